This is an optimization exercise on Yosys and OpenROAD, whose aim is small area, not a production implementation.
Where RTL was checked, it was by simulation tests only, not by an equivalence proof against the original.
Runs are listed by start time; runs that overlapped did not see each other's results, and the first one shown may already differ from the original design.
Some runs may be left out. An edit can pass the tests and still lose a function that they never use.
No functional check of the RTL was part of runs 8, 14 and 15.
In runs 6 to 18 the design's own scripts or RTL, not TritonCTS, make the clock network.
The clock input has no modelled driver; a real chip could not lean on it and would need a root buffer or a full tree.
Power and IR drop assume default switching activity.

`design.v`:
```
module clock (
	input clk,     
	input rst_n,  
	output clk100ms,
	output tick100ms  
);
reg [23:0] cnt100ms;
reg rclk100ms;
always @(posedge clk or negedge rst_n) begin : proc_cnt100ms
	if(~rst_n) begin
		cnt100ms <= 0;
		rclk100ms <=0;
	end else begin
		if(cnt100ms == 24'd4_999) begin
			cnt100ms <= 24'd0;
			rclk100ms <= ~rclk100ms;
		end
		else
			cnt100ms <= cnt100ms + 1'd1;
	end
end
assign clk100ms = rclk100ms;
assign tick100ms = (cnt100ms == 24'd4_999) & ~rclk100ms;
endmodule
module light_control (
	input clk,     
	input ce,      
	input rst_n,   
	output Gx,Rx,Gy,Ry
);
reg rGx;
reg rGy;
reg rRx;
reg rRy;
reg [1:0] state;
reg [23:0] cnt;
parameter Tx =30;
parameter Ty = 15;
always @(posedge clk or negedge rst_n) begin : proc_cnt
	if(~rst_n) begin
		cnt <= 0;
	end else if (ce) begin
		if (cnt == (Tx+Ty)*10-1)
			cnt <= 0;
		else
			cnt <= 1'd1+cnt;
	end
end
always @(posedge clk or negedge rst_n) begin : proc_light_control
	if(~rst_n) begin
		state <= 2'd0;
		rGx <= 1'd0;
		rGy <= 1'd0;
		rRx <=1'd0;
		rRy <= 1'd0;
	end else if (ce) begin
		case (state)
			2'd0:begin 
				if(cnt == Tx * 10 - 51) begin
					state <= 2'd1;
					rGx <= 1'b0;
				end
				else
					rGx <= 1'b1;
					rRy <= 1'b1;
					rRx <= 1'b0;
					rGy <= 1'b0;
			end
			2'd1:begin 
				if(cnt == Tx*10 -1) begin
					state <= 2'd2;
					rGx <= 1'b0;
				end
				else if(cnt == Tx*10 - 6) begin 
					rGx <= 1'b1;
				end
				else if(cnt == Tx*10 - 11) begin 
					rGx <= 1'b0;
					end
				else if(cnt == Tx*10 - 16) begin 
					rGx <= 1'b1;
					end
				else if(cnt == Tx*10 - 21) begin 
					rGx <= 1'b0;
					end
				else if(cnt == Tx*10 - 26) begin 
					rGx <= 1'b1;
					end
				else if(cnt == Tx*10 - 31) begin 
					rGx <= 1'b0;
					end
				else if(cnt == Tx*10 - 36) begin 
					rGx <= 1'b1;
					end
				else if(cnt == Tx*10 - 41) begin 
					rGx <= 1'b0;
					end
				else if(cnt == Tx*10- 46) begin 
					rGx <= 1'b1;
					end
			end
			2'd2:begin 
				if(cnt == (Tx+Ty)*10-51) begin 
					state <= 2'd3;
					rGy <= 1'b0;
				end
				else begin
					rRy <=1'b0;
					rGy <= 1'b1;
					rRx <= 1'b1;
				end
			end
			2'd3:begin 
				if(cnt == (Tx+Ty)*10-1) begin
					rGy <= 1'b0;
					state <= 2'd0;
				end
				else if(cnt == (Tx+Ty)*10-6) begin 
					rGy <= 1'b1;
				end
				else if(cnt == (Tx+Ty)*10-11) begin 
					rGy<= 1'b0;
					end
				else if(cnt == (Tx+Ty)*10-16) begin 
					rGy <= 1'b1;
					end
				else if(cnt == (Tx+Ty)*10-21) begin 
					rGy <= 1'b0;
					end		
				if(cnt == (Tx+Ty)*10-26) begin
					rGy <= 1'b1;
				end
				else if(cnt == (Tx+Ty)*10-31) begin 
					rGy <= 1'b0;
				end
				else if(cnt == (Tx+Ty)*10-36) begin 
					rGy<= 1'b1;
					end
				else if(cnt == (Tx+Ty)*10-41) begin 
					rGy <= 1'b0;
					end
				else if(cnt == (Tx+Ty)*10-46) begin 
					rGy <= 1'b1;
					end
			end
			default : state <= 2'd0;
		endcase
	end
end
assign Gx = rGx;
assign Gy = rGy;
assign Rx = rRx;
assign Ry = rRy;
endmodule
module num_generate (
	input clk,     
	input ce,      
	input rst_n,  
	output [7:0]Numout,
	output test
	);
parameter Tx =30;
parameter Ty = 15;
reg [7:0] rNumout;
reg [8:0]cnt1;
reg clk1;
reg flag;
always @(posedge clk or negedge rst_n) begin : proc_Numour
	if(~rst_n) begin
		rNumout <= Tx-1;
		cnt1 <=0;
		flag <=0;
	end else if (ce) begin
		if(flag ==0) begin
			if(cnt1 == 9) begin
				cnt1 <=0;
				rNumout <=rNumout -1'b1;
			end
			else cnt1 <= cnt1 +1'b1;
			if(rNumout == 8'b11111111) begin
				rNumout <= Ty-1;
				flag <=1;
			end
		end
		else if (flag==1) begin 
			if(cnt1 == 9) begin
				cnt1 <=0;
				rNumout <=rNumout -1'b1;
			end
			else cnt1 <= cnt1 +1'b1;
			if(rNumout == 8'b11111111) begin
				rNumout <= Tx-1;
				flag <=0;
			end
		end
		end
	end
	assign Numout = rNumout;
endmodule
module number_mod_module
(
	CLK,RSTn,Number_Data,Ten_Data,One_Data
);
	input CLK;
	input RSTn;
	input [7:0]Number_Data;
	output[3:0]Ten_Data;
	output[3:0]One_Data;
	 reg [31:0]rTen;
	 reg[31:0]rOne;
	 always@(posedge CLK or negedge RSTn)
	 	if(!RSTn)
	 		begin
	 			rOne<=32'd0;
	 		end
	 	else
	 		begin
	 			rTen<=Number_Data/10;
	 			rOne<=Number_Data%10;
	 		end
	 		assign Ten_Data=rTen[3:0];
	 		assign One_Data=rOne[3:0];
	 endmodule
module smg_encoder_module
(
	CLK,RSTn,Ten_Data,One_Data,Ten_SMG_Data,One_SMG_Data
); 
	input CLK;
	input RSTn;
	input [3:0]Ten_Data;
	input [3:0]One_Data;
	output[7:0]Ten_SMG_Data;
	output[7:0]One_SMG_Data;
	parameter 
	_0=8'b1100_0000,
	_1=8'b1111_1001,
	_2=8'b1010_0100,
	_3=8'b1011_0000,
	_4=8'b1001_1001,
	_5=8'b1001_0010,
	_6=8'b1000_0010,
	_7=8'b1111_1000,
	_8=8'b1000_0000,
	_9=8'b1001_0000;
	reg[7:0] rTen_SMG_Data;
	always@(posedge CLK or negedge RSTn)
		if(!RSTn)
			begin
				rTen_SMG_Data<=8'b1111_1111;
			end
		else
			case(Ten_Data)
				4'd0:rTen_SMG_Data<=_0;
				4'd1:rTen_SMG_Data<=_1;
				4'd2:rTen_SMG_Data<=_2;
				4'd3:rTen_SMG_Data<=_3;
				4'd4:rTen_SMG_Data<=_4;
				4'd5:rTen_SMG_Data<=_5;
				4'd6:rTen_SMG_Data<=_6;
				4'd7:rTen_SMG_Data<=_7;
				4'd8:rTen_SMG_Data<=_8;
				4'd9:rTen_SMG_Data<=_9;
			endcase
		reg[7:0]rOne_SMG_Data;
		always@(posedge CLK or negedge RSTn)
			if(!RSTn)
				begin
					rOne_SMG_Data<=8'b1111_1111;
				end
			else
				case(One_Data)
				4'd0:rOne_SMG_Data<=_0;
				4'd1:rOne_SMG_Data<=_1;
				4'd2:rOne_SMG_Data<=_2;
				4'd3:rOne_SMG_Data<=_3;
				4'd4:rOne_SMG_Data<=_4;
				4'd5:rOne_SMG_Data<=_5;
				4'd6:rOne_SMG_Data<=_6;
				4'd7:rOne_SMG_Data<=_7;
				4'd8:rOne_SMG_Data<=_8;
				4'd9:rOne_SMG_Data<=_9;
			endcase
	assign Ten_SMG_Data=rTen_SMG_Data;
	assign One_SMG_Data=rOne_SMG_Data;
endmodule
module row_scan_module
(
	CLK,RSTn,Ten_SMG_Data,One_SMG_Data,Row_Scan_Sig
); 
	input CLK;
	input RSTn;
	input [7:0]Ten_SMG_Data;
	input [7:0]One_SMG_Data;
	output[7:0]Row_Scan_Sig;
	parameter T10MS=19'd999;
	reg[18:0] Count1;
	always@(posedge CLK or negedge RSTn)
		if(!RSTn)
			Count1<=19'd0;
		else if(Count1==T10MS)
			Count1<=19'd0;
		else
			Count1<=Count1+19'b1;
	reg[1:0]t;
	always @(posedge CLK or negedge RSTn)
		if(!RSTn)
			t<=2'd0;
		else if (t==2'd2)
			t<=2'd0;
		else if (Count1==T10MS)
			t<=t+1'b1;
	reg[7:0]rData;
	always@(posedge CLK or negedge RSTn)
		if(!RSTn)
			rData<=8'd0;
		else if (Count1==T10MS)
			case(t)
				2'd0:rData<=Ten_SMG_Data;
				2'd1:rData<=One_SMG_Data;
			endcase
	assign Row_Scan_Sig=rData;
endmodule
module column_scan_module
(
	CLK,RSTn,Column_Scan_Sig
); 
	input CLK;
	input RSTn;
	output [1:0] Column_Scan_Sig;
	parameter T10MS=19'd999;
	reg[18:0] Count1;
	always @ (posedge CLK or negedge RSTn)
		if(!RSTn)
			Count1<=19'd0;
		else if(Count1==T10MS)
			Count1<=19'd0;
		else
			Count1<=Count1+19'b1;
	reg[1:0]t;
	always@(posedge CLK or negedge RSTn)
		if(!RSTn)
			t<=2'd0;
		else if (t==2'd2)
			t<=2'd0;
		else if(Count1==T10MS)
			t<=t+1'b1;
	reg[1:0]rColumn_Scan;
	always@(posedge CLK or negedge RSTn)
		if(!RSTn)
			rColumn_Scan<=2'b10;
		else if(Count1==T10MS)
			case(t)
				2'd0:rColumn_Scan<=2'b10;
				2'd1:rColumn_Scan<=2'b01;
			endcase
	assign Column_Scan_Sig=rColumn_Scan;
endmodule
 module smg_scan_module
 (
 	CLK,RSTn,Ten_SMG_Data,One_SMG_Data,
 	Row_Scan_Sig,Column_Scan_Sig
 );
 	input CLK;
 	input RSTn;
 	input[7:0]Ten_SMG_Data;
 	input[7:0]One_SMG_Data;
 	output[7:0]Row_Scan_Sig;
 	output[1:0]Column_Scan_Sig;
 	row_scan_module U1
 	(
 		.CLK(CLK),
 		.RSTn(RSTn),
 		.Ten_SMG_Data(Ten_SMG_Data),
 		.One_SMG_Data(One_SMG_Data),
 		.Row_Scan_Sig(Row_Scan_Sig)
 	);
 	column_scan_module U2
 	(
 		.CLK(CLK),
 		.RSTn(RSTn),
 		.Column_Scan_Sig(Column_Scan_Sig)
 	);
 endmodule
module num_display
(
    CLK, RSTn, 
	 Number_Data,
	 Row_Scan_Sig, Column_Scan_Sig
);
    input CLK;
	 input RSTn;
	 input [7:0]Number_Data;
	 output [7:0]Row_Scan_Sig;
	 output [1:0]Column_Scan_Sig;
	 wire [3:0]Ten_Data;
	 wire [3:0]One_Data;
	 number_mod_module U1
	 (
	     .CLK( CLK ),
		  .RSTn( RSTn ),
		  .Number_Data( Number_Data ),
		  .Ten_Data( Ten_Data ), 
		  .One_Data( One_Data ) 
	 );
	 wire [7:0]Ten_SMG_Data;
	 wire [7:0]One_SMG_Data;
	 smg_encoder_module U2
	 (
	     .CLK( CLK ),
		  .RSTn( RSTn ),
		  .Ten_Data( Ten_Data ), 
		  .One_Data( One_Data ), 
		  .Ten_SMG_Data( Ten_SMG_Data ),
		  .One_SMG_Data( One_SMG_Data ) 
	 );
	 smg_scan_module U3
	 (
	     .CLK( CLK ),
		  .RSTn( RSTn ),
		  .Ten_SMG_Data( Ten_SMG_Data ), 
		  .One_SMG_Data( One_SMG_Data ), 
		  .Row_Scan_Sig( Row_Scan_Sig ), 
		  .Column_Scan_Sig( Column_Scan_Sig )
	 );
endmodule
module traffic_light (
	input clk,     
	input rst_n,   
	output [7:0]Row_Scan_Sig,
	output[1:0]Column_Scan_Sig,
	output[1:0]Column_Scan_Sig2,
	output [3:0]ledout
);
parameter Tx=30;
parameter Ty=15;
wire clk100ms;
wire tick100ms;
wire [7:0] Numout;
clock U1
(
	.clk(clk),
	.rst_n(rst_n),
	.clk100ms(clk100ms),
	.tick100ms(tick100ms)
	);
light_control #(Tx,Ty) U2
(
	.clk(clk),
	.ce(tick100ms),
	.rst_n(rst_n),
	.Gx(ledout[0]),
	.Rx(ledout[1]),
	.Gy(ledout[2]),
	.Ry(ledout[3])
	);
num_generate #(Tx,Ty) U3
(
	.clk(clk),
	.ce(tick100ms),
	.rst_n(rst_n),
	.Numout(Numout)
	);
num_display U4
(
	.CLK(clk),
	.RSTn(rst_n),
	.Number_Data(Numout),
	.Row_Scan_Sig(Row_Scan_Sig),
	.Column_Scan_Sig(Column_Scan_Sig)
	);
num_display U5
(
	.CLK(clk),
	.RSTn(rst_n),
	.Column_Scan_Sig(Column_Scan_Sig2)
	);
endmodule
```
`run.sh`:
```
#!/bin/bash
# synth_recipe.tcl (not shown) runs the flow's synth.tcl, then flattens the netlist and writes it again
# the make line also repeats each setting of config.mk as NAME=value (left out here)
make -C /OpenROAD-flow-scripts/flow DESIGN_CONFIG=/design/flow/config.mk WORK_HOME=/design/flow/orfs CLKGATE_MAP_FILE= SYNTH_SCRIPT=/design/flow/synth_recipe.tcl finish
```
`config.mk`:
```
export PLATFORM = sky130hd
export DESIGN_NAME = traffic_light
export DESIGN_NICKNAME = traffic_light
export VERILOG_FILES = /design/flow/design.v
export SDC_FILE = /design/flow/constraint.sdc
export NUM_CORES = 4
export LEC_CHECK = 0
export CAP_MARGIN = 20
export CORE_MARGIN = 2
export CORE_UTILIZATION = 40
export SLEW_MARGIN = 20
```
`constraint.sdc`:
```
create_clock -name core_clock -period 5.0 [get_ports {clk}]
set_input_delay 1.0000 -clock core_clock [delete_from_list [all_inputs] [get_ports {clk}]]
set_output_delay 1.0000 -clock core_clock [all_outputs]
set_load 0.01 [all_outputs]
```
==> results.cfg, run 1 <==
[run_status]
status = no timing/DRC/antenna violations

[placement]
dp.cells = 1180
place_hpwl_mm = 10.9
pre_cts_slack_ns = 1.78
portBuffers = 17
place_area_sq_mm = 0.00937
routabilityCongestion = 0.855

[synthesis]
synth_top_family_by_area = simple AND/OR/NAND/NOR gates
synth_compound_gate_area_share_pct = 9.94
synth_top_area_share_pct = 40.6
synthAdderAreaFrac_pct = 2.88
avgSynthCellArea_sq_um = 9.77
yosysTopAreaCell = dfrtp_1
yosys.area_share.simple_pct = 23.3
yosysWarnings = 7
synthMuxAreaShare_pct = 2.30
ys_seq_elements = 170
seq_area_frac_synth_pct = 47.8
synth_edf_count = 4
ys_types = 80
synth_area_leaders = dfrtp_1 41%, xnor2_1 7.3%, dfstp_2 5.8%
synth_xor_area_share_pct = 11.0
yosys_most_used_dff = dfrtp_1
synth_nets = 941
syn_inst = 920
postSynth.asyncResetShare_pct = 97.6
syn-cell-area_sq_mm = 0.00899

[floorplanning]
die_h_um = 154
start_util_pct = 40.9
fp.coreArea_sq_mm = 0.0220
placementRows = 54
die_x_um = 154
dieArea_sq_mm = 0.0237
ios = 18

[clock_network]
postCtsSetupRepairBufs = 0
numCtsBuffers = 17
post_cts_resized = 0
cts_tree = built
root_buffer = clkbuf_16
hold_buffers = 0
clockBufferDepth = 2
insertion_delay_ns = 0.43
clkSinkCount = 170
clk_pin_slew_ns = 0.06
h-tree-depth = 4

[sta]
fin_crit_sh_pct = 64.7
finalCriticalPeriod_ns = 3.24
worst_slew_pin_slew_ns = 0.987
finalHoldViolCount = 0
rsz0062_at_grt = no
fin_skew_ns = 0.0173
tns_ns = 0
fmax_ghz = 0.309
post-route-worst-setup-slack_ns = 1.76
setup_viol = 0
final_max_slew_viol_count = 0
max_slew_margin_pct = 33.7
hold_ws_ns = 0.432

[detailed_routing]
wl_per_cell_um = 13.4
num_vias = 6354
dr.pass1.iters = 4
final_antenna_net_count = 0
drt-total-wl_mm = 16.2
drtIter0Drc = 326
post-route-drc-count = 0
viasPerCell = 5.24

[finish]
post-route-util_pct = 45.4
finish.net_count = 940
drive_gt1_share_pct = 9.55
area_growth_pct = 11.0
postLayoutCellArea_sq_mm = 0.00998
diodes = 0
instances_no_fill = 1212

[pwr]
p_per_area_mw_per_mm2 = 277
leakage_nw = 4.14
ir_drop_mv = 0.199
power_mw = 2.77

[setup_path]
cp.required_ns = 5.31
end_kind = register
crit_arrival_ns = 3.55
startpoint_type = register
crit_type = reg2reg
worst-path-max-fanout = 16

[worst_hold_path]
hold_path.class = reg2reg

[global_route]
grt.total_usage_pct = 14.5
antenna_found_initial = 0
grt_max_degree = 99
grt_pass1_wl_mm = 28.7
overflow = 0
grt_pass1_vias = 5988

[run]
max_cap_violations = 0
==> power by group <==
group / leakage (nW) / switching (mW) / internal (mW) / total (mW)
combinational: 1.63 / 0.0290 / 0.00603 / 0.0351
clock: 0.287 / 0.557 / 0.785 / 1.34
sequential: 2.23 / 0.00505 / 1.39 / 1.39
==> layer usage <==
| metal | part of all wire, % | global-route usage (%) |
|---|---|---|
| met1 | 51 | 20.4 |
| met2 | 45 | 22.7 |
| met3 | 2.7 | 2.99 |
| met4 | 1.2 | 4.36 |
| met5 | 0 | 0 |
==> cell families (layout without fill, tap and decap cells) <==
logic type | after synthesis | in the layout
XOR/XNOR | 113 | 113
flip-flops | 170 | 170
adder cells (fa/ha/maj) | 21 | 21
buffers and inverters | 59 | 71
AO/OA/AOI/OAI | 134 | 134
AND/OR/NAND/NOR | 403 | 403
multiplexers | 20 | 20
==> worst paths after layout <==
path / to / slack [ns] / cells after the start / start
worst min-delay path: U4.U1.rOne[0] / 0.43 / 0 / U3.rNumout[0]
worst max-delay path: U4.U1.rOne[3] / 1.76 / 12 / U3.rNumout[5]
min in group asynchronous: U4.U3.U2.rColumn_Scan[0] / 0.63 / 1 / rst_n
worst min register to register: U4.U1.rOne[0] / 0.43 / 0 / U3.rNumout[0]
worst max register to register: U4.U1.rOne[3] / 1.76 / 12 / U3.rNumout[5]
max in group asynchronous: asynchronous set/reset pin / 3.29 / 2 / rst_n
==> synth_stat cells (all sizes together), types with 7 or more instances <==
library cell and n:
clkbuf 24, dfrtp 146, nand2b 11, o21ai 35
xnor2 75, o31ai 7, a31oi 7, a21oi 34
buf 16, nor3 28, mux2i 15, nand4 23
ha 19, nor2b 12, and2 8, a22o 8
nand3 68, inv 19, nor4 20, dfstp 20
and3 23, nand2 96, xor2 38, nor2 84
==> cell type report <==
| cell class | count | area, sq um |
|---|---|---|
| fillers | 2043 | 12000 |
| multi-input cells | 691 | 4460 |
| flip-flops and latches | 170 | 4300 |
| clock buffers | 17 | 425 |
| well taps | 280 | 350 |
| repair buffers | 20 | 194 |
| clock inverters | 15 | 175 |
| inverters | 19 | 71.3 |
==> critical path, stage by stage, from the launching register on <==
cell and delay (ns):
dfrtp_1 0.54, nor2_2 0.31, inv_1 0.07, ha_1 0.31
nand2b_1 0.23, o21ai_1 0.36, nand2_2 0.17, a221oi_1 0.30
nand2_1 0.13, o21ai_2 0.25, maj3_1 0.23, o211ai_1 0.09
o211a_1 0.14
==> registers in the layout, indices dropped and copies added (netlist names), 6 cells and up, named ones only <==
name,count
U4.U2.rTen_SMG_Data,7
U4.U3.U1.rData,8
U5.U3.U2.Count1,19
U4.U2.rOne_SMG_Data,7
U3.rNumout,6
U4.U3.U2.Count1,19
U1.cnt100ms,24
U3.cnt1,9
U2.cnt,24
U4.U3.U1.Count1,19
==> placed cells by master (no fill, tap or decap), types with 4 or more instances in the layout <==
| cell type | netlist | final |
|---|---|---|
| a21boi_0 | 5 | 5 |
| and4_1 | 5 | 5 |
| xnor2_1 | 75 | 75 |
| o31ai_1 | 7 | 7 |
| clkinv_4 | 0 | 4 |
| a31oi_1 | 6 | 6 |
| edfxtp_1 | 4 | 4 |
| nor4_1 | 16 | 15 |
| a21oi_1 | 32 | 32 |
| nand2_1 | 95 | 95 |
| clkbuf_16 | 0 | 17 |
| a22oi_1 | 5 | 5 |
| nand2b_1 | 11 | 11 |
| o21a_1 | 5 | 5 |
| inv_1 | 18 | 18 |
| dfrtp_1 | 146 | 146 |
| clkdlybuf4s50_1 | 0 | 16 |
| dfstp_2 | 20 | 20 |
| mux2i_1 | 15 | 15 |
| nor2_1 | 82 | 82 |
| xor2_1 | 38 | 38 |
| and3_1 | 23 | 23 |
| ha_1 | 19 | 19 |
| nor2b_1 | 11 | 11 |
| and2_1 | 8 | 8 |
| a22o_1 | 8 | 8 |
| nor3_1 | 26 | 25 |
| mux2_2 | 4 | 4 |
| or3_1 | 5 | 5 |
| o22ai_1 | 4 | 4 |
| o21ai_0 | 31 | 31 |
| nand3_1 | 67 | 67 |
| nand4_1 | 22 | 22 |
==> run 2, diff against run 1 <==
==> design.v (replaced) <==
module traffic_light (
	input clk,     
	input rst_n,   
	output [7:0]Row_Scan_Sig,
	output[1:0]Column_Scan_Sig,
	output[1:0]Column_Scan_Sig2,
	output [3:0]ledout
);
reg [9:0] f;
reg [3:0] s;
reg [3:0] r;
reg ph;           
reg [1:0] t;      
reg [3:0] o;      
wire st = (f == 10'b1000111000);
wire fb = f[9] ^ f[6] ^ st;
wire s9 = (s == 4'd9);
wire adv = st & s9;
wire r9 = (r == 4'd9);
wire rl = (r == 4'd0) & (t == 2'd3);
wire [3:0] nr = r9 ? 4'd0 : r + 4'd1;
wire nph = rl ? ~ph : ph;
wire [1:0] nt = r9 ? ((o == 4'd0) ? t - 2'd1 : t) : rl ? (ph ? 2'd2 : 2'd1) : t;
wire [3:0] no = r9 ? ((o == 4'd0) ? 4'd9 : o - 4'd1) : rl ? (ph ? 4'd9 : 4'd4) : o;
always @(posedge clk or negedge rst_n) begin
	if (~rst_n) begin
		f <= 10'b0001110000;
		s <= 4'd4;
		r <= 4'd0;
		ph <= 1'b0;
		t <= 2'd2;
		o <= 4'd9;
	end else begin
		f <= {f[8:0], fb};
		if (st)
			s <= s9 ? 4'd0 : s + 4'd1;
		if (adv) begin
			r <= nr;
			ph <= nph;
			t <= nt;
			o <= no;
		end
	end
end
wire first = (r == 4'd0) & (t == 2'd2) & (o == 4'd9);
wire k0 = first & (s == 4'd4);
wire odd = s[0];
wire lph = s9 ? nph : ph;
wire [1:0] lt = s9 ? nt : t;
wire [3:0] lo = s9 ? no : o;
wire [3:0] lr = s9 ? nr : r;
wire lfirst = first & ~s9;
wire ge5 = (lt != 2'd3) & ((lt != 2'd0) | (lo >= 4'd5) | (lr >= 4'd5));
assign ledout[0] = ~lph & ge5 & ~lfirst;   
assign ledout[1] = lph;                    
assign ledout[2] = lph & ge5;              
assign ledout[3] = ~lph & ~lfirst;         
wire [3:0] d = odd ? ((t == 2'd3) ? 4'd9 : {2'b00, t}) : ((t == 2'd3) ? 4'd5 : o);
reg [7:0] seg;
always @(*) begin
	case (d)
		4'd0: seg = 8'b1100_0000;
		4'd1: seg = 8'b1111_1001;
		4'd2: seg = 8'b1010_0100;
		4'd3: seg = 8'b1011_0000;
		4'd4: seg = 8'b1001_1001;
		4'd5: seg = 8'b1001_0010;
		4'd6: seg = 8'b1000_0010;
		4'd7: seg = 8'b1111_1000;
		4'd8: seg = 8'b1000_0000;
		default: seg = 8'b1001_0000;
	endcase
end
assign Row_Scan_Sig = k0 ? 8'h00 : seg;
assign Column_Scan_Sig = (odd | k0) ? 2'b10 : 2'b01;
assign Column_Scan_Sig2 = Column_Scan_Sig;
endmodule
==> results.cfg, run 2 <==
[run_status]
status = no timing/DRC/antenna violations

[synthesis]
ys_types = 50
synthAdderAreaFrac_pct = 5.28
ys_seq_elements = 25
yosysMostFrequentCell = dfrtp_1
yosys_most_used_dff = dfrtp_1
synth_area_leaders = dfrtp_1 27%, dfstp_2 11%, ha_1 5.3%
synth_commonest_cells = 18 x dfrtp_1, 16 x nand2_1, 13 x a21oi_1, 13 x nor2_1, 10 x inv_1
syn_inst = 184
yosysTopAreaCell = dfrtp_1
synth_edf_count = 0
avgSynthCellArea_sq_um = 9.02
yosysWarnings = 1
yosys.area_share.simple_pct = 26.5
synth_top_area_share_pct = 27.1
synth_compound_gate_area_share_pct = 16.8
postSynth.asyncResetShare_pct = 100
seq_area_frac_synth_pct = 38.2
synth_top_family_by_area = simple AND/OR/NAND/NOR gates
synth_xor_area_share_pct = 3.17
syn-cell-area_sq_mm = 0.00166
synth_nets = 193
synthMuxAreaShare_pct = 2.56

[setup_path]
r2r_cells = 5
crit_top_cell = ha_1
crit_type = reg2out
startpoint_type = register
path_cells = ha_1, a211oi_1, inv_1, ha_1, nor3_1, clkdlybuf4s50_1
end_kind = output pin
crit_arrival_ns = 3.05
cp.depth = 6
cp.required_ns = 4.00
critPathLaunch = t[0]
slowest_delay_ns = 0.61
timing.rr.start = f[7]
worst-path-buf-inv = 2
crit_family = adder cells
slowest_stage = a211oi_1
worst-path-max-fanout = 13

[detailed_routing]
final_antenna_net_count = 0
drt-total-wl_mm = 3.42
viasPerCell = 5.63
num_vias = 1358
dr.pass1.iters = 4
drtIter0Drc = 90
post-route-drc-count = 0
wl_per_cell_um = 14.2

[worst_hold_path]
whs_path_depth = 0
hp-start = f[5]
hold_path.class = reg2reg

[finish]
area_growth_pct = 12.4
mostFrequentLayoutCell = dfrtp_1
finish.net_count = 201
layout_common_cells = 18 x dfrtp_1, 16 x nand2_1, 16 x clkdlybuf4s50_1
largest_reg_flops = 10
fillers = 390
largest-register = f
drive_gt1_share_pct = 11.5
diodes = 0

[clock_network]
post_cts_resized = 0
clkSinkCount = 25
h-tree-depth = 1
hold_buffers = 0
clockBufferDepth = 2
cts_tree = built
clk_pin_slew_ns = 0.09
insertion_delay_ns = 0.27
root_buffer = clkbuf_8
numCtsBuffers = 3
postCtsSetupRepairBufs = 0

[sta]
finalHoldViolCount = 0
finalCriticalPeriod_ns = 4.05
worst_slew_pin_slew_ns = 0.688
max_slew_margin_pct = 53.9
rsz0062_at_grt = no
setup_viol = 0
final_max_slew_viol_count = 0
fin_crit_sh_pct = 81.0
fmax_ghz = 0.247
fin_skew_ns = 0.00666
tns_ns = 0

[floorplanning]
fp.coreArea_sq_mm = 0.00400
start_util_pct = 41.5
die_x_um = 68.4
ios = 18
die_h_um = 68.4
dieArea_sq_mm = 0.00468
placementRows = 23

[placement]
place_hpwl_mm = 2.55
portBuffers = 17
routabilityCongestion = 0.802

[run]
max_cap_violations = 0

[global_route]
grt_pass1_wl_mm = 5.94
grt_pass1_vias = 1280
grt_max_degree = 26
overflow = 0
grt.total_usage_pct = 16.7
antenna_found_initial = 0
==> run 2: kinds of logic after synthesis <==
logic type               after synthesis
multiplexers                           4
AO/OA/AOI/OAI                         44
AND/OR/NAND/NOR                       72
flip-flops                            25
buffers and inverters                 26
adder cells (fa/ha/maj)                7
XOR/XNOR                               6
==> run 2: final cells by class <==
| class | count | area, sq um | share of cell area (%) |
|---|---|---|---|
| multi-input combinational | 133 | 902 | 48.4 |
| tap | 50 | 62.6 | 3.35 |
| clock buffer | 3 | 41.3 | 2.21 |
| clock inverter | 1 | 7.51 | 0.402 |
| inverter | 10 | 37.5 | 2.01 |
| sequential | 25 | 634 | 34.0 |
| timing repair buffer | 19 | 180 | 9.66 |
==> run 2: path summary, 6_finish.rpt <==
path / endpoint / slack [ns]
setup reg to reg: o[3] / 2.90
min in group asynchronous: r[3] / 0.71
hold / removal: f[6] / 0.37
max in group asynchronous: o[0] / 3.91
setup / recovery: Row_Scan_Sig[1] / 0.95
hold reg to reg: f[6] / 0.37
==> run 2: per-stage QoR <==
step / hold WS [ns] / area [sq um] / std cells / utilization, % / setup WS, ns
2_1_floorplan: 0.347 / 1660 / 184 / - / 2.04
3_3_place_gp: 0.357 / 1820 / 237 / 45.5 / 1.41
3_5_place_dp: 0.358 / 1820 / 237 / 45.5 / 1.27
4_1_cts: 0.371 / 1870 / 241 / 46.8 / 0.953
5_1_grt: 0.377 / 1870 / 241 / 46.6 / 0.737
6_report: 0.369 / 1870 / 241 / 46.6 / 0.949
==> run 2: metal layers <==
| metal | vias to the layer above | GRT usage [%] | part of all wire, % |
|---|---|---|---|
| met5 | - | 0 | 0 |
| met1 | 662 | 21.5 | 47 |
| met4 | 0 | 4.00 | 1.0 |
| met3 | 6 | 3.78 | 3.0 |
| met2 | 27 | 28.2 | 49 |
| li1 | 663 | - | - |
Power of run 2 is not shown: the default activity estimate is doubtful for this run.
==> run 3, diff against run 2 <==
==> design.v (replaced) <==
module traffic_light (
	input clk,     
	input rst_n,   
	output [7:0]Row_Scan_Sig,
	output[1:0]Column_Scan_Sig,
	output[1:0]Column_Scan_Sig2,
	output [3:0]ledout
);
localparam [9:0] F0 = 10'b0001110000;
localparam [2:0] M0 = 3'b010;
localparam [1:0] T0 = 2'd2;
localparam [3:0] O0 = 4'd9;
reg [9:0] fx;
reg sp;
reg [2:0] smx;
reg rh;
reg [2:0] rmx;
reg ph;           
reg [1:0] tx;
reg [3:0] ox;
wire [9:0] f = fx ^ F0;
wire [2:0] sm = smx ^ M0;
wire [2:0] rm = rmx ^ M0;
wire [1:0] t = tx ^ T0;      
wire [3:0] o = ox ^ O0;      
wire st = (f == 10'b1000111000);
wire fb = f[9] ^ f[6] ^ st;
wire s9 = sp & ~sm[1] & sm[0];
wire k0 = ~sm[2] & sm[1] & ~sm[0];
wire adv = st & s9;
wire first = ~rm[2] & rm[1] & ~rm[0];
wire r4 = rm[1] & rm[0];
wire r9 = rh & r4;
wire r0 = ~rh & rm[2] & rm[1];
wire rl = r0 & (t == 2'd3);
wire nph = ph ^ rl;
reg [3:0] odec;    
always @(*) begin
	case (o)
		4'd1: odec = 4'd0;
		4'd2: odec = 4'd1;
		4'd3: odec = 4'd2;
		4'd4: odec = 4'd3;
		4'd5: odec = 4'd4;
		4'd6: odec = 4'd5;
		4'd7: odec = 4'd6;
		4'd8: odec = 4'd7;
		4'd9: odec = 4'd8;
		default: odec = (t == 2'd0) ? 4'd5 : 4'd9;
	endcase
end
wire o0 = (o == 4'd0);
wire [1:0] tdec = {t[1] ^ ~t[0], ~t[0]};
wire [1:0] nt = r9 ? (o0 ? tdec : t) : rl ? (ph ? 2'd2 : 2'd1) : t;
wire [3:0] no = r9 ? odec : rl ? (ph ? 4'd9 : 4'd4) : o;
always @(posedge clk or negedge rst_n) begin
	if (~rst_n) begin
		fx <= 10'd0;
		sp <= 1'b0;
		smx <= 3'd0;
		rh <= 1'b0;
		rmx <= 3'd0;
		ph <= 1'b0;
		tx <= 2'd0;
		ox <= 4'd0;
	end else begin
		fx <= {f[8:0], fb} ^ F0;
		if (st) begin
			sp <= ~sp;
			if (~sp)
				smx <= {sm[1:0], ~(sm[2] | sm[1])} ^ M0;
		end
		if (adv) begin
			if (r4)
				rh <= ~rh;
			rmx <= {rm[1:0], ~(rm[2] | rm[1])} ^ M0;
			ph <= nph;
			tx <= nt ^ T0;
			ox <= no ^ O0;
		end
	end
end
wire t12 = t[1] ^ t[0];
wire o5 = o[3] | (o[2] & (o[1] | o[0]));
wire o6 = o[3] | (o[2] & o[1]);
wire ge5c = (t != 2'd3) & (t12 | o5 | rh);
wire ge5a = r9 ? (t12 | o6) : (rl | ((t != 2'd3) & (t12 | o5 | rh | r4)));
wire ge5 = s9 ? ge5a : ge5c;
wire lph = ph ^ (s9 & rl);
wire lfirst = first & ~s9;
assign ledout[0] = ~lph & ge5 & ~lfirst;   
assign ledout[1] = lph;                    
assign ledout[2] = lph & ge5;              
assign ledout[3] = ~lph & ~lfirst;         
wire [3:0] d = k0 ? 4'd8 : sp ? {t[1] & t[0], 1'b0, t[1] & ~t[0], t[0]} : o;
wire [6:0] seg;
assign seg[0] = (~d[3] & ~d[2] & ~d[1] & d[0]) | (d[2] & ~d[1] & ~d[0]);
assign seg[1] = d[2] & (d[1] ^ d[0]);
assign seg[2] = ~d[2] & d[1] & ~d[0];
assign seg[3] = (~d[3] & ~d[2] & ~d[1] & d[0]) | (d[2] & ~d[1] & ~d[0]) | (d[2] & d[1] & d[0]);
assign seg[4] = (d[2] & ~d[1]) | d[0];
assign seg[5] = (~d[3] & ~d[2] & d[0]) | (~d[2] & d[1]) | (d[1] & d[0]);
assign seg[6] = (~d[3] & ~d[2] & ~d[1]) | (d[2] & d[1] & d[0]);
assign Row_Scan_Sig = {~k0, seg};
assign Column_Scan_Sig = (sp | k0) ? 2'b10 : 2'b01;
assign Column_Scan_Sig2 = Column_Scan_Sig;
endmodule
==> flow/run.sh (new file) <==
#!/bin/bash
# Own layout flow: the standard flow, with two changes for area.
#  1. After the standard synthesis, its combinational logic is re-mapped with an
#     area-oriented ABC script (flip-flops untouched: same names, same cells).
#  2. Ports are buffered with buf_1, and CTS inserts no dummy load.
# Each tool's output goes to a log file of its own in the work folder.
set -euo pipefail
W=$(pwd)
LIB=$FLOW_HOME/platforms/sky130hd/lib/sky130_fd_sc_hd__tt_025C_1v80.lib
R=$W/orfs/results/${FLOW_PLATFORM}/traffic_light/base
YOSYS=$(command -v yosys || echo "$FLOW_HOME/../tools/install/yosys/bin/yosys")

bash standard.sh synth > "$W/log_1_std_synth.txt" 2>&1
cp "$R/1_2_yosys.v" "$W/std_1_2_yosys.v"

sed -e "s#@LIB@#$LIB#g" -e "s#@IN@#$W/std_1_2_yosys.v#" -e "s#@OUT@#$W/remap_1_2_yosys.v#" \
    -e "s#@TOP@#$FLOW_TOP#" -e "s#@ABC@#$W/flow/remap.abc#" flow/remap.ys > "$W/remap_run.ys"
ok=0
if "$YOSYS" -s "$W/remap_run.ys" > "$W/log_2_remap.txt" 2>&1; then
  grep -E '^\s*sky130_fd_sc_hd__df' "$W/std_1_2_yosys.v" | awk '{print $1, $2}' | sort > "$W/ff_std.txt"
  grep -E '^\s*sky130_fd_sc_hd__df' "$W/remap_1_2_yosys.v" | awk '{print $1, $2}' | sort > "$W/ff_remap.txt"
  if [[ -s "$W/ff_std.txt" ]] && cmp -s "$W/ff_std.txt" "$W/ff_remap.txt"; then ok=1; fi
fi
if [[ $ok == 1 ]]; then
  echo "using the re-mapped netlist" > "$W/log_3_choice.txt"
  cp "$W/remap_1_2_yosys.v" "$R/1_2_yosys.v"
  touch "$R/1_2_yosys.v"
  bash standard.sh synth > "$W/log_4_synth_odb.txt" 2>&1
else
  echo "re-map failed or changed the flip-flops: using the standard netlist" > "$W/log_3_choice.txt"
fi

CTS="-sink_clustering_enable -repair_clock_nets -dont_use_dummy_load -buf_list sky130_fd_sc_hd__clkbuf_8"
bash standard.sh finish \
  "BUFFER_PORTS_ARGS=-buffer_cell sky130_fd_sc_hd__buf_1" \
  "CTS_ARGS=$CTS" \
  > "$W/log_5_layout.txt" 2>&1
==> flow/remap.abc (new file) <==
strash
&get -n
&deepsyn -T 20
&put
dch -f
amap
topo
==> flow/remap.ys (new file) <==
# Re-map the combinational logic of the standard synthesis netlist for area.
# The flip-flop instances are kept as they are (same names and cell types).
read_liberty -ignore_miss_func @LIB@
blackbox sky130_fd_sc_hd__df* sky130_fd_sc_hd__conb_1
read_verilog @IN@
hierarchy -top @TOP@
flatten
opt -purge
abc -liberty @LIB@ -dont_use sky130_fd_sc_hd__probe_p_8 -dont_use sky130_fd_sc_hd__probec_p_8 -dont_use sky130_fd_sc_hd__lpflow_bleeder_1 -dont_use sky130_fd_sc_hd__lpflow_clkbufkapwr_1 -dont_use sky130_fd_sc_hd__lpflow_clkbufkapwr_16 -dont_use sky130_fd_sc_hd__lpflow_clkbufkapwr_2 -dont_use sky130_fd_sc_hd__lpflow_clkbufkapwr_4 -dont_use sky130_fd_sc_hd__lpflow_clkbufkapwr_8 -dont_use sky130_fd_sc_hd__lpflow_clkinvkapwr_1 -dont_use sky130_fd_sc_hd__lpflow_clkinvkapwr_16 -dont_use sky130_fd_sc_hd__lpflow_clkinvkapwr_2 -dont_use sky130_fd_sc_hd__lpflow_clkinvkapwr_4 -dont_use sky130_fd_sc_hd__lpflow_clkinvkapwr_8 -dont_use sky130_fd_sc_hd__lpflow_decapkapwr_12 -dont_use sky130_fd_sc_hd__lpflow_decapkapwr_3 -dont_use sky130_fd_sc_hd__lpflow_decapkapwr_4 -dont_use sky130_fd_sc_hd__lpflow_decapkapwr_6 -dont_use sky130_fd_sc_hd__lpflow_decapkapwr_8 -dont_use sky130_fd_sc_hd__lpflow_inputiso0n_1 -dont_use sky130_fd_sc_hd__lpflow_inputiso0p_1 -dont_use sky130_fd_sc_hd__lpflow_inputiso1n_1 -dont_use sky130_fd_sc_hd__lpflow_inputiso1p_1 -dont_use sky130_fd_sc_hd__lpflow_inputisolatch_1 -dont_use sky130_fd_sc_hd__lpflow_isobufsrc_1 -dont_use sky130_fd_sc_hd__lpflow_isobufsrc_16 -dont_use sky130_fd_sc_hd__lpflow_isobufsrc_2 -dont_use sky130_fd_sc_hd__lpflow_isobufsrc_4 -dont_use sky130_fd_sc_hd__lpflow_isobufsrc_8 -dont_use sky130_fd_sc_hd__lpflow_isobufsrckapwr_16 -dont_use sky130_fd_sc_hd__lpflow_lsbuf_lh_hl_isowell_tap_1 -dont_use sky130_fd_sc_hd__lpflow_lsbuf_lh_hl_isowell_tap_2 -dont_use sky130_fd_sc_hd__lpflow_lsbuf_lh_hl_isowell_tap_4 -dont_use sky130_fd_sc_hd__lpflow_lsbuf_lh_isowell_4 -dont_use sky130_fd_sc_hd__lpflow_lsbuf_lh_isowell_tap_1 -dont_use sky130_fd_sc_hd__lpflow_lsbuf_lh_isowell_tap_2 -dont_use sky130_fd_sc_hd__lpflow_lsbuf_lh_isowell_tap_4 -dont_use sky130_fd_sc_hd__fill_1 -dont_use sky130_fd_sc_hd__fill_2 -dont_use sky130_fd_sc_hd__fill_4 -dont_use sky130_fd_sc_hd__fill_8  -script @ABC@
opt_clean -purge
read_liberty -lib -ignore_redef @LIB@
hilomap -singleton -hicell sky130_fd_sc_hd__conb_1 HI -locell sky130_fd_sc_hd__conb_1 LO
splitnets
opt_clean -purge
read_liberty -lib -ignore_redef @LIB@
check -assert
stat -liberty @LIB@
write_verilog -noattr -nohex -nodec @OUT@
==> standard.sh (new file) <==
#!/bin/bash
# synth_recipe.tcl (not shown) runs the flow's synth.tcl, then flattens the netlist and writes it again
# the make line also repeats each setting of config.mk as NAME=value (left out here)
make -C /OpenROAD-flow-scripts/flow DESIGN_CONFIG=/design/flow/config.mk WORK_HOME=/design/flow/orfs CLKGATE_MAP_FILE= SYNTH_SCRIPT=/design/flow/synth_recipe.tcl "${@:-finish}"
--- a/config.mk
+++ b/config.mk
@@ -7,5 +7,5 @@
 export LEC_CHECK = 0
 export CAP_MARGIN = 20
 export CORE_MARGIN = 2
-export CORE_UTILIZATION = 40
+export CORE_UTILIZATION = 85
 export SLEW_MARGIN = 20
removed: run.sh
==> results.cfg, run 3 <==
[run_status]
status = did not finish
flow.stopped_at = 3_3_place_gp
stop_error = [ERROR GPL-0301] Utilization 104.773 % exceeds 100%.

[floorplanning]
die_x_um = 40.7
die_h_um = 40.7
start_util_pct = 89.2
placementRows = 13
ios = 18

[synthesis]
yosysWarnings = 1
synth_nets = 130
syn-cell-area_sq_mm = 0.00115
syn_inst = 128
avgSynthCellArea_sq_um = 8.95

[placement]
portBuffers = 17
==> run 4, diff against run 3 <==
--- a/config.mk
+++ b/config.mk
@@ -7,5 +7,5 @@
 export LEC_CHECK = 0
 export CAP_MARGIN = 20
 export CORE_MARGIN = 2
-export CORE_UTILIZATION = 85
+export CORE_UTILIZATION = 60
 export SLEW_MARGIN = 20
==> results.cfg, run 4 <==
[setup_path]
crit_arrival_ns = 2.46
cp.required_ns = 4.00
worst-path-buf-inv = 2
path_cells = clkinv_1, nor3_1, nand3_1, nor2b_1, a21oi_1, o21a_1, nor3b_1, nor2_1, buf_1
regToRegSetupSlack_ns = 2.44
end_kind = output pin
timing.rr.start = sp
worst-path-max-fanout = 6
endpoint = ledout[0]
slowest_delay_ns = 0.46
critPathLaunch = sp
cp.depth = 9
slowest_stage = nor3_1
crit_family = simple AND/OR/NAND/NOR gates
startpoint_type = register
crit_type = reg2out
r2r_cells = 9

[sta]
rsz0062_at_grt = no
final_max_slew_viol_count = 0
finalHoldViolCount = 0
setup_viol = 0
max_slew_margin_pct = 59.1
finalCriticalPeriod_ns = 3.46
fmax_ghz = 0.289
fin_crit_sh_pct = 69.2
fin_skew_ns = 0.0263
worst_slew_pin_slew_ns = 0.608
post-route-worst-setup-slack_ns = 1.54
tns_ns = 0

[synthesis]
yosysWarnings = 1
syn-cell-area_sq_mm = 0.00115
synth_nets = 130
avgSynthCellArea_sq_um = 8.95
syn_inst = 128

[floorplanning]
placementRows = 15
start_util_pct = 65.0
dieArea_sq_mm = 0.00228
die_x_um = 47.7
ios = 18
fp.coreArea_sq_mm = 0.00176
die_h_um = 47.7

[clock_network]
clkSinkCount = 25
clk_pin_slew_ns = 0.09
clockBufferDepth = 2
hold_buffers = 0
root_buffer = clkbuf_8
post_cts_resized = 0
h-tree-depth = 1
cts_tree = built
postCtsSetupRepairBufs = 0
numCtsBuffers = 3
insertion_delay_ns = 0.28

[detailed_routing]
drtIter0Drc = 30
num_vias = 989
wl_per_cell_um = 13.2
drt-total-wl_mm = 2.30
dr.pass1.iters = 4
viasPerCell = 5.68
post-route-drc-count = 0
final_antenna_net_count = 0

[global_route]
antenna_found_initial = 0
grt_pass1_wl_mm = 3.59
grt_pass1_vias = 860
grt_max_degree = 26
grt.total_usage_pct = 22.8
overflow = 0

[placement]
pre_cts_slack_ns = 1.86
portBuffers = 17
routabilityCongestion = 0.872
place_hpwl_mm = 1.75

[finish]
register_area_sq_um = 626
drive_gt1_share_pct = 2.68
mostFrequentLayoutCell = dfrtp_1
finish.net_count = 153
multi_input_area_sq_um = 434
layout_common_cells = 25 x dfrtp_1, 23 x clkinv_1, 22 x nor2_1
fillers = 143
area_growth_pct = 12.6
diodes = 0

[run_status]
status = no timing/DRC/antenna violations

[run]
max_cap_violations = 0

[worst_hold_path]
hold_path.class = reg2reg
## run 4: worst min-delay path by stage
stage / startpoint / end / slack, ns / depth (start not counted)
after floorplan: fx[2] / fx[3] / 0.35 / 0
after global placement: fx[2] / fx[3] / 0.36 / 0
after detailed placement: fx[7] / fx[8] / 0.36 / 0
after CTS: fx[2] / fx[3] / 0.39 / 0
after global routing: fx[7] / fx[8] / 0.41 / 0
final: fx[2] / fx[3] / 0.39 / 0
## run 4: area by class of cell
| type | instances | area share (%) |
|---|---|---|
| Clock buffer | 3 | 3.20 |
| Inverter | 23 | 6.69 |
| Multi-Input combinational cell | 80 | 33.7 |
| Sequential cell | 25 | 48.5 |
| Tap cell | 25 | 2.42 |
| Timing Repair Buffer | 18 | 5.53 |
## run 4: per-layer routing
metal | track usage (%) | routed length, um | share of wire (%)
met1 | 31.9 | 1070 | 46
met2 | 36.3 | 1080 | 47
met3 | 3.77 | 116 | 5.0
met4 | 8.11 | 40 | 1.7
met5 | 0 | 0 | 0
## run 4: stage by stage
step                      hold slack (ns)  std cells  cell area (sq um)  utilization (%)
after floorplan                     0.354        128               1150                -
after global placement              0.356        171               1250             70.8
after detailed placement            0.364        171               1250             70.8
after CTS                           0.389        174               1290             73.1
after global routing                0.407        174               1290             73.1
final                               0.394        174               1290             73.1
Power of run 4 is not shown: the default activity estimate is doubtful for this run.
==> run 5, diff against run 4 <==
--- a/flow/run.sh
+++ b/flow/run.sh
@@ -2,7 +2,9 @@
 # Own layout flow: the standard flow, with two changes for area.
 #  1. After the standard synthesis, its combinational logic is re-mapped with an
 #     area-oriented ABC script (flip-flops untouched: same names, same cells).
-#  2. Ports are buffered with buf_1, and CTS inserts no dummy load.
+#  2. Ports are buffered with buf_1.
+#  3. The clock tree is one clkbuf_16 driving every register (cts_one_buffer.tcl,
+#     run as ORFS's PRE_CTS_TCL hook in place of TritonCTS).
 # Each tool's output goes to a log file of its own in the work folder.
 set -euo pipefail
 W=$(pwd)
@@ -30,8 +32,7 @@
   echo "re-map failed or changed the flip-flops: using the standard netlist" > "$W/log_3_choice.txt"
 fi
 
-CTS="-sink_clustering_enable -repair_clock_nets -dont_use_dummy_load -buf_list sky130_fd_sc_hd__clkbuf_8"
 bash standard.sh finish \
   "BUFFER_PORTS_ARGS=-buffer_cell sky130_fd_sc_hd__buf_1" \
-  "CTS_ARGS=$CTS" \
+  "PRE_CTS_TCL=$W/flow/cts_one_buffer.tcl" \
   > "$W/log_5_layout.txt" 2>&1
==> flow/cts_one_buffer.tcl (new file) <==
# PRE_CTS_TCL hook: a clock tree of one buffer. The clock port drives a single
# clkbuf_16 placed at the centre of the registers, and that buffer drives every
# register's clock pin, so all registers get the same clock arrival.
rename clock_tree_synthesis orfs_clock_tree_synthesis
proc clock_tree_synthesis { args } {
  set block [ord::get_db_block]
  set port [lindex [get_ports clk] 0]
  set clknet [$block findNet [get_full_name [get_nets -of_objects $port]]]
  set master [[ord::get_db] findMaster sky130_fd_sc_hd__clkbuf_16]
  set buf [odb::dbInst_create $block $master clkbuf_root]
  set net [odb::dbNet_create $block clk_root]
  $net setSigType CLOCK
  set xs 0
  set ys 0
  set n 0
  foreach it [$clknet getITerms] {
    set inst [$it getInst]
    if { [$inst getName] == "clkbuf_root" } { continue }
    set loc [$inst getLocation]
    set xs [expr { $xs + [lindex $loc 0] }]
    set ys [expr { $ys + [lindex $loc 1] }]
    incr n
    $it disconnect
    $it connect $net
  }
  $buf setLocation [expr { $xs / $n }] [expr { $ys / $n }]
  $buf setPlacementStatus PLACED
  [$buf findITerm A] connect $clknet
  [$buf findITerm X] connect $net
  puts "clock_tree_synthesis (one buffer): clkbuf_16 drives $n clock pins"
  set_propagated_clock [all_clocks]
}
--- a/config.mk
+++ b/config.mk
@@ -7,5 +7,5 @@
 export LEC_CHECK = 0
 export CAP_MARGIN = 20
 export CORE_MARGIN = 2
-export CORE_UTILIZATION = 60
+export CORE_UTILIZATION = 70
 export SLEW_MARGIN = 20
==> results.cfg, run 5 <==
[run_status]
flow.stopped_at = 4_1_cts
status = did not finish
stop_error = [ERROR STA-0100] unsupported object type Port.

[synthesis]
avgSynthCellArea_sq_um = 8.95
yosysWarnings = 1
syn-cell-area_sq_mm = 0.00115
synth_nets = 130
syn_inst = 128

[placement]
routabilityCongestion = 0.896
pre_cts_slack_ns = 1.89
place_hpwl_mm = 1.67
portBuffers = 17
dp.cells = 162

[floorplanning]
start_util_pct = 75.2
die_h_um = 44.5
ios = 18
die_x_um = 44.5
placementRows = 14
## run 5: worst max-delay path by stage
stage                      endpoint  cells past startpoint
after detailed placement  ledout[0]                      9
after global placement    ledout[0]                      9
after floorplan           ledout[3]                      7
## run 5: power by group through the flow
stage / clock network [mW] / logic (mW) / registers (mW)
3_3_place_gp: 0 / 0.00452 / 0.206
2_1_floorplan: 0 / 0.000000155 / 0.206
3_5_place_dp: 0 / 0.00463 / 0.206
## run 5: through the flow
stage | total power [mW] | hold WS (ns) | cell area [sq um] | utilization, %
after floorplan | 0.206 | 0.354 | 1150 | -
after global placement | 0.211 | 0.355 | 1240 | 81.2
after detailed placement | 0.211 | 0.362 | 1240 | 81.2
==> run 6, diff against run 5 <==
--- a/flow/cts_one_buffer.tcl
+++ b/flow/cts_one_buffer.tcl
@@ -4,8 +4,7 @@
 rename clock_tree_synthesis orfs_clock_tree_synthesis
 proc clock_tree_synthesis { args } {
   set block [ord::get_db_block]
-  set port [lindex [get_ports clk] 0]
-  set clknet [$block findNet [get_full_name [get_nets -of_objects $port]]]
+  set clknet [[$block findBTerm clk] getNet]
   set master [[ord::get_db] findMaster sky130_fd_sc_hd__clkbuf_16]
   set buf [odb::dbInst_create $block $master clkbuf_root]
   set net [odb::dbNet_create $block clk_root]
==> results.cfg, run 6 <==
[finish]
mostFrequentLayoutCell = dfrtp_1
area_growth_pct = 10.2
drive_gt1_share_pct = 1.36
layout_common_cells = 25 x dfrtp_1, 23 x clkinv_1, 22 x nor2_1
diodes = 0
finish.net_count = 151

[setup_path]
slowest_delay_ns = 0.47
end_kind = output pin
path_cells = clkinv_1, nor3_1, nand3_1, nor2b_1, a21oi_1, o21a_1, nor3b_1, nor2_1, buf_1
cp.depth = 9
cp.required_ns = 4.00
startpoint_type = register
worst-path-buf-inv = 2
crit_type = reg2out
slowest_stage = nor3_1
crit_family = simple AND/OR/NAND/NOR gates
worst-path-max-fanout = 6
crit_arrival_ns = 2.35
r2r_cells = 9

[detailed_routing]
drtIter0Drc = 29
num_vias = 954
viasPerCell = 5.85
post-route-drc-count = 0
final_antenna_net_count = 0
drt-total-wl_mm = 2.13
wl_per_cell_um = 13.0
dr.pass1.iters = 4

[floorplanning]
dieArea_sq_mm = 0.00198
die_x_um = 44.5
start_util_pct = 75.2
placementRows = 14
die_h_um = 44.5
fp.coreArea_sq_mm = 0.00152
ios = 18

[clock_network]
postCtsSetupRepairBufs = 0
insertion_delay_ns = 0.15
hold_buffers = 0
post_cts_resized = 0
clk_pin_slew_ns = 0.09

[synthesis]
yosysWarnings = 1
avgSynthCellArea_sq_um = 8.95
synth_nets = 130
syn-cell-area_sq_mm = 0.00115
syn_inst = 128

[placement]
portBuffers = 17
routabilityCongestion = 0.896
place_hpwl_mm = 1.67

[sta]
fin_skew_ns = 0.00158
fin_crit_sh_pct = 67.0
setup_viol = 0
fmax_ghz = 0.298
finalHoldViolCount = 0
max_slew_margin_pct = 58.3
rsz0062_at_grt = no
tns_ns = 0
final_max_slew_viol_count = 0
finalCriticalPeriod_ns = 3.35
worst_slew_pin_slew_ns = 0.621

[worst_hold_path]
whs_path_depth = 0
hold_path.class = reg2reg

[run_status]
status = no timing/DRC/antenna violations

[global_route]
grt_max_degree = 26
grt.total_usage_pct = 23.7
grt_pass1_wl_mm = 3.54
antenna_found_initial = 0
grt_pass1_vias = 857
overflow = 0

[run]
max_cap_violations = 0
## run 6: layout make-up
class / instances / area (sq um)
flip-flops and latches: 25 / 626
multi-input cells: 80 / 434
fillers: 94 / 262
inverters: 23 / 86.3
repair buffers: 18 / 71.3
plain buffers: 1 / 25.0
well taps: 16 / 20.0
## run 6: through the flow
| step | instance area, sq um | util (%) | cells | worst slack, ns | hold slack, ns |
|---|---|---|---|---|---|
| after floorplan | 1150 | - | 128 | 2.20 | 0.354 |
| after global placement | 1240 | 81.2 | 162 | 2.04 | 0.355 |
| after detailed placement | 1240 | 81.2 | 162 | 1.89 | 0.362 |
| after CTS | 1260 | 82.8 | 163 | 1.70 | 0.382 |
| after global routing | 1260 | 82.8 | 163 | 1.43 | 0.397 |
| final | 1260 | 82.8 | 163 | 1.65 | 0.380 |
## run 6: final timing paths
path | end | startpoint | slack, ns
worst max-delay path | ledout[0] | sp | 1.65
worst min-delay path | fx[3] | fx[2] | 0.38
worst max register to register | register | sp | 2.42
worst min register to register | fx[3] | fx[2] | 0.38
max in group asynchronous | fx[0] | rst_n | 3.95
min in group asynchronous | smx[0] | rst_n | 0.81
## run 6: metal layers
layer	vias to the layer above	share of wire [%]	track usage [%]
met3	2	4.9	0.816
li1	485	-	-
met5	-	0	0
met1	432	48	34.7
met2	35	46	39.4
met4	0	0.80	5.45
Power of run 6 is not shown: the default activity estimate is doubtful for this run.
==> run 7, diff against run 6 <==
--- a/config.mk
+++ b/config.mk
@@ -6,6 +6,6 @@
 export NUM_CORES = 4
 export LEC_CHECK = 0
 export CAP_MARGIN = 20
-export CORE_MARGIN = 2
-export CORE_UTILIZATION = 70
+export CORE_AREA = 2.3 2.72 57.6 59.9
+export DIE_AREA = 0 0 59.7 62.0
 export SLEW_MARGIN = 20
==> results.cfg, run 7 <==
[run_status]
status = no timing/DRC/antenna violations

[synthesis]
synth_nets = 130
syn_inst = 128
syn-cell-area_sq_mm = 0.00115
avgSynthCellArea_sq_um = 8.95
yosysWarnings = 1

[detailed_routing]
num_vias = 944
post-route-drc-count = 0
viasPerCell = 5.22
wl_per_cell_um = 12.0
drtIter0Drc = 33
drt-total-wl_mm = 2.16
final_antenna_net_count = 0
dr.pass1.iters = 4

[worst_hold_path]
hold_path.class = reg2reg

[floorplanning]
die_h_um = 62
placementRows = 21
ios = 18
fp.coreArea_sq_mm = 0.00315
start_util_pct = 36.3
die_x_um = 59.7
dieArea_sq_mm = 0.00370

[sta]
worst_slew_pin_slew_ns = 0.656
rsz0062_at_grt = no
fmax_ghz = 0.295
setup_viol = 0
finalCriticalPeriod_ns = 3.39
final_max_slew_viol_count = 0
max_slew_margin_pct = 55.9
tns_ns = 0
finalHoldViolCount = 0
fin_skew_ns = 0.00147
fin_crit_sh_pct = 67.8

[setup_path]
crit_arrival_ns = 2.39
slowest_delay_ns = 0.46
cp.required_ns = 4.00
worst-path-max-fanout = 6
end_kind = output pin
startpoint_type = register
path_cells = clkinv_1, nor3_1, nand3_1, nor2b_1, a21oi_1, o21a_1, nor3b_1, nor2_1, buf_1
crit_type = reg2out
slowest_stage = nor3_1

[finish]
finish.net_count = 151
postLayoutCellArea_sq_mm = 0.00128
diodes = 0
layout_common_cells = 25 x dfrtp_1, 23 x clkinv_1, 22 x nor2_1
drive_gt1_share_pct = 1.36
area_growth_pct = 12.1
mostFrequentLayoutCell = dfrtp_1
fillers = 326

[placement]
place_hpwl_mm = 1.74
routabilityCongestion = 0.789
portBuffers = 17
place_area_sq_mm = 0.00126

[global_route]
antenna_found_initial = 0
overflow = 0
grt_pass1_vias = 838
grt_pass1_wl_mm = 3.63
grt_max_degree = 26
grt.total_usage_pct = 12.2

[clock_network]
clk_pin_slew_ns = 0.09
post_cts_resized = 0
hold_buffers = 0
insertion_delay_ns = 0.15
postCtsSetupRepairBufs = 0

[run]
max_cap_violations = 0
==> run 7: path summary, 6_finish.rpt <==
check                            from        end  slack [ns]  cells after the start
worst max-delay path               sp  ledout[2]        1.61                      9
worst min-delay path            fx[2]      fx[3]        0.38                      0
worst max register to register     sp   register        2.47                      9
worst min register to register  fx[2]      fx[3]        0.38                      0
max in group asynchronous       rst_n     rmx[2]        3.96                      2
min in group asynchronous       rst_n      ox[2]        0.80                      2
==> run 7: area by class of cell <==
cell class,instances,area (sq um),area share (%)
timing repair buffer,18,71.3,5.55
inverter,23,86.3,6.72
multi-input combinational,80,434,33.8
buffer,1,25.0,1.95
sequential,25,626,48.7
tap,34,42.5,3.31
==> run 7: per-layer routing <==
layer | vias to the layer above | global-route usage, % | wire length (um) | part of all wire (%)
li1 | 482 | - | - | -
met1 | 438 | 18.8 | 1120 | 52
met2 | 22 | 19.9 | 954 | 44
met3 | 2 | 0.414 | 67 | 3.1
met4 | 0 | 1.27 | 25 | 1.2
met5 | - | 0 | 0 | 0
==> run 7: through the flow <==
step	worst slack, ns	utilization (%)	hold WS, ns	cells
4_1_cts	1.60	40.8	0.389	181
3_5_place_dp	1.81	40.0	0.361	180
2_1_floorplan	2.20	-	0.354	128
3_3_place_gp	1.99	40.0	0.357	180
5_1_grt	1.34	40.8	0.408	181
6_report	1.61	40.8	0.384	181
==> run 7: worst max-delay path: cells and delay by family, from the launching register on <==
kind / cells / cell delay [ns]
buffers and inverters: 2 / 0.29
AND/OR/NAND/NOR: 5 / 1.29
AO/OA/AOI/OAI: 2 / 0.23
flip-flops: 1 / 0.44
Power of run 7 is not shown: the default activity estimate is doubtful for this run.
==> run 8, diff against run 7 <==
--- a/design.v
+++ b/design.v
@@ -6,11 +6,10 @@
 	output[1:0]Column_Scan_Sig2,
 	output [3:0]ledout
 );
-localparam [9:0] F0 = 10'b0001110000;
 localparam [2:0] M0 = 3'b010;
 localparam [1:0] T0 = 2'd2;
 localparam [3:0] O0 = 4'd9;
-reg [9:0] fx;
+reg [9:0] f;
 reg sp;
 reg [2:0] smx;
 reg rh;
@@ -18,13 +17,12 @@
 reg ph;           
 reg [1:0] tx;
 reg [3:0] ox;
-wire [9:0] f = fx ^ F0;
 wire [2:0] sm = smx ^ M0;
 wire [2:0] rm = rmx ^ M0;
 wire [1:0] t = tx ^ T0;      
 wire [3:0] o = ox ^ O0;      
-wire st = (f == 10'b1000111000);
-wire fb = f[9] ^ f[6] ^ st;
+wire st = (f == 10'b0001000000);
+wire fb = ~(f[9] ^ f[2]) & ~st;
 wire s9 = sp & ~sm[1] & sm[0];
 wire k0 = ~sm[2] & sm[1] & ~sm[0];
 wire adv = st & s9;
@@ -34,7 +32,10 @@
 wire r0 = ~rh & rm[2] & rm[1];
 wire rl = r0 & (t == 2'd3);
 wire nph = ph ^ rl;
-reg [3:0] odec;    
+wire o0 = (o == 4'd0);
+wire ev_o = r9 | rl;
+wire ev_t = (r9 & o0) | rl;
+reg [3:0] odec;
 always @(*) begin
 	case (o)
 		4'd1: odec = 4'd0;
@@ -46,16 +47,15 @@
 		4'd7: odec = 4'd6;
 		4'd8: odec = 4'd7;
 		4'd9: odec = 4'd8;
-		default: odec = (t == 2'd0) ? 4'd5 : 4'd9;
+		default: odec = (t == 2'd0) ? (ph ? 4'd0 : 4'd5) : 4'd9;
 	endcase
 end
-wire o0 = (o == 4'd0);
-wire [1:0] tdec = {t[1] ^ ~t[0], ~t[0]};
-wire [1:0] nt = r9 ? (o0 ? tdec : t) : rl ? (ph ? 2'd2 : 2'd1) : t;
-wire [3:0] no = r9 ? odec : rl ? (ph ? 4'd9 : 4'd4) : o;
+wire [1:0] tdec = (rl & ~ph) ? 2'd1 : {t[1] ^ ~t[0], ~t[0]};
+wire [1:0] nt = ev_t ? tdec : t;
+wire [3:0] no = ev_o ? odec : o;
 always @(posedge clk or negedge rst_n) begin
 	if (~rst_n) begin
-		fx <= 10'd0;
+		f <= 10'd0;
 		sp <= 1'b0;
 		smx <= 3'd0;
 		rh <= 1'b0;
@@ -64,7 +64,7 @@
 		tx <= 2'd0;
 		ox <= 4'd0;
 	end else begin
-		fx <= {f[8:0], fb} ^ F0;
+		f <= {f[8:7], f[6] & ~st, f[5:0], fb};
 		if (st) begin
 			sp <= ~sp;
 			if (~sp)
@@ -92,7 +92,8 @@
 assign ledout[1] = lph;                    
 assign ledout[2] = lph & ge5;              
 assign ledout[3] = ~lph & ~lfirst;         
-wire [3:0] d = k0 ? 4'd8 : sp ? {t[1] & t[0], 1'b0, t[1] & ~t[0], t[0]} : o;
+wire t3 = t[1] & t[0];
+wire [3:0] d = k0 ? 4'd8 : sp ? {t3, 1'b0, t[1] & ~t[0], t[0]} : {o[3], o[2] | t3, o[1], o[0] | t3};
 wire [6:0] seg;
 assign seg[0] = (~d[3] & ~d[2] & ~d[1] & d[0]) | (d[2] & ~d[1] & ~d[0]);
 assign seg[1] = d[2] & (d[1] ^ d[0]);
==> flow/run.sh (replaced) <==
#!/bin/bash
# Own layout flow: the standard flow, with three changes for area.
#  1. After the standard synthesis, its combinational logic is re-mapped with an
#     area-oriented ABC script (flip-flops untouched: same names, same cells).
#     ABC's deepsyn is randomised, so it runs with four seeds and the smallest
#     netlist whose flip-flops match the standard synthesis's is kept.
#  2. Ports are buffered with buf_1.
#  3. The clock tree is one buf_12 driving every register (cts_one_buffer.tcl,
#     run as ORFS's PRE_CTS_TCL hook in place of TritonCTS).
# Each tool's output goes to a log file of its own in the work folder.
set -euo pipefail
W=$(pwd)
LIB=$FLOW_HOME/platforms/sky130hd/lib/sky130_fd_sc_hd__tt_025C_1v80.lib
R=$W/orfs/results/${FLOW_PLATFORM}/traffic_light/base
YOSYS=$(command -v yosys || echo "$FLOW_HOME/../tools/install/yosys/bin/yosys")

bash standard.sh synth > "$W/log_1_std_synth.txt" 2>&1
cp "$R/1_2_yosys.v" "$W/std_1_2_yosys.v"
grep -E '^\s*sky130_fd_sc_hd__df' "$W/std_1_2_yosys.v" | awk '{print $1, $2}' | sort > "$W/ff_std.txt"

for S in 1 2 3 4; do
  sed -e "s#@SEED@#$S#" flow/remap.abc > "$W/remap_$S.abc"
  sed -e "s#@LIB@#$LIB#g" -e "s#@IN@#$W/std_1_2_yosys.v#" -e "s#@OUT@#$W/remap_$S.v#" \
      -e "s#@TOP@#$FLOW_TOP#" -e "s#@ABC@#$W/remap_$S.abc#" flow/remap.ys > "$W/remap_$S.ys"
  ( "$YOSYS" -s "$W/remap_$S.ys" > "$W/log_2_remap_$S.txt" 2>&1 || true ) &
done
wait

best=""
best_area=""
for S in 1 2 3 4; do
  [[ -s "$W/remap_$S.v" ]] || continue
  grep -E '^\s*sky130_fd_sc_hd__df' "$W/remap_$S.v" | awk '{print $1, $2}' | sort > "$W/ff_remap_$S.txt"
  [[ -s "$W/ff_std.txt" ]] && cmp -s "$W/ff_std.txt" "$W/ff_remap_$S.txt" || continue
  a=$(grep 'Chip area' "$W/log_2_remap_$S.txt" | tail -1 | awk '{print $NF}')
  [[ -n "$a" ]] || continue
  if [[ -z "$best" ]] || awk -v a="$a" -v b="$best_area" 'BEGIN { exit !(a < b) }'; then
    best=$S
    best_area=$a
  fi
done

if [[ -n "$best" ]]; then
  echo "using the re-mapped netlist of seed $best (area $best_area)" > "$W/log_3_choice.txt"
  cp "$W/remap_$best.v" "$R/1_2_yosys.v"
  touch "$R/1_2_yosys.v"
  bash standard.sh synth > "$W/log_4_synth_odb.txt" 2>&1
else
  echo "re-map failed or changed the flip-flops: using the standard netlist" > "$W/log_3_choice.txt"
fi

bash standard.sh finish \
  "BUFFER_PORTS_ARGS=-buffer_cell sky130_fd_sc_hd__buf_1" \
  "PRE_CTS_TCL=$W/flow/cts_one_buffer.tcl" \
  > "$W/log_5_layout.txt" 2>&1
--- a/flow/cts_one_buffer.tcl
+++ b/flow/cts_one_buffer.tcl
@@ -1,11 +1,11 @@
 # PRE_CTS_TCL hook: a clock tree of one buffer. The clock port drives a single
-# clkbuf_16 placed at the centre of the registers, and that buffer drives every
+# buf_12 placed at the centre of the registers, and that buffer drives every
 # register's clock pin, so all registers get the same clock arrival.
 rename clock_tree_synthesis orfs_clock_tree_synthesis
 proc clock_tree_synthesis { args } {
   set block [ord::get_db_block]
   set clknet [[$block findBTerm clk] getNet]
-  set master [[ord::get_db] findMaster sky130_fd_sc_hd__clkbuf_16]
+  set master [[ord::get_db] findMaster sky130_fd_sc_hd__buf_12]
   set buf [odb::dbInst_create $block $master clkbuf_root]
   set net [odb::dbNet_create $block clk_root]
   $net setSigType CLOCK
@@ -26,6 +26,6 @@
   $buf setPlacementStatus PLACED
   [$buf findITerm A] connect $clknet
   [$buf findITerm X] connect $net
-  puts "clock_tree_synthesis (one buffer): clkbuf_16 drives $n clock pins"
+  puts "clock_tree_synthesis (one buffer): buf_12 drives $n clock pins"
   set_propagated_clock [all_clocks]
 }
==> flow/remap.abc (replaced) <==
strash
&get -n
&deepsyn -T 30 -S @SEED@
&put
dch -f
amap
topo
==> results.cfg, run 8 <==
[floorplanning]
die_h_um = 62
start_util_pct = 36.4
dieArea_sq_mm = 0.00370
placementRows = 21
ios = 18
fp.coreArea_sq_mm = 0.00315
die_x_um = 59.7

[finish]
area_growth_pct = 11.7
mostFrequentLayoutCell = dfrtp_1
finish.net_count = 153
fillers = 319
drive_gt1_share_pct = 1.34
layout_common_cells = 25 x dfrtp_1, 22 x clkinv_1, 21 x nor2_1
diodes = 0
post-route-util_pct = 40.6

[setup_path]
r2r_cells = 8
timing.rr.start = f[0]
startpoint_type = register
end_kind = output pin
cp.required_ns = 4.00
worstReg2RegEnd = ox[2]
crit_type = reg2out
worst-path-max-fanout = 6
regToRegSetupSlack_ns = 2.22
crit_arrival_ns = 1.99

[synthesis]
avgSynthCellArea_sq_um = 8.83
yosysWarnings = 1
syn_inst = 130
syn-cell-area_sq_mm = 0.00115
synth_nets = 132

[detailed_routing]
final_antenna_net_count = 0
viasPerCell = 5.31
drt-total-wl_mm = 2.25
dr.pass1.iters = 4
drtIter0Drc = 23
wl_per_cell_um = 12.3
post-route-drc-count = 0
num_vias = 972

[sta]
fmax_ghz = 0.334
rsz0062_at_grt = no
setup_viol = 0
finalCriticalPeriod_ns = 2.99
worst_slew_pin_slew_ns = 0.540
fin_skew_ns = 0.00262
finalHoldViolCount = 0
tns_ns = 0
max_slew_margin_pct = 63.7
final_max_slew_viol_count = 0
fin_crit_sh_pct = 59.9

[clock_network]
insertion_delay_ns = 0.13
clk_pin_slew_ns = 0.10
postCtsSetupRepairBufs = 0
post_cts_resized = 0
hold_buffers = 0

[global_route]
grt_pass1_wl_mm = 3.82
overflow = 0
antenna_found_initial = 0
grt_pass1_vias = 814
grt.total_usage_pct = 12.9
grt_max_degree = 26

[worst_hold_path]
whs_path_depth = 0
hold_path.class = reg2reg
hp-start = f[4]
hold_path_end = f[5]

[run_status]
status = no timing/DRC/antenna violations

[placement]
routabilityCongestion = 0.824
place_hpwl_mm = 1.73
portBuffers = 17

[run]
max_cap_violations = 0
[run 8: critical path: stages, from the launching register on]
cell	delay (ns)
dfrtp_1	0.38
clkinv_1	0.13
nor2_1	0.34
nor2_1	0.09
nor2_1	0.14
nor2_1	0.06
nor3_1	0.27
clkinv_1	0.13
o21ai_0	0.16
buf_1	0.17
[run 8: per-layer routing]
metal  wire, um  GRT usage, %
met1       1210          20.4
met2        941          20.5
met3         83         0.621
met4         18         0.952
met5          0             0
[run 8: per-stage QoR]
stage / instances / cell area [sq um] / setup WS, ns / hold slack [ns]
after floorplan: 130 / 1150 / 2.22 / 0.346
after global placement: 182 / 1260 / 2.24 / 0.350
after detailed placement: 182 / 1260 / 2.18 / 0.360
after CTS: 183 / 1280 / 2.03 / 0.383
after global routing: 183 / 1280 / 1.72 / 0.404
final: 183 / 1280 / 2.01 / 0.379
[run 8: cell type report]
cell class,count,area (sq um),area share (%)
Multi-Input combinational cell,83,439,34.3
Tap cell,34,42.5,3.32
Sequential cell,25,626,48.8
Buffer,1,20.0,1.56
Timing Repair Buffer,18,71.3,5.57
Inverter,22,82.6,6.45
[run 8: worst max path at each step]
stage,startpoint,end
after detailed placement,f[0],ox[2]
after floorplan,smx[1],Row_Scan_Sig[5]
after CTS,tx[0],Row_Scan_Sig[5]
after global routing,tx[0],Row_Scan_Sig[5]
final,tx[0],Row_Scan_Sig[5]
after global placement,f[0],ox[2]
Power of run 8 is not shown: the default activity estimate is doubtful for this run.
==> run 9, diff against run 8 <==
==> design.v (replaced) <==
module traffic_light (
	input clk,     
	input rst_n,   
	output [7:0]Row_Scan_Sig,
	output[1:0]Column_Scan_Sig,
	output[1:0]Column_Scan_Sig2,
	output [3:0]ledout
);
localparam [2:0] Q0 = 3'b101;
localparam [2:0] RM0 = 3'b010;
localparam [1:0] T0 = 2'd2;
localparam [3:0] O0 = 4'd9;
reg [9:0] f;
reg sp;
reg [2:0] qx;
reg rh;
reg [2:0] rmx;
reg ph;           
reg [1:0] tx;
reg [3:0] ox;
wire [2:0] q = qx ^ Q0;
wire [2:0] rm = rmx ^ RM0;
wire [1:0] t = tx ^ T0;      
wire [3:0] o = ox ^ O0;      
wire st = (f == 10'b0001000000);
wire fb = ~(f[9] ^ f[2]) & ~st;
wire k0 = ~sp & q[2] & ~q[1] & q[0];
wire s5 = sp & q[2];
wire adv = st & ~sp & ~q[2] & ~q[1] & q[0];
reg [2:0] nq;
always @(*) begin
	if (sp)
		nq = q[2] ? 3'b100 : q;
	else
		case (q)
			3'b000: nq = 3'b001;
			3'b001: nq = {1'b1, t};
			3'b010: nq = 3'b011;
			3'b100: nq = 3'b010;
			default: nq = 3'b000;
		endcase
end
wire first = ~rm[2] & rm[1] & ~rm[0];
wire r4 = rm[1] & rm[0];
wire r9 = rh & r4;
wire r0 = ~rh & rm[2] & rm[1];
wire t3 = t[1] & t[0];
wire rl = r0 & t3;
wire o0 = (o == 4'd0);
wire ev_o = r9 | rl;
wire ev_t = (r9 & o0) | rl;
reg [3:0] odec;
always @(*) begin
	case (o)
		4'd1: odec = 4'd0;
		4'd2: odec = 4'd1;
		4'd3: odec = 4'd2;
		4'd4: odec = 4'd3;
		4'd5: odec = 4'd4;
		4'd6: odec = 4'd5;
		4'd7: odec = 4'd6;
		4'd8: odec = 4'd7;
		4'd9: odec = 4'd8;
		default: odec = (t == 2'd0) ? (ph ? 4'd0 : 4'd5) : 4'd9;
	endcase
end
wire [1:0] tdec = (rl & ~ph) ? 2'd1 : {t[1] ^ ~t[0], ~t[0]};
always @(posedge clk or negedge rst_n) begin
	if (~rst_n) begin
		f <= 10'd0;
		sp <= 1'b0;
		qx <= 3'd0;
		rh <= 1'b0;
		rmx <= 3'd0;
		ph <= 1'b0;
		tx <= 2'd0;
		ox <= 4'd0;
	end else begin
		f <= {f[8:7], f[6] & ~st, f[5:0], fb};
		if (st) begin
			sp <= ~sp;
			qx <= nq ^ Q0;
		end
		if (adv) begin
			if (r4)
				rh <= ~rh;
			rmx <= {rm[1:0], ~(rm[2] | rm[1])} ^ RM0;
			ph <= ph ^ rl;
			if (ev_t)
				tx <= tdec ^ T0;
			if (ev_o)
				ox <= odec ^ O0;
		end
	end
end
wire o5 = o[3] | (o[2] & (o[1] | o[0]));
wire ge5 = ~t3 & (t[1] | t[0] | o5 | rh);
assign ledout[0] = ~ph & ge5 & ~first;   
assign ledout[1] = ph;                   
assign ledout[2] = ph & ge5;             
assign ledout[3] = ~ph & ~first;         
wire [1:0] ts = s5 ? q[1:0] : t;
wire ts3 = ts[1] & ts[0];
wire [3:0] d = k0 ? 4'd8 : sp ? {ts3, 1'b0, ts[1] & ~ts[0], ts[0]} : {o[3], o[2] | t3, o[1], o[0] | t3};
wire [6:0] seg;
assign seg[0] = (~d[3] & ~d[2] & ~d[1] & d[0]) | (d[2] & ~d[1] & ~d[0]);
assign seg[1] = d[2] & (d[1] ^ d[0]);
assign seg[2] = ~d[2] & d[1] & ~d[0];
assign seg[3] = (~d[3] & ~d[2] & ~d[1] & d[0]) | (d[2] & ~d[1] & ~d[0]) | (d[2] & d[1] & d[0]);
assign seg[4] = (d[2] & ~d[1]) | d[0];
assign seg[5] = (~d[3] & ~d[2] & d[0]) | (~d[2] & d[1]) | (d[1] & d[0]);
assign seg[6] = (~d[3] & ~d[2] & ~d[1]) | (d[2] & d[1] & d[0]);
assign Row_Scan_Sig = {~k0, seg};
assign Column_Scan_Sig = (sp | k0) ? 2'b10 : 2'b01;
assign Column_Scan_Sig2 = Column_Scan_Sig;
endmodule
--- a/flow/run.sh
+++ b/flow/run.sh
@@ -2,7 +2,7 @@
 # Own layout flow: the standard flow, with three changes for area.
 #  1. After the standard synthesis, its combinational logic is re-mapped with an
 #     area-oriented ABC script (flip-flops untouched: same names, same cells).
-#     ABC's deepsyn is randomised, so it runs with four seeds and the smallest
+#     ABC's deepsyn is randomised, so it runs (twice in a row) with four seeds and the smallest
 #     netlist whose flip-flops match the standard synthesis's is kept.
 #  2. Ports are buffered with buf_1.
 #  3. The clock tree is one buf_12 driving every register (cts_one_buffer.tcl,
==> flow/remap.abc (replaced) <==
strash
&get -n
&deepsyn -T 25 -S @SEED@
&put
dch -f
amap
strash
&get -n
&deepsyn -T 25 -S 1@SEED@
&put
dch -f
amap
topo
==> results.cfg, run 9 <==
[global_route]
grt.total_usage_pct = 11.5
grt_pass1_vias = 824
grt_max_degree = 26
antenna_found_initial = 0
grt_pass1_wl_mm = 3.40
overflow = 0

[setup_path]
worst-path-max-fanout = 6
endpoint = ox[2]
end_kind = register
path_cells = or4_1, nor3_1, o21ai_0, nor3_1, nand2_1, nor4_1, clkinv_1, nand2_1, o21ai_0, a21oi_1, o22ai_1
slowest_delay_ns = 0.51
timing.rr.start = f[0]
crit_family = simple AND/OR/NAND/NOR gates
worst-path-buf-inv = 1
startpoint_type = register
r2r_cells = 11
crit_type = reg2reg
worstReg2RegEnd = ox[2]
cp.depth = 11
slowest_stage = or4_1
regToRegSetupSlack_ns = 1.30
cp.required_ns = 5.01
critPathLaunch = f[0]
crit_arrival_ns = 3.71

[sta]
final_max_slew_viol_count = 0
worst_slew_pin_slew_ns = 0.609
setup_viol = 0
fin_crit_sh_pct = 74.0
finalHoldViolCount = 0
rsz0062_at_grt = no
max_slew_margin_pct = 59.0
fmax_ghz = 0.270
tns_ns = 0
finalCriticalPeriod_ns = 3.70
fin_skew_ns = 0.00120

[floorplanning]
dieArea_sq_mm = 0.00370
fp.coreArea_sq_mm = 0.00315
die_x_um = 59.7
placementRows = 21
ios = 18
start_util_pct = 35.4
die_h_um = 62

[synthesis]
yosysWarnings = 1
syn_inst = 125
syn-cell-area_sq_mm = 0.00112
synth_nets = 127
avgSynthCellArea_sq_um = 8.94

[clock_network]
hold_buffers = 0
insertion_delay_ns = 0.13
clk_pin_slew_ns = 0.09
post_cts_resized = 0
postCtsSetupRepairBufs = 0

[detailed_routing]
drtIter0Drc = 43
num_vias = 894
post-route-drc-count = 0
viasPerCell = 5.02
final_antenna_net_count = 0
drt-total-wl_mm = 2.06
dr.pass1.iters = 4
wl_per_cell_um = 11.6

[finish]
finish.net_count = 148
post-route-util_pct = 39.7
reg.largest.list = f: 10 flops, ox: 4 flops, rmx: 3 flops
mostFrequentLayoutCell = dfrtp_1
layout_common_cells = 25 x dfrtp_1, 23 x clkinv_1, 17 x buf_1
postLayoutCellArea_sq_mm = 0.00125
largest_reg_flops = 10
drive_gt1_share_pct = 1.39
largest-register = f
area_growth_pct = 12.0
diodes = 0

[placement]
place_hpwl_mm = 1.64
place_area_sq_mm = 0.00123
portBuffers = 17
routabilityCongestion = 0.697

[run]
max_cap_violations = 0

[run_status]
status = no timing/DRC/antenna violations

[worst_hold_path]
hold_path.class = reg2reg
==> run 9: final cells by class <==
type | instances | area [sq um]
Tap cell | 34 | 42.5
Fill cell | 322 | 1900
Multi-Input combinational cell | 77 | 405
Buffer | 1 | 20.0
Timing Repair Buffer | 18 | 71.3
Sequential cell | 25 | 626
Inverter | 23 | 86.3
==> run 9: through the flow <==
step,hold slack [ns],setup WS [ns],std cells
3_5_place_dp,0.357,1.34,177
6_report,0.373,1.30,178
2_1_floorplan,0.346,1.78,125
3_3_place_gp,0.347,1.51,177
5_1_grt,0.387,0.891,178
4_1_cts,0.379,1.29,178
==> run 9: worst min path at each step <==
stage | slack (ns) | from | to | cells past startpoint
5_1_grt | 0.39 | f[0] | f[1] | 0
4_1_cts | 0.38 | f[5] | f[6] | 0
3_5_place_dp | 0.36 | f[5] | f[6] | 0
3_3_place_gp | 0.35 | f[0] | f[1] | 0
2_1_floorplan | 0.35 | f[4] | f[5] | 0
6_report | 0.37 | f[5] | f[6] | 0
==> run 9: routing by layer <==
metal | global-route usage [%] | wire (um) | share of wire [%] | vias to the layer above
li1 | - | - | - | 468
met5 | 0 | 0 | 0 | -
met2 | 18.8 | 897 | 43 | 17
met4 | 2.54 | 50 | 2.4 | 0
met1 | 16.9 | 1060 | 51 | 405
met3 | 0.828 | 59 | 2.9 | 4
Power of run 9 is not shown: the default activity estimate is doubtful for this run.
==> run 10, diff against run 9 <==
--- a/design.v
+++ b/design.v
@@ -46,24 +46,16 @@
 wire r0 = ~rh & rm[2] & rm[1];
 wire t3 = t[1] & t[0];
 wire rl = r0 & t3;
-wire o0 = (o == 4'd0);
+wire tz = (t == 2'd0);
+wire o0 = o[3] & ~o[0];
+wire o5 = o[0];             
 wire ev_o = r9 | rl;
 wire ev_t = (r9 & o0) | rl;
-reg [3:0] odec;
-always @(*) begin
-	case (o)
-		4'd1: odec = 4'd0;
-		4'd2: odec = 4'd1;
-		4'd3: odec = 4'd2;
-		4'd4: odec = 4'd3;
-		4'd5: odec = 4'd4;
-		4'd6: odec = 4'd5;
-		4'd7: odec = 4'd6;
-		4'd8: odec = 4'd7;
-		4'd9: odec = 4'd8;
-		default: odec = (t == 2'd0) ? (ph ? 4'd0 : 4'd5) : 4'd9;
-	endcase
-end
+wire [3:0] odec;
+assign odec[3] = o[2] & o[1];
+assign odec[2] = (~o[3] & o[1]) | (o[2] & o[0]) | (tz & o[1]);
+assign odec[1] = ~o[2] | (~o[3] & o[1]) | (tz & ph & o[3] & ~o[0]);
+assign odec[0] = ~((~o[3] & ~o[0]) | (o[2] & ~o[1]) | (tz & ph & ~o[0]));
 wire [1:0] tdec = (rl & ~ph) ? 2'd1 : {t[1] ^ ~t[0], ~t[0]};
 always @(posedge clk or negedge rst_n) begin
 	if (~rst_n) begin
@@ -93,24 +85,29 @@
 		end
 	end
 end
-wire o5 = o[3] | (o[2] & (o[1] | o[0]));
 wire ge5 = ~t3 & (t[1] | t[0] | o5 | rh);
 assign ledout[0] = ~ph & ge5 & ~first;   
 assign ledout[1] = ph;                   
 assign ledout[2] = ph & ge5;             
 assign ledout[3] = ~ph & ~first;         
 wire [1:0] ts = s5 ? q[1:0] : t;
-wire ts3 = ts[1] & ts[0];
-wire [3:0] d = k0 ? 4'd8 : sp ? {ts3, 1'b0, ts[1] & ~ts[0], ts[0]} : {o[3], o[2] | t3, o[1], o[0] | t3};
-wire [6:0] seg;
-assign seg[0] = (~d[3] & ~d[2] & ~d[1] & d[0]) | (d[2] & ~d[1] & ~d[0]);
-assign seg[1] = d[2] & (d[1] ^ d[0]);
-assign seg[2] = ~d[2] & d[1] & ~d[0];
-assign seg[3] = (~d[3] & ~d[2] & ~d[1] & d[0]) | (d[2] & ~d[1] & ~d[0]) | (d[2] & d[1] & d[0]);
-assign seg[4] = (d[2] & ~d[1]) | d[0];
-assign seg[5] = (~d[3] & ~d[2] & d[0]) | (~d[2] & d[1]) | (d[1] & d[0]);
-assign seg[6] = (~d[3] & ~d[2] & ~d[1]) | (d[2] & d[1] & d[0]);
-assign Row_Scan_Sig = {~k0, seg};
+wire [6:0] segt;
+assign segt[0] = ~ts[1] & ts[0];
+assign segt[1] = 1'b0;
+assign segt[2] = ts[1] & ~ts[0];
+assign segt[3] = ~ts[1] & ts[0];
+assign segt[4] = ts[0];
+assign segt[5] = ts[1] ^ ts[0];
+assign segt[6] = ~ts[1];
+wire [6:0] sego;
+assign sego[0] = ~o[3] & o[2] & ~o[0];
+assign sego[1] = (o[3] & o[2] & o[0]) | t3;
+assign sego[2] = ~o[2] & o[1] & ~o[0];
+assign sego[3] = ~o[3] & o[2];
+assign sego[4] = ~o[1] | (~o[3] & o[2]) | t3;
+assign sego[5] = (~o[2] & ~o[0]) | (~o[3] & o[2] & o[1]);
+assign sego[6] = o[1] & o[2] & ~t3 & ~(o[3] & o[0]);
+assign Row_Scan_Sig = {~k0, sp ? segt : (sego & {7{~k0}})};
 assign Column_Scan_Sig = (sp | k0) ? 2'b10 : 2'b01;
 assign Column_Scan_Sig2 = Column_Scan_Sig;
 endmodule
==> results.cfg, run 10 <==
[synthesis]
synth_nets = 124
syn-cell-area_sq_mm = 0.00109
avgSynthCellArea_sq_um = 8.97
syn_inst = 122
yosysWarnings = 1

[sta]
rsz0062_at_grt = no
final_max_slew_viol_count = 0
setup_viol = 0
finalCriticalPeriod_ns = 4.05
fin_crit_sh_pct = 80.9
worst_slew_pin_slew_ns = 0.430
fin_skew_ns = 0.00198
fmax_ghz = 0.247
finalHoldViolCount = 0
max_slew_margin_pct = 71.1
tns_ns = 0

[finish]
diodes = 0
multi_input_area_sq_um = 372
fillers = 300
register_area_sq_um = 626
area_growth_pct = 12.2
largest_reg_flops = 10
mostFrequentLayoutCell = clkinv_1
layout_common_cells = 26 x clkinv_1, 25 x dfrtp_1, 21 x nor2_1
reg.largest.list = f: 10 flops, ox: 4 flops, rmx: 3 flops
largest-register = f
finish.net_count = 145
drive_gt1_share_pct = 1.42

[setup_path]
worst-path-max-fanout = 6
end_kind = register
cp.required_ns = 5.02
startpoint_type = register
crit_type = reg2reg
crit_arrival_ns = 4.06

[detailed_routing]
dr.pass1.iters = 4
post-route-drc-count = 0
num_vias = 882
drt-total-wl_mm = 2.10
wl_per_cell_um = 12.0
drtIter0Drc = 55
final_antenna_net_count = 0
viasPerCell = 5.04

[global_route]
antenna_found_initial = 0
grt_max_degree = 26
overflow = 0
grt.total_usage_pct = 12.2
grt_pass1_vias = 787
grt_pass1_wl_mm = 3.60

[clock_network]
postCtsSetupRepairBufs = 0
clk_pin_slew_ns = 0.10
post_cts_resized = 0
insertion_delay_ns = 0.13
hold_buffers = 0

[floorplanning]
fp.coreArea_sq_mm = 0.00315
ios = 18
dieArea_sq_mm = 0.00370
die_x_um = 59.7
die_h_um = 62
placementRows = 21
start_util_pct = 34.7

[placement]
place_hpwl_mm = 1.66
portBuffers = 17
routabilityCongestion = 0.872

[run_status]
status = no timing/DRC/antenna violations

[worst_hold_path]
hold_path.class = reg2reg

[run]
max_cap_violations = 0
-- run 10: final timing paths --
| path | from | to | slack, ns | depth (start not counted) |
|---|---|---|---|---|
| min in group asynchronous | rst_n | ox[1] | 0.83 | 2 |
| max reg2reg | f[4] | tx[1] | 0.95 | 15 |
| min reg2reg | f[3] | f[4] | 0.38 | 0 |
| max in group asynchronous | rst_n | f[7] | 3.93 | 2 |
| max | f[4] | tx[1] | 0.95 | 15 |
| min | f[3] | f[4] | 0.38 | 0 |
-- run 10: layer usage --
metal  track usage, %  wire length [um]
met4             1.27                18
met3            0.621                61
met2             19.9               897
met5                0                 0
met1             18.6              1130
-- run 10: area by class of cell --
cell class              count  area share [%]
plain buffers               1            1.63
inverters                  26            7.94
multi-input cells          71            30.2
flip-flops and latches     25            50.9
well taps                  34            3.46
repair buffers             18            5.80
-- run 10: critical path: stages, from the launching register on --
cell,delay [ns]
dfrtp_1,0.39
or4_1,0.52
nor3_1,0.39
o21ai_0,0.24
clkinv_1,0.11
nand2_1,0.07
nor2_1,0.33
clkinv_1,0.22
nor3_1,0.29
clkinv_1,0.12
o21ai_0,0.36
clkinv_1,0.21
o31ai_1,0.32
o21ai_0,0.18
nand2_1,0.09
o21ai_0,0.07
-- run 10: stage by stage --
stage | setup slack [ns] | cell area (sq um) | util, % | instances | hold WS, ns
2_1_floorplan | 1.60 | 1090 | - | 122 | 0.346
3_3_place_gp | 1.18 | 1210 | 38.3 | 174 | 0.352
3_5_place_dp | 1.04 | 1210 | 38.3 | 174 | 0.355
4_1_cts | 1.01 | 1230 | 39.0 | 175 | 0.378
5_1_grt | 0.515 | 1230 | 39.0 | 175 | 0.390
6_report | 0.954 | 1230 | 39.0 | 175 | 0.375
Power of run 10 is not shown: the default activity estimate is doubtful for this run.
==> run 11, diff against run 10 <==
--- a/design.v
+++ b/design.v
@@ -9,7 +9,7 @@
 localparam [2:0] Q0 = 3'b101;
 localparam [2:0] RM0 = 3'b010;
 localparam [1:0] T0 = 2'd2;
-localparam [3:0] O0 = 4'd9;
+localparam [3:0] O0 = 4'b1100;
 reg [9:0] f;
 reg sp;
 reg [2:0] qx;
@@ -47,15 +47,16 @@
 wire t3 = t[1] & t[0];
 wire rl = r0 & t3;
 wire tz = (t == 2'd0);
-wire o0 = o[3] & ~o[0];
-wire o5 = o[0];             
+wire w = t3 & ph;
+wire o0 = ~o[3] & ~o[2];
+wire o5 = o[3];             
 wire ev_o = r9 | rl;
 wire ev_t = (r9 & o0) | rl;
 wire [3:0] odec;
-assign odec[3] = o[2] & o[1];
-assign odec[2] = (~o[3] & o[1]) | (o[2] & o[0]) | (tz & o[1]);
-assign odec[1] = ~o[2] | (~o[3] & o[1]) | (tz & ph & o[3] & ~o[0]);
-assign odec[0] = ~((~o[3] & ~o[0]) | (o[2] & ~o[1]) | (tz & ph & ~o[0]));
+assign odec[3] = ~((~o[3] & o[2]) | (~w & ~o[2] & ~o[1]));
+assign odec[2] = ~o[1] | ~o[0] | (~tz & ~o[3] & ~o[2]);
+assign odec[1] = (o[2] & o[0]) | (~w & ~o[2] & ~o[1]);
+assign odec[0] = o[2] & ~(o[1] & ~o[0]);
 wire [1:0] tdec = (rl & ~ph) ? 2'd1 : {t[1] ^ ~t[0], ~t[0]};
 always @(posedge clk or negedge rst_n) begin
 	if (~rst_n) begin
@@ -91,23 +92,21 @@
 assign ledout[2] = ph & ge5;             
 assign ledout[3] = ~ph & ~first;         
 wire [1:0] ts = s5 ? q[1:0] : t;
-wire [6:0] segt;
-assign segt[0] = ~ts[1] & ts[0];
-assign segt[1] = 1'b0;
-assign segt[2] = ts[1] & ~ts[0];
-assign segt[3] = ~ts[1] & ts[0];
-assign segt[4] = ts[0];
-assign segt[5] = ts[1] ^ ts[0];
-assign segt[6] = ~ts[1];
-wire [6:0] sego;
-assign sego[0] = ~o[3] & o[2] & ~o[0];
-assign sego[1] = (o[3] & o[2] & o[0]) | t3;
-assign sego[2] = ~o[2] & o[1] & ~o[0];
-assign sego[3] = ~o[3] & o[2];
-assign sego[4] = ~o[1] | (~o[3] & o[2]) | t3;
-assign sego[5] = (~o[2] & ~o[0]) | (~o[3] & o[2] & o[1]);
-assign sego[6] = o[1] & o[2] & ~t3 & ~(o[3] & o[0]);
-assign Row_Scan_Sig = {~k0, sp ? segt : (sego & {7{~k0}})};
+wire [3:0] tc;              
+assign tc[3] = ts[1] & ts[0];
+assign tc[2] = ts[1] | ts[0];
+assign tc[1] = ~ts[1];
+assign tc[0] = ~(ts[1] & ts[0]);
+wire [3:0] d = k0 ? 4'b1101 : sp ? tc : o;
+wire [6:0] seg;
+assign seg[0] = ~d[3] & d[2] & d[1];
+assign seg[1] = d[3] & ~d[2];
+assign seg[2] = ~d[3] & ~d[1] & d[0];
+assign seg[3] = d[2] & d[1];
+assign seg[4] = ~d[0] | (d[2] & d[1]);
+assign seg[5] = (~d[3] & ~d[1]) | (d[2] & d[1] & d[0]);
+assign seg[6] = d[1] & d[0] & ~(d[3] & ~d[2]);
+assign Row_Scan_Sig = {~k0, seg};
 assign Column_Scan_Sig = (sp | k0) ? 2'b10 : 2'b01;
 assign Column_Scan_Sig2 = Column_Scan_Sig;
 endmodule
==> results.cfg, run 11 <==
[sta]
worst_slew_pin_slew_ns = 0.598
setup_viol = 0
tns_ns = 0
rsz0062_at_grt = no
fmax_ghz = 0.231
fin_skew_ns = 0.00476
max_slew_margin_pct = 59.9
fin_crit_sh_pct = 86.7
finalHoldViolCount = 0
finalCriticalPeriod_ns = 4.34
final_max_slew_viol_count = 0

[finish]
largest-register = f
area_growth_pct = 13.0
fillers = 301
largest_reg_flops = 10
drive_gt1_share_pct = 2.21
diodes = 0
layout_common_cells = 27 x clkinv_1, 25 x dfrtp_1, 17 x buf_1
finish.net_count = 140
mostFrequentLayoutCell = clkinv_1
reg.largest.list = f: 10 flops, ox: 4 flops, rmx: 3 flops

[global_route]
grt_max_degree = 26
antenna_found_initial = 0
grt.total_usage_pct = 10.8
overflow = 0
grt_pass1_vias = 751
grt_pass1_wl_mm = 3.25

[setup_path]
timing.rr.start = f[4]
regToRegSetupSlack_ns = 0.66
startpoint_type = register
worstReg2RegEnd = tx[1]
crit_arrival_ns = 4.39
end_kind = register
crit_type = reg2reg
critPathLaunch = f[4]
cp.required_ns = 5.05
worst-path-max-fanout = 6
r2r_cells = 14

[floorplanning]
die_x_um = 59.7
die_h_um = 62
placementRows = 21
start_util_pct = 34.2
fp.coreArea_sq_mm = 0.00315
dieArea_sq_mm = 0.00370
ios = 18

[detailed_routing]
post-route-drc-count = 0
dr.pass1.iters = 4
viasPerCell = 5.24
drt-total-wl_mm = 2.02
final_antenna_net_count = 0
drtIter0Drc = 30
wl_per_cell_um = 11.9
num_vias = 890

[synthesis]
synth_nets = 119
syn_inst = 117
avgSynthCellArea_sq_um = 9.22
yosysWarnings = 1
syn-cell-area_sq_mm = 0.00108

[run]
max_cap_violations = 0

[clock_network]
postCtsSetupRepairBufs = 0
insertion_delay_ns = 0.13
clk_pin_slew_ns = 0.09
hold_buffers = 0

[placement]
place_hpwl_mm = 1.69
routabilityCongestion = 0.793
portBuffers = 17

[worst_hold_path]
whs_path_depth = 0
hp-start = f[7]
hold_path.class = reg2reg
hold_path_end = f[8]

[run_status]
status = no timing/DRC/antenna violations
-- run 11: metal layers --
metal	vias up	routed length [um]	GRT usage, %
met5	-	0	0
met4	0	23	0.635
met3	2	58	0.414
met2	21	919	19.1
met1	417	1020	15.6
li1	450	-	-
-- run 11: worst max-delay path, cell delays in order, from the launching register on --
cell and delay (ns):
dfrtp_1 0.39, or4_1 0.51, nor3_1 0.52, clkinv_1 0.26, nor4_2 0.58, clkinv_1 0.23, nor3_1 0.31, clkinv_1 0.13
o21ai_0 0.44, nand2_1 0.14, nor2_1 0.18, clkinv_1 0.11, o22ai_1 0.21, clkinv_1 0.11, o22ai_1 0.16
-- run 11: final cells by class --
cell class,count,area [sq um],share of cell area [%]
timing repair buffer,18,71.3,5.85
sequential,25,626,51.3
buffer,1,20.0,1.64
inverter,27,101,8.32
tap,34,42.5,3.49
multi-input combinational,65,358,29.4
-- run 11: through the flow --
stage | hold WS (ns) | worst slack [ns] | instances | utilization (%) | instance area (sq um)
2_1_floorplan | 0.346 | 1.22 | 117 | - | 1080
3_3_place_gp | 0.355 | 0.852 | 169 | 37.8 | 1190
3_5_place_dp | 0.358 | 0.469 | 169 | 37.8 | 1190
4_1_cts | 0.380 | 0.446 | 170 | 38.5 | 1210
5_1_grt | 0.389 | 0.133 | 170 | 38.7 | 1220
6_report | 0.378 | 0.664 | 170 | 38.7 | 1220
-- run 11: repair_timing --
action | 4_1_cts | 5_1_grt
hold endpoints to repair | 0 | 0
setup endpoints to repair | 0 | 2
gates resized for setup | 0 | 1
-- run 11: worst max-delay path by stage --
stage / end / slack [ns] / cells past startpoint
after floorplan: tx[1] / 1.22 / 14
after global placement: tx[1] / 0.85 / 14
after detailed placement: tx[1] / 0.47 / 14
after CTS: tx[1] / 0.45 / 14
after global routing: tx[1] / 0.13 / 14
final: tx[1] / 0.66 / 14
Power of run 11 is not shown: the default activity estimate is doubtful for this run.
==> run 12, diff against run 11 <==
--- a/flow/run.sh
+++ b/flow/run.sh
@@ -2,8 +2,8 @@
 # Own layout flow: the standard flow, with three changes for area.
 #  1. After the standard synthesis, its combinational logic is re-mapped with an
 #     area-oriented ABC script (flip-flops untouched: same names, same cells).
-#     ABC's deepsyn is randomised, so it runs (twice in a row) with four seeds and the smallest
-#     netlist whose flip-flops match the standard synthesis's is kept.
+#     ABC's deepsyn is randomised, so it runs with two scripts and four seeds each,
+#     and the smallest netlist whose flip-flops match the standard synthesis's is kept.
 #  2. Ports are buffered with buf_1.
 #  3. The clock tree is one buf_12 driving every register (cts_one_buffer.tcl,
 #     run as ORFS's PRE_CTS_TCL hook in place of TritonCTS).
@@ -18,17 +18,21 @@
 cp "$R/1_2_yosys.v" "$W/std_1_2_yosys.v"
 grep -E '^\s*sky130_fd_sc_hd__df' "$W/std_1_2_yosys.v" | awk '{print $1, $2}' | sort > "$W/ff_std.txt"
 
-for S in 1 2 3 4; do
-  sed -e "s#@SEED@#$S#" flow/remap.abc > "$W/remap_$S.abc"
-  sed -e "s#@LIB@#$LIB#g" -e "s#@IN@#$W/std_1_2_yosys.v#" -e "s#@OUT@#$W/remap_$S.v#" \
-      -e "s#@TOP@#$FLOW_TOP#" -e "s#@ABC@#$W/remap_$S.abc#" flow/remap.ys > "$W/remap_$S.ys"
-  ( "$YOSYS" -s "$W/remap_$S.ys" > "$W/log_2_remap_$S.txt" 2>&1 || true ) &
+# eight ABC runs, four at a time: two scripts (remap_a.abc, remap_b.abc), four seeds each
+for K in a b; do
+  for S in 1 2 3 4; do
+    N=$K$S
+    sed -e "s#@SEED@#$S#" flow/remap_$K.abc > "$W/remap_$N.abc"
+    sed -e "s#@LIB@#$LIB#g" -e "s#@IN@#$W/std_1_2_yosys.v#" -e "s#@OUT@#$W/remap_$N.v#" \
+        -e "s#@TOP@#$FLOW_TOP#" -e "s#@ABC@#$W/remap_$N.abc#" flow/remap.ys > "$W/remap_$N.ys"
+    ( "$YOSYS" -s "$W/remap_$N.ys" > "$W/log_2_remap_$N.txt" 2>&1 || true ) &
+  done
+  wait
 done
-wait
 
 best=""
 best_area=""
-for S in 1 2 3 4; do
+for S in a1 a2 a3 a4 b1 b2 b3 b4; do
   [[ -s "$W/remap_$S.v" ]] || continue
   grep -E '^\s*sky130_fd_sc_hd__df' "$W/remap_$S.v" | awk '{print $1, $2}' | sort > "$W/ff_remap_$S.txt"
   [[ -s "$W/ff_std.txt" ]] && cmp -s "$W/ff_std.txt" "$W/ff_remap_$S.txt" || continue
==> flow/remap_a.abc (new file) <==
strash
&get -n
&deepsyn -T 25 -S @SEED@
&put
dch -f
amap
strash
&get -n
&deepsyn -T 25 -S 1@SEED@
&put
dch -f
amap
topo
==> flow/remap_b.abc (new file) <==
strash
&get -n
&deepsyn -T 30 -S @SEED@
&put
dch -f
amap
strash
dch -f
amap
topo
removed: flow/remap.abc
==> results.cfg, run 12 <==
[clock_network]
post_cts_resized = 0
clk_pin_slew_ns = 0.09
postCtsSetupRepairBufs = 0
insertion_delay_ns = 0.13
hold_buffers = 0

[sta]
fin_skew_ns = 0.00476
final_max_slew_viol_count = 0
max_slew_margin_pct = 59.9
rsz0062_at_grt = no
fin_crit_sh_pct = 86.7
worst_slew_pin_slew_ns = 0.598
finalHoldViolCount = 0
tns_ns = 0
fmax_ghz = 0.231
setup_viol = 0
finalCriticalPeriod_ns = 4.34

[detailed_routing]
num_vias = 890
drt-total-wl_mm = 2.02
viasPerCell = 5.24
final_antenna_net_count = 0
wl_per_cell_um = 11.9
post-route-drc-count = 0
dr.pass1.iters = 4
drtIter0Drc = 30

[placement]
place_hpwl_mm = 1.69
routabilityCongestion = 0.793
portBuffers = 17

[setup_path]
crit_top_cell = clkinv_1
crit_arrival_ns = 4.39
worst-path-buf-inv = 5
end_kind = register
crit_family = simple AND/OR/NAND/NOR gates
endpoint = tx[1]
timing.rr.start = f[4]
slowest_stage = nor4_2
worst-path-max-fanout = 6
worstReg2RegEnd = tx[1]
cp.required_ns = 5.05
slowest_delay_ns = 0.58
path_cells = or4_1, nor3_1, clkinv_1, nor4_2, clkinv_1, nor3_1, clkinv_1, o21ai_0, nand2_1, nor2_1, clkinv_1, o22ai_1, clkinv_1, o22ai_1
critPathLaunch = f[4]
crit_type = reg2reg
regToRegSetupSlack_ns = 0.66
cp.depth = 14
startpoint_type = register
r2r_cells = 14

[floorplanning]
die_x_um = 59.7
dieArea_sq_mm = 0.00370
ios = 18
start_util_pct = 34.2
fp.coreArea_sq_mm = 0.00315
placementRows = 21
die_h_um = 62

[synthesis]
syn_inst = 117
syn-cell-area_sq_mm = 0.00108
synth_nets = 119
yosysWarnings = 1
avgSynthCellArea_sq_um = 9.22

[finish]
largest-register = f
diodes = 0
largest_reg_flops = 10
mostFrequentLayoutCell = clkinv_1
area_growth_pct = 13.0
layout_common_cells = 27 x clkinv_1, 25 x dfrtp_1, 17 x buf_1
fillers = 301
finish.net_count = 140
reg.largest.list = f: 10 flops, ox: 4 flops, rmx: 3 flops
drive_gt1_share_pct = 2.21

[run_status]
status = no timing/DRC/antenna violations

[global_route]
overflow = 0
antenna_found_initial = 0
grt_pass1_wl_mm = 3.25
grt_pass1_vias = 751
grt.total_usage_pct = 10.8
grt_max_degree = 26

[worst_hold_path]
hold_path.class = reg2reg

[run]
max_cap_violations = 0
run 12: cell type report:
type	count	area [sq um]	area share (%)
buffer	1	20.0	1.64
inverter	27	101	8.32
multi-input combinational	65	358	29.4
sequential	25	626	51.3
tap	34	42.5	3.49
timing repair buffer	18	71.3	5.85
run 12: layer usage:
metal  up-vias  wire length [um]  global-route usage [%]
met5         -                 0                       0
met4         0                23                   0.635
met3         2                58                   0.414
met2        21               919                    19.1
met1       417              1020                    15.6
li1        450                 -                       -
run 12: per-stage QoR:
stage | hold WS [ns] | instance area [sq um] | std cells | worst slack, ns | utilization, %
after floorplan | 0.346 | 1080 | 117 | 1.22 | -
after global placement | 0.355 | 1190 | 169 | 0.852 | 37.8
after detailed placement | 0.358 | 1190 | 169 | 0.469 | 37.8
after CTS | 0.380 | 1210 | 170 | 0.446 | 38.5
after global routing | 0.389 | 1220 | 170 | 0.133 | 38.7
final | 0.378 | 1220 | 170 | 0.664 | 38.7
run 12: worst min-delay path by stage:
stage          startpoint   end  slack (ns)  depth (start not counted)
3_5_place_dp         f[3]  f[4]        0.36                          0
6_report             f[7]  f[8]        0.38                          0
4_1_cts              f[3]  f[4]        0.38                          0
5_1_grt              f[7]  f[8]        0.39                          0
2_1_floorplan        f[0]  f[1]        0.35                          0
3_3_place_gp         f[4]  f[5]        0.35                          0
Power of run 12 is not shown: the default activity estimate is doubtful for this run.
==> run 13, diff against run 12 <==
==> flow/run.sh (replaced) <==
#!/bin/bash
# Own layout flow: the standard flow, with three changes for area.
#  1. After the standard synthesis, its combinational logic is re-mapped with an
#     area-oriented ABC script (flip-flops untouched: same names, same cells).
#     ABC's deepsyn is randomised, so it runs in rounds of four seeds, each round
#     starting from the smallest netlist so far whose flip-flops match the
#     standard synthesis's; the smallest is kept.
#  2. Ports are buffered with buf_1.
#  3. The clock tree is one buf_12 driving every register (cts_one_buffer.tcl,
#     run as ORFS's PRE_CTS_TCL hook in place of TritonCTS).
# Each tool's output goes to a log file of its own in the work folder.
set -euo pipefail
W=$(pwd)
LIB=$FLOW_HOME/platforms/sky130hd/lib/sky130_fd_sc_hd__tt_025C_1v80.lib
R=$W/orfs/results/${FLOW_PLATFORM}/traffic_light/base
YOSYS=$(command -v yosys || echo "$FLOW_HOME/../tools/install/yosys/bin/yosys")

bash standard.sh synth > "$W/log_1_std_synth.txt" 2>&1
cp "$R/1_2_yosys.v" "$W/std_1_2_yosys.v"
grep -E '^\s*sky130_fd_sc_hd__df' "$W/std_1_2_yosys.v" | awk '{print $1, $2}' | sort > "$W/ff_std.txt"

cur="$W/std_1_2_yosys.v"
best=""
best_area=""
for round in 1 2 3; do
  for S in 1 2 3 4; do
    N=r${round}s$S
    sed -e "s#@SEED@#$round$S#" flow/remap.abc > "$W/remap_$N.abc"
    sed -e "s#@LIB@#$LIB#g" -e "s#@IN@#$cur#" -e "s#@OUT@#$W/remap_$N.v#" \
        -e "s#@TOP@#$FLOW_TOP#" -e "s#@ABC@#$W/remap_$N.abc#" flow/remap.ys > "$W/remap_$N.ys"
    ( "$YOSYS" -s "$W/remap_$N.ys" > "$W/log_2_remap_$N.txt" 2>&1 || true ) &
  done
  wait
  for S in 1 2 3 4; do
    N=r${round}s$S
    [[ -s "$W/remap_$N.v" ]] || continue
    grep -E '^\s*sky130_fd_sc_hd__df' "$W/remap_$N.v" | awk '{print $1, $2}' | sort > "$W/ff_remap_$N.txt"
    [[ -s "$W/ff_std.txt" ]] && cmp -s "$W/ff_std.txt" "$W/ff_remap_$N.txt" || continue
    a=$(grep 'Chip area' "$W/log_2_remap_$N.txt" | tail -1 | awk '{print $NF}')
    [[ -n "$a" ]] || continue
    if [[ -z "$best" ]] || awk -v a="$a" -v b="$best_area" 'BEGIN { exit !(a < b) }'; then
      best=$N
      best_area=$a
    fi
  done
  [[ -n "$best" ]] && cur="$W/remap_$best.v"
done

if [[ -n "$best" ]]; then
  echo "using the re-mapped netlist $best (area $best_area)" > "$W/log_3_choice.txt"
  cp "$W/remap_$best.v" "$R/1_2_yosys.v"
  touch "$R/1_2_yosys.v"
  bash standard.sh synth > "$W/log_4_synth_odb.txt" 2>&1
else
  echo "re-map failed or changed the flip-flops: using the standard netlist" > "$W/log_3_choice.txt"
fi

bash standard.sh finish \
  "BUFFER_PORTS_ARGS=-buffer_cell sky130_fd_sc_hd__buf_1" \
  "PRE_CTS_TCL=$W/flow/cts_one_buffer.tcl" \
  > "$W/log_5_layout.txt" 2>&1
==> flow/remap.abc (new file) <==
strash
&get -n
&deepsyn -T 30 -S @SEED@
&put
dch -f
amap
strash
dch -f
amap
topo
removed: flow/remap_a.abc
removed: flow/remap_b.abc
==> results.cfg, run 13 <==
[finish]
post-route-util_pct = 38.2
finish.net_count = 138
diodes = 0
layout_common_cells = 25 x dfrtp_1, 23 x clkinv_1, 17 x buf_1
area_growth_pct = 13.3
largest_reg_flops = 10
largest-register = f
drive_gt1_share_pct = 2.24
reg.largest.list = f: 10 flops, ox: 4 flops, rmx: 3 flops
mostFrequentLayoutCell = dfrtp_1
instances_no_fill = 168

[sta]
worst_slew_pin_slew_ns = 0.496
tns_ns = 0
finalHoldViolCount = 0
max_slew_margin_pct = 66.6
fin_crit_sh_pct = 76.3
final_max_slew_viol_count = 0
rsz0062_at_grt = no
fin_skew_ns = 0.00149
setup_viol = 0
finalCriticalPeriod_ns = 3.82
fmax_ghz = 0.262

[global_route]
antenna_found_initial = 0
overflow = 0
grt_pass1_vias = 755
grt_pass1_wl_mm = 3.24
grt.total_usage_pct = 11.0
grt_max_degree = 26

[detailed_routing]
wl_per_cell_um = 11.5
viasPerCell = 5.08
post-route-drc-count = 0
drtIter0Drc = 15
final_antenna_net_count = 0
dr.pass1.iters = 4
num_vias = 854
drt-total-wl_mm = 1.93

[worst_hold_path]
hp-start = f[7]
hold_path.class = reg2reg

[placement]
place_hpwl_mm = 1.57
dp.cells = 167
portBuffers = 17
routabilityCongestion = 0.819

[clock_network]
postCtsSetupRepairBufs = 0
hold_buffers = 0
insertion_delay_ns = 0.13
clk_pin_slew_ns = 0.09
post_cts_resized = 0

[setup_path]
end_kind = register
timing.rr.start = f[6]
crit_type = reg2reg
startpoint_type = register
critPathLaunch = f[6]
worst-path-max-fanout = 6
cp.required_ns = 5.01
crit_arrival_ns = 3.83

[run]
max_cap_violations = 0

[floorplanning]
die_h_um = 62
dieArea_sq_mm = 0.00370
ios = 18
start_util_pct = 33.7
placementRows = 21
die_x_um = 59.7
fp.coreArea_sq_mm = 0.00315

[synthesis]
avgSynthCellArea_sq_um = 9.33
syn-cell-area_sq_mm = 0.00106
syn_inst = 114
yosysWarnings = 1
synth_nets = 116

[run_status]
status = no timing/DRC/antenna violations
-- run 13: layout make-up --
class | count | area [sq um]
fillers | 321 | 1950
flip-flops and latches | 25 | 626
multi-input cells | 66 | 352
inverters | 23 | 86.3
repair buffers | 19 | 78.8
well taps | 34 | 42.5
plain buffers | 1 | 20.0
-- run 13: worst max-delay path, stage by stage, from the launching register on --
cell and delay, ns:
dfrtp_1 0.35, clkinv_1 0.08, or4_1 0.52, nor3_1 0.19, buf_4 0.17, o21ai_0 0.11
clkinv_1 0.08, nand2_1 0.06, nor2_1 0.30, clkinv_1 0.18, nor3_1 0.27, clkinv_1 0.13
o21ai_0 0.43, nor2b_1 0.32, nand2_1 0.14, o21ai_0 0.26, o21ai_0 0.11
-- run 13: stage by stage --
| step | hold slack (ns) | instance area [sq um] | setup WS (ns) |
|---|---|---|---|
| 2_1_floorplan | 0.346 | 1060 | 1.51 |
| 3_3_place_gp | 0.350 | 1180 | 1.30 |
| 3_5_place_dp | 0.353 | 1180 | 1.17 |
| 4_1_cts | 0.374 | 1200 | 1.15 |
| 5_1_grt | 0.379 | 1200 | 0.558 |
| 6_report | 0.371 | 1200 | 1.18 |
-- run 13: path summary, 6_finish.rpt --
| check | end | slack (ns) | depth (start not counted) |
|---|---|---|---|
| max in group asynchronous | qx[1] | 3.94 | 2 |
| worst max-delay path | tx[1] | 1.18 | 16 |
| worst max register to register | tx[1] | 1.18 | 16 |
| min in group asynchronous | f[9] | 0.83 | 2 |
| worst min-delay path | f[8] | 0.37 | 0 |
| worst min register to register | f[8] | 0.37 | 0 |
-- run 13: metal layers --
layer,part of all wire [%],track usage (%),up-vias
li1,-,-,435
met1,49,16.1,407
met3,2.9,0.621,2
met2,47,18.6,10
met5,0,0,-
met4,1.3,1.27,0
Power of run 13 is not shown: the default activity estimate is doubtful for this run.
==> run 14, diff against run 13 <==
--- a/design.v
+++ b/design.v
@@ -8,8 +8,8 @@
 );
 localparam [2:0] Q0 = 3'b101;
 localparam [2:0] RM0 = 3'b010;
-localparam [1:0] T0 = 2'd2;
-localparam [3:0] O0 = 4'b1100;
+localparam [1:0] T0 = 2'b01;
+localparam [3:0] O0 = 4'b0101;
 reg [9:0] f;
 reg sp;
 reg [2:0] qx;
@@ -44,20 +44,22 @@
 wire r4 = rm[1] & rm[0];
 wire r9 = rh & r4;
 wire r0 = ~rh & rm[2] & rm[1];
-wire t3 = t[1] & t[0];
+wire t3 = ~t[1] & ~t[0];
+wire tz = t[1] & ~t[0];
+wire t12 = t[0];
 wire rl = r0 & t3;
-wire tz = (t == 2'd0);
 wire w = t3 & ph;
-wire o0 = ~o[3] & ~o[2];
-wire o5 = o[3];             
+wire o0 = o[3] & o[2] & o[1];
+wire o5 = (~o[3] & o[2]) | (~o[2] & ~o[0]);      
 wire ev_o = r9 | rl;
 wire ev_t = (r9 & o0) | rl;
 wire [3:0] odec;
-assign odec[3] = ~((~o[3] & o[2]) | (~w & ~o[2] & ~o[1]));
-assign odec[2] = ~o[1] | ~o[0] | (~tz & ~o[3] & ~o[2]);
-assign odec[1] = (o[2] & o[0]) | (~w & ~o[2] & ~o[1]);
-assign odec[0] = o[2] & ~(o[1] & ~o[0]);
-wire [1:0] tdec = (rl & ~ph) ? 2'd1 : {t[1] ^ ~t[0], ~t[0]};
+assign odec[3] = (o[1] & o[0]) | (~w & ~o[1] & ~o[0]);
+assign odec[2] = ~o[0] | (o[3] & ~o[2]) | (~o[3] & o[2] & ~o[1]);
+assign odec[1] = ~o[2] | (~o[3] & o[0]);
+assign odec[0] = ~o[1] | (~o[3] & ~o[2]) | (~tz & o[3] & o[2]);
+wire jy = rl & ~ph;
+wire [1:0] tdec = {jy | t[0], jy | ~t[1]};
 always @(posedge clk or negedge rst_n) begin
 	if (~rst_n) begin
 		f <= 10'd0;
@@ -86,26 +88,26 @@
 		end
 	end
 end
-wire ge5 = ~t3 & (t[1] | t[0] | o5 | rh);
+wire ge5 = ~t3 & (t12 | o5 | rh);
 assign ledout[0] = ~ph & ge5 & ~first;   
 assign ledout[1] = ph;                   
 assign ledout[2] = ph & ge5;             
 assign ledout[3] = ~ph & ~first;         
 wire [1:0] ts = s5 ? q[1:0] : t;
 wire [3:0] tc;              
-assign tc[3] = ts[1] & ts[0];
-assign tc[2] = ts[1] | ts[0];
-assign tc[1] = ~ts[1];
-assign tc[0] = ~(ts[1] & ts[0]);
-wire [3:0] d = k0 ? 4'b1101 : sp ? tc : o;
+assign tc[3] = ts[1];
+assign tc[2] = ~ts[0];
+assign tc[1] = ts[1] | ts[0];
+assign tc[0] = ~ts[1] | ts[0];
+wire [3:0] d = k0 ? 4'b0111 : sp ? tc : o;
 wire [6:0] seg;
-assign seg[0] = ~d[3] & d[2] & d[1];
-assign seg[1] = d[3] & ~d[2];
-assign seg[2] = ~d[3] & ~d[1] & d[0];
-assign seg[3] = d[2] & d[1];
-assign seg[4] = ~d[0] | (d[2] & d[1]);
-assign seg[5] = (~d[3] & ~d[1]) | (d[2] & d[1] & d[0]);
-assign seg[6] = d[1] & d[0] & ~(d[3] & ~d[2]);
+assign seg[0] = d[3] & d[0];
+assign seg[1] = ~d[3] & ~d[0];
+assign seg[2] = ~d[3] & ~d[2] & d[1];
+assign seg[3] = d[3] & ~(d[2] & d[1]);
+assign seg[4] = ~d[1] | (d[3] & ~d[2]);
+assign seg[5] = ~d[2];
+assign seg[6] = d[3] & d[1];
 assign Row_Scan_Sig = {~k0, seg};
 assign Column_Scan_Sig = (sp | k0) ? 2'b10 : 2'b01;
 assign Column_Scan_Sig2 = Column_Scan_Sig;
==> results.cfg, run 14 <==
[floorplanning]
die_h_um = 62
ios = 18
dieArea_sq_mm = 0.00370
die_x_um = 59.7
fp.coreArea_sq_mm = 0.00315
placementRows = 21
start_util_pct = 34.4

[sta]
fin_crit_sh_pct = 78.3
fin_skew_ns = 0.00265
setup_viol = 0
worst_slew_pin_slew_ns = 0.766
max_slew_margin_pct = 48.5
tns_ns = 0
fmax_ghz = 0.255
finalCriticalPeriod_ns = 3.92
final_max_slew_viol_count = 0
finalHoldViolCount = 0
rsz0062_at_grt = no

[worst_hold_path]
hold_path_end = f[5]
hold_path.class = reg2reg
whs_path_depth = 0
hp-start = f[4]

[finish]
mostFrequentLayoutCell = dfrtp_1
finish.net_count = 139
register_area_sq_um = 626
drive_gt1_share_pct = 1.48
fillers = 324
largest_reg_flops = 10
diodes = 0
largest-register = f
reg.largest.list = f: 10 flops, ox: 4 flops, rmx: 3 flops
multi_input_area_sq_um = 379
area_growth_pct = 12.4
layout_common_cells = 25 x dfrtp_1, 21 x clkinv_1, 17 x buf_1

[global_route]
grt_max_degree = 26
grt_pass1_vias = 771
overflow = 0
grt.total_usage_pct = 11.5
grt_pass1_wl_mm = 3.39
antenna_found_initial = 0

[run_status]
status = no timing/DRC/antenna violations

[detailed_routing]
wl_per_cell_um = 12.1
drt-total-wl_mm = 2.04
dr.pass1.iters = 4
final_antenna_net_count = 0
viasPerCell = 5.14
num_vias = 868
drtIter0Drc = 28
post-route-drc-count = 0

[synthesis]
yosysWarnings = 1
syn_inst = 116
synth_nets = 118
syn-cell-area_sq_mm = 0.00108
avgSynthCellArea_sq_um = 9.34

[setup_path]
r2r_cells = 11
startpoint_type = register
cp.required_ns = 5.02
crit_type = reg2reg
worst-path-max-fanout = 6
timing.rr.start = f[0]
end_kind = register
regToRegSetupSlack_ns = 1.08
worstReg2RegEnd = ox[1]
crit_arrival_ns = 3.93

[placement]
place_hpwl_mm = 1.56
portBuffers = 17
routabilityCongestion = 0.829

[clock_network]
hold_buffers = 0
post_cts_resized = 0
clk_pin_slew_ns = 0.09
insertion_delay_ns = 0.13
postCtsSetupRepairBufs = 0

[run]
max_cap_violations = 0
-- run 14: worst max path at each step --
| stage | start | to | slack, ns |
|---|---|---|---|
| 2_1_floorplan | qx[0] | Row_Scan_Sig[2] | 1.62 |
| 3_3_place_gp | f[0] | ox[1] | 1.38 |
| 3_5_place_dp | f[0] | ox[1] | 1.11 |
| 4_1_cts | f[0] | ox[1] | 1.10 |
| 5_1_grt | f[0] | ox[1] | 0.60 |
| 6_report | f[0] | ox[1] | 1.08 |
-- run 14: cell type report --
| cell class | instances | share of cell area (%) |
|---|---|---|
| buffer | 1 | 1.64 |
| multi-input combinational | 70 | 31.1 |
| timing repair buffer | 18 | 5.86 |
| inverter | 21 | 6.47 |
| sequential | 25 | 51.4 |
| tap | 34 | 3.49 |
-- run 14: worst max-delay path, stage by stage, from the launching register on --
cell and delay, ns:
dfrtp_1 0.38, or4_1 0.51, nor3_1 0.46, clkinv_1 0.20, nor4_1 0.71, clkinv_1 0.32
nor3_1 0.46, clkinv_1 0.16, nand2_1 0.14, clkinv_1 0.16, a211oi_1 0.22, a21oi_1 0.08
-- run 14: metal layers --
metal / global-route usage, % / routed length, um
met1: 17.7 / 1090
met2: 18.0 / 847
met3: 0.414 / 59
met4: 2.54 / 40
met5: 0 / 0
-- run 14: stage by stage --
step	utilization [%]	setup slack, ns	cell area, sq um	hold slack (ns)	cells
detailed placement	38.0	1.11	1200	0.354	168
floorplan	-	1.62	1080	0.346	116
global route	38.6	0.598	1220	0.383	169
global placement	38.0	1.38	1200	0.348	168
CTS	38.6	1.10	1220	0.377	169
finish	38.6	1.08	1220	0.374	169
Power of run 14 is not shown: the default activity estimate is doubtful for this run.
==> run 15, diff against run 14 <==
==> design.v (replaced) <==
module traffic_light (
	input clk,     
	input rst_n,   
	output [7:0]Row_Scan_Sig,
	output[1:0]Column_Scan_Sig,
	output[1:0]Column_Scan_Sig2,
	output [3:0]ledout
);
localparam [2:0] Q0 = 3'b100;
localparam [2:0] RM0 = 3'b010;
localparam [1:0] T0 = 2'd2;
localparam [3:0] O0 = 4'b1100;
reg [9:0] f;
reg sp;
reg [2:0] qx;
reg rh;
reg [2:0] rmx;
reg ph;           
reg [1:0] tx;
reg [3:0] ox;
wire [2:0] q = qx ^ Q0;
wire [2:0] rm = rmx ^ RM0;
wire [1:0] t = tx ^ T0;      
wire [3:0] o = ox ^ O0;      
wire st = (f == 10'b0001000000);
wire fb = ~(f[9] ^ f[2]) & ~st;
wire k0 = ~sp & q[2] & ~q[0];
wire s5 = sp & q[2];
wire adv = st & ~sp & ~q[2] & q[1] & ~q[0];
reg [2:0] nq;
always @(*) begin
	if (sp)
		case (q)
			3'b000: nq = 3'b011;
			3'b001: nq = 3'b010;
			3'b011: nq = 3'b001;
			3'b010: nq = 3'b101;
			default: nq = 3'b000;
		endcase
	else
		case (q)
			3'b011: nq = 3'b001;
			3'b010: nq = {1'b1, t};
			3'b000: nq = 3'b011;
			3'b001: nq = 3'b010;
			default: nq = 3'b000;
		endcase
end
wire first = ~rm[2] & rm[1] & ~rm[0];
wire r4 = rm[1] & rm[0];
wire r9 = rh & r4;
wire r0 = ~rh & rm[2] & rm[1];
wire t3 = t[1] & t[0];
wire rl = r0 & t3;
wire tz = (t == 2'd0);
wire w = t3 & ph;
wire o0 = ~o[3] & ~o[2];
wire o5 = o[3];             
wire ev_o = r9 | rl;
wire ev_t = (r9 & o0) | rl;
wire [3:0] odec;
assign odec[3] = ~((~o[3] & o[2]) | (~w & ~o[2] & ~o[1]));
assign odec[2] = ~o[1] | ~o[0] | (~tz & ~o[3] & ~o[2]);
assign odec[1] = (o[2] & o[0]) | (~w & ~o[2] & ~o[1]);
assign odec[0] = o[2] & ~(o[1] & ~o[0]);
wire [1:0] tdec = (rl & ~ph) ? 2'd1 : {t[1] ^ ~t[0], ~t[0]};
always @(posedge clk or negedge rst_n) begin
	if (~rst_n) begin
		f <= 10'd0;
		sp <= 1'b0;
		qx <= 3'd0;
		rh <= 1'b0;
		rmx <= 3'd0;
		ph <= 1'b0;
		tx <= 2'd0;
		ox <= 4'd0;
	end else begin
		f <= {f[8:7], f[6] & ~st, f[5:0], fb};
		if (st) begin
			sp <= ~sp;
			qx <= nq ^ Q0;
		end
		if (adv) begin
			if (r4)
				rh <= ~rh;
			rmx <= {rm[1:0], ~(rm[2] | rm[1])} ^ RM0;
			ph <= ph ^ rl;
			if (ev_t)
				tx <= tdec ^ T0;
			if (ev_o)
				ox <= odec ^ O0;
		end
	end
end
wire ge5 = ~t3 & (t[1] | t[0] | o5 | rh);
assign ledout[0] = ~ph & ge5 & ~first;   
assign ledout[1] = ph;                   
assign ledout[2] = ph & ge5;             
assign ledout[3] = ~ph & ~first;         
wire [1:0] ts = s5 ? q[1:0] : t;
wire [3:0] tc;              
assign tc[3] = ts[1] & ts[0];
assign tc[2] = ts[1] | ts[0];
assign tc[1] = ~ts[1];
assign tc[0] = ~(ts[1] & ts[0]);
wire [3:0] d = k0 ? 4'b1101 : sp ? tc : o;
wire [6:0] seg;
assign seg[0] = ~d[3] & d[2] & d[1];
assign seg[1] = d[3] & ~d[2];
assign seg[2] = ~d[3] & ~d[1] & d[0];
assign seg[3] = d[2] & d[1];
assign seg[4] = ~d[0] | (d[2] & d[1]);
assign seg[5] = (~d[3] & ~d[1]) | (d[2] & d[1] & d[0]);
assign seg[6] = d[1] & d[0] & ~(d[3] & ~d[2]);
assign Row_Scan_Sig = {~k0, seg};
assign Column_Scan_Sig = (sp | k0) ? 2'b10 : 2'b01;
assign Column_Scan_Sig2 = Column_Scan_Sig;
endmodule
==> results.cfg, run 15 <==
[run_status]
status = no timing/DRC/antenna violations

[detailed_routing]
wl_per_cell_um = 11.2
dr.pass1.iters = 4
final_antenna_net_count = 0
viasPerCell = 5.03
drt-total-wl_mm = 1.95
post-route-drc-count = 0
num_vias = 870
drtIter0Drc = 15

[sta]
fin_skew_ns = 0.00253
rsz0062_at_grt = no
finalHoldViolCount = 0
fin_crit_sh_pct = 77.4
tns_ns = 0
final_max_slew_viol_count = 0
worst_slew_pin_slew_ns = 0.674
setup_viol = 0
fmax_ghz = 0.258
max_slew_margin_pct = 54.6
finalCriticalPeriod_ns = 3.87
hold_ws_ns = 0.373

[floorplanning]
dieArea_sq_mm = 0.00370
die_h_um = 62
fp.coreArea_sq_mm = 0.00315
start_util_pct = 33.9
placementRows = 21
die_x_um = 59.7
ios = 18

[finish]
reg.largest.list = f: 10 flops, ox: 4 flops
postLayoutCellArea_sq_mm = 0.00121
layout_common_cells = 25 x dfrtp_1, 24 x nor2_1, 21 x clkinv_1
largest_reg_flops = 10
largest-register = f
mostFrequentLayoutCell = dfrtp_1
post-route-util_pct = 38.4
diodes = 0
drive_gt1_share_pct = 2.16
area_growth_pct = 13.2
finish.net_count = 143

[clock_network]
post_cts_resized = 0
insertion_delay_ns = 0.13
clk_pin_slew_ns = 0.10
postCtsSetupRepairBufs = 0
hold_buffers = 0

[placement]
routabilityCongestion = 0.774
place_area_sq_mm = 0.00119
place_hpwl_mm = 1.54
portBuffers = 17

[synthesis]
synth_nets = 121
syn_inst = 119
yosysWarnings = 1
syn-cell-area_sq_mm = 0.00107
avgSynthCellArea_sq_um = 8.98

[worst_hold_path]
hold_path.class = reg2reg

[setup_path]
crit_family = simple AND/OR/NAND/NOR gates
regToRegSetupSlack_ns = 1.13
worst-path-buf-inv = 2
startpoint_type = register
path_cells = or4_1, or4_1, nor3_1, nand2_1, nor2_1, clkinv_1, nor3_1, buf_4, nand2_1, nor4_1, nor2_1, nor3_1, a221oi_1
crit_top_cell = nor3_1
slowest_delay_ns = 0.52
crit_type = reg2reg
worst-path-max-fanout = 7
cp.required_ns = 5.00
crit_arrival_ns = 3.88
end_kind = register
slowest_stage = nor4_1

[global_route]
met3_usage_pct = 0.207
grt_util_met1_pct = 18.1
grt_pass1_wl_mm = 3.25
grt_pass1_vias = 761
antenna_found_initial = 0
grt_util_met2_pct = 16.5
top_usage_layer = met1
grt.total_usage_pct = 10.9
grt_max_degree = 26
overflow = 0

[run]
max_cap_violations = 0
==> run 15: path summary, 6_finish.rpt <==
| path | from | to | cells past startpoint |
|---|---|---|---|
| worst max-delay path | f[7] | ox[1] | 13 |
| worst min-delay path | f[1] | f[2] | 0 |
| worst max register to register | f[7] | ox[1] | 13 |
| worst min register to register | f[1] | f[2] | 0 |
| max in group asynchronous | rst_n | ox[2] | 2 |
| min in group asynchronous | rst_n | qx[2] | 2 |
==> run 15: final cells by class <==
class,count,area (sq um)
timing repair buffer,19,78.8
buffer,1,20.0
inverter,21,78.8
multi-input combinational,73,364
tap,34,42.5
fill,324,1940
sequential,25,626
==> run 15: metrics by stage <==
| stage | worst slack, ns | cells |
|---|---|---|
| final | 1.13 | 173 |
| after CTS | 1.14 | 173 |
| after detailed placement | 1.17 | 172 |
| after global routing | 0.730 | 173 |
| after floorplan | 1.41 | 119 |
| after global placement | 1.22 | 172 |
==> run 15: metal layers <==
layer,wire length (um),share of wire [%],vias to the layer above
met5,0,0,-
met4,10,0.51,0
met3,34,1.7,2
met2,898,46,12
met1,1000,51,413
li1,-,-,443
Power of run 15 is not shown: the default activity estimate is doubtful for this run.
==> run 16, diff against run 15 <==
--- a/design.v
+++ b/design.v
@@ -6,7 +6,7 @@
 	output[1:0]Column_Scan_Sig2,
 	output [3:0]ledout
 );
-localparam [2:0] Q0 = 3'b100;
+localparam [2:0] Q0 = 3'b101;
 localparam [2:0] RM0 = 3'b010;
 localparam [1:0] T0 = 2'd2;
 localparam [3:0] O0 = 4'b1100;
@@ -24,25 +24,19 @@
 wire [3:0] o = ox ^ O0;      
 wire st = (f == 10'b0001000000);
 wire fb = ~(f[9] ^ f[2]) & ~st;
-wire k0 = ~sp & q[2] & ~q[0];
+wire k0 = ~sp & q[2] & ~q[1] & q[0];
 wire s5 = sp & q[2];
-wire adv = st & ~sp & ~q[2] & q[1] & ~q[0];
+wire adv = st & ~sp & ~q[2] & ~q[1] & q[0];
 reg [2:0] nq;
 always @(*) begin
 	if (sp)
-		case (q)
-			3'b000: nq = 3'b011;
-			3'b001: nq = 3'b010;
-			3'b011: nq = 3'b001;
-			3'b010: nq = 3'b101;
-			default: nq = 3'b000;
-		endcase
+		nq = q[2] ? 3'b100 : q;
 	else
 		case (q)
-			3'b011: nq = 3'b001;
-			3'b010: nq = {1'b1, t};
-			3'b000: nq = 3'b011;
-			3'b001: nq = 3'b010;
+			3'b000: nq = 3'b001;
+			3'b001: nq = {1'b1, t};
+			3'b010: nq = 3'b011;
+			3'b100: nq = 3'b010;
 			default: nq = 3'b000;
 		endcase
 end
--- a/flow/run.sh
+++ b/flow/run.sh
@@ -22,7 +22,7 @@
 cur="$W/std_1_2_yosys.v"
 best=""
 best_area=""
-for round in 1 2 3; do
+for round in 1 2 3 4 5; do
   for S in 1 2 3 4; do
     N=r${round}s$S
     sed -e "s#@SEED@#$round$S#" flow/remap.abc > "$W/remap_$N.abc"
==> results.cfg, run 16 <==
[finish]
mostFrequentLayoutCell = dfrtp_1
instances_no_fill = 168
reg.largest.list = f: 10 flops, ox: 4 flops, rmx: 3 flops
layout_common_cells = 25 x dfrtp_1, 23 x clkinv_1, 17 x buf_1
largest-register = f
area_growth_pct = 13.3
drive_gt1_share_pct = 2.24
diodes = 0
multi_input_area_sq_um = 352
largest_reg_flops = 10
fillers = 321
register_area_sq_um = 626
finish.net_count = 138

[sta]
rsz0062_at_grt = no
setup_viol = 0
final_max_slew_viol_count = 0
hold_ws_ns = 0.371
finalHoldViolCount = 0
max_slew_margin_pct = 66.6
finalCriticalPeriod_ns = 3.82
fin_skew_ns = 0.00149
fin_crit_sh_pct = 76.3
worst_slew_pin_slew_ns = 0.496
tns_ns = 0
fmax_ghz = 0.262

[setup_path]
startpoint_type = register
crit_family = simple AND/OR/NAND/NOR gates
slowest_delay_ns = 0.52
path_cells = clkinv_1, or4_1, nor3_1, buf_4, o21ai_0, clkinv_1, nand2_1, nor2_1, clkinv_1, nor3_1, clkinv_1, o21ai_0, nor2b_1, nand2_1, o21ai_0, o21ai_0
worst-path-max-fanout = 6
worst-path-buf-inv = 5
end_kind = register
cp.required_ns = 5.01
crit_type = reg2reg
crit_arrival_ns = 3.83
slowest_stage = or4_1

[detailed_routing]
final_antenna_net_count = 0
drt-total-wl_mm = 1.93
dr.pass1.iters = 4
viasPerCell = 5.08
drtIter0Drc = 15
post-route-drc-count = 0
num_vias = 854
wl_per_cell_um = 11.5

[floorplanning]
fp.coreArea_sq_mm = 0.00315
die_h_um = 62
start_util_pct = 33.7
dieArea_sq_mm = 0.00370
ios = 18
die_x_um = 59.7
placementRows = 21

[global_route]
grt_pass1_vias = 755
grt_max_degree = 26
overflow = 0
grt_pass1_wl_mm = 3.24
grt.total_usage_pct = 11.0
antenna_found_initial = 0

[worst_hold_path]
hold_path.class = reg2reg

[placement]
place_hpwl_mm = 1.57
dp.cells = 167
routabilityCongestion = 0.819
portBuffers = 17

[clock_network]
post_cts_resized = 0
postCtsSetupRepairBufs = 0
hold_buffers = 0
insertion_delay_ns = 0.13
clk_pin_slew_ns = 0.09

[synthesis]
syn_inst = 114
yosysWarnings = 1
synth_nets = 116
avgSynthCellArea_sq_um = 9.33
syn-cell-area_sq_mm = 0.00106

[run_status]
status = no timing/DRC/antenna violations

[run]
max_cap_violations = 0
-- run 16: worst reg2reg max path, cell delays in order (launching register included) --
cell and delay (ns):
dfrtp_1 0.35, clkinv_1 0.08, or4_1 0.52, nor3_1 0.19, buf_4 0.17, o21ai_0 0.11, clkinv_1 0.08, nand2_1 0.06
nor2_1 0.30, clkinv_1 0.18, nor3_1 0.27, clkinv_1 0.13, o21ai_0 0.43, nor2b_1 0.32, nand2_1 0.14, o21ai_0 0.26
o21ai_0 0.11
-- run 16: final cells by class --
cell class	count	share of cell area, %
tap	34	3.53
timing repair buffer	19	6.54
multi-input combinational	66	29.2
buffer	1	1.66
inverter	23	7.17
sequential	25	51.9
-- run 16: final timing paths --
| check | start | end | slack [ns] | cells past startpoint |
|---|---|---|---|---|
| worst max-delay path | f[6] | tx[1] | 1.18 | 16 |
| max in group asynchronous | rst_n | qx[1] | 3.94 | 2 |
| min in group asynchronous | rst_n | f[9] | 0.83 | 2 |
| worst min register to register | f[7] | f[8] | 0.37 | 0 |
| worst min-delay path | f[7] | f[8] | 0.37 | 0 |
| worst max register to register | f[6] | tx[1] | 1.18 | 16 |
-- run 16: per-layer routing --
layer	global-route usage, %	up-vias	routed length, um
met2	18.6	10	900
met3	0.621	2	57
met5	0	-	0
met4	1.27	0	25
met1	16.1	407	950
li1	-	435	-
-- run 16: through the flow --
stage	cell area (sq um)	utilization (%)	worst slack [ns]
6_report	1200	38.2	1.18
5_1_grt	1200	38.2	0.558
4_1_cts	1200	38.2	1.15
3_5_place_dp	1180	37.6	1.17
3_3_place_gp	1180	37.6	1.30
2_1_floorplan	1060	-	1.51
Power of run 16 is not shown: the default activity estimate is doubtful for this run.
==> run 17, diff against run 16 <==
==> flow/remap.abc (replaced) <==
strash
&get -n
&deepsyn -J 400 -T 90 -S @SEED@
&put
dch -f
amap
strash
dch -f
amap
topo
==> results.cfg, run 17 <==
[setup_path]
worst-path-max-fanout = 6
worst-path-buf-inv = 5
cp.required_ns = 5.01
worstReg2RegEnd = tx[1]
endpoint = tx[1]
crit_type = reg2reg
slowest_stage = or4_1
startpoint_type = register
cp.depth = 16
crit_family = simple AND/OR/NAND/NOR gates
r2r_cells = 16
path_cells = clkinv_1, or4_1, nor3_1, buf_4, o21ai_0, clkinv_1, nand2_1, nor2_1, clkinv_1, nor3_1, clkinv_1, o21ai_0, nor2b_1, nand2_1, o21ai_0, o21ai_0
regToRegSetupSlack_ns = 1.18
crit_arrival_ns = 3.83
timing.rr.start = f[6]
end_kind = register
critPathLaunch = f[6]
slowest_delay_ns = 0.52

[sta]
fin_crit_sh_pct = 76.3
rsz0062_at_grt = no
finalCriticalPeriod_ns = 3.82
fin_skew_ns = 0.00149
finalHoldViolCount = 0
fmax_ghz = 0.262
final_max_slew_viol_count = 0
post-route-worst-setup-slack_ns = 1.18
worst_slew_pin_slew_ns = 0.496
tns_ns = 0
max_slew_margin_pct = 66.6
setup_viol = 0

[finish]
finish.net_count = 138
reg.largest.list = f: 10 flops, ox: 4 flops, rmx: 3 flops
mostFrequentLayoutCell = dfrtp_1
post-route-util_pct = 38.2
largest_reg_flops = 10
area_growth_pct = 13.3
layout_common_cells = 25 x dfrtp_1, 23 x clkinv_1, 17 x buf_1
fillers = 321
largest-register = f
drive_gt1_share_pct = 2.24
diodes = 0

[placement]
pre_cts_slack_ns = 1.17
place_hpwl_mm = 1.57
portBuffers = 17
routabilityCongestion = 0.819

[detailed_routing]
viasPerCell = 5.08
dr.pass1.iters = 4
num_vias = 854
post-route-drc-count = 0
drt-total-wl_mm = 1.93
drtIter0Drc = 15
final_antenna_net_count = 0
wl_per_cell_um = 11.5

[floorplanning]
die_h_um = 62
dieArea_sq_mm = 0.00370
die_x_um = 59.7
start_util_pct = 33.7
placementRows = 21
fp.coreArea_sq_mm = 0.00315
ios = 18

[worst_hold_path]
hold_path.class = reg2reg
whs_path_depth = 0
hp-start = f[7]

[global_route]
grt_pass1_vias = 755
overflow = 0
antenna_found_initial = 0
grt_max_degree = 26
grt.total_usage_pct = 11.0
grt_pass1_wl_mm = 3.24

[synthesis]
synth_nets = 116
syn_inst = 114
syn-cell-area_sq_mm = 0.00106
avgSynthCellArea_sq_um = 9.33
yosysWarnings = 1

[clock_network]
clk_pin_slew_ns = 0.09
insertion_delay_ns = 0.13
hold_buffers = 0
postCtsSetupRepairBufs = 0
post_cts_resized = 0

[run]
max_cap_violations = 0

[run_status]
status = no timing/DRC/antenna violations
==> run 17: worst min-delay path by stage <==
| stage | end | slack (ns) |
|---|---|---|
| 3_3_place_gp | f[8] | 0.35 |
| 2_1_floorplan | f[1] | 0.35 |
| 4_1_cts | f[8] | 0.37 |
| 3_5_place_dp | f[8] | 0.35 |
| 6_report | f[8] | 0.37 |
| 5_1_grt | f[8] | 0.38 |
==> run 17: through the flow <==
stage	hold WS [ns]	instance area, sq um	std cells
after floorplan	0.346	1060	114
after global placement	0.350	1180	167
after detailed placement	0.353	1180	167
after CTS	0.374	1200	168
after global routing	0.379	1200	168
final	0.371	1200	168
==> run 17: cell type report <==
class,count,area [sq um],share of cell area (%)
Buffer,1,20.0,1.66
Timing Repair Buffer,19,78.8,6.54
Sequential cell,25,626,51.9
Tap cell,34,42.5,3.53
Multi-Input combinational cell,66,352,29.2
Inverter,23,86.3,7.17
==> run 17: worst reg2reg max path: cells and delay by family, from the launching register on <==
family,cells,cell delay [ns]
and+or+nand+nor,7,1.80
AOI/OAI and AO/OA,4,0.91
buffers and inverters,5,0.64
DFF,1,0.35
==> run 17: metal layers <==
metal | share of wire [%] | up-vias | wire [um] | global-route usage [%]
li1 | - | 435 | - | -
met1 | 49 | 407 | 950 | 16.1
met2 | 47 | 10 | 900 | 18.6
met3 | 2.9 | 2 | 57 | 0.621
met4 | 1.3 | 0 | 25 | 1.27
met5 | 0 | - | 0 | 0
Power of run 17 is not shown: the default activity estimate is doubtful for this run.
==> run 18, diff against run 17 <==
--- a/flow/run.sh
+++ b/flow/run.sh
@@ -2,7 +2,7 @@
 # Own layout flow: the standard flow, with three changes for area.
 #  1. After the standard synthesis, its combinational logic is re-mapped with an
 #     area-oriented ABC script (flip-flops untouched: same names, same cells).
-#     ABC's deepsyn is randomised, so it runs in rounds of four seeds, each round
+#     ABC's deepsyn is randomised, so it runs in rounds of twelve seeds, each round
 #     starting from the smallest netlist so far whose flip-flops match the
 #     standard synthesis's; the smallest is kept.
 #  2. Ports are buffered with buf_1.
@@ -22,16 +22,17 @@
 cur="$W/std_1_2_yosys.v"
 best=""
 best_area=""
-for round in 1 2 3 4 5; do
-  for S in 1 2 3 4; do
+for round in 1 2 3 4; do
+  for S in $(seq 1 12); do
     N=r${round}s$S
-    sed -e "s#@SEED@#$round$S#" flow/remap.abc > "$W/remap_$N.abc"
+    sed -e "s#@SEED@#$(( (round - 1) * 12 + S ))#" flow/remap.abc > "$W/remap_$N.abc"
     sed -e "s#@LIB@#$LIB#g" -e "s#@IN@#$cur#" -e "s#@OUT@#$W/remap_$N.v#" \
         -e "s#@TOP@#$FLOW_TOP#" -e "s#@ABC@#$W/remap_$N.abc#" flow/remap.ys > "$W/remap_$N.ys"
     ( "$YOSYS" -s "$W/remap_$N.ys" > "$W/log_2_remap_$N.txt" 2>&1 || true ) &
+    if (( S % 4 == 0 )); then wait; fi
   done
   wait
-  for S in 1 2 3 4; do
+  for S in $(seq 1 12); do
     N=r${round}s$S
     [[ -s "$W/remap_$N.v" ]] || continue
     grep -E '^\s*sky130_fd_sc_hd__df' "$W/remap_$N.v" | awk '{print $1, $2}' | sort > "$W/ff_remap_$N.txt"
==> flow/remap.abc (replaced) <==
strash
&get -n
&deepsyn -J 800 -T 120 -S @SEED@
&put
dch -f
amap
strash
dch -f
amap
topo
==> results.cfg, run 18 <==
[floorplanning]
placementRows = 21
die_h_um = 62
dieArea_sq_mm = 0.00370
die_x_um = 59.7
ios = 18
fp.coreArea_sq_mm = 0.00315
start_util_pct = 33.7

[synthesis]
synth_nets = 116
syn-cell-area_sq_mm = 0.00106
yosysWarnings = 1
avgSynthCellArea_sq_um = 9.33
syn_inst = 114

[detailed_routing]
wl_per_cell_um = 11.5
dr.pass1.iters = 4
viasPerCell = 5.08
drtIter0Drc = 15
drt-total-wl_mm = 1.93
final_antenna_net_count = 0
post-route-drc-count = 0
num_vias = 854

[global_route]
grt.total_usage_pct = 11.0
grt_max_degree = 26
grt_pass1_vias = 755
overflow = 0
grt_pass1_wl_mm = 3.24
antenna_found_initial = 0

[placement]
place_hpwl_mm = 1.57
portBuffers = 17
pre_cts_slack_ns = 1.17
routabilityCongestion = 0.819

[finish]
diodes = 0
finish.net_count = 138
area_growth_pct = 13.3
largest_reg_flops = 10
largest-register = f
layout_common_cells = 25 x dfrtp_1, 23 x clkinv_1, 17 x buf_1
mostFrequentLayoutCell = dfrtp_1
drive_gt1_share_pct = 2.24
reg.largest.list = f: 10 flops, ox: 4 flops, rmx: 3 flops

[clock_network]
hold_buffers = 0
post_cts_resized = 0
clk_pin_slew_ns = 0.09
insertion_delay_ns = 0.13
postCtsSetupRepairBufs = 0

[sta]
fmax_ghz = 0.262
final_max_slew_viol_count = 0
worst_slew_pin_slew_ns = 0.496
fin_crit_sh_pct = 76.3
rsz0062_at_grt = no
finalHoldViolCount = 0
setup_viol = 0
fin_skew_ns = 0.00149
finalCriticalPeriod_ns = 3.82
tns_ns = 0
max_slew_margin_pct = 66.6
post-route-worst-setup-slack_ns = 1.18

[run_status]
status = no timing/DRC/antenna violations

[setup_path]
r2r_cells = 16
cp.required_ns = 5.01
crit_type = reg2reg
end_kind = register
path_cells = clkinv_1, or4_1, nor3_1, buf_4, o21ai_0, clkinv_1, nand2_1, nor2_1, clkinv_1, nor3_1, clkinv_1, o21ai_0, nor2b_1, nand2_1, o21ai_0, o21ai_0
startpoint_type = register
worst-path-max-fanout = 6
crit_arrival_ns = 3.83
slowest_delay_ns = 0.52
slowest_stage = or4_1

[worst_hold_path]
whs_path_depth = 0
hold_path.class = reg2reg

[run]
max_cap_violations = 0
-- run 18: worst paths after layout --
check | end | slack, ns | from
max | tx[1] | 1.18 | f[6]
max reg2reg | tx[1] | 1.18 | f[6]
min in group asynchronous | f[9] | 0.83 | rst_n
min | f[8] | 0.37 | f[7]
max in group asynchronous | qx[1] | 3.94 | rst_n
min reg2reg | f[8] | 0.37 | f[7]
-- run 18: worst max-delay path: cells and delay by family, from the launching register on --
family	cells	cell delay [ns]
flops	1	0.35
buf+inv	5	0.64
simple gates	7	1.80
compound gates	4	0.91
-- run 18: final cells by class --
| class | count | area (sq um) |
|---|---|---|
| buffer | 1 | 20.0 |
| fill | 321 | 1950 |
| inverter | 23 | 86.3 |
| multi-input combinational | 66 | 352 |
| sequential | 25 | 626 |
| tap | 34 | 42.5 |
| timing repair buffer | 19 | 78.8 |
-- run 18: through the flow --
stage | cells | utilization, % | hold slack [ns] | cell area, sq um
floorplan | 114 | - | 0.346 | 1060
global placement | 167 | 37.6 | 0.350 | 1180
detailed placement | 167 | 37.6 | 0.353 | 1180
CTS | 168 | 38.2 | 0.374 | 1200
global route | 168 | 38.2 | 0.379 | 1200
finish | 168 | 38.2 | 0.371 | 1200
-- run 18: metal layers --
layer  track usage [%]  up-vias  routed length, um
li1                  -      435                  -
met1              16.1      407                950
met2              18.6       10                900
met3             0.621        2                 57
met4              1.27        0                 25
met5                 0        -                  0
Power of run 18 is not shown: the default activity estimate is doubtful for this run.

## port drivers added, routing unchanged
The flow's constraints put no driver on any port. The routed layouts listed below were extracted and timed again, unchanged, in two steps. Step 1, drivers: a clkbuf_16 drives clk and a buf_2 each remaining input, both assumed. Step 2 adds t to the input delays and takes it off the output delays; t is the mean of the earliest and latest rising clock arrival at the registers after step 1. Input paths then give back, and output paths get back, about the clock's delay inside the block. Three values: ideal, step 1, step 2; two values: the first two.
run	t, ns	setup WS [ns]	worst register clock-pin slew, ns	worst slew at a driven data input, ns
run 1	0.470	1.763 / 1.763 / 1.763	0.08 / 0.08	0.04
run 2	0.288	0.949 / 0.925 / 1.213	0.09 / 0.09	0.03
run 4	0.285	1.541 / 1.517 / 1.803	0.09 / 0.09	0.03
run 6	0.176	1.649 / 1.622 / 1.799	0.09 / 0.09	0.03
run 7	0.181	1.608 / 1.578 / 1.760	0.09 / 0.09	0.03
run 8	0.161	2.007 / 1.976 / 2.137	0.10 / 0.10	0.03
run 9	0.157	1.298 / 1.298 / 1.298	0.09 / 0.09	0.03
run 10	0.158	0.954 / 0.954 / 0.954	0.10 / 0.10	0.03
run 11	0.156	0.664 / 0.664 / 0.664	0.09 / 0.09	0.03
run 12	0.156	0.664 / 0.664 / 0.664	0.09 / 0.09	0.03
run 13	0.157	1.185 / 1.185 / 1.185	0.09 / 0.09	0.03
run 14	0.161	1.083 / 1.083 / 1.083	0.09 / 0.09	0.03
run 15	0.158	1.128 / 1.128 / 1.128	0.10 / 0.10	0.03
run 16	0.157	1.185 / 1.185 / 1.185	0.09 / 0.09	0.03
run 17	0.157	1.185 / 1.185 / 1.185	0.09 / 0.09	0.03
run 18	0.157	1.185 / 1.185 / 1.185	0.09 / 0.09	0.03
After both steps every run listed still meets setup and hold.
